Background: an optimization exercise with open tools, aiming at small area and a short achievable clock period. Do not read the settings as production practice.
Function was checked by simulation only, so behaviour that the tests miss may differ from the original.
Order is by start time. A run may have started before the one above it ended, and the first run may already hold edits.
The series may have gaps, and a smaller design here may also do less where the tests do not look.
Power is estimated from default activity; no workload was simulated.

File: design.v
module mult_unit (
    input  logic        clock,
    input  logic        reset,
    input  logic        start,
    input  logic [31:0] rs1,
    input  logic [31:0] rs2,
    input  logic [2:0]  func,
    input  logic [5:0]  dest_tag_in,
    input  logic        cdb_taken,
    input  logic        branch_mispredict,
    output logic [5:0]  dest_tag_out,
    output logic [31:0] result,
    output logic        done,
    output logic        full
);
    mult u_mult (
        .clock             (clock),
        .reset             (reset),
        .start             (start),
        .rs1               (rs1),
        .rs2               (rs2),
        .func              (func),
        .dest_tag_in       (dest_tag_in),
        .cdb_taken         (cdb_taken),
        .branch_mispredict (branch_mispredict),
        .dest_tag_out      (dest_tag_out),
        .result            (result),
        .done              (done),
        .full              (full)
    );
endmodule

`timescale 1ns/100ps
typedef logic [31:0] DATA;
typedef enum logic [2:0] {
    M_MUL,
    M_MULH,
    M_MULHSU,
    M_MULHU
} MULT_FUNC;
module mult (
    input clock, reset, start,
    input DATA rs1, rs2,
    input MULT_FUNC func,
    input logic [6-1:0] dest_tag_in,
    input logic cdb_taken,
    input logic branch_mispredict,
    output logic [6-1:0] dest_tag_out,
    output DATA result,
    output logic done,
    output logic full
);
    MULT_FUNC [4-2:0] internal_funcs;
    MULT_FUNC func_out;
    logic cool;
    logic [(64*(4-1))-1:0] internal_sums, internal_mcands, internal_mpliers;
    logic [4-2:0] internal_dones;
    logic  [4-2:0][6-1:0] dest_tag_internal;
    logic [63:0] mcand, mplier, product;
    logic [63:0] mcand_out, mplier_out;  
    logic [4-1:0][63:0] product_sum_reg, next_mplier_reg, next_mcand_reg;
    logic [4-1:0] empty, new_empty, new_start, new_done, new_done2;
    mult_stage mstage [4-1:0] (
        .clock (clock),
        .reset (reset || branch_mispredict),
        .func        ({internal_funcs,   func}),
        .dest_tag_in({dest_tag_internal, dest_tag_in}),
        .start       (new_start),  
        .prev_sum    ({internal_sums,    64'h0}),  
        .mplier      ({internal_mpliers, mplier}),
        .mcand       ({internal_mcands,  mcand}),
        .product_sum ({product,    internal_sums}),
        .next_mplier ({mplier_out, internal_mpliers}),
        .next_mcand  ({mcand_out,  internal_mcands}),
        .next_func   ({func_out,   internal_funcs}),
        .done        ({cool,       internal_dones}),  
        .dest_tag_out({dest_tag_out, dest_tag_internal})
    );
   always_ff @(posedge clock) begin
        if(reset || branch_mispredict)begin
            empty <= '1;
            new_done <= '0;
            done <= 0;
        end else begin
            empty <= new_empty;
            new_done <= new_done2;
            done <= new_done2[4 - 1];
        end
   end
   always_comb begin
        new_empty = empty;
        new_start = '0;
        new_done2 = new_done;
        full = 0;
        if(cdb_taken)begin
            new_empty = new_empty << 1;
            new_empty[0] = ~start;
            new_start = ~new_empty;
            new_done2 = ~new_empty;
        end else begin
            for(int i = 4 - 2; i >=0; i--)begin
                if(new_empty[i+1] && !new_empty[i])begin
                    new_empty[i+1] = 0;
                    new_empty[i] = 1;
                    new_start[i+1] = 1;
                    new_done2[i+1] = 1;
                    new_done2[i] = 0;
                end else begin
                    new_start[i+1] = 0;
                end
            end
            if(new_empty[0])begin
                new_empty[0] = ~start;
                new_start[0] = start;
                new_done2[0] = start;
            end else begin
                new_start[0] = 0;
            end
        end
        if(~cdb_taken && ~new_empty[0] && ~new_empty[1] && ~new_empty[2] && ~new_empty[3]) begin
            full = 1;
        end
   end
    always_comb begin
        case (func)
            M_MUL, M_MULH, M_MULHSU: mcand = {{(32){rs1[31]}}, rs1};
            default:                 mcand = {32'b0, rs1};
        endcase
        case (func)
            M_MUL, M_MULH: mplier = {{(32){rs2[31]}}, rs2};
            default:       mplier = {32'b0, rs2};
        endcase
    end
    assign result = (func_out == M_MUL) ? product[31:0] : product[63:32];
    logic [31:0] count;
endmodule  
module mult_stage (
    input clock, reset, start,
    input [63:0] prev_sum, mplier, mcand,
    input MULT_FUNC func,
    input  [6-1:0] dest_tag_in,
    output logic [63:0] product_sum, next_mplier, next_mcand,
    output MULT_FUNC next_func,
    output logic done,
    output logic [6-1:0] dest_tag_out
);
    parameter SHIFT = 64/4;
    logic [63:0] partial_product, shifted_mplier, shifted_mcand;
    assign partial_product = mplier[SHIFT-1:0] * mcand;
    assign shifted_mplier = {{SHIFT{1'b0}}, mplier[63:SHIFT]};
    assign shifted_mcand = {mcand[63-SHIFT:0], {SHIFT{1'b0}}};
    always_ff @(posedge clock) begin
        if(start) begin
            product_sum <= prev_sum + partial_product;
            next_mplier <= shifted_mplier;
            next_mcand  <= shifted_mcand;
            next_func   <= func;
            dest_tag_out <= dest_tag_in;
        end
    end
    always_ff @(posedge clock) begin
        if (reset) begin
            done <= 1'b0;
        end else begin
            done <= start;
        end
    end
endmodule  
File: run.sh
#!/bin/bash
# synth_recipe.tcl (not shown) runs the flow's synth.tcl, then flattens the netlist and writes it again
# the make line also repeats each setting of config.mk as NAME=value (left out here)
make -C /OpenROAD-flow-scripts/flow DESIGN_CONFIG=/design/flow/config.mk WORK_HOME=/design/flow/orfs CLKGATE_MAP_FILE= SYNTH_SCRIPT=/design/flow/synth_recipe.tcl finish
File: config.mk
export PLATFORM = sky130hd
export DESIGN_NAME = mult_unit
export DESIGN_NICKNAME = mult_unit
export VERILOG_FILES = /design/flow/design.v
export SDC_FILE = /design/flow/constraint.sdc
export NUM_CORES = 4
export LEC_CHECK = 0
export CAP_MARGIN = 20
export CORE_MARGIN = 2
export CORE_UTILIZATION = 40
export PLACE_DENSITY = 0.6
export SLEW_MARGIN = 20
File: constraint.sdc
create_clock -name core_clock -period 9.5 [get_ports {clock}]
set_input_delay 1.9000 -clock core_clock [delete_from_list [all_inputs] [get_ports {clock}]]
set_output_delay 1.9000 -clock core_clock [all_outputs]
set_load 0.01 [all_outputs]
==> implementation parameters, run 1 <==
Parameter                              Value

Setup path
  FF-to-FF setup slack ... 0.41 ns
  Cell with the largest stage delay on the worst path ... edfxtp_1
  Type of the worst setup path ... flop to flop
  Most prevalent standard cell on the critical path ... fa_1
  Worst Setup Start Kind ... flop
  Worst reg2reg path startpoint ... u_mult.mstage[0].next_mcand[27]
  Stages on the worst setup path ... 28
  Setup crit start ... u_mult.mstage[0].next_mcand[27]
  Highest fanout seen on the critical path ... 11
  Crit-path leading delay family ... adder cells
  Worst setup path end ... u_mult.mstage[1].product_sum[58]
  Reg-to-reg endpoint ... u_mult.mstage[1].product_sum[58]
  Count of buffer and inverter cells on the critical path ... 3
  Endpoint kind of the worst setup timing path ... flop
  Data required, critical path ... 9.85 ns
  Slowest stage delay, CP ... 0.75 ns
  Data arrival, critical path ... 9.45 ns
  Worst r2r path cells ... 28

Floorplan
  I/O Pins ... 118
  Starting utilization of the core area ... 40.3%
  Chip width ... 390 microns
  Die footprint ... 152000 sq um
  Std cell rows ... 141
  Core outline area ... 148000 sq um
  Height of the chip ... 390 microns

Synth
  Synthesis-stage register bit count ... 397
  Async set or reset register ratio after synthesis ... 0%
  Number of synthesized flops with an enable pin ... 392
  Number of distinct library cells after synthesis ... 87
  Yosys warning count ... 2
  Gate count after technology mapping ... 5816
  Mean instance size in the synthesized netlist ... 10.2 sq um
  Most used flip-flop cell after synthesis ... edfxtp_1
  Netlist area before placement ... 59500 sq um
  Syn_nets ... 7436
  Post-synthesis sequential area ratio ... 19.9%

Timing
  Unrepaired setup endpoints after global routing ... no
  Share of the cycle needed by the critical path after routing ... 95.7%
  Sum of negative setup slack ... 0 ns
  Top achievable clock speed ... 110 MHz
  Number of endpoints failing setup at the final stage ... 0
  Worst slew slack as a fraction of its limit ... 28.1%
  Minimum period implied by the final worst setup slack ... 9.09 ns
  Slew at the pin closest to its max-slew limit ... 1.08 ns
  Count of final hold-check violations ... 0
  Worst clock skew on the final layout ... 0.0294 ns
  Number of max-slew violations in the final report ... 0

Detailed routing
  Vias per cell ... 5.09
  DRT Pass-1 Iters ... 5
  Overall via count from detail_route ... 40.3k
  Detailed Route Iter0 Violations ... 2470
  Number of remaining DRC errors ... 0
  Final Routed Wirelength ... 155000 microns
  Antenna Nets Post-Route ... 0
  Detailed-route wire length per cell ... 19.6 microns

Clock tree
  Number of levels the H-tree was split into ... 2
  Total clock sinks ... 397
  Clock-pin slew of the registers on the worst-case setup and hold paths ... 0.07 ns
  TritonCTS clock tree ... yes
  Maximum count of clock buffers along a single path ... 3
  Clk root buf ... clkbuf_16
  Clock latency on the worst-skew pair ... 0.62 ns
  TritonCTS buffer count ... 46

Final layout
  Area Growth Syn to Fin ... 9.94%
  Non-Filler Instances ... 7927
  Net total in the final layout ... 7582
  Count of antenna diodes in the layout ... 0
  Layout cells sized above 1 ... 5.37%
  Flip-flop count of the largest register after layout ... 256

Global route
  Leftover overflow at the end of global routing ... 0
  Number of antenna violations at the first check in global routing ... 9
  Wire length of the first global-routing pass ... 248000 microns
  Pin count of the biggest net entering global routing ... 75
  Via count of the first global-routing pass ... 43.5k
  Total GRT Usage ... 21.0%

Job
  Max-capacitance violation count ... 0

Placed design
  Placer's final routability congestion estimate ... 0.900
  Half-perimeter wire length after detailed placement ... 130000 microns
  Number of input and output port buffers inserted ... 117
  Total instance count after detailed placement ... 7831

Min path
  Hold crit path type ... flop to flop
  Hold path startpoint ... u_mult.mstage[0].dest_tag_out[3]

Outcome
  Outcome ... timing/DRC/antenna clean
==> per-layer routing <==
metal,up-vias,share of wire [%],routed length [microns],GRT usage [%]
met2,1117,48,74000,34.8
met4,8,1.6,2530,3.73
met3,171,5.8,9060,2.89
met1,20800,45,69700,29.9
li1,18200,-,-,-
met5,-,0.033,52,0
==> final cells by class <==
type                       instances  area (sq um)
timing repair buffer             299          2730
clock buffer                      53          1180
tap                             1930          2410
inverter                        1239          4650
fill                           14000         82400
multi-input combinational       3979         42300
sequential                       397         11900
clock inverter                    30           299
==> worst reg2reg max path, delay by kind of cell, from the launching register on <==
kind                       cells  cell delay [ns]
DFF                            1             0.75
xor gates and xnor gates       2             0.64
AOI/OAI and AO/OA             12             2.81
and+or+nand+nor                3             0.61
buffers and inverters          3             0.15
adders and majority gates      8             3.84
==> placed cells by master, fill, tap and decap left out, drive strengths merged, types with 6 or more instances in the layout <==
cell              n
or2               6
or3              14
clkinv           23
clkdlybuf4s50   116
ha              323
mux2             32
nand3            39
a21oi           192
and3             27
nor2            119
xnor2           169
a211o             9
nor2b            30
a211oi           23
a21o            105
fa             1219
a21boi            6
xor2             64
a31o              7
clkbuf           53
buf             183
inv            1241
nand4            25
nand2b           24
and2            375
and4              7
o21a             33
a31oi            15
o21bai           26
nor3             40
o21ai           104
edfxtp          392
o31ai             7
nand2           841
o31a              6
o211ai           15
==> synthesized netlist by cell type (6+ instances only) <==
master    count  area [sq um]
a211o_1       9          78.8
a211oi_1     22           165
a21o_1      105           788
a21oi_1     191           956
a31o_2        6          52.6
a31oi_1      15          93.8
and2_1      374          2340
and3_1       27           169
and4_1        6          52.6
clkbuf_1    199           747
edfxtp_1    392         11800
fa_1       1219         24400
ha_1        323          4040
inv_1      1239          4650
mux2_2       32           360
nand2_1     841          3160
nand2b_1     24           150
nand3_1      39           195
nand4_1      25           156
nor2_1      119           447
nor2b_1      30           188
nor3_1       38           190
o211ai_1     15           113
o21a_1       32           240
o21ai_0      93           465
o21ai_1      10          50.1
o21bai_1     26           195
o31a_1        6          52.6
or2_2         6          37.5
or3_1        13          81.3
xnor2_1     169          1480
xor2_1       64           561
==> worst min path at each step <==
stage	to	slack [ns]	cells past startpoint
after CTS	u_mult.mstage[2].dest_tag_out[2]	0.40	0
after detailed placement	u_mult.mstage[2].dest_tag_out[2]	0.40	0
after global routing	u_mult.mstage[3].product_sum[10]	0.42	0
final	u_mult.mstage[1].dest_tag_out[3]	0.41	0
after floorplan	u_mult.mstage[1].dest_tag_out[0]	0.40	0
after global placement	u_mult.mstage[3].dest_tag_out[3]	0.40	0
==> through the flow <==
stage                     util, %  cell area (sq um)  hold WS (ns)  setup WS (ns)
after detailed placement     43.2              63800         0.405          0.141
after CTS                    44.2              65300         0.400          0.317
after global routing         44.3              65500         0.416        0.00152
final                        44.3              65500         0.405          0.406
after global placement       43.2              63800         0.401          0.194
after floorplan                 -              59500         0.400           1.34
==> cells by family after synthesis <==
family / Yosys count / synth area share [%]
multiplexers: 34 / 0.639
AND/OR/NAND/NOR: 1562 / 12.3
flip-flops: 397 / 19.9
AO/OA/AOI/OAI: 607 / 6.78
adder cells (fa/ha/maj): 1542 / 47.8
buffers and inverters: 1440 / 9.08
XOR/XNOR: 234 / 3.47
==> timing repair <==
action	CTS	global route
setup endpoints to repair	0	7
hold buffers	0	0
resized for setup	0	1
buffers inserted	0	13
Power of run 1 is left out: the tool's default activity adds up to more than one toggle a clock period on the data nets, which glitch-free logic cannot reach.
==> run 2: too many edits to list; what changed since run 1 <==
design.v: 168 -> 1795 lines; modules unchanged: 1
  mult: edited, 96 -> 66 lines
  mul33: new, 1689 lines, shown in part
  removed: mult_stage
==> module mult as of run 2 <==
module mult (
    input clock, reset, start,
    input DATA rs1, rs2,
    input MULT_FUNC func,
    input logic [6-1:0] dest_tag_in,
    input logic cdb_taken,
    input logic branch_mispredict,
    output logic [6-1:0] dest_tag_out,
    output DATA result,
    output logic done,
    output logic full
);
    logic [3:0] v, nv;
    logic [3:0] en;          
    logic [3:0] stay;        
    assign stay[3] = v[3];
    assign stay[2] = v[2] & v[3];
    assign stay[1] = v[1] & stay[2];
    assign stay[0] = v[0] & stay[1];
    assign en = {4{cdb_taken}} | ~stay;
    always_comb begin
        nv[0] = start | (~cdb_taken & stay[0]);
        nv[1] = v[0]  | (~cdb_taken & stay[1]);
        nv[2] = v[1]  | (~cdb_taken & stay[2]);
        nv[3] = v[2]  | (~cdb_taken & stay[3]);
    end
    assign full = ~cdb_taken & (start | stay[0]) & (v[0] | stay[1])
                & (v[1] | stay[2]) & (v[2] | v[3]);
    always_ff @(posedge clock) begin
        if (reset || branch_mispredict) v <= '0;
        else                            v <= nv;
    end
    assign done = v[3];
    logic [31:0] a, b;
    logic        sa, sb, hi;
    logic [6-1:0] tag0, tag1, tag2, tag3;
    logic [31:0] res1, res2, res3;
    always_ff @(posedge clock) begin
        if (en[0]) begin
            a    <= rs1;
            b    <= rs2;
            sa   <= rs1[31] & ((func == M_MUL) | (func == M_MULH) | (func == M_MULHSU));
            sb   <= rs2[31] & ((func == M_MUL) | (func == M_MULH));
            hi   <= (func != M_MUL);
            tag0 <= dest_tag_in;
        end
    end
    logic [63:0] prod;
    mul33 u_mul (.x({sa, a}), .y({sb, b}), .p(prod));
    always_ff @(posedge clock) begin
        if (en[1]) begin
            res1 <= hi ? prod[63:32] : prod[31:0];
            tag1 <= tag0;
        end
        if (en[2]) begin
            res2 <= res1;
            tag2 <= tag1;
        end
        if (en[3]) begin
            res3 <= res2;
            tag3 <= tag2;
        end
    end
    assign result = res3;
    assign dest_tag_out = tag3;
endmodule
==> module mul33 as of run 2, first 37 of 1689 lines <==
module mul33 (input [32:0] x, input [32:0] y, output [63:0] p);
    wire [34:0] yy = {y[32], y, 1'b0};   
    wire [16:0] one, two, neg;
    assign one[0] = yy[1] ^ yy[0];
    assign two[0] = (yy[2] & ~yy[1] & ~yy[0]) | (~yy[2] & yy[1] & yy[0]);
    assign neg[0] = yy[2];
    assign one[1] = yy[3] ^ yy[2];
    assign two[1] = (yy[4] & ~yy[3] & ~yy[2]) | (~yy[4] & yy[3] & yy[2]);
    assign neg[1] = yy[4];
    assign one[2] = yy[5] ^ yy[4];
    assign two[2] = (yy[6] & ~yy[5] & ~yy[4]) | (~yy[6] & yy[5] & yy[4]);
    assign neg[2] = yy[6];
    assign one[3] = yy[7] ^ yy[6];
    assign two[3] = (yy[8] & ~yy[7] & ~yy[6]) | (~yy[8] & yy[7] & yy[6]);
    assign neg[3] = yy[8];
    assign one[4] = yy[9] ^ yy[8];
    assign two[4] = (yy[10] & ~yy[9] & ~yy[8]) | (~yy[10] & yy[9] & yy[8]);
    assign neg[4] = yy[10];
    assign one[5] = yy[11] ^ yy[10];
    assign two[5] = (yy[12] & ~yy[11] & ~yy[10]) | (~yy[12] & yy[11] & yy[10]);
    assign neg[5] = yy[12];
    assign one[6] = yy[13] ^ yy[12];
    assign two[6] = (yy[14] & ~yy[13] & ~yy[12]) | (~yy[14] & yy[13] & yy[12]);
    assign neg[6] = yy[14];
    assign one[7] = yy[15] ^ yy[14];
    assign two[7] = (yy[16] & ~yy[15] & ~yy[14]) | (~yy[16] & yy[15] & yy[14]);
    assign neg[7] = yy[16];
    assign one[8] = yy[17] ^ yy[16];
    assign two[8] = (yy[18] & ~yy[17] & ~yy[16]) | (~yy[18] & yy[17] & yy[16]);
    assign neg[8] = yy[18];
    assign one[9] = yy[19] ^ yy[18];
    assign two[9] = (yy[20] & ~yy[19] & ~yy[18]) | (~yy[20] & yy[19] & yy[18]);
    assign neg[9] = yy[20];
    assign one[10] = yy[21] ^ yy[20];
    assign two[10] = (yy[22] & ~yy[21] & ~yy[20]) | (~yy[22] & yy[21] & yy[20]);
    assign neg[10] = yy[22];
    assign one[11] = yy[23] ^ yy[22];
--- a/config.mk
+++ b/config.mk
@@ -6,4 +6,5 @@
 export NUM_CORES = 4
 export LEC_CHECK = 0
+export ABC_AREA = 1
 export CAP_MARGIN = 20
 export CORE_MARGIN = 2
==> run 2 against run 1 <==
  * Worst hold slack better by 0.0090 ns
  * Via count is 29% lower
  * Sequential share of layout area is 2.1 points lower
  * Area after synthesis is 45% lower
  * Clock skew is 0.0031 ns lower
  * Die area is 45% lower
  * Setup slack better by 0.28 ns
  * Critical path type unchanged
==> implementation parameters, run 2 <==
Parameter                              Value

Outcome
  Outcome ... timing/DRC/antenna clean

Global route
  Via count of the first global-routing pass ... 28.8k (-34%)
  Leftover overflow at the end of global routing ... 0 (unchanged)
  Total GRT Usage ... 30.8% (+9.8 points)
  Number of antenna violations at the first check in global routing ... 3 (-6)
  Wire length of the first global-routing pass ... 189000 microns (-24%)
  Pin count of the biggest net entering global routing ... 58 (-23%)

Detailed routing
  DRT Pass-1 Iters ... 8 (+3)
  Detailed Route Iter0 Violations ... 3354 (+36%)
  Final Routed Wirelength ... 128000 microns (-17%)
  Detailed-route wire length per cell ... 26.5 microns (+35%)
  Number of remaining DRC errors ... 0 (unchanged)
  Vias per cell ... 5.87 (+15%)
  Antenna Nets Post-Route ... 0 (unchanged)
  Overall via count from detail_route ... 28.4k (-29%)

Synth
  Cell with the most instances after synthesis ... inv_1
  Netlist area before placement ... 32700 sq um (-45%)
  Top cell type by total area after synthesis ... fa_1
  Yosys warning count ... 1 (-1)
  Most used flip-flop cell after synthesis ... edfxtp_1
  Top cell type's share of synthesized area ... 28.4% (-13 points)
  Number of distinct library cells after synthesis ... 38 (-56%)
  Async set or reset register ratio after synthesis ... 0% (unchanged)
  Synthesis-stage register bit count ... 191 (-52%)
  Number of synthesized flops with an enable pin ... 187 (-52%)
  Cell types occupying the most area after synthesis ... fa_1 28%, edfxtp_1 17%, xor2_1 14%
  Syn_nets ... 4481 (-40%)
  Gate count after technology mapping ... 3814 (-34%)
  List of most frequent post-synthesis cells ... 673 x inv_1, 528 x xor2_1, 510 x o22ai_1
  Post-synthesis sequential area ratio ... 17.4% (-2.5 points)
  Mean instance size in the synthesized netlist ... 8.56 sq um (-16%)

Setup path
  Data required, critical path ... 9.74 ns (-0.11 ns)
  Data arrival, critical path ... 9.06 ns (-0.39 ns)
  Most prevalent standard cell on the critical path ... fa_1
  Worst path cell trace ... inv_2, o21ai_2, o22ai_1, xor2_1, fa_1, fa_1, fa_1, fa_1, inv_1, fa_1, inv_1, fa_1, inv_1, fa_1, inv_1, ha_1, a21oi_1, o21ai_0, a21oi_1, nand2_1, nand3b_1, o21ai_1, o21ai_1
  FF-to-FF setup slack ... 0.69 ns (+0.28 ns)
  Type of the worst setup path ... flop to flop
  Worst reg2reg path startpoint ... u_mult.b[23]
  Slowest stage delay, CP ... 1.09 ns (+0.34 ns)
  Endpoint kind of the worst setup timing path ... flop
  Cell with the largest stage delay on the worst path ... o21ai_2
  Worst Setup Start Kind ... flop
  Setup crit start ... u_mult.b[23]
  Highest fanout seen on the critical path ... 28 (+17)

Timing
  Slew at the pin closest to its max-slew limit ... 1.23 ns (+0.149 ns)
  Worst slew slack as a fraction of its limit ... 18.2% (-10 points)
  Top achievable clock speed ... 113 MHz (+3.2%)
  Unrepaired setup endpoints after global routing ... no
  Count of final hold-check violations ... 0 (unchanged)
  Minimum period implied by the final worst setup slack ... 8.81 ns (-0.280 ns)
  Worst clock skew on the final layout ... 0.0263 ns (-0.00314 ns)
  Share of the cycle needed by the critical path after routing ... 92.8% (-2.9 points)
  Number of endpoints failing setup at the final stage ... 0 (unchanged)
  Number of max-slew violations in the final report ... 0 (unchanged)
  Sum of negative setup slack ... 0 ns (unchanged)

Floorplan
  Starting utilization of the core area ... 40.5% (+0.21 points)
  Std cell rows ... 104 (-26%)
  Core outline area ... 80700 sq um (-45%)
  Height of the chip ... 290 microns (-26%)
  Chip width ... 290 microns (-26%)
  I/O Pins ... 118 (unchanged)
  Die footprint ... 84000 sq um (-45%)

Clock tree
  TritonCTS buffer count ... 17 (-63%)
  TritonCTS clock tree ... yes
  Total clock sinks ... 191 (-52%)
  Clock-pin slew of the registers on the worst-case setup and hold paths ... 0.09 ns (+0.02 ns)
  Clk root buf ... clkbuf_16
  Clock latency on the worst-skew pair ... 0.52 ns (-0.10 ns)
  Number of hold buffers added after cts ... 0 (unchanged)
  Maximum count of clock buffers along a single path ... 2 (-1)
  # resized after CTS ... 0 (unchanged)
  Post-CTS Repair Setup Buffers ... 0 (unchanged)
  Number of levels the H-tree was split into ... 4 (+2)

Placed design
  Number of input and output port buffers inserted ... 117 (unchanged)
  Placer's final routability congestion estimate ... 1.02 (+13%)
  Half-perimeter wire length after detailed placement ... 94400 microns (-28%)

Final layout
  Most common cell after layout, fill and taps aside ... inv_1
  Leading cell types in the layout, fill and taps excluded ... 658 x inv_1, 528 x xor2_1, 510 x o22ai_1, 464 x fa_1, 356 x nand2_1
  Count of antenna diodes in the layout ... 0 (unchanged)
  Layout cells sized above 1 ... 5.52% (+0.15 points)
  Net total in the final layout ... 4442 (-41%)
  Area Growth Syn to Fin ... 8.91%

Min path
  Hold path startpoint ... u_mult.res2[8]
  Hold crit path type ... flop to flop

Job
  Max-capacitance violation count ... 0 (unchanged)
## run 2: cell count changes in the layout (fill, tap and decap cells not counted), moves of 37 or more
cell,before,now
xor2_1,64,528
fa_1,1219,464
inv_2,0,37
nand2_1,841,356
inv_1,1239,658
buf_4,166,92
a21oi_1,190,130
ha_1,323,125
and2_1,374,0
edfxtp_1,392,187
o22ai_1,3,510
nor2_1,116,199
xnor2_1,169,2
a21o_1,105,8
## run 2: through the flow
stage | instance area [sq um] | setup slack (ns) | std cells | util (%) | hold WS, ns
2_1_floorplan | 32700 | 3.42 | 3814 | - | 0.400
3_3_place_gp | 34900 | 1.02 | 4815 | 43.3 | 0.402
3_5_place_dp | 34900 | 1.06 | 4815 | 43.3 | 0.405
4_1_cts | 35500 | 1.02 | 4847 | 44.1 | 0.416
5_1_grt | 35600 | 0.537 | 4848 | 44.1 | 0.425
6_report | 35600 | 0.686 | 4848 | 44.1 | 0.414
## run 2: final cells by class
cell class / instances / area (sq um)
timing repair buffer: 210 / 1880
inverter: 707 / 2650
fill: 8034 / 45100
clock buffer: 18 / 439
multi-input combinational: 2648 / 23400
clock inverter: 14 / 204
sequential: 191 / 5700
tap: 1060 / 1330
## run 2: critical path, delay by kind of cell (launching register included)
| kind | cells | cell delay (ns) |
|---|---|---|
| AOI/OAI and AO/OA | 7 | 2.61 |
| xor gates and xnor gates | 1 | 0.22 |
| adders and majority gates | 8 | 3.35 |
| buffers and inverters | 5 | 0.90 |
| DFF | 1 | 0.96 |
| and+or+nand+nor | 2 | 0.46 |
## run 2: metal layers
layer | up-vias | global-route usage [%] | wire length (microns)
li1 | 12300 | - | -
met1 | 13600 | 39.4 | 48800
met2 | 2049 | 46.4 | 54900
met3 | 456 | 9.76 | 16400
met4 | 2 | 17.0 | 8230
met5 | - | 0 | 11
## run 2: kinds of logic after synthesis
group	synth area share [%]
AO/OA/AOI/OAI	15.1
XOR/XNOR	14.2
adder cells (fa/ha/maj)	33.2
buffers and inverters	11.3
flip-flops	17.4
AND/OR/NAND/NOR	8.65
## run 2: final timing paths
kind,end,cells past startpoint
max,u_mult.res1[6],23
min,u_mult.res3[8],0
max reg2reg,u_mult.res1[6],23
min reg2reg,u_mult.res3[8],0
Power of run 2 is left out for the same reason.
==> inputs of run 3 (changes only) <==
--- a/config.mk
+++ b/config.mk
@@ -11,3 +11,4 @@
 export CORE_UTILIZATION = 40
 export PLACE_DENSITY = 0.6
+export SETUP_SLACK_MARGIN = 5
 export SLEW_MARGIN = 20
==> run 3 against run 2 <==
  * Routed wire length increased by 17%
  * First-iteration DRC count increased by 24%
  * Flip-flop and latch count unchanged
  * Synthesized cell count unchanged
  * Non-clock buffer count increased by 255
  * Global-route usage increased by 4.8 points
  * Worst hold slack improved by 0.0055 ns
  * Critical endpoint is now u_mult.res1[16]
==> implementation parameters, run 3 <==
Parameter                              Value

Final layout
  Layout cells sized above 1 ... 23.5% (+18 points)
  Net total in the final layout ... 4717 (+6.2%)
  Most common cell after layout, fill and taps aside ... inv_1
  Area Growth Syn to Fin ... 28.2%
  Fill count ... 7341 (-8.6%)
  Leading cell types in the layout, fill and taps excluded ... 578 x inv_1, 521 x xor2_1, 483 x o22ai_1, 394 x fa_1, 292 x nand2_1
  Post-Layout Inst Area ... 41900 sq um (+18%)
  Area of the multi-input gates ... 26200 sq um (+12%)
  Area taken by flip-flops and latches ... 5700 sq um (unchanged)

Setup path
  Highest fanout seen on the critical path ... 19 (-32%)
  Most prevalent standard cell on the critical path ... fa_1
  Worst r2r path cells ... 25 (+8.7%)
  Worst Setup Start Kind ... flop
  Data required, critical path ... 9.74 ns (about the same)
  Data arrival, critical path ... 6.80 ns (-2.26 ns)
  Type of the worst setup path ... flop to flop
  Endpoint kind of the worst setup timing path ... flop
  Slowest stage delay, CP ... 0.54 ns (-0.55 ns)
  Cell with the largest stage delay on the worst path ... fa_1

Placed design
  Number of input and output port buffers inserted ... 117 (unchanged)
  Half-perimeter wire length after detailed placement ... 93400 microns (-1.1%)
  Placed Instance Area ... 35400 sq um (+1.3%)
  Placer's final routability congestion estimate ... 1.00 (-1.5%)

Synth
  Most used flip-flop cell after synthesis ... edfxtp_1
  Syn_nets ... 4481 (unchanged)
  Number of synthesized flops with an enable pin ... 187 (unchanged)
  Yosys warning count ... 1 (unchanged)
  Gate count after technology mapping ... 3814 (unchanged)
  List of most frequent post-synthesis cells ... 673 x inv_1, 528 x xor2_1, 510 x o22ai_1
  Synthesis-stage register bit count ... 191 (unchanged)
  Top cell type's share of synthesized area ... 28.4% (unchanged)
  Top cell type by total area after synthesis ... fa_1
  Async set or reset register ratio after synthesis ... 0% (unchanged)
  Netlist area before placement ... 32700 sq um (unchanged)
  Post-synthesis sequential area ratio ... 17.4% (unchanged)
  Cell types occupying the most area after synthesis ... fa_1 28%, edfxtp_1 17%, xor2_1 14%
  Mean instance size in the synthesized netlist ... 8.56 sq um (unchanged)
  Number of distinct library cells after synthesis ... 38 (unchanged)
  Cell with the most instances after synthesis ... inv_1

Global route
  Total GRT Usage ... 35.7% (+4.8 points)
  Met3 Resource Use GR ... 16.0% (+6.2 points)
  Via count of the first global-routing pass ... 31.9k (+11%)
  Pin count of the biggest net entering global routing ... 59 (+1.7%)
  GR Layer Usage met1 ... 43.2% (+3.8 points)
  Most Used Layer, Global Route ... met2
  Met2 track demand over resource ... 52.0% (+5.6 points)
  Number of antenna violations at the first check in global routing ... 3 (unchanged)
  Wire length of the first global-routing pass ... 216000 microns (+14%)
  Leftover overflow at the end of global routing ... 0 (unchanged)

Floorplan
  Chip width ... 290 microns (unchanged)
  Starting utilization of the core area ... 40.5% (unchanged)
  Std cell rows ... 104 (unchanged)
  I/O Pins ... 118 (unchanged)
  Height of the chip ... 290 microns (unchanged)
  Core outline area ... 80700 sq um (unchanged)
  Die footprint ... 84000 sq um (unchanged)

Detailed routing
  Antenna Nets Post-Route ... 0 (unchanged)
  Detailed Route Iter0 Violations ... 4171 (+24%)
  Number of remaining DRC errors ... 0 (unchanged)
  Detailed-route wire length per cell ... 29.4 microns (+11%)
  Final Routed Wirelength ... 151000 microns (+17%)
  Overall via count from detail_route ... 31.7k (+11%)
  Vias per cell ... 6.19 (+5.5%)
  DRT Pass-1 Iters ... 12 (+4)

Timing
  Worst slew slack as a fraction of its limit ... 23.5% (+5.3 points)
  Slew at the pin closest to its max-slew limit ... 1.14 ns (-0.0913 ns)
  Number of endpoints failing setup at the final stage ... 0 (unchanged)
  Unrepaired setup endpoints after global routing ... yes
  Number of max-slew violations in the final report ... 0 (unchanged)
  Sum of negative setup slack ... 0 ns (unchanged)
  Post-Route Hold Slack ... 0.420 ns (+0.00547 ns)
  Minimum period implied by the final worst setup slack ... 6.56 ns (-2.25 ns)
  Top achievable clock speed ... 152 MHz (+34%)
  Share of the cycle needed by the critical path after routing ... 69.1% (-24 points)
  Count of final hold-check violations ... 0 (unchanged)
  Worst clock skew on the final layout ... 0.0310 ns (+0.00468 ns)

Clock tree
  Clk root buf ... clkbuf_16
  Maximum count of clock buffers along a single path ... 2 (unchanged)
  TritonCTS buffer count ... 17 (unchanged)
  Total clock sinks ... 191 (unchanged)
  Number of hold buffers added after cts ... 0 (unchanged)
  Clock latency on the worst-skew pair ... 0.52 ns (about the same)
  Clock-pin slew of the registers on the worst-case setup and hold paths ... 0.11 ns (+0.02 ns)
  Number of levels the H-tree was split into ... 4 (unchanged)
  TritonCTS clock tree ... yes

Min path
  Hold crit path type ... flop to flop
  Hold Path Cell Cnt ... 0 (unchanged)

Job
  Max-capacitance violation count ... 0 (unchanged)

Outcome
  Outcome ... timing/DRC/antenna clean
[run 3: logic make-up after synthesis]
| group | count (synthesis) | share of synthesized area (%) |
|---|---|---|
| buffers and inverters | 975 | 11.3 |
| flip-flops | 191 | 17.4 |
| AND/OR/NAND/NOR | 694 | 8.65 |
| XOR/XNOR | 530 | 14.2 |
| AO/OA/AOI/OAI | 835 | 15.1 |
| adder cells (fa/ha/maj) | 589 | 33.2 |
[run 3: worst paths after layout]
check	end	slack [ns]	start
worst max-delay path	u_mult.res1[16]	2.94	u_mult.a[8]
worst min-delay path	u_mult.res3[7]	0.42	u_mult.res2[7]
worst min register to register	u_mult.res3[7]	0.42	u_mult.res2[7]
worst max register to register	u_mult.res1[16]	2.94	u_mult.a[8]
[run 3: layout make-up]
cell class	count	share of cell area, %
multi-input combinational	2661	62.5
sequential	191	13.6
timing repair buffer	465	12.1
inverter	707	7.01
tap	1060	3.17
clock buffer	17	1.02
clock inverter	15	0.433
timing repair inverter	7	0.149
antenna	1	0.00598
[run 3: critical path, delay by kind of cell (launching register included)]
family / cells / cell delay, ns
and+or+nand+nor: 9 / 1.01
AOI/OAI and AO/OA: 1 / 0.17
xor gates and xnor gates: 1 / 0.21
DFF: 1 / 0.48
buffers and inverters: 7 / 1.13
adders and majority gates: 7 / 3.26
[run 3: what timing repair did]
action / 4_1_cts / 5_1_grt
resized for setup: 502 / 236
endpoints found under the hold margin: 0 / 0
gates cloned: 34 / 3
pin swaps: 122 / 85
endpoints found under the setup margin: 33 / 33
setup buffers: 212 / 37
[run 3: stage by stage]
| stage | setup WS (ns) | util [%] | std cells |
|---|---|---|---|
| 2_1_floorplan | 3.74 | - | 3814 |
| 3_3_place_gp | 1.36 | 43.8 | 4803 |
| 3_5_place_dp | 1.43 | 43.8 | 4803 |
| 4_1_cts | 3.14 | 50.2 | 5081 |
| 5_1_grt | 2.81 | 51.9 | 5123 |
| 6_report | 2.94 | 51.9 | 5124 |
[run 3: metal layers]
layer	part of all wire (%)	wire length, microns
met5	0.11	167
met4	8.2	12400
met3	15	23200
met2	41	61700
met1	35	53200
Power of run 3 is left out for the same reason.
==> inputs of run 4 (changes only) <==
--- a/design.v
+++ b/design.v
@@ -72,6 +72,19 @@
     end
     assign done = v[3];
-    logic [31:0] a, b;
-    logic        sa, sb, hi;
+    logic [31:0] a;
+    logic        sa, hi;
+    logic [16:0] one, two, neg;
+    logic        sbi;
+    logic [34:0] yy;
+    logic [16:0] one_in, two_in, neg_in;
+    assign sbi = rs2[31] & ((func == M_MUL) | (func == M_MULH));
+    assign yy  = {sbi, sbi, rs2, 1'b0};
+    always_comb begin
+        for (int j = 0; j < 17; j++) begin
+            one_in[j] = yy[2*j+1] ^ yy[2*j];
+            two_in[j] = (yy[2*j+2] & ~yy[2*j+1] & ~yy[2*j]) | (~yy[2*j+2] & yy[2*j+1] & yy[2*j]);
+            neg_in[j] = yy[2*j+2];
+        end
+    end
     logic [6-1:0] tag0, tag1, tag2, tag3;
     logic [31:0] res1, res2, res3;
@@ -79,7 +92,8 @@
         if (en[0]) begin
             a    <= rs1;
-            b    <= rs2;
+            one  <= one_in;
+            two  <= two_in;
+            neg  <= neg_in;
             sa   <= rs1[31] & ((func == M_MUL) | (func == M_MULH) | (func == M_MULHSU));
-            sb   <= rs2[31] & ((func == M_MUL) | (func == M_MULH));
             hi   <= (func != M_MUL);
             tag0 <= dest_tag_in;
@@ -87,5 +101,5 @@
     end
     logic [63:0] prod;
-    mul33 u_mul (.x({sa, a}), .y({sb, b}), .p(prod));
+    mul33 u_mul (.x({sa, a}), .one(one), .two(two), .neg(neg), .p(prod));
     always_ff @(posedge clock) begin
         if (en[1]) begin
@@ -105,58 +119,5 @@
     assign dest_tag_out = tag3;
 endmodule
-module mul33 (input [32:0] x, input [32:0] y, output [63:0] p);
-    wire [34:0] yy = {y[32], y, 1'b0};   
-    wire [16:0] one, two, neg;
-    assign one[0] = yy[1] ^ yy[0];
-    assign two[0] = (yy[2] & ~yy[1] & ~yy[0]) | (~yy[2] & yy[1] & yy[0]);
-    assign neg[0] = yy[2];
-    assign one[1] = yy[3] ^ yy[2];
-    assign two[1] = (yy[4] & ~yy[3] & ~yy[2]) | (~yy[4] & yy[3] & yy[2]);
-    assign neg[1] = yy[4];
-    assign one[2] = yy[5] ^ yy[4];
-    assign two[2] = (yy[6] & ~yy[5] & ~yy[4]) | (~yy[6] & yy[5] & yy[4]);
-    assign neg[2] = yy[6];
-    assign one[3] = yy[7] ^ yy[6];
-    assign two[3] = (yy[8] & ~yy[7] & ~yy[6]) | (~yy[8] & yy[7] & yy[6]);
-    assign neg[3] = yy[8];
-    assign one[4] = yy[9] ^ yy[8];
-    assign two[4] = (yy[10] & ~yy[9] & ~yy[8]) | (~yy[10] & yy[9] & yy[8]);
-    assign neg[4] = yy[10];
-    assign one[5] = yy[11] ^ yy[10];
-    assign two[5] = (yy[12] & ~yy[11] & ~yy[10]) | (~yy[12] & yy[11] & yy[10]);
-    assign neg[5] = yy[12];
-    assign one[6] = yy[13] ^ yy[12];
-    assign two[6] = (yy[14] & ~yy[13] & ~yy[12]) | (~yy[14] & yy[13] & yy[12]);
-    assign neg[6] = yy[14];
-    assign one[7] = yy[15] ^ yy[14];
-    assign two[7] = (yy[16] & ~yy[15] & ~yy[14]) | (~yy[16] & yy[15] & yy[14]);
-    assign neg[7] = yy[16];
-    assign one[8] = yy[17] ^ yy[16];
-    assign two[8] = (yy[18] & ~yy[17] & ~yy[16]) | (~yy[18] & yy[17] & yy[16]);
-    assign neg[8] = yy[18];
-    assign one[9] = yy[19] ^ yy[18];
-    assign two[9] = (yy[20] & ~yy[19] & ~yy[18]) | (~yy[20] & yy[19] & yy[18]);
-    assign neg[9] = yy[20];
-    assign one[10] = yy[21] ^ yy[20];
-    assign two[10] = (yy[22] & ~yy[21] & ~yy[20]) | (~yy[22] & yy[21] & yy[20]);
-    assign neg[10] = yy[22];
-    assign one[11] = yy[23] ^ yy[22];
-    assign two[11] = (yy[24] & ~yy[23] & ~yy[22]) | (~yy[24] & yy[23] & yy[22]);
-    assign neg[11] = yy[24];
-    assign one[12] = yy[25] ^ yy[24];
-    assign two[12] = (yy[26] & ~yy[25] & ~yy[24]) | (~yy[26] & yy[25] & yy[24]);
-    assign neg[12] = yy[26];
-    assign one[13] = yy[27] ^ yy[26];
-    assign two[13] = (yy[28] & ~yy[27] & ~yy[26]) | (~yy[28] & yy[27] & yy[26]);
-    assign neg[13] = yy[28];
-    assign one[14] = yy[29] ^ yy[28];
-    assign two[14] = (yy[30] & ~yy[29] & ~yy[28]) | (~yy[30] & yy[29] & yy[28]);
-    assign neg[14] = yy[30];
-    assign one[15] = yy[31] ^ yy[30];
-    assign two[15] = (yy[32] & ~yy[31] & ~yy[30]) | (~yy[32] & yy[31] & yy[30]);
-    assign neg[15] = yy[32];
-    assign one[16] = yy[33] ^ yy[32];
-    assign two[16] = (yy[34] & ~yy[33] & ~yy[32]) | (~yy[34] & yy[33] & yy[32]);
-    assign neg[16] = yy[34];
+module mul33 (input [32:0] x, input [16:0] one, input [16:0] two, input [16:0] neg, output [63:0] p);
     wire [34:0] xx = {x[32], x, 1'b0};   
     wire pp0_0 = ((one[0] & xx[1]) | (two[0] & xx[0])) ^ neg[0];
==> run 4 against run 3 <==
  * Utilization decreased by 1.2 points
  * Setup slack better by 0.48 ns
  * Critical path depth shrank 4
  * Sequential share of layout area grew 1.1 points
  * Flip-flop and latch count grew 17
  * Still clean
  * Worst hold slack got worse by 0.0055 ns
  * Global-route usage decreased by 3.0 points
==> implementation parameters, run 4 <==
Parameter                              Value

Setup path
  Worst setup path end ... u_mult.res1[21]
  FF-to-FF setup slack ... 3.42 ns (+0.48 ns)
  Endpoint kind of the worst setup timing path ... flop
  Worst reg2reg path startpoint ... u_mult.a[1]
  Data required, critical path ... 9.79 ns (+0.05 ns)
  Highest fanout seen on the critical path ... 17 (-2)
  Reg-to-reg endpoint ... u_mult.res1[21]
  Data arrival, critical path ... 6.37 ns (-0.43 ns)
  Setup crit start ... u_mult.a[1]
  Type of the worst setup path ... flop to flop
  Worst Setup Start Kind ... flop
  Worst r2r path cells ... 21 (-16%)

Clock tree
  Number of levels the H-tree was split into ... 1 (-3)
  Maximum count of clock buffers along a single path ... 3 (+1)
  Clock-pin slew of the registers on the worst-case setup and hold paths ... 0.06 ns (-0.05 ns)
  Total clock sinks ... 208 (+8.9%)
  TritonCTS clock tree ... yes
  Clock latency on the worst-skew pair ... 0.58 ns (+0.06 ns)
  Clk root buf ... clkbuf_16
  TritonCTS buffer count ... 26 (+9)

Timing
  Top achievable clock speed ... 164 MHz (+7.8%)
  Slew at the pin closest to its max-slew limit ... 0.873 ns (-0.263 ns)
  Post-Route Hold Slack ... 0.414 ns (-0.00551 ns)
  Count of final hold-check violations ... 0 (unchanged)
  Minimum period implied by the final worst setup slack ... 6.08 ns (-0.476 ns)
  Worst clock skew on the final layout ... 0.0203 ns (-0.0107 ns)
  Sum of negative setup slack ... 0 ns (unchanged)
  Worst slew slack as a fraction of its limit ... 41.6% (+18 points)
  Number of endpoints failing setup at the final stage ... 0 (unchanged)
  Number of max-slew violations in the final report ... 0 (unchanged)
  Unrepaired setup endpoints after global routing ... yes
  Share of the cycle needed by the critical path after routing ... 64.0% (-5.0 points)

Detailed routing
  Antenna Nets Post-Route ... 0 (unchanged)
  Number of remaining DRC errors ... 0 (unchanged)
  Final Routed Wirelength ... 144000 microns (-4.5%)
  Detailed Route Iter0 Violations ... 4291 (+2.9%)
  Detailed-route wire length per cell ... 27.9 microns (-5.1%)
  DRT Pass-1 Iters ... 9 (-3)
  Vias per cell ... 5.98 (-3.3%)
  Overall via count from detail_route ... 30.8k (-2.8%)

Final layout
  Leading cell types in the layout, fill and taps excluded ... 593 x inv_1, 549 x xor2_1, 463 x o22ai_1, 379 x fa_1, 300 x nand2_1
  Area Growth Syn to Fin ... 25.3%
  Layout cells sized above 1 ... 23.8% (+0.32 points)
  Most common cell after layout, fill and taps aside ... inv_1
  Net total in the final layout ... 4719 (+0.042%)

Floorplan
  Core outline area ... 83600 sq um (+3.6%)
  Die footprint ... 86700 sq um (+3.3%)
  Chip width ... 295 microns (+1.6%)
  Std cell rows ... 106 (+1.9%)
  I/O Pins ... 118 (unchanged)
  Height of the chip ... 295 microns (+1.6%)
  Starting utilization of the core area ... 40.4% (-0.083 points)

Global route
  Total GRT Usage ... 32.7% (-3.0 points)
  Number of antenna violations at the first check in global routing ... 1 (-2)
  Via count of the first global-routing pass ... 30.8k (-3.7%)
  Pin count of the biggest net entering global routing ... 55 (-6.8%)
  Wire length of the first global-routing pass ... 207000 microns (-3.9%)
  Leftover overflow at the end of global routing ... 0 (unchanged)

Synth
  Cell types occupying the most area after synthesis ... fa_1 28%, edfxtp_1 18%, xor2_1 15%
  Gate count after technology mapping ... 3865 (+1.3%)
  List of most frequent post-synthesis cells ... 699 x inv_1, 580 x xor2_1, 512 x o22ai_1
  Most used flip-flop cell after synthesis ... edfxtp_1
  Netlist area before placement ... 33800 sq um (+3.4%)
  Syn_nets ... 4532 (+1.1%)
  Number of distinct library cells after synthesis ... 51 (+34%)
  Top cell type's share of synthesized area ... 27.5% (-0.92 points)
  Synthesis-stage register bit count ... 208 (+8.9%)
  Async set or reset register ratio after synthesis ... 0% (unchanged)
  Post-synthesis sequential area ratio ... 18.4% (+0.95 points)
  Number of synthesized flops with an enable pin ... 204 (+9.1%)
  Cell with the most instances after synthesis ... inv_1
  Mean instance size in the synthesized netlist ... 8.73 sq um (+2.0%)
  Yosys warning count ... 1 (unchanged)
  Top cell type by total area after synthesis ... fa_1

Min path
  Hold path startpoint ... u_mult.res2[24]
  Hold Path Cell Cnt ... 0 (unchanged)
  Hold crit path type ... flop to flop

Placed design
  Number of input and output port buffers inserted ... 117 (unchanged)
  Placer's final routability congestion estimate ... 0.991 (-1.1%)
  Half-perimeter wire length after detailed placement ... 94900 microns (+1.7%)

Outcome
  Outcome ... timing/DRC/antenna clean

Job
  Max-capacitance violation count ... 0 (unchanged)
run 4: cell types whose count changed after synthesis, moves of 10 or more:
cell / delta
inv_1: +26
nand2_1: -25
a211oi_1: -10
mux2_2: +14
edfxtp_1: +17
xor2_1: +52
buf_2: +13
buf_1: -42
inv_2: +19
a21oi_1: -14
o21ai_1: -19
nor2_2: +18
clkbuf_1: +18
o21ai_0: -25
run 4: how the worst min path moves through the flow:
stage | endpoint
after floorplan | u_mult.res2[0]
after global routing | u_mult.res2[22]
after CTS | u_mult.res3[24]
after detailed placement | u_mult.res2[1]
final | u_mult.res3[24]
after global placement | u_mult.tag2[5]
run 4: metal layers:
metal  vias up  part of all wire, %  GRT usage, %
li1      12800                    -             -
met1     14700                   36          40.4
met2      2564                   42          48.9
met3       747                   14          12.0
met4         4                  8.3          19.2
met5         -                0.088          1.08
run 4: stage by stage:
| step | util, % | std cells | setup WS, ns | cell area [sq um] |
|---|---|---|---|---|
| after floorplan | - | 3865 | 4.14 | 35200 |
| after global placement | 43.5 | 4870 | 2.35 | 36400 |
| after detailed placement | 43.5 | 4870 | 2.35 | 36400 |
| after CTS | 49.4 | 5114 | 3.55 | 41200 |
| after global routing | 50.6 | 5152 | 3.28 | 42300 |
| final | 50.6 | 5154 | 3.42 | 42300 |
run 4: cell type report:
cell class	instances	area (sq um)
timing repair inverter	20	163
fill	7681	41200
antenna	2	5.00
tap	1080	1350
multi-input combinational	2645	26100
timing repair buffer	398	4180
sequential	208	6210
inverter	753	3460
clock buffer	34	732
clock inverter	14	114
run 4: cell families after synthesis:
family / share of synthesized area [%]
AOI/OAI and AO/OA: 13.6
xor gates and xnor gates: 15.2
adders and majority gates: 32.1
buffers and inverters: 11.5
DFF: 18.4
muxes: 0.467
and+or+nand+nor: 8.78
run 4: critical path: stages, from the launching register on:
cell and delay [ns]:
edfxtp_1 0.42, inv_1 0.12, buf_4 0.32, o22ai_2 0.17, xor2_2 0.24, fa_1 0.43, fa_1 0.42, fa_1 0.37
inv_1 0.08, fa_1 0.43, fa_2 0.62, inv_1 0.06, ha_1 0.31, ha_4 0.29, a21oi_1 0.22, o21ai_0 0.14
inv_1 0.09, o21ai_1 0.11, inv_1 0.07, nand2_1 0.14, o21ai_0 0.54, nand2_1 0.17
run 4: what timing repair did:
action | CTS | global route
setup buffers | 168 | 35
cloned | 28 | 2
setup endpoints to repair | 33 | 33
resized for setup | 565 | 187
hold buffers | 0 | 0
pin swaps | 77 | 103
Power of run 4 is left out for the same reason.
--- run 5: outline of the changes from run 4 ---
design.v: 1756 -> 1224 lines; modules unchanged: 1
  mult: edited, 80 -> 113 lines
  tree8: new, 1071 lines, shown in part
  removed: mul33
==> module mult as of run 5 <==
module mult (
    input clock, reset, start,
    input DATA rs1, rs2,
    input MULT_FUNC func,
    input logic [6-1:0] dest_tag_in,
    input logic cdb_taken,
    input logic branch_mispredict,
    output logic [6-1:0] dest_tag_out,
    output DATA result,
    output logic done,
    output logic full
);
    logic [3:0] v, nv;
    logic [3:0] en;          
    logic [3:0] stay;        
    assign stay[3] = v[3];
    assign stay[2] = v[2] & v[3];
    assign stay[1] = v[1] & stay[2];
    assign stay[0] = v[0] & stay[1];
    assign en = {4{cdb_taken}} | ~stay;
    always_comb begin
        nv[0] = start | (~cdb_taken & stay[0]);
        nv[1] = v[0]  | (~cdb_taken & stay[1]);
        nv[2] = v[1]  | (~cdb_taken & stay[2]);
        nv[3] = v[2]  | (~cdb_taken & stay[3]);
    end
    assign full = ~cdb_taken & (start | stay[0]) & (v[0] | stay[1])
                & (v[1] | stay[2]) & (v[2] | v[3]);
    always_ff @(posedge clock) begin
        if (reset || branch_mispredict) v <= '0;
        else                            v <= nv;
    end
    assign done = v[3];
    logic [31:0] a;
    logic        sa, hi;
    logic [34:0] t;
    logic [10:0] s1, s2, s3, s4, neg;
    logic [6-1:0] tag0, tag1, tag2, tag3;
    logic        sai, sbi;
    logic [35:0] yy;
    logic [34:0] xin;
    logic [10:0] s1_in, s2_in, s3_in, s4_in, neg_in;
    logic [2:0]  mag [11];
    assign sai = rs1[31] & ((func == M_MUL) | (func == M_MULH) | (func == M_MULHSU));
    assign sbi = rs2[31] & ((func == M_MUL) | (func == M_MULH));
    assign xin = {sai, sai, sai, rs1};
    assign yy  = {sbi, sbi, sbi, rs2, 1'b0};
    always_comb begin
        for (int j = 0; j < 11; j++) begin
            mag[j] = {1'b0, yy[3*j+2], 1'b0} + {2'b0, yy[3*j+1]} + {2'b0, yy[3*j]};
            if (yy[3*j+3]) mag[j] = 3'd4 - mag[j];
            s1_in[j] = (mag[j] == 3'd1);
            s2_in[j] = (mag[j] == 3'd2);
            s3_in[j] = (mag[j] == 3'd3);
            s4_in[j] = (mag[j] == 3'd4);
            neg_in[j] = yy[3*j+3];
        end
    end
    always_ff @(posedge clock) begin
        if (en[0]) begin
            a    <= rs1;
            sa   <= sai;
            t    <= xin + {xin[33:0], 1'b0};
            s1   <= s1_in;
            s2   <= s2_in;
            s3   <= s3_in;
            s4   <= s4_in;
            neg  <= neg_in;
            hi   <= (func != M_MUL);
            tag0 <= dest_tag_in;
        end
    end
    logic [63:0] ra, rb;
    tree8 u_tree (.x({sa, a}), .t(t), .s1(s1), .s2(s2), .s3(s3), .s4(s4), .neg(neg), .ra(ra), .rb(rb));
    logic [7:0] g_lo, p_lo;
    always_comb begin
        for (int k = 0; k < 8; k++) begin
            logic [4:0] s;
            s = {1'b0, ra[4*k +: 4]} + {1'b0, rb[4*k +: 4]};
            g_lo[k] = s[4];
            p_lo[k] = &(ra[4*k +: 4] ^ rb[4*k +: 4]);
        end
    end
    logic [31:0] ua, ub;
    logic [7:0]  ug, up;
    always_ff @(posedge clock) begin
        if (en[1]) begin
            ua   <= hi ? ra[63:32] : ra[31:0];
            ub   <= hi ? rb[63:32] : rb[31:0];
            ug   <= hi ? g_lo : 8'b0;
            up   <= p_lo;
            tag1 <= tag0;
        end
    end
    logic        cin;
    logic [31:0] res2, res3;
    always_comb begin
        cin = 1'b0;
        for (int k = 0; k < 8; k++) cin = ug[k] | (up[k] & cin);
    end
    always_ff @(posedge clock) begin
        if (en[2]) begin
            res2 <= ua + ub + {31'b0, cin};
            tag2 <= tag1;
        end
        if (en[3]) begin
            res3 <= res2;
            tag3 <= tag2;
        end
    end
    assign result = res3;
    assign dest_tag_out = tag3;
endmodule
==> module tree8 as of run 5, first 19 of 1071 lines <==
module tree8 (input [32:0] x, input [34:0] t, input [10:0] s1, input [10:0] s2,
    input [10:0] s3, input [10:0] s4, input [10:0] neg,
    output [63:0] ra, output [63:0] rb);
    wire [36:0] xe = {{2{x[32]}}, x, 2'b00};   
    wire pp0_0 = ((s1[0] & xe[2]) | (s2[0] & xe[1]) | (s3[0] & t[0]) | (s4[0] & xe[0])) ^ neg[0];
    wire pp0_1 = ((s1[0] & xe[3]) | (s2[0] & xe[2]) | (s3[0] & t[1]) | (s4[0] & xe[1])) ^ neg[0];
    wire pp0_2 = ((s1[0] & xe[4]) | (s2[0] & xe[3]) | (s3[0] & t[2]) | (s4[0] & xe[2])) ^ neg[0];
    wire pp0_3 = ((s1[0] & xe[5]) | (s2[0] & xe[4]) | (s3[0] & t[3]) | (s4[0] & xe[3])) ^ neg[0];
    wire pp0_4 = ((s1[0] & xe[6]) | (s2[0] & xe[5]) | (s3[0] & t[4]) | (s4[0] & xe[4])) ^ neg[0];
    wire pp0_5 = ((s1[0] & xe[7]) | (s2[0] & xe[6]) | (s3[0] & t[5]) | (s4[0] & xe[5])) ^ neg[0];
    wire pp0_6 = ((s1[0] & xe[8]) | (s2[0] & xe[7]) | (s3[0] & t[6]) | (s4[0] & xe[6])) ^ neg[0];
    wire pp0_7 = ((s1[0] & xe[9]) | (s2[0] & xe[8]) | (s3[0] & t[7]) | (s4[0] & xe[7])) ^ neg[0];
    wire pp0_8 = ((s1[0] & xe[10]) | (s2[0] & xe[9]) | (s3[0] & t[8]) | (s4[0] & xe[8])) ^ neg[0];
    wire pp0_9 = ((s1[0] & xe[11]) | (s2[0] & xe[10]) | (s3[0] & t[9]) | (s4[0] & xe[9])) ^ neg[0];
    wire pp0_10 = ((s1[0] & xe[12]) | (s2[0] & xe[11]) | (s3[0] & t[10]) | (s4[0] & xe[10])) ^ neg[0];
    wire pp0_11 = ((s1[0] & xe[13]) | (s2[0] & xe[12]) | (s3[0] & t[11]) | (s4[0] & xe[11])) ^ neg[0];
    wire pp0_12 = ((s1[0] & xe[14]) | (s2[0] & xe[13]) | (s3[0] & t[12]) | (s4[0] & xe[12])) ^ neg[0];
    wire pp0_13 = ((s1[0] & xe[15]) | (s2[0] & xe[14]) | (s3[0] & t[13]) | (s4[0] & xe[13])) ^ neg[0];
    wire pp0_14 = ((s1[0] & xe[16]) | (s2[0] & xe[15]) | (s3[0] & t[14]) | (s4[0] & xe[14])) ^ neg[0];
--- a/config.mk
+++ b/config.mk
@@ -11,4 +11,4 @@
 export CORE_UTILIZATION = 40
 export PLACE_DENSITY = 0.6
-export SETUP_SLACK_MARGIN = 5
+export SETUP_SLACK_MARGIN = 3
 export SLEW_MARGIN = 20
==> run 5 against run 4 <==
  * Final cell count is 11% lower
  * Largest cell class unchanged
  * Critical path type unchanged
  * Register-to-register slack improved by 0.20 ns
  * Critical endpoint is now u_mult.ug[6]
  * Via count fell by 4.4%
  * Setup slack improved by 0.20 ns
  * First-iteration DRC count up 12%
  * Global-route usage hardly changed
  * Area after synthesis shrank 2.3%
==> implementation parameters, run 5 <==
Parameter                              Value

Setup path
  Worst path cell trace ... inv_1, o22ai_1, a221oi_1, xor2_1, fa_1, fa_1, fa_1, inv_1, fa_1, inv_1, ha_1, ha_1, a21oi_1, or2_2, a21oi_1
  FF-to-FF setup slack ... 3.62 ns (+0.20 ns)
  Data arrival, critical path ... 6.33 ns (-0.04 ns)
  Crit-path leading delay family ... adder cells
  Slowest stage delay, CP ... 0.97 ns (+0.35 ns)
  Cell with the largest stage delay on the worst path ... a221oi_1
  Worst Setup Start Kind ... flop
  Count of buffer and inverter cells on the critical path ... 3 (-3)
  Most prevalent standard cell on the critical path ... fa_1
  Endpoint kind of the worst setup timing path ... flop
  Worst r2r path cells ... 15 (-29%)
  Type of the worst setup path ... flop to flop
  Highest fanout seen on the critical path ... 22 (+5)
  Data required, critical path ... 9.95 ns (+0.16 ns)
  Reg-to-reg endpoint ... u_mult.ug[6]
  Worst reg2reg path startpoint ... u_mult.a[12]

Final layout
  Layout cells sized above 1 ... 5.46% (-18 points)
  Most common cell after layout, fill and taps aside ... inv_1
  Most flop-heavy register ... u_mult.t
  Area of the multi-input gates ... 21100 sq um (-19%)
  Net total in the final layout ... 4019 (-15%)
  Leading cell types in the layout, fill and taps excluded ... 437 x inv_1, 428 x nand2_1, 422 x xor2_1, 340 x o22ai_1, 337 x a221oi_1
  Area Growth Syn to Fin ... 8.43%
  Post-Layout Inst Area ... 35800 sq um (-15%)
  Area taken by flip-flops and latches ... 8760 sq um (+41%)
  Flip-flop count of the largest register after layout ... 35
  Fill count ... 8073 (+5.1%)

Synth
  Netlist area before placement ... 33000 sq um (-2.3%)
  List of most frequent post-synthesis cells ... 438 x inv_1, 430 x nand2_1, 422 x xor2_1
  Syn_nets ... 4115 (-9.2%)
  Synthesis-stage register bit count ... 293 (+41%)
  Gate count after technology mapping ... 3573 (-7.6%)
  Number of synthesized flops with an enable pin ... 289 (+42%)
  Yosys warning count ... 2 (+1)
  Most used flip-flop cell after synthesis ... edfxtp_1
  Cell types occupying the most area after synthesis ... edfxtp_1 26%, fa_1 17%, xor2_1 11%
  Async set or reset register ratio after synthesis ... 0% (unchanged)
  Post-synthesis sequential area ratio ... 26.6% (+8.2 points)
  Number of distinct library cells after synthesis ... 47 (-7.8%)
  Top cell type's share of synthesized area ... 26.3% (-1.2 points)
  Mean instance size in the synthesized netlist ... 9.23 sq um (+5.7%)
  Cell with the most instances after synthesis ... inv_1
  Top cell type by total area after synthesis ... edfxtp_1

Floorplan
  Std cell rows ... 105 (-0.94%)
  Height of the chip ... 291 microns (-1.1%)
  Starting utilization of the core area ... 40.3% (-0.11 points)
  Die footprint ... 84800 sq um (-2.3%)
  Core outline area ... 81800 sq um (-2.0%)
  Chip width ... 291 microns (-1.1%)
  I/O Pins ... 118 (unchanged)

Detailed routing
  Vias per cell ... 6.45 (+7.8%)
  Routed met3 length ... 19400 microns (-6.3%)
  Overall via count from detail_route ... 29.5k (-4.4%)
  Detailed Route Iter0 Violations ... 4806 (+12%)
  Uppermost metal layer occupied by signal nets ... met5
  Final Routed Wirelength ... 142000 microns (-1.3%)
  Antenna Nets Post-Route ... 0 (unchanged)
  Met1 Wirelength ... 53300 microns (+4.0%)
  Number of remaining DRC errors ... 0 (unchanged)
  DRT Pass-1 Iters ... 9 (unchanged)
  Detailed-route wire length per cell ... 31.1 microns (+11%)
  Detailed route wirelength on metal2 ... 59400 microns (-0.71%)

Global route
  Number of antenna violations at the first check in global routing ... 2 (+1)
  Total GRT Usage ... 32.8% (+0.048 points)
  Pin count of the biggest net entering global routing ... 78 (+42%)
  Leftover overflow at the end of global routing ... 0 (unchanged)
  Wire length of the first global-routing pass ... 203000 microns (-1.9%)
  Via count of the first global-routing pass ... 28.4k (-7.9%)

Outcome
  Outcome ... timing/DRC/antenna clean

Min path
  Hold path startpoint ... u_mult.res2[21]
  Hold Path Cell Cnt ... 0 (unchanged)
  Hold crit path type ... flop to flop
  Hold-critical path endpoint ... u_mult.res3[21]

Clock tree
  TritonCTS clock tree ... yes
  TritonCTS buffer count ... 35 (+35%)
  Clock latency on the worst-skew pair ... 0.61 ns (+0.03 ns)
  Maximum count of clock buffers along a single path ... 3 (unchanged)
  Post-CTS Repair Setup Buffers ... 0 (-100%)
  Total clock sinks ... 293 (+41%)
  Clk root buf ... clkbuf_16
  # resized after CTS ... 0 (-100%)
  Number of levels the H-tree was split into ... 2 (+1)
  Number of hold buffers added after cts ... 0 (unchanged)
  Clock-pin slew of the registers on the worst-case setup and hold paths ... 0.06 ns (about the same)

Placed design
  Placed Instance Area ... 34700 sq um (-4.7%)
  Placer's final routability congestion estimate ... 1.07 (+8.3%)
  Number of input and output port buffers inserted ... 117 (unchanged)
  Half-perimeter wire length after detailed placement ... 103000 microns (+8.6%)

Timing
  Number of max-slew violations in the final report ... 0 (unchanged)
  Number of endpoints failing setup at the final stage ... 0 (unchanged)
  Worst slew slack as a fraction of its limit ... 18.9% (-23 points)
  Minimum period implied by the final worst setup slack ... 5.88 ns (-0.200 ns)
  Sum of negative setup slack ... 0 ns (unchanged)
  Top achievable clock speed ... 170 MHz (+3.4%)
  Worst clock skew on the final layout ... 0.0654 ns (+0.0451 ns)
  Count of final hold-check violations ... 0 (unchanged)
  Slew at the pin closest to its max-slew limit ... 1.22 ns (+0.343 ns)
  Share of the cycle needed by the critical path after routing ... 61.9% (-2.1 points)
  Unrepaired setup endpoints after global routing ... no

Job
  Max-capacitance violation count ... 0 (unchanged)
## run 5: layer usage
metal / GRT usage (%) / up-vias
met5: 0 / -
met4: 17.1 / 4
met3: 13.1 / 612
met2: 49.0 / 2240
met1: 40.7 / 14200
li1: - / 12500
## run 5: layout make-up
type | count | share of cell area (%)
Multi-Input combinational cell | 2494 | 58.9
Clock inverter | 23 | 0.591
Clock buffer | 37 | 2.47
Inverter | 453 | 4.76
Sequential cell | 293 | 24.5
Antenna cell | 1 | 0.00700
Tap cell | 1070 | 3.74
Timing Repair Buffer | 200 | 5.02
## run 5: worst max path at each step
stage            startpoint           end  slack (ns)  cells past startpoint
2_1_floorplan     cdb_taken  u_mult.a[10]        4.27                      2
3_5_place_dp   u_mult.a[11]  u_mult.ug[6]        3.82                     15
4_1_cts        u_mult.a[11]  u_mult.ug[6]        3.82                     15
5_1_grt        u_mult.a[14]  u_mult.ug[7]        3.47                     18
6_report       u_mult.a[12]  u_mult.ug[6]        3.62                     15
3_3_place_gp   u_mult.a[12]  u_mult.ug[6]        3.83                     15
## run 5: cells by family after synthesis
group | after synthesis | synth area share [%]
compound gates | 945 | 20.2
buf+inv | 786 | 9.61
simple gates | 643 | 8.04
fa+ha+maj | 464 | 23.8
xor+xnor | 442 | 11.7
flops | 293 | 26.6
## run 5: per-stage QoR
stage | hold slack [ns] | worst slack [ns] | instances | util, %
2_1_floorplan | 0.400 | 4.27 | 3573 | -
3_3_place_gp | 0.401 | 3.83 | 4510 | 42.3
3_5_place_dp | 0.405 | 3.82 | 4510 | 42.3
4_1_cts | 0.416 | 3.82 | 4570 | 43.7
5_1_grt | 0.424 | 3.47 | 4570 | 43.7
6_report | 0.414 | 3.62 | 4571 | 43.7
## run 5: worst register-to-register path, cell delays in order, from the launching register on
cell and delay, ns:
edfxtp_1 0.62, inv_1 0.70, o22ai_1 0.20, a221oi_1 0.97, xor2_1 0.23, fa_1 0.50
fa_1 0.43, fa_1 0.51, inv_1 0.05, fa_1 0.47, inv_1 0.04, ha_1 0.29
ha_1 0.30, a21oi_1 0.07, or2_2 0.27, a21oi_1 0.12
Power of run 5 is not shown: the default activity estimate is doubtful for this run.
==> inputs of run 6 (changes only) <==
--- a/design.v
+++ b/design.v
@@ -113,20 +113,19 @@
     logic [63:0] ra, rb;
     tree8 u_tree (.x({sa, a}), .t(t), .s1(s1), .s2(s2), .s3(s3), .s4(s4), .neg(neg), .ra(ra), .rb(rb));
-    logic [7:0] g_lo, p_lo;
+    logic [15:0] g_lo, p_lo;
     always_comb begin
-        for (int k = 0; k < 8; k++) begin
-            logic [4:0] s;
-            s = {1'b0, ra[4*k +: 4]} + {1'b0, rb[4*k +: 4]};
-            g_lo[k] = s[4];
-            p_lo[k] = &(ra[4*k +: 4] ^ rb[4*k +: 4]);
+        for (int k = 0; k < 16; k++) begin
+            g_lo[k] = (ra[2*k+1] & rb[2*k+1])
+                    | ((ra[2*k+1] ^ rb[2*k+1]) & ra[2*k] & rb[2*k]);
+            p_lo[k] = (ra[2*k+1] ^ rb[2*k+1]) & (ra[2*k] ^ rb[2*k]);
         end
     end
     logic [31:0] ua, ub;
-    logic [7:0]  ug, up;
+    logic [15:0] ug, up;
     always_ff @(posedge clock) begin
         if (en[1]) begin
             ua   <= hi ? ra[63:32] : ra[31:0];
             ub   <= hi ? rb[63:32] : rb[31:0];
-            ug   <= hi ? g_lo : 8'b0;
+            ug   <= hi ? g_lo : 16'b0;
             up   <= p_lo;
             tag1 <= tag0;
@@ -134,12 +133,13 @@
     end
     logic        cin;
-    logic [31:0] res2, res3;
+    logic [31:0] res2, res3, sum2;
+    add32bk u_add (.a(ua), .b(ub), .ci(cin), .s(sum2));
     always_comb begin
         cin = 1'b0;
-        for (int k = 0; k < 8; k++) cin = ug[k] | (up[k] & cin);
+        for (int k = 0; k < 16; k++) cin = ug[k] | (up[k] & cin);
     end
     always_ff @(posedge clock) begin
         if (en[2]) begin
-            res2 <= ua + ub + {31'b0, cin};
+            res2 <= sum2;
             tag2 <= tag1;
         end
@@ -1223,2 +1223,154 @@
     assign rb = {fs679, fc676, fs675, fs673, fc666, fs665, fs661, fc650, fs649, fs643, fc628, fs627, fs619, fc600, fs599, fs589, fc566, fs565, fs553, fs539, fs525, fs511, fc480, fs479, fs463, fs445, fs427, fs409, fs389, fs369, fs349, fs329, fs309, fs289, fs269, fs251, fs233, fs215, fs199, fs183, fs167, fs153, fs139, fs125, fs113, fs101, fs89, fs79, fs69, fs59, fs51, fs43, fs35, fs29, fs23, fs17, fs13, fs9, fs5, fs3, fs1, 1'b0, 1'b0, pp0_0};
 endmodule
+module add32bk (input [31:0] a, input [31:0] b, input ci, output [31:0] s);
+    wire [31:0] p = a ^ b;
+    wire [31:0] g = a & b;
+    wire gg1 = g[0] | (p[0] & ci);
+    wire pp1 = p[0] & 1'b0;
+    wire gg2 = g[2] | (p[2] & g[1]);
+    wire pp2 = p[2] & p[1];
+    wire gg3 = g[4] | (p[4] & g[3]);
+    wire pp3 = p[4] & p[3];
+    wire gg4 = g[6] | (p[6] & g[5]);
+    wire pp4 = p[6] & p[5];
+    wire gg5 = g[8] | (p[8] & g[7]);
+    wire pp5 = p[8] & p[7];
+    wire gg6 = g[10] | (p[10] & g[9]);
+    wire pp6 = p[10] & p[9];
+    wire gg7 = g[12] | (p[12] & g[11]);
+    wire pp7 = p[12] & p[11];
+    wire gg8 = g[14] | (p[14] & g[13]);
+    wire pp8 = p[14] & p[13];
+    wire gg9 = g[16] | (p[16] & g[15]);
+    wire pp9 = p[16] & p[15];
+    wire gg10 = g[18] | (p[18] & g[17]);
+    wire pp10 = p[18] & p[17];
+    wire gg11 = g[20] | (p[20] & g[19]);
+    wire pp11 = p[20] & p[19];
+    wire gg12 = g[22] | (p[22] & g[21]);
+    wire pp12 = p[22] & p[21];
+    wire gg13 = g[24] | (p[24] & g[23]);
+    wire pp13 = p[24] & p[23];
+    wire gg14 = g[26] | (p[26] & g[25]);
+    wire pp14 = p[26] & p[25];
+    wire gg15 = g[28] | (p[28] & g[27]);
+    wire pp15 = p[28] & p[27];
+    wire gg16 = g[30] | (p[30] & g[29]);
+    wire pp16 = p[30] & p[29];
+    wire gg17 = gg2 | (pp2 & gg1);
+    wire pp17 = pp2 & pp1;
+    wire gg18 = gg4 | (pp4 & gg3);
+    wire pp18 = pp4 & pp3;
+    wire gg19 = gg6 | (pp6 & gg5);
+    wire pp19 = pp6 & pp5;
+    wire gg20 = gg8 | (pp8 & gg7);
+    wire pp20 = pp8 & pp7;
+    wire gg21 = gg10 | (pp10 & gg9);
+    wire pp21 = pp10 & pp9;
+    wire gg22 = gg12 | (pp12 & gg11);
+    wire pp22 = pp12 & pp11;
+    wire gg23 = gg14 | (pp14 & gg13);
+    wire pp23 = pp14 & pp13;
+    wire gg24 = gg16 | (pp16 & gg15);
+    wire pp24 = pp16 & pp15;
+    wire gg25 = gg18 | (pp18 & gg17);
+    wire pp25 = pp18 & pp17;
+    wire gg26 = gg20 | (pp20 & gg19);
+    wire pp26 = pp20 & pp19;
+    wire gg27 = gg22 | (pp22 & gg21);
+    wire pp27 = pp22 & pp21;
+    wire gg28 = gg24 | (pp24 & gg23);
+    wire pp28 = pp24 & pp23;
+    wire gg29 = gg26 | (pp26 & gg25);
+    wire pp29 = pp26 & pp25;
+    wire gg30 = gg28 | (pp28 & gg27);
+    wire pp30 = pp28 & pp27;
+    wire gg31 = gg30 | (pp30 & gg29);
+    wire pp31 = pp30 & pp29;
+    wire gg32 = gg27 | (pp27 & gg29);
+    wire pp32 = pp27 & pp29;
+    wire gg33 = gg19 | (pp19 & gg25);
+    wire pp33 = pp19 & pp25;
+    wire gg34 = gg21 | (pp21 & gg29);
+    wire pp34 = pp21 & pp29;
+    wire gg35 = gg23 | (pp23 & gg32);
+    wire pp35 = pp23 & pp32;
+    wire gg36 = gg3 | (pp3 & gg17);
+    wire pp36 = pp3 & pp17;
+    wire gg37 = gg5 | (pp5 & gg25);
+    wire pp37 = pp5 & pp25;
+    wire gg38 = gg7 | (pp7 & gg33);
+    wire pp38 = pp7 & pp33;
+    wire gg39 = gg9 | (pp9 & gg29);
+    wire pp39 = pp9 & pp29;
+    wire gg40 = gg11 | (pp11 & gg34);
+    wire pp40 = pp11 & pp34;
+    wire gg41 = gg13 | (pp13 & gg32);
+    wire pp41 = pp13 & pp32;
+    wire gg42 = gg15 | (pp15 & gg35);
+    wire pp42 = pp15 & pp35;
+    wire gg43 = g[1] | (p[1] & gg1);
+    wire pp43 = p[1] & pp1;
+    wire gg44 = g[3] | (p[3] & gg17);
+    wire pp44 = p[3] & pp17;
+    wire gg45 = g[5] | (p[5] & gg36);
+    wire pp45 = p[5] & pp36;
+    wire gg46 = g[7] | (p[7] & gg25);
+    wire pp46 = p[7] & pp25;
+    wire gg47 = g[9] | (p[9] & gg37);
+    wire pp47 = p[9] & pp37;
+    wire gg48 = g[11] | (p[11] & gg33);
+    wire pp48 = p[11] & pp33;
+    wire gg49 = g[13] | (p[13] & gg38);
+    wire pp49 = p[13] & pp38;
+    wire gg50 = g[15] | (p[15] & gg29);
+    wire pp50 = p[15] & pp29;
+    wire gg51 = g[17] | (p[17] & gg39);
+    wire pp51 = p[17] & pp39;
+    wire gg52 = g[19] | (p[19] & gg34);
+    wire pp52 = p[19] & pp34;
+    wire gg53 = g[21] | (p[21] & gg40);
+    wire pp53 = p[21] & pp40;
+    wire gg54 = g[23] | (p[23] & gg32);
+    wire pp54 = p[23] & pp32;
+    wire gg55 = g[25] | (p[25] & gg41);
+    wire pp55 = p[25] & pp41;
+    wire gg56 = g[27] | (p[27] & gg35);
+    wire pp56 = p[27] & pp35;
+    wire gg57 = g[29] | (p[29] & gg42);
+    wire pp57 = p[29] & pp42;
+    wire gg58 = g[31] | (p[31] & gg31);
+    wire pp58 = p[31] & pp31;
+    assign s[0] = p[0] ^ ci;
+    assign s[1] = p[1] ^ gg1;
+    assign s[2] = p[2] ^ gg43;
+    assign s[3] = p[3] ^ gg17;
+    assign s[4] = p[4] ^ gg44;
+    assign s[5] = p[5] ^ gg36;
+    assign s[6] = p[6] ^ gg45;
+    assign s[7] = p[7] ^ gg25;
+    assign s[8] = p[8] ^ gg46;
+    assign s[9] = p[9] ^ gg37;
+    assign s[10] = p[10] ^ gg47;
+    assign s[11] = p[11] ^ gg33;
+    assign s[12] = p[12] ^ gg48;
+    assign s[13] = p[13] ^ gg38;
+    assign s[14] = p[14] ^ gg49;
+    assign s[15] = p[15] ^ gg29;
+    assign s[16] = p[16] ^ gg50;
+    assign s[17] = p[17] ^ gg39;
+    assign s[18] = p[18] ^ gg51;
+    assign s[19] = p[19] ^ gg34;
+    assign s[20] = p[20] ^ gg52;
+    assign s[21] = p[21] ^ gg40;
+    assign s[22] = p[22] ^ gg53;
+    assign s[23] = p[23] ^ gg32;
+    assign s[24] = p[24] ^ gg54;
+    assign s[25] = p[25] ^ gg41;
+    assign s[26] = p[26] ^ gg55;
+    assign s[27] = p[27] ^ gg35;
+    assign s[28] = p[28] ^ gg56;
+    assign s[29] = p[29] ^ gg42;
+    assign s[30] = p[30] ^ gg57;
+    assign s[31] = p[31] ^ gg31;
+endmodule
--- a/config.mk
+++ b/config.mk
@@ -11,4 +11,5 @@
 export CORE_UTILIZATION = 40
 export PLACE_DENSITY = 0.6
-export SETUP_SLACK_MARGIN = 3
+export SETUP_SLACK_MARGIN = 5
 export SLEW_MARGIN = 20
+export TNS_END_PERCENT = 0
==> run 6 against run 5 <==
  * Area after synthesis fell by 2.3%
  * First-iteration DRC count rose by 10%
  * Register-to-register slack improved by 0.83 ns
  * Utilization rose by 2.1 points
  * Still clean
  * Die area fell by 2.3%
  * Final cell count fell by 2.1%
==> implementation parameters, run 6 <==
Parameter                              Value

Floorplan
  Height of the chip ... 288 microns (-1.1%)
  Chip width ... 288 microns (-1.1%)
  Core outline area ... 80200 sq um (-2.1%)
  Std cell rows ... 104 (-0.95%)
  Die footprint ... 82800 sq um (-2.3%)
  I/O Pins ... 118 (unchanged)
  Starting utilization of the core area ... 40.2% (-0.10 points)

Timing
  Number of endpoints failing setup at the final stage ... 0 (unchanged)
  Worst clock skew on the final layout ... 0.0550 ns (-0.0104 ns)
  Share of the cycle needed by the critical path after routing ... 53.2% (-8.7 points)
  Unrepaired setup endpoints after global routing ... yes
  Number of max-slew violations in the final report ... 0 (unchanged)
  Post-Route Hold Slack ... 0.415 ns (+0.00189 ns)
  Minimum period implied by the final worst setup slack ... 5.06 ns (-0.827 ns)
  Slew at the pin closest to its max-slew limit ... 0.990 ns (-0.226 ns)
  Count of final hold-check violations ... 0 (unchanged)
  Worst slew slack as a fraction of its limit ... 33.6% (+15 points)
  Top achievable clock speed ... 198 MHz (+16%)
  Sum of negative setup slack ... 0 ns (unchanged)

Synth
  Mean instance size in the synthesized netlist ... 9.60 sq um (+4.0%)
  Top cell type by total area after synthesis ... edfxtp_1
  Post-synthesis sequential area ratio ... 28.7% (+2.1 points)
  Most used flip-flop cell after synthesis ... edfxtp_1
  Dominant combinational cell family by area after synthesis ... adder cells
  Syn_nets ... 3897 (-5.3%)
  Cell types occupying the most area after synthesis ... edfxtp_1 28%, fa_1 18%, xor2_1 11%
  Portion of netlist area occupied by mux cells ... 0% (unchanged)
  Number of distinct library cells after synthesis ... 41 (-13%)
  Synthesis-stage register bit count ... 309 (+5.5%)
  Number of synthesized flops with an enable pin ... 305 (+5.5%)
  Adder and majority cell fraction of the synthesized area ... 24.7% (+0.85 points)
  Gate count after technology mapping ... 3356 (-6.1%)
  Netlist area before placement ... 32200 sq um (-2.3%)
  Yosys warning count ... 2 (unchanged)
  Share of the synthesized netlist area taken by xor and xnor gates ... 12.0% (+0.22 points)
  List of most frequent post-synthesis cells ... 437 x inv_1, 411 x xor2_1, 359 x nand2_1
  Top cell type's share of synthesized area ... 28.4% (+2.1 points)
  Simple logic cell fraction of the synthesized area ... 6.17% (-1.9 points)
  Cell with the most instances after synthesis ... inv_1
  Async set or reset register ratio after synthesis ... 0% (unchanged)
  Synth Area in Compound Gates ... 19.4% (-0.82 points)

Global route
  Most Used Layer, Global Route ... met2
  GR Layer Usage met1 ... 40.3% (-0.38 points)
  Total GRT Usage ... 32.6% (-0.19 points)
  Via count of the first global-routing pass ... 28.2k (-0.49%)
  Pin count of the biggest net entering global routing ... 73 (-6.4%)
  Met2 track demand over resource ... 47.1% (-2.0 points)
  Number of antenna violations at the first check in global routing ... 4 (+2)
  Wire length of the first global-routing pass ... 197000 microns (-3.0%)
  Leftover overflow at the end of global routing ... 0 (unchanged)
  Met3 Resource Use GR ... 14.4% (+1.3 points)

Detailed routing
  Detailed-route wire length per cell ... 30.6 microns (-1.6%)
  Number of remaining DRC errors ... 0 (unchanged)
  Final Routed Wirelength ... 137000 microns (-3.6%)
  DRT Pass-1 Iters ... 8 (-1)
  Vias per cell ... 6.54 (+1.4%)
  Overall via count from detail_route ... 29.3k (-0.70%)
  Detailed Route Iter0 Violations ... 5307 (+10%)
  Antenna Nets Post-Route ... 0 (unchanged)

Job
  Max-capacitance violation count ... 0 (unchanged)

Setup path
  Endpoint kind of the worst setup timing path ... flop
  FF-to-FF setup slack ... 4.44 ns (+0.83 ns)
  Crit-path leading delay family ... adder cells
  Type of the worst setup path ... flop to flop
  Worst path cell trace ... buf_4, clkinvlp_2, o22ai_1, a221oi_1, xor2_1, fa_1, fa_1, fa_1, inv_1, fa_1, ha_1, ha_1, nand3_1, a21oi_1
  Cell with the largest stage delay on the worst path ... a221oi_1
  Slowest stage delay, CP ... 0.67 ns (-0.30 ns)
  Count of buffer and inverter cells on the critical path ... 3 (unchanged)
  Data required, critical path ... 9.81 ns (-0.14 ns)
  Highest fanout seen on the critical path ... 11 (-50%)
  Most prevalent standard cell on the critical path ... fa_1
  Data arrival, critical path ... 5.37 ns (-0.96 ns)
  Worst Setup Start Kind ... flop

Outcome
  Outcome ... timing/DRC/antenna clean

Clock tree
  Clock latency on the worst-skew pair ... 0.61 ns (about the same)
  Maximum count of clock buffers along a single path ... 3 (unchanged)
  Number of levels the H-tree was split into ... 2 (unchanged)
  TritonCTS buffer count ... 38 (+8.6%)
  Number of hold buffers added after cts ... 0 (unchanged)
  Clk root buf ... clkbuf_16
  Clock-pin slew of the registers on the worst-case setup and hold paths ... 0.06 ns (about the same)
  TritonCTS clock tree ... yes
  Total clock sinks ... 309 (+5.5%)

Final layout
  Net total in the final layout ... 3930 (-2.2%)
  Leading cell types in the layout, fill and taps excluded ... 410 x xor2_1, 399 x inv_1, 346 x nand2_1, 341 x o22ai_1, 333 x a221oi_1
  Share of the core filled with cells in the final layout ... 45.8% (+2.1 points)
  Area Growth Syn to Fin ... 14.0%
  Post-Layout Inst Area ... 36700 sq um (+2.7%)
  Layout cells sized above 1 ... 10.9% (+5.5 points)
  Most flop-heavy register ... u_mult.t
  Most common cell after layout, fill and taps aside ... xor2_1
  Flip-flop count of the largest register after layout ... 35 (unchanged)

Min path
  Hold crit path type ... flop to flop

Placed design
  Placer's final routability congestion estimate ... 1.02 (-4.5%)
  Half-perimeter wire length after detailed placement ... 89100 microns (-14%)
  Placed Instance Area ... 34100 sq um (-1.5%)
  Number of input and output port buffers inserted ... 117 (unchanged)
[run 6: cell count changes after synthesis, moves of 14 or more]
| cell | before | now |
|---|---|---|
| nand3_1 | 49 | 34 |
| nor2_1 | 84 | 58 |
| buf_1 | 5 | 35 |
| ha_1 | 191 | 176 |
| nand2_1 | 430 | 359 |
| clkbuf_1 | 159 | 301 |
| a21oi_1 | 113 | 66 |
| buf_2 | 166 | 0 |
| o21ai_0 | 75 | 52 |
| fa_1 | 273 | 287 |
| edfxtp_1 | 289 | 305 |
[run 6: repair_timing]
action                     in CTS  in global routing
buffers inserted              100                  3
setup endpoints to repair      98                102
resized for setup             122                 13
cloned                         21                  0
pin swaps                      10                 15
[run 6: worst reg2reg max path, stage by stage (launching register included)]
cell	delay (ns)
edfxtp_1	0.49
buf_4	0.19
clkinvlp_2	0.40
o22ai_1	0.13
a221oi_1	0.67
xor2_1	0.19
fa_1	0.51
fa_1	0.45
fa_1	0.53
inv_1	0.07
fa_1	0.43
ha_1	0.25
ha_1	0.31
nand3_1	0.09
a21oi_1	0.06
[run 6: stage by stage]
stage / setup slack, ns / std cells
3_5_place_dp: 4.08 / 4285
6_report: 4.44 / 4477
3_3_place_gp: 4.08 / 4285
4_1_cts: 4.73 / 4473
2_1_floorplan: 4.81 / 3356
5_1_grt: 4.44 / 4476
[run 6: per-layer routing]
metal / vias to the layer above / wire, microns
met1: 14000 / 48800
met4: 10 / 11300
li1: 12000 / -
met3: 772 / 21300
met2: 2516 / 55400
met5: - / 115
[run 6: kinds of logic (layout without fill, tap and decap cells)]
logic type,after synthesis,count (layout)
AOI/OAI and AO/OA,864,864
xor gates and xnor gates,440,440
adders and majority gates,463,463
buffers and inverters,781,841
DFF,309,309
other,0,1
and+or+nand+nor,499,499
[run 6: layout make-up]
class,count,area (sq um)
diodes,1,2.50
clock buffers,47,1010
clock inverters,20,175
fillers,7726,43400
inverters,445,1790
multi-input cells,2266,20200
flip-flops and latches,309,9240
well taps,1060,1330
repair buffers,309,2820
repair inverters,20,115
[run 6: worst paths after layout]
kind	from	to	cells past startpoint
min reg2reg	u_mult.tag1[5]	u_mult.tag2[5]	0
min	u_mult.tag1[5]	u_mult.tag2[5]	0
max	u_mult.a[16]	u_mult.ug[10]	14
max reg2reg	u_mult.a[16]	u_mult.ug[10]	14
Power of run 6 is not shown: the default activity estimate is doubtful for this run.
--- run 7: outline of the changes from run 6 ---
design.v: 1376 -> 1521 lines; modules unchanged: 1
  mult: edited, 113 -> 100 lines
  tree8: edited, 1071 -> 1071 lines, shown in part
  add64bk: new, 310 lines
  removed: add32bk
==> module mult, changes in run 7 <==
@@ -73,33 +73,20 @@
     logic [63:0] ra, rb;
     tree8 u_tree (.x({sa, a}), .t(t), .s1(s1), .s2(s2), .s3(s3), .s4(s4), .neg(neg), .ra(ra), .rb(rb));
-    logic [15:0] g_lo, p_lo;
-    always_comb begin
-        for (int k = 0; k < 16; k++) begin
-            g_lo[k] = (ra[2*k+1] & rb[2*k+1])
-                    | ((ra[2*k+1] ^ rb[2*k+1]) & ra[2*k] & rb[2*k]);
-            p_lo[k] = (ra[2*k+1] ^ rb[2*k+1]) & (ra[2*k] ^ rb[2*k]);
-        end
-    end
-    logic [31:0] ua, ub;
-    logic [15:0] ug, up;
+    logic [63:0] ua, ub;
+    logic        hi1;
     always_ff @(posedge clock) begin
         if (en[1]) begin
-            ua   <= hi ? ra[63:32] : ra[31:0];
-            ub   <= hi ? rb[63:32] : rb[31:0];
-            ug   <= hi ? g_lo : 16'b0;
-            up   <= p_lo;
+            ua   <= ra;
+            ub   <= rb;
+            hi1  <= hi;
             tag1 <= tag0;
         end
     end
-    logic        cin;
-    logic [31:0] res2, res3, sum2;
-    add32bk u_add (.a(ua), .b(ub), .ci(cin), .s(sum2));
-    always_comb begin
-        cin = 1'b0;
-        for (int k = 0; k < 16; k++) cin = ug[k] | (up[k] & cin);
-    end
+    logic [63:0] sum2;
+    logic [31:0] res2, res3;
+    add64bk u_add (.a(ua), .b(ub), .ci(1'b0), .s(sum2));
     always_ff @(posedge clock) begin
         if (en[2]) begin
-            res2 <= sum2;
+            res2 <= hi1 ? sum2[63:32] : sum2[31:0];
             tag2 <= tag1;
         end
==> module tree8 as of run 7, first 19 of 1071 lines <==
module tree8 (input [32:0] x, input [34:0] t, input [10:0] s1, input [10:0] s2,
    input [10:0] s3, input [10:0] s4, input [10:0] neg,
    output [63:0] ra, output [63:0] rb);
    wire [36:0] xe = {{2{x[32]}}, x, 2'b00};   
    wire pp0_0 = ((s1[0] & xe[2]) | (s2[0] & xe[1]) | (s3[0] & t[0]) | (s4[0] & xe[0])) ^ neg[0];
    wire pp0_1 = ((s1[0] & xe[3]) | (s2[0] & xe[2]) | (s3[0] & t[1]) | (s4[0] & xe[1])) ^ neg[0];
    wire pp0_2 = ((s1[0] & xe[4]) | (s2[0] & xe[3]) | (s3[0] & t[2]) | (s4[0] & xe[2])) ^ neg[0];
    wire pp0_3 = ((s1[0] & xe[5]) | (s2[0] & xe[4]) | (s3[0] & t[3]) | (s4[0] & xe[3])) ^ neg[0];
    wire pp0_4 = ((s1[0] & xe[6]) | (s2[0] & xe[5]) | (s3[0] & t[4]) | (s4[0] & xe[4])) ^ neg[0];
    wire pp0_5 = ((s1[0] & xe[7]) | (s2[0] & xe[6]) | (s3[0] & t[5]) | (s4[0] & xe[5])) ^ neg[0];
    wire pp0_6 = ((s1[0] & xe[8]) | (s2[0] & xe[7]) | (s3[0] & t[6]) | (s4[0] & xe[6])) ^ neg[0];
    wire pp0_7 = ((s1[0] & xe[9]) | (s2[0] & xe[8]) | (s3[0] & t[7]) | (s4[0] & xe[7])) ^ neg[0];
    wire pp0_8 = ((s1[0] & xe[10]) | (s2[0] & xe[9]) | (s3[0] & t[8]) | (s4[0] & xe[8])) ^ neg[0];
    wire pp0_9 = ((s1[0] & xe[11]) | (s2[0] & xe[10]) | (s3[0] & t[9]) | (s4[0] & xe[9])) ^ neg[0];
    wire pp0_10 = ((s1[0] & xe[12]) | (s2[0] & xe[11]) | (s3[0] & t[10]) | (s4[0] & xe[10])) ^ neg[0];
    wire pp0_11 = ((s1[0] & xe[13]) | (s2[0] & xe[12]) | (s3[0] & t[11]) | (s4[0] & xe[11])) ^ neg[0];
    wire pp0_12 = ((s1[0] & xe[14]) | (s2[0] & xe[13]) | (s3[0] & t[12]) | (s4[0] & xe[12])) ^ neg[0];
    wire pp0_13 = ((s1[0] & xe[15]) | (s2[0] & xe[14]) | (s3[0] & t[13]) | (s4[0] & xe[13])) ^ neg[0];
    wire pp0_14 = ((s1[0] & xe[16]) | (s2[0] & xe[15]) | (s3[0] & t[14]) | (s4[0] & xe[14])) ^ neg[0];
==> module add64bk as of run 7 <==
module add64bk (input [63:0] a, input [63:0] b, input ci, output [63:0] s);
    wire [63:0] p = a ^ b;
    wire [63:0] g = a & b;
    wire gg1 = g[0] | (p[0] & ci);
    wire pp1 = p[0] & 1'b0;
    wire gg2 = g[2] | (p[2] & g[1]);
    wire pp2 = p[2] & p[1];
    wire gg3 = g[4] | (p[4] & g[3]);
    wire pp3 = p[4] & p[3];
    wire gg4 = g[6] | (p[6] & g[5]);
    wire pp4 = p[6] & p[5];
    wire gg5 = g[8] | (p[8] & g[7]);
    wire pp5 = p[8] & p[7];
    wire gg6 = g[10] | (p[10] & g[9]);
    wire pp6 = p[10] & p[9];
    wire gg7 = g[12] | (p[12] & g[11]);
    wire pp7 = p[12] & p[11];
    wire gg8 = g[14] | (p[14] & g[13]);
    wire pp8 = p[14] & p[13];
    wire gg9 = g[16] | (p[16] & g[15]);
    wire pp9 = p[16] & p[15];
    wire gg10 = g[18] | (p[18] & g[17]);
    wire pp10 = p[18] & p[17];
    wire gg11 = g[20] | (p[20] & g[19]);
    wire pp11 = p[20] & p[19];
    wire gg12 = g[22] | (p[22] & g[21]);
    wire pp12 = p[22] & p[21];
    wire gg13 = g[24] | (p[24] & g[23]);
    wire pp13 = p[24] & p[23];
    wire gg14 = g[26] | (p[26] & g[25]);
    wire pp14 = p[26] & p[25];
    wire gg15 = g[28] | (p[28] & g[27]);
    wire pp15 = p[28] & p[27];
    wire gg16 = g[30] | (p[30] & g[29]);
    wire pp16 = p[30] & p[29];
    wire gg17 = g[32] | (p[32] & g[31]);
    wire pp17 = p[32] & p[31];
    wire gg18 = g[34] | (p[34] & g[33]);
    wire pp18 = p[34] & p[33];
    wire gg19 = g[36] | (p[36] & g[35]);
    wire pp19 = p[36] & p[35];
    wire gg20 = g[38] | (p[38] & g[37]);
    wire pp20 = p[38] & p[37];
    wire gg21 = g[40] | (p[40] & g[39]);
    wire pp21 = p[40] & p[39];
    wire gg22 = g[42] | (p[42] & g[41]);
    wire pp22 = p[42] & p[41];
    wire gg23 = g[44] | (p[44] & g[43]);
    wire pp23 = p[44] & p[43];
    wire gg24 = g[46] | (p[46] & g[45]);
    wire pp24 = p[46] & p[45];
    wire gg25 = g[48] | (p[48] & g[47]);
    wire pp25 = p[48] & p[47];
    wire gg26 = g[50] | (p[50] & g[49]);
    wire pp26 = p[50] & p[49];
    wire gg27 = g[52] | (p[52] & g[51]);
    wire pp27 = p[52] & p[51];
    wire gg28 = g[54] | (p[54] & g[53]);
    wire pp28 = p[54] & p[53];
    wire gg29 = g[56] | (p[56] & g[55]);
    wire pp29 = p[56] & p[55];
    wire gg30 = g[58] | (p[58] & g[57]);
    wire pp30 = p[58] & p[57];
    wire gg31 = g[60] | (p[60] & g[59]);
    wire pp31 = p[60] & p[59];
    wire gg32 = g[62] | (p[62] & g[61]);
    wire pp32 = p[62] & p[61];
    wire gg33 = gg2 | (pp2 & gg1);
    wire pp33 = pp2 & pp1;
    wire gg34 = gg4 | (pp4 & gg3);
    wire pp34 = pp4 & pp3;
    wire gg35 = gg6 | (pp6 & gg5);
    wire pp35 = pp6 & pp5;
    wire gg36 = gg8 | (pp8 & gg7);
    wire pp36 = pp8 & pp7;
    wire gg37 = gg10 | (pp10 & gg9);
    wire pp37 = pp10 & pp9;
    wire gg38 = gg12 | (pp12 & gg11);
    wire pp38 = pp12 & pp11;
    wire gg39 = gg14 | (pp14 & gg13);
    wire pp39 = pp14 & pp13;
    wire gg40 = gg16 | (pp16 & gg15);
    wire pp40 = pp16 & pp15;
    wire gg41 = gg18 | (pp18 & gg17);
    wire pp41 = pp18 & pp17;
    wire gg42 = gg20 | (pp20 & gg19);
    wire pp42 = pp20 & pp19;
    wire gg43 = gg22 | (pp22 & gg21);
    wire pp43 = pp22 & pp21;
    wire gg44 = gg24 | (pp24 & gg23);
    wire pp44 = pp24 & pp23;
    wire gg45 = gg26 | (pp26 & gg25);
    wire pp45 = pp26 & pp25;
    wire gg46 = gg28 | (pp28 & gg27);
    wire pp46 = pp28 & pp27;
    wire gg47 = gg30 | (pp30 & gg29);
    wire pp47 = pp30 & pp29;
    wire gg48 = gg32 | (pp32 & gg31);
    wire pp48 = pp32 & pp31;
    wire gg49 = gg34 | (pp34 & gg33);
    wire pp49 = pp34 & pp33;
    wire gg50 = gg36 | (pp36 & gg35);
    wire pp50 = pp36 & pp35;
    wire gg51 = gg38 | (pp38 & gg37);
    wire pp51 = pp38 & pp37;
    wire gg52 = gg40 | (pp40 & gg39);
    wire pp52 = pp40 & pp39;
    wire gg53 = gg42 | (pp42 & gg41);
    wire pp53 = pp42 & pp41;
    wire gg54 = gg44 | (pp44 & gg43);
    wire pp54 = pp44 & pp43;
    wire gg55 = gg46 | (pp46 & gg45);
    wire pp55 = pp46 & pp45;
    wire gg56 = gg48 | (pp48 & gg47);
    wire pp56 = pp48 & pp47;
    wire gg57 = gg50 | (pp50 & gg49);
    wire pp57 = pp50 & pp49;
    wire gg58 = gg52 | (pp52 & gg51);
    wire pp58 = pp52 & pp51;
    wire gg59 = gg54 | (pp54 & gg53);
    wire pp59 = pp54 & pp53;
    wire gg60 = gg56 | (pp56 & gg55);
    wire pp60 = pp56 & pp55;
    wire gg61 = gg58 | (pp58 & gg57);
    wire pp61 = pp58 & pp57;
    wire gg62 = gg60 | (pp60 & gg59);
    wire pp62 = pp60 & pp59;
    wire gg63 = gg62 | (pp62 & gg61);
    wire pp63 = pp62 & pp61;
    wire gg64 = gg59 | (pp59 & gg61);
    wire pp64 = pp59 & pp61;
    wire gg65 = gg51 | (pp51 & gg57);
    wire pp65 = pp51 & pp57;
    wire gg66 = gg53 | (pp53 & gg61);
    wire pp66 = pp53 & pp61;
    wire gg67 = gg55 | (pp55 & gg64);
    wire pp67 = pp55 & pp64;
    wire gg68 = gg35 | (pp35 & gg49);
    wire pp68 = pp35 & pp49;
    wire gg69 = gg37 | (pp37 & gg57);
    wire pp69 = pp37 & pp57;
    wire gg70 = gg39 | (pp39 & gg65);
    wire pp70 = pp39 & pp65;
    wire gg71 = gg41 | (pp41 & gg61);
    wire pp71 = pp41 & pp61;
    wire gg72 = gg43 | (pp43 & gg66);
    wire pp72 = pp43 & pp66;
    wire gg73 = gg45 | (pp45 & gg64);
    wire pp73 = pp45 & pp64;
    wire gg74 = gg47 | (pp47 & gg67);
    wire pp74 = pp47 & pp67;
    wire gg75 = gg3 | (pp3 & gg33);
    wire pp75 = pp3 & pp33;
    wire gg76 = gg5 | (pp5 & gg49);
    wire pp76 = pp5 & pp49;
    wire gg77 = gg7 | (pp7 & gg68);
    wire pp77 = pp7 & pp68;
    wire gg78 = gg9 | (pp9 & gg57);
    wire pp78 = pp9 & pp57;
    wire gg79 = gg11 | (pp11 & gg69);
    wire pp79 = pp11 & pp69;
    wire gg80 = gg13 | (pp13 & gg65);
    wire pp80 = pp13 & pp65;
    wire gg81 = gg15 | (pp15 & gg70);
    wire pp81 = pp15 & pp70;
    wire gg82 = gg17 | (pp17 & gg61);
    wire pp82 = pp17 & pp61;
    wire gg83 = gg19 | (pp19 & gg71);
    wire pp83 = pp19 & pp71;
    wire gg84 = gg21 | (pp21 & gg66);
    wire pp84 = pp21 & pp66;
    wire gg85 = gg23 | (pp23 & gg72);
    wire pp85 = pp23 & pp72;
    wire gg86 = gg25 | (pp25 & gg64);
    wire pp86 = pp25 & pp64;
    wire gg87 = gg27 | (pp27 & gg73);
    wire pp87 = pp27 & pp73;
    wire gg88 = gg29 | (pp29 & gg67);
    wire pp88 = pp29 & pp67;
    wire gg89 = gg31 | (pp31 & gg74);
    wire pp89 = pp31 & pp74;
    wire gg90 = g[1] | (p[1] & gg1);
    wire pp90 = p[1] & pp1;
    wire gg91 = g[3] | (p[3] & gg33);
    wire pp91 = p[3] & pp33;
    wire gg92 = g[5] | (p[5] & gg75);
    wire pp92 = p[5] & pp75;
    wire gg93 = g[7] | (p[7] & gg49);
    wire pp93 = p[7] & pp49;
    wire gg94 = g[9] | (p[9] & gg76);
    wire pp94 = p[9] & pp76;
    wire gg95 = g[11] | (p[11] & gg68);
    wire pp95 = p[11] & pp68;
    wire gg96 = g[13] | (p[13] & gg77);
    wire pp96 = p[13] & pp77;
    wire gg97 = g[15] | (p[15] & gg57);
    wire pp97 = p[15] & pp57;
    wire gg98 = g[17] | (p[17] & gg78);
    wire pp98 = p[17] & pp78;
    wire gg99 = g[19] | (p[19] & gg69);
    wire pp99 = p[19] & pp69;
    wire gg100 = g[21] | (p[21] & gg79);
    wire pp100 = p[21] & pp79;
    wire gg101 = g[23] | (p[23] & gg65);
    wire pp101 = p[23] & pp65;
    wire gg102 = g[25] | (p[25] & gg80);
    wire pp102 = p[25] & pp80;
    wire gg103 = g[27] | (p[27] & gg70);
    wire pp103 = p[27] & pp70;
    wire gg104 = g[29] | (p[29] & gg81);
    wire pp104 = p[29] & pp81;
    wire gg105 = g[31] | (p[31] & gg61);
    wire pp105 = p[31] & pp61;
    wire gg106 = g[33] | (p[33] & gg82);
    wire pp106 = p[33] & pp82;
    wire gg107 = g[35] | (p[35] & gg71);
    wire pp107 = p[35] & pp71;
    wire gg108 = g[37] | (p[37] & gg83);
    wire pp108 = p[37] & pp83;
    wire gg109 = g[39] | (p[39] & gg66);
    wire pp109 = p[39] & pp66;
    wire gg110 = g[41] | (p[41] & gg84);
    wire pp110 = p[41] & pp84;
    wire gg111 = g[43] | (p[43] & gg72);
    wire pp111 = p[43] & pp72;
    wire gg112 = g[45] | (p[45] & gg85);
    wire pp112 = p[45] & pp85;
    wire gg113 = g[47] | (p[47] & gg64);
    wire pp113 = p[47] & pp64;
    wire gg114 = g[49] | (p[49] & gg86);
    wire pp114 = p[49] & pp86;
    wire gg115 = g[51] | (p[51] & gg73);
    wire pp115 = p[51] & pp73;
    wire gg116 = g[53] | (p[53] & gg87);
    wire pp116 = p[53] & pp87;
    wire gg117 = g[55] | (p[55] & gg67);
    wire pp117 = p[55] & pp67;
    wire gg118 = g[57] | (p[57] & gg88);
    wire pp118 = p[57] & pp88;
    wire gg119 = g[59] | (p[59] & gg74);
    wire pp119 = p[59] & pp74;
    wire gg120 = g[61] | (p[61] & gg89);
    wire pp120 = p[61] & pp89;
    wire gg121 = g[63] | (p[63] & gg63);
    wire pp121 = p[63] & pp63;
    assign s[0] = p[0] ^ ci;
    assign s[1] = p[1] ^ gg1;
    assign s[2] = p[2] ^ gg90;
    assign s[3] = p[3] ^ gg33;
    assign s[4] = p[4] ^ gg91;
    assign s[5] = p[5] ^ gg75;
    assign s[6] = p[6] ^ gg92;
    assign s[7] = p[7] ^ gg49;
    assign s[8] = p[8] ^ gg93;
    assign s[9] = p[9] ^ gg76;
    assign s[10] = p[10] ^ gg94;
    assign s[11] = p[11] ^ gg68;
    assign s[12] = p[12] ^ gg95;
    assign s[13] = p[13] ^ gg77;
    assign s[14] = p[14] ^ gg96;
    assign s[15] = p[15] ^ gg57;
    assign s[16] = p[16] ^ gg97;
    assign s[17] = p[17] ^ gg78;
    assign s[18] = p[18] ^ gg98;
    assign s[19] = p[19] ^ gg69;
    assign s[20] = p[20] ^ gg99;
    assign s[21] = p[21] ^ gg79;
    assign s[22] = p[22] ^ gg100;
    assign s[23] = p[23] ^ gg65;
    assign s[24] = p[24] ^ gg101;
    assign s[25] = p[25] ^ gg80;
    assign s[26] = p[26] ^ gg102;
    assign s[27] = p[27] ^ gg70;
    assign s[28] = p[28] ^ gg103;
    assign s[29] = p[29] ^ gg81;
    assign s[30] = p[30] ^ gg104;
    assign s[31] = p[31] ^ gg61;
    assign s[32] = p[32] ^ gg105;
    assign s[33] = p[33] ^ gg82;
    assign s[34] = p[34] ^ gg106;
    assign s[35] = p[35] ^ gg71;
    assign s[36] = p[36] ^ gg107;
    assign s[37] = p[37] ^ gg83;
    assign s[38] = p[38] ^ gg108;
    assign s[39] = p[39] ^ gg66;
    assign s[40] = p[40] ^ gg109;
    assign s[41] = p[41] ^ gg84;
    assign s[42] = p[42] ^ gg110;
    assign s[43] = p[43] ^ gg72;
    assign s[44] = p[44] ^ gg111;
    assign s[45] = p[45] ^ gg85;
    assign s[46] = p[46] ^ gg112;
    assign s[47] = p[47] ^ gg64;
    assign s[48] = p[48] ^ gg113;
    assign s[49] = p[49] ^ gg86;
    assign s[50] = p[50] ^ gg114;
    assign s[51] = p[51] ^ gg73;
    assign s[52] = p[52] ^ gg115;
    assign s[53] = p[53] ^ gg87;
    assign s[54] = p[54] ^ gg116;
    assign s[55] = p[55] ^ gg67;
    assign s[56] = p[56] ^ gg117;
    assign s[57] = p[57] ^ gg88;
    assign s[58] = p[58] ^ gg118;
    assign s[59] = p[59] ^ gg74;
    assign s[60] = p[60] ^ gg119;
    assign s[61] = p[61] ^ gg89;
    assign s[62] = p[62] ^ gg120;
    assign s[63] = p[63] ^ gg63;
endmodule
==> run 7 against run 6 <==
  * Setup slack better by 0.39 ns
  * Non-clock buffer count is 72 lower
  * Utilization down 1.2 points
  * Clock skew about the same
  * Sequential share of layout area up 1.8 points
  * Via count decreased by 0.68%
  * Register-to-register slack gained 0.39 ns
  * First-iteration DRC count down 20%
  * Flip-flop and latch count grew 32
  * Critical endpoint is now u_mult.ub[22]
  * Largest cell class unchanged
  * Highest routed layer is now met4
==> implementation parameters, run 7 <==
Parameter                              Value

Outcome
  Outcome ... timing/DRC/antenna clean

Setup path
  Data required, critical path ... 9.77 ns (-0.04 ns)
  Type of the worst setup path ... flop to flop
  Data arrival, critical path ... 4.94 ns (-0.43 ns)
  Endpoint kind of the worst setup timing path ... flop
  Worst r2r path cells ... 10 (-4)
  Worst reg2reg path startpoint ... u_mult.a[6]
  Worst Setup Start Kind ... flop
  Reg-to-reg endpoint ... u_mult.ub[22]
  FF-to-FF setup slack ... 4.83 ns (+0.39 ns)
  Highest fanout seen on the critical path ... 13 (+2)

Global route
  Total GRT Usage ... 29.7% (-2.9 points)
  Pin count of the biggest net entering global routing ... 75 (+2.7%)
  Via count of the first global-routing pass ... 28.5k (+1.0%)
  Number of antenna violations at the first check in global routing ... 1 (-3)
  Wire length of the first global-routing pass ... 191000 microns (-3.2%)
  Leftover overflow at the end of global routing ... 0 (unchanged)

Synth
  Number of distinct library cells after synthesis ... 46 (+12%)
  Cell types occupying the most area after synthesis ... edfxtp_1 30%, fa_1 18%, xor2_1 11%
  Gate count after technology mapping ... 3463 (+3.2%)
  Number of synthesized flops with an enable pin ... 337 (+10%)
  Async set or reset register ratio after synthesis ... 0% (unchanged)
  Cell with the most instances after synthesis ... inv_1
  Top cell type's share of synthesized area ... 29.7% (+1.2 points)
  Yosys warning count ... 2 (unchanged)
  Post-synthesis sequential area ratio ... 29.9% (+1.2 points)
  Most used flip-flop cell after synthesis ... edfxtp_1
  Syn_nets ... 4026 (+3.3%)
  Synthesis-stage register bit count ... 341 (+10%)
  Netlist area before placement ... 34100 sq um (+5.9%)
  Mean instance size in the synthesized netlist ... 9.85 sq um (+2.6%)
  List of most frequent post-synthesis cells ... 547 x inv_1, 413 x xor2_1, 353 x a221oi_1
  Top cell type by total area after synthesis ... edfxtp_1

Min path
  Hold path startpoint ... u_mult.res2[8]
  Hold-critical path endpoint ... u_mult.res3[8]
  Hold crit path type ... flop to flop
  Hold Path Cell Cnt ... 0 (unchanged)

Final layout
  Area Growth Syn to Fin ... 10.9%
  Net total in the final layout ... 3984 (+1.4%)
  Most common cell after layout, fill and taps aside ... inv_1
  Flip-flop count of the largest register after layout ... 64 (+83%)
  Leading cell types in the layout, fill and taps excluded ... 531 x inv_1, 411 x xor2_1, 352 x a221oi_1, 341 x o22ai_1, 337 x edfxtp_1
  Fill count ... 8065 (+4.4%)
  Largest registers ... u_mult.ua x64, u_mult.ub x62, u_mult.t x35
  Non-Filler Instances ... 4596 (+2.7%)
  Most flop-heavy register ... u_mult.ua
  Share of the core filled with cells in the final layout ... 44.6% (-1.2 points)
  Post-Layout Inst Area ... 37800 sq um (+3.0%)
  Layout cells sized above 1 ... 7.19% (-3.7 points)

Clock tree
  TritonCTS clock tree ... yes
  Number of hold buffers added after cts ... 0 (unchanged)
  Clock-pin slew of the registers on the worst-case setup and hold paths ... 0.06 ns (about the same)
  Number of levels the H-tree was split into ... 2 (unchanged)
  Maximum count of clock buffers along a single path ... 3 (unchanged)
  Clk root buf ... clkbuf_16
  TritonCTS buffer count ... 38 (unchanged)
  Total clock sinks ... 341 (+10%)
  Clock latency on the worst-skew pair ... 0.61 ns (about the same)

Placed design
  Half-perimeter wire length after detailed placement ... 90300 microns (+1.3%)
  Setup WS pre-CTS ... 4.34 ns (+0.264 ns)
  Number of input and output port buffers inserted ... 117 (unchanged)
  Placer's final routability congestion estimate ... 1.04 (+1.1%)
  Placed Instance Area ... 36200 sq um (+5.9%)
  Total instance count after detailed placement ... 4486 (+4.7%)

Detailed routing
  Detailed route wirelength on metal2 ... 52700 microns (-4.9%)
  Antenna Nets Post-Route ... 0 (unchanged)
  Detailed-route wire length per cell ... 28.5 microns (-6.8%)
  Detailed Route Iter0 Violations ... 4233 (-20%)
  Met1 Wirelength ... 48400 microns (-0.82%)
  Final Routed Wirelength ... 131000 microns (-4.3%)
  Uppermost metal layer occupied by signal nets ... met4
  Vias per cell ... 6.32 (-3.3%)
  Routed met3 length ... 19500 microns (-8.1%)
  DRT Pass-1 Iters ... 9 (+1)
  Number of remaining DRC errors ... 0 (unchanged)
  Overall via count from detail_route ... 29.1k (-0.68%)

Timing
  Count of final hold-check violations ... 0 (unchanged)
  Number of endpoints failing setup at the final stage ... 0 (unchanged)
  Sum of negative setup slack ... 0 ns (unchanged)
  Unrepaired setup endpoints after global routing ... yes
  Share of the cycle needed by the critical path after routing ... 49.1% (-4.1 points)
  Worst slew slack as a fraction of its limit ... 26.8% (-6.8 points)
  Slew at the pin closest to its max-slew limit ... 1.09 ns (+0.104 ns)
  Worst clock skew on the final layout ... 0.0554 ns (+0.000424 ns)
  Top achievable clock speed ... 214 MHz (+8.3%)
  Post-layout worst setup margin ... 4.83 ns (+0.389 ns)
  Number of max-slew violations in the final report ... 0 (unchanged)
  Minimum period implied by the final worst setup slack ... 4.67 ns (-0.389 ns)
  Post-Route Hold Slack ... 0.411 ns (-0.00476 ns)

Floorplan
  Std cell rows ... 107 (+2.9%)
  Chip width ... 296 microns (+2.9%)
  Starting utilization of the core area ... 40.2% (about the same)
  Core outline area ... 84900 sq um (+5.9%)
  Height of the chip ... 296 microns (+2.9%)
  Die footprint ... 87600 sq um (+5.8%)
  I/O Pins ... 118 (unchanged)

Pwr
  Leakage power figure ... 15.5 nW
  Total design power ... 13.9 mW
  PwrDens ... 369 nW/um^2
  Worst voltage drop across the vdd grid ... 201 uV

Job
  Max-capacitance violation count ... 0 (unchanged)
[run 7: cell types whose count changed after synthesis, moves of 8 or more]
cell / before / now
clkbuf_1: 301 / 260
a21o_1: 2 / 15
a221oi_1: 345 / 353
xnor2_1: 29 / 41
edfxtp_1: 305 / 337
nor2_1: 58 / 74
fa_1: 287 / 309
buf_2: 0 / 19
buf_1: 35 / 49
nand2_1: 359 / 223
o21ai_0: 52 / 63
nand4_1: 5 / 14
inv_1: 437 / 547
[run 7: kinds of logic (layout without fill, tap and decap cells)]
family,after synthesis,after routing,share of synthesized area [%]
mux,4,4,0.117
simple gates,405,405,5.21
fa+ha+maj,485,485,24.6
other cells,0,3,0
compound gates,889,889,18.7
flops,341,341,29.9
xor+xnor,454,454,11.7
buf+inv,885,871,9.81
[run 7: how the worst max path moves through the flow]
stage,from,to,slack [ns],cells after the start
2_1_floorplan,cdb_taken,u_mult.a[10],4.24,2
3_3_place_gp,start,full,4.33,4
3_5_place_dp,start,full,4.34,4
4_1_cts,cdb_taken,full,4.94,3
5_1_grt,u_mult.s2[3],u_mult.ub[33],4.89,13
6_report,u_mult.a[6],u_mult.ub[22],4.83,10
[run 7: worst max-delay path, stage by stage (launching register included)]
cell	delay, ns
edfxtp_1	0.95
clkinvlp_2	0.88
o22ai_1	0.29
a221oi_1	0.09
xor2_1	0.20
ha_1	0.27
fa_1	0.56
inv_1	0.06
fa_1	0.48
inv_1	0.05
fa_1	0.52
[run 7: layout make-up]
type                       instances  area [sq um]  share of cell area (%)
antenna                            3          7.51                  0.0199
multi-input combinational       2237         20600                    54.5
clock buffer                      43           991                    2.62
sequential                       341         10200                    27.0
timing repair buffer             237          2090                    5.54
clock inverter                    25           270                   0.715
timing repair inverter             9          47.5                   0.126
tap                             1144          1430                    3.79
inverter                         557          2150                    5.68
[run 7: power by group]
group	total (mW)	switching [mW]	internal (mW)	leakage, nW
clock	1.50	0.634	0.868	0.604
sequential	3.26	0.417	2.84	3.67
combinational	9.18	5.69	3.49	11.3
[run 7: timing repair]
item | CTS | global route
setup endpoints to repair | 34 | 43
pin swaps | 2 | 0
buffers inserted | 21 | 9
gates cloned | 8 | 1
resized for setup | 20 | 16
[run 7: per-layer routing]
| layer | global-route usage, % | vias to the layer above |
|---|---|---|
| met5 | 0.277 | - |
| met4 | 17.4 | 0 |
| met3 | 13.3 | 657 |
| met1 | 36.9 | 13900 |
| met2 | 42.4 | 2410 |
| li1 | - | 12100 |
==> inputs of run 8 (changes only) <==
--- a/config.mk
+++ b/config.mk
@@ -10,4 +10,5 @@
 export CORE_MARGIN = 2
 export CORE_UTILIZATION = 40
+export CTS_BUF_LIST = sky130_fd_sc_hd__clkbuf_4 sky130_fd_sc_hd__clkbuf_8
 export PLACE_DENSITY = 0.6
 export SETUP_SLACK_MARGIN = 5
==> run 8 against run 7 <==
  * Maximum frequency rose by 2.4%
  * Still clean
  * Via count grew 0.12%
  * Sequential share of layout area hardly changed
  * Combinational power barely moved
  * Critical path type unchanged
  * Final cell count is 0.96% higher
==> implementation parameters, run 8 <==
Parameter                              Value

Clock tree
  Clock latency on the worst-skew pair ... 0.69 ns (+0.08 ns)
  TritonCTS buffer count ... 59 (+55%)
  Total clock sinks ... 341 (unchanged)
  Maximum count of clock buffers along a single path ... 3 (unchanged)
  Number of levels the H-tree was split into ... 2 (unchanged)
  Number of hold buffers added after cts ... 0 (unchanged)
  Clock-pin slew of the registers on the worst-case setup and hold paths ... 0.06 ns (about the same)
  Clk root buf ... clkbuf_8
  TritonCTS clock tree ... yes

Global route
  Wire length of the first global-routing pass ... 191000 microns (+0.32%)
  Met3 Resource Use GR ... 14.3% (+0.92 points)
  Pin count of the biggest net entering global routing ... 75 (unchanged)
  GR Layer Usage met1 ... 36.4% (-0.51 points)
  Met2 track demand over resource ... 42.9% (+0.46 points)
  Via count of the first global-routing pass ... 28.7k (+0.64%)
  Total GRT Usage ... 29.8% (+0.11 points)
  Number of antenna violations at the first check in global routing ... 3 (+2)
  Most Used Layer, Global Route ... met2
  Leftover overflow at the end of global routing ... 0 (unchanged)

Final layout
  Share of the core filled with cells in the final layout ... 44.5% (about the same)
  Area of the multi-input gates ... 20600 sq um (about the same)
  Area Growth Syn to Fin ... 10.8% (about the same)
  Layout cells sized above 1 ... 8.10% (+0.91 points)
  Most flop-heavy register ... u_mult.ua
  Non-Filler Instances ... 4640 (+0.96%)
  Net total in the final layout ... 4008 (+0.60%)
  Leading cell types in the layout, fill and taps excluded ... 531 x inv_1, 410 x xor2_1, 352 x a221oi_1, 341 x o22ai_1, 337 x edfxtp_1
  Post-Layout Inst Area ... 37800 sq um (about the same)
  Fill count ... 8120 (+0.68%)
  Flip-flop count of the largest register after layout ... 64 (unchanged)
  Largest registers ... u_mult.ua x64, u_mult.ub x62, u_mult.t x35
  Most common cell after layout, fill and taps aside ... inv_1
  Area taken by flip-flops and latches ... 10200 sq um (unchanged)

Floorplan
  Die footprint ... 87600 sq um (unchanged)
  Chip width ... 296 microns (unchanged)
  Starting utilization of the core area ... 40.2% (unchanged)
  Core outline area ... 84900 sq um (unchanged)
  I/O Pins ... 118 (unchanged)
  Std cell rows ... 107 (unchanged)
  Height of the chip ... 296 microns (unchanged)

Synth
  Gate count after technology mapping ... 3463 (unchanged)
  List of most frequent post-synthesis cells ... 547 x inv_1, 413 x xor2_1, 353 x a221oi_1
  Top cell type's share of synthesized area ... 29.7% (unchanged)
  Yosys warning count ... 2 (unchanged)
  Cell types occupying the most area after synthesis ... edfxtp_1 30%, fa_1 18%, xor2_1 11%
  Mean instance size in the synthesized netlist ... 9.85 sq um (unchanged)
  Top cell type by total area after synthesis ... edfxtp_1
  Syn_nets ... 4026 (unchanged)
  Number of synthesized flops with an enable pin ... 337 (unchanged)
  Netlist area before placement ... 34100 sq um (unchanged)
  Most used flip-flop cell after synthesis ... edfxtp_1
  Cell with the most instances after synthesis ... inv_1
  Post-synthesis sequential area ratio ... 29.9% (unchanged)
  Number of distinct library cells after synthesis ... 46 (unchanged)
  Async set or reset register ratio after synthesis ... 0% (unchanged)
  Synthesis-stage register bit count ... 341 (unchanged)

Pwr
  Total design power ... 13.8 mW (-1.0%)
  Worst voltage drop across the vdd grid ... 215 uV (+7.0%)
  Leakage power figure ... 15.6 nW (+0.19%)
  PwrDens ... 365 nW/um^2 (-0.95%)

Setup path
  Worst Setup Start Kind ... flop
  Count of buffer and inverter cells on the critical path ... 3 (unchanged)
  Slowest stage delay, CP ... 0.97 ns (+0.02 ns)
  Endpoint kind of the worst setup timing path ... flop
  Worst path cell trace ... clkinvlp_4, o22ai_1, a221oi_1, xor2_1, fa_1, fa_1, inv_1, fa_1, inv_1, fa_1
  Type of the worst setup path ... flop to flop
  Data arrival, critical path ... 4.98 ns (+0.04 ns)
  Cell with the largest stage delay on the worst path ... edfxtp_1
  Data required, critical path ... 9.92 ns (+0.15 ns)
  Crit-path leading delay family ... adder cells
  Most prevalent standard cell on the critical path ... fa_1
  Highest fanout seen on the critical path ... 13 (unchanged)

Timing
  Sum of negative setup slack ... 0 ns (unchanged)
  Count of final hold-check violations ... 0 (unchanged)
  Worst slew slack as a fraction of its limit ... 33.8% (+7.0 points)
  Slew at the pin closest to its max-slew limit ... 0.990 ns (-0.105 ns)
  Post-Route Hold Slack ... 0.383 ns (-0.0276 ns)
  Number of endpoints failing setup at the final stage ... 0 (unchanged)
  Number of max-slew violations in the final report ... 0 (unchanged)
  Top achievable clock speed ... 219 MHz (+2.4%)
  Worst clock skew on the final layout ... 0.0569 ns (+0.00152 ns)
  Share of the cycle needed by the critical path after routing ... 48.0% (-1.2 points)
  Unrepaired setup endpoints after global routing ... yes
  Minimum period implied by the final worst setup slack ... 4.56 ns (-0.111 ns)
  Post-layout worst setup margin ... 4.94 ns (+0.111 ns)

Detailed routing
  Number of remaining DRC errors ... 0 (unchanged)
  Detailed Route Iter0 Violations ... 4304 (+1.7%)
  Vias per cell ... 6.27 (-0.83%)
  Antenna Nets Post-Route ... 0 (unchanged)
  DRT Pass-1 Iters ... 10 (+1)
  Final Routed Wirelength ... 131000 microns (+0.39%)
  Overall via count from detail_route ... 29.1k (+0.12%)
  Detailed-route wire length per cell ... 28.3 microns (-0.57%)

Placed design
  Placed Instance Area ... 36200 sq um (unchanged)
  Placer's final routability congestion estimate ... 1.04 (unchanged)
  Setup WS pre-CTS ... 4.34 ns (unchanged)
  Number of input and output port buffers inserted ... 117 (unchanged)
  Half-perimeter wire length after detailed placement ... 90300 microns (unchanged)
  Total instance count after detailed placement ... 4486 (unchanged)

Min path
  Hold crit path type ... flop to flop

Outcome
  Outcome ... timing/DRC/antenna clean

Job
  Max-capacitance violation count ... 0 (unchanged)
-- run 8: cell counts after synthesis --
Identical to the previous run, type by type.
-- run 8: metal layers --
metal / share of wire (%) / wire length [microns]
met1: 36 / 47900
met2: 40 / 52800
met3: 15 / 20400
met4: 7.9 / 10400
met5: 0 / 0
-- run 8: cells by family (layout without fill, tap and decap cells) --
group	count (synthesis)	in the layout	synth area share, %
buffers and inverters	885	915	9.81
other	0	3	0
AO/OA/AOI/OAI	889	889	18.7
adder cells (fa/ha/maj)	485	485	24.6
AND/OR/NAND/NOR	405	405	5.21
flip-flops	341	341	29.9
multiplexers	4	4	0.117
XOR/XNOR	454	454	11.7
-- run 8: timing repair --
action / in CTS / in global routing
resized for setup: 19 / 21
setup endpoints to repair: 31 / 41
cloned: 8 / 1
pin swaps: 1 / 0
setup buffers: 21 / 12
-- run 8: path summary, 6_finish.rpt --
kind                        from             end  slack [ns]  cells past startpoint
setup / recovery     u_mult.a[6]   u_mult.ub[32]        4.94                     10
hold / removal    u_mult.tag2[4]  u_mult.tag3[4]        0.38                      0
setup reg to reg     u_mult.a[6]   u_mult.ub[32]        4.94                     10
hold reg to reg   u_mult.tag2[4]  u_mult.tag3[4]        0.38                      0
-- run 8: cell type report --
cell class                      instances  share of cell area, %
Antenna cell                            3                 0.0199
Tap cell                             1144                   3.79
Clock inverter                         34                  0.656
Timing Repair Buffer                  240                   5.61
Timing Repair inverter                  9                  0.132
Sequential cell                       341                   27.0
Clock buffer                           75                   2.48
Multi-Input combinational cell       2237                   54.6
Inverter                              557                   5.69
-- run 8: worst reg2reg max path, delay by kind of cell (launching register included) --
family | cells | cell delay (ns)
xor+xnor | 1 | 0.22
fa+ha+maj | 4 | 2.00
compound gates | 2 | 0.38
flops | 1 | 0.97
buf+inv | 3 | 0.71
-- run 8: power by group --
part           internal (mW)  switching [mW]  total (mW)
registers               2.84           0.421        3.26
clock network          0.731           0.621        1.35
logic                   3.49            5.69        9.18
==> inputs of run 9 (changes only) <==
--- a/config.mk
+++ b/config.mk
@@ -9,5 +9,5 @@
 export CAP_MARGIN = 20
 export CORE_MARGIN = 2
-export CORE_UTILIZATION = 40
+export CORE_UTILIZATION = 50
 export CTS_BUF_LIST = sky130_fd_sc_hd__clkbuf_4 sky130_fd_sc_hd__clkbuf_8
 export PLACE_DENSITY = 0.6
==> run 9 against run 8 <==
  * Critical path type unchanged
  * Utilization is 11 points higher
  * Register-to-register slack got worse by 0.18 ns
  * Count of clock-buffer cells in the layout rose by 5
  * Largest cell class unchanged
  * Area after synthesis stayed put
  * Critical endpoint is now u_mult.ua[40]
  * Still clean on timing, DRC and antenna
  * Clock power grew 9%
  * Synthesized cell count unchanged
==> implementation parameters, run 9 <==
Parameter                              Value

Timing
  Top achievable clock speed ... 211 MHz (-3.8%)
  Unrepaired setup endpoints after global routing ... yes
  Count of final hold-check violations ... 0 (unchanged)
  Number of endpoints failing setup at the final stage ... 0 (unchanged)
  Minimum period implied by the final worst setup slack ... 4.74 ns (+0.182 ns)
  Number of max-slew violations in the final report ... 0 (unchanged)
  Share of the cycle needed by the critical path after routing ... 49.9% (+1.9 points)
  Worst slew slack as a fraction of its limit ... 29.8% (-4.0 points)
  Worst clock skew on the final layout ... 0.0508 ns (-0.00616 ns)
  Sum of negative setup slack ... 0 ns (unchanged)
  Slew at the pin closest to its max-slew limit ... 1.05 ns (+0.0628 ns)

Synth
  Cell with the most instances after synthesis ... inv_1
  Async set or reset register ratio after synthesis ... 0% (unchanged)
  Synthesis-stage register bit count ... 341 (unchanged)
  Top cell type's share of synthesized area ... 29.7% (unchanged)
  Gate count after technology mapping ... 3463 (unchanged)
  List of most frequent post-synthesis cells ... 547 x inv_1, 413 x xor2_1, 353 x a221oi_1
  Post-synthesis sequential area ratio ... 29.9% (unchanged)
  Number of synthesized flops with an enable pin ... 337 (unchanged)
  Top cell type by total area after synthesis ... edfxtp_1
  Netlist area before placement ... 34100 sq um (unchanged)
  Most used flip-flop cell after synthesis ... edfxtp_1
  Cell types occupying the most area after synthesis ... edfxtp_1 30%, fa_1 18%, xor2_1 11%
  Number of distinct library cells after synthesis ... 46 (unchanged)
  Mean instance size in the synthesized netlist ... 9.85 sq um (unchanged)
  Yosys warning count ... 2 (unchanged)
  Syn_nets ... 4026 (unchanged)

Clock tree
  TritonCTS clock tree ... yes
  TritonCTS buffer count ... 61 (+3.4%)
  Number of hold buffers added after cts ... 0 (unchanged)
  Clock latency on the worst-skew pair ... 0.73 ns (+0.04 ns)
  Total clock sinks ... 341 (unchanged)
  Maximum count of clock buffers along a single path ... 3 (unchanged)
  Clk root buf ... clkbuf_8
  Number of levels the H-tree was split into ... 2 (unchanged)
  Clock-pin slew of the registers on the worst-case setup and hold paths ... 0.06 ns (about the same)

Setup path
  Worst Setup Start Kind ... flop
  Data arrival, critical path ... 5.13 ns (+0.15 ns)
  FF-to-FF setup slack ... 4.76 ns (-0.18 ns)
  Setup crit start ... u_mult.a[7]
  Reg-to-reg endpoint ... u_mult.ua[40]
  Worst r2r path cells ... 11 (+1)
  Type of the worst setup path ... flop to flop
  Data required, critical path ... 9.89 ns (-0.03 ns)
  Worst reg2reg path startpoint ... u_mult.a[7]
  Highest fanout seen on the critical path ... 13 (unchanged)
  Endpoint kind of the worst setup timing path ... flop

Detailed routing
  Detailed-route wire length per cell ... 32.1 microns (+13%)
  Detailed Route Iter0 Violations ... 4584 (+6.5%)
  Overall via count from detail_route ... 29.8k (+2.4%)
  Vias per cell ... 6.80 (+8.5%)
  Antenna Nets Post-Route ... 0 (unchanged)
  DRT Pass-1 Iters ... 11 (+1)
  Final Routed Wirelength ... 141000 microns (+6.9%)
  Number of remaining DRC errors ... 0 (unchanged)

Min path
  Hold path startpoint ... u_mult.res2[29]
  Hold Path Cell Cnt ... 0 (unchanged)
  Hold crit path type ... flop to flop
  Hold-critical path endpoint ... u_mult.res3[29]

Pwr
  Worst voltage drop across the vdd grid ... 213 uV (-0.76%)
  Leakage power figure ... 15.5 nW (-0.20%)
  PwrDens ... 366 nW/um^2 (+0.17%)

Placed design
  Number of input and output port buffers inserted ... 117 (unchanged)
  Half-perimeter wire length after detailed placement ... 97000 microns (+7.5%)
  Placer's final routability congestion estimate ... 1.06 (+2.3%)

Global route
  Total GRT Usage ... 39.6% (+9.9 points)
  Number of antenna violations at the first check in global routing ... 7 (+4)
  Via count of the first global-routing pass ... 29.5k (+2.9%)
  Pin count of the biggest net entering global routing ... 135 (+80%)
  Wire length of the first global-routing pass ... 203000 microns (+6.1%)
  Leftover overflow at the end of global routing ... 0 (unchanged)

Floorplan
  Height of the chip ... 265 microns (-10%)
  Chip width ... 265 microns (-10%)
  Die footprint ... 70300 sq um (-20%)
  Starting utilization of the core area ... 50.6% (+10 points)
  Core outline area ... 67400 sq um (-21%)
  Std cell rows ... 95 (-11%)
  I/O Pins ... 118 (unchanged)

Final layout
  Most flop-heavy register ... u_mult.ua
  Largest registers ... u_mult.ua x64, u_mult.ub x62, u_mult.t x35
  Area Growth Syn to Fin ... 10.2%
  Net total in the final layout ... 4017 (+0.22%)
  Leading cell types in the layout, fill and taps excluded ... 514 x inv_1, 411 x xor2_1, 352 x a221oi_1, 341 x o22ai_1, 337 x edfxtp_1
  Layout cells sized above 1 ... 8.74% (+0.64 points)
  Most common cell after layout, fill and taps aside ... inv_1
  Share of the core filled with cells in the final layout ... 55.8% (+11 points)
  Flip-flop count of the largest register after layout ... 64 (unchanged)

Outcome
  Outcome ... timing/DRC/antenna clean

Job
  Max-capacitance violation count ... 0 (unchanged)
==> run 9: what timing repair did <==
item | CTS | global route
endpoints found under the setup margin | 39 | 49
pin swaps | 2 | 0
cloned | 21 | 2
resized for setup | 34 | 9
buffers inserted | 19 | 22
==> run 9: final cells by class <==
cell class / count / area (sq um)
fillers: 5997 / 29800
multi-input cells: 2237 / 20600
flip-flops and latches: 341 / 10200
inverters: 557 / 2190
repair buffers: 233 / 2120
well taps: 873 / 1090
clock buffers: 80 / 982
clock inverters: 29 / 270
repair inverters: 23 / 120
diodes: 5 / 12.5
==> run 9: critical path, stage by stage (launching register included) <==
cell,delay (ns)
edfxtp_1,0.92
clkinvlp_2,0.89
o22ai_1,0.31
a221oi_1,0.10
xor2_1,0.36
fa_1,0.24
inv_1,0.05
fa_1,0.47
inv_1,0.05
fa_1,0.49
inv_1,0.05
fa_1,0.47
==> run 9: through the flow <==
stage	setup WS (ns)	std cells	hold slack [ns]	instance area, sq um	power (mW)
6_report	4.76	4378	0.418	37600	13.8
4_1_cts	4.96	4347	0.419	37300	13.6
2_1_floorplan	4.24	3463	0.400	34100	8.48
3_5_place_dp	4.37	4198	0.405	35700	12.1
5_1_grt	4.85	4376	0.422	37600	14.8
3_3_place_gp	4.32	4198	0.400	35700	11.7
==> run 9: layer usage <==
| layer | GRT usage [%] | wire (microns) | vias up |
|---|---|---|---|
| li1 | - | - | 12200 |
| met1 | 50.6 | 52500 | 14500 |
| met2 | 57.4 | 57800 | 2439 |
| met3 | 16.1 | 19900 | 643 |
| met4 | 21.6 | 10300 | 4 |
| met5 | 0 | 37 | - |
==> run 9: cells by family after synthesis <==
kind of cell / Yosys count / synth area share [%]
xor+xnor: 454 / 11.7
buf+inv: 885 / 9.81
flops: 341 / 29.9
simple gates: 405 / 5.21
compound gates: 889 / 18.7
mux: 4 / 0.117
fa+ha+maj: 485 / 24.6
==> run 9: power breakdown <==
| part | total (mW) | internal, mW | switching (mW) |
|---|---|---|---|
| combinational | 8.96 | 3.46 | 5.50 |
| sequential | 3.32 | 2.84 | 0.478 |
| clock | 1.47 | 0.809 | 0.659 |
| total | 13.8 | 7.11 | 6.64 |
==> run 9: worst max path at each step <==
stage | to | slack, ns | depth (start not counted)
after detailed placement | full | 4.37 | 4
after floorplan | u_mult.a[10] | 4.24 | 2
final | u_mult.ua[40] | 4.76 | 11
after CTS | u_mult.ub[34] | 4.96 | 13
after global routing | u_mult.ub[29] | 4.85 | 14
after global placement | full | 4.32 | 4
==> inputs of run 10 (changes only) <==
--- a/config.mk
+++ b/config.mk
@@ -9,8 +9,8 @@
 export CAP_MARGIN = 20
 export CORE_MARGIN = 2
-export CORE_UTILIZATION = 50
+export CORE_UTILIZATION = 40
 export CTS_BUF_LIST = sky130_fd_sc_hd__clkbuf_4 sky130_fd_sc_hd__clkbuf_8
 export PLACE_DENSITY = 0.6
 export SETUP_SLACK_MARGIN = 5
-export SLEW_MARGIN = 20
+export SLEW_MARGIN = 60
 export TNS_END_PERCENT = 0
==> run 10 against run 9 <==
  * Still clean on timing, DRC and antenna
  * Count of clock-buffer cells in the layout decreased by 10
  * Global-route usage shrank 10 points
  * Area after synthesis is the same
  * Clock power is 6% lower
  * Critical path depth grew 3
  * First-iteration DRC count shrank 9.9%
  * Clock skew shrank 0.0080 ns
  * Routed wire length decreased by 7.3%
  * Sequential power down 5%
  * Sequential share of layout area shrank 0.58 points
  * Power increased by 1.3%
  * Utilization fell by 11 points
  * Largest cell class unchanged
  * Largest power group unchanged
==> implementation parameters, run 10 <==
Parameter                              Value

Clock tree
  Number of levels the H-tree was split into ... 2 (unchanged)
  TritonCTS clock tree ... yes
  Number of hold buffers added after cts ... 0 (unchanged)
  Total clock sinks ... 341 (unchanged)
  Maximum count of clock buffers along a single path ... 3 (unchanged)
  TritonCTS buffer count ... 57 (-6.6%)
  Clk root buf ... clkbuf_8
  Clock-pin slew of the registers on the worst-case setup and hold paths ... 0.06 ns (about the same)
  Clock latency on the worst-skew pair ... 0.69 ns (-0.04 ns)

Setup path
  Data arrival, critical path ... 4.92 ns (-0.21 ns)
  Slowest stage delay, CP ... 0.61 ns (-0.31 ns)
  FF-to-FF setup slack ... 4.97 ns (+0.20 ns)
  Reg-to-reg endpoint ... u_mult.ub[35]
  Worst path cell trace ... buf_6, clkinvlp_4, buf_8, o22ai_1, a221oi_2, xor2_1, fa_1, inv_1, fa_1, inv_1, fa_1, fa_1, inv_1, fa_1
  Data required, critical path ... 9.89 ns (about the same)
  Endpoint kind of the worst setup timing path ... flop
  Worst Setup Start Kind ... flop
  Worst reg2reg path startpoint ... u_mult.a[25]
  Highest fanout seen on the critical path ... 13 (unchanged)
  Worst r2r path cells ... 14 (+3)
  Type of the worst setup path ... flop to flop
  Most prevalent standard cell on the critical path ... fa_1
  Cell with the largest stage delay on the worst path ... fa_1
  Count of buffer and inverter cells on the critical path ... 6 (+2)
  Crit-path leading delay family ... adder cells

Floorplan
  Height of the chip ... 296 microns (+12%)
  Die footprint ... 87600 sq um (+25%)
  Std cell rows ... 107 (+13%)
  I/O Pins ... 118 (unchanged)
  Starting utilization of the core area ... 40.2% (-10 points)
  Core outline area ... 84900 sq um (+26%)
  Chip width ... 296 microns (+12%)

Synth
  Top cell type by total area after synthesis ... edfxtp_1
  Most used flip-flop cell after synthesis ... edfxtp_1
  Gate count after technology mapping ... 3463 (unchanged)
  Cell types occupying the most area after synthesis ... edfxtp_1 30%, fa_1 18%, xor2_1 11%
  Adder and majority cell fraction of the synthesized area ... 24.6% (unchanged)
  Yosys warning count ... 2 (unchanged)
  Number of distinct library cells after synthesis ... 46 (unchanged)
  Portion of netlist area occupied by mux cells ... 0.117% (unchanged)
  Synthesis-stage register bit count ... 341 (unchanged)
  Async set or reset register ratio after synthesis ... 0% (unchanged)
  Post-synthesis sequential area ratio ... 29.9% (unchanged)
  Cell with the most instances after synthesis ... inv_1
  Number of synthesized flops with an enable pin ... 337 (unchanged)
  Share of the synthesized netlist area taken by xor and xnor gates ... 11.7% (unchanged)
  Dominant combinational cell family by area after synthesis ... adder cells
  Syn_nets ... 4026 (unchanged)
  Simple logic cell fraction of the synthesized area ... 5.21% (unchanged)
  Synth Area in Compound Gates ... 18.7% (unchanged)
  Netlist area before placement ... 34100 sq um (unchanged)
  Top cell type's share of synthesized area ... 29.7% (unchanged)
  List of most frequent post-synthesis cells ... 547 x inv_1, 413 x xor2_1, 353 x a221oi_1
  Mean instance size in the synthesized netlist ... 9.85 sq um (unchanged)

Pwr
  Worst voltage drop across the vdd grid ... 192 uV (-9.8%)
  PwrDens ... 363 nW/um^2 (-0.84%)
  Leakage power figure ... 16.0 nW (+2.8%)

Global route
  Wire length of the first global-routing pass ... 191000 microns (-6.1%)
  Via count of the first global-routing pass ... 28.4k (-3.9%)
  Total GRT Usage ... 29.5% (-10 points)
  Leftover overflow at the end of global routing ... 0 (unchanged)
  Pin count of the biggest net entering global routing ... 75 (-44%)
  Number of antenna violations at the first check in global routing ... 2 (-5)

Final layout
  Most flop-heavy register ... u_mult.ua
  Non-Filler Instances ... 4673 (+6.7%)
  Net total in the final layout ... 4043 (+0.65%)
  Leading cell types in the layout, fill and taps excluded ... 529 x inv_1, 401 x xor2_1, 347 x a221oi_1, 341 x o22ai_1, 337 x edfxtp_1
  Flip-flop count of the largest register after layout ... 64 (unchanged)
  Layout cells sized above 1 ... 9.87% (+1.1 points)
  Largest registers ... u_mult.ua x64, u_mult.ub x62, u_mult.t x35
  Area Growth Syn to Fin ... 12.7%
  Most common cell after layout, fill and taps aside ... inv_1

Min path
  Hold-critical path endpoint ... u_mult.res3[27]
  Hold path startpoint ... u_mult.res2[27]
  Hold Path Cell Cnt ... 0 (unchanged)
  Hold crit path type ... flop to flop

Timing
  Slew at the pin closest to its max-slew limit ... 0.695 ns (-0.357 ns)
  Worst clock skew on the final layout ... 0.0428 ns (-0.00801 ns)
  Number of endpoints failing setup at the final stage ... 0 (unchanged)
  Count of final hold-check violations ... 0 (unchanged)
  Minimum period implied by the final worst setup slack ... 4.53 ns (-0.205 ns)
  Top achievable clock speed ... 221 MHz (+4.5%)
  Worst slew slack as a fraction of its limit ... 53.6% (+24 points)
  Unrepaired setup endpoints after global routing ... yes
  Sum of negative setup slack ... 0 ns (unchanged)
  Share of the cycle needed by the critical path after routing ... 47.7% (-2.2 points)
  Number of max-slew violations in the final report ... 0 (unchanged)

Detailed routing
  Detailed Route Iter0 Violations ... 4130 (-9.9%)
  Detailed-route wire length per cell ... 27.9 microns (-13%)
  DRT Pass-1 Iters ... 11 (unchanged)
  Number of remaining DRC errors ... 0 (unchanged)
  Antenna Nets Post-Route ... 0 (unchanged)
  Overall via count from detail_route ... 29.1k (-2.3%)
  Final Routed Wirelength ... 130000 microns (-7.3%)
  Vias per cell ... 6.22 (-8.5%)

Placed design
  Half-perimeter wire length after detailed placement ... 94000 microns (-3.1%)
  Total instance count after detailed placement ... 4537 (+8.1%)
  Number of input and output port buffers inserted ... 117 (unchanged)
  Placer's final routability congestion estimate ... 1.04 (-2.2%)

Job
  Max-capacitance violation count ... 0 (unchanged)

Outcome
  Outcome ... timing/DRC/antenna clean
[run 10: cell counts after synthesis]
Identical to the previous run, type by type.
[run 10: per-stage QoR]
step | setup slack, ns | power (mW) | utilization (%) | hold WS [ns] | area, sq um
finish | 4.97 | 13.9 | 45.3 | 0.410 | 38400
global route | 4.93 | 15.1 | 45.3 | 0.421 | 38400
CTS | 4.89 | 13.8 | 44.8 | 0.410 | 38000
detailed placement | 4.31 | 12.3 | 43.3 | 0.405 | 36800
global placement | 4.33 | 12.0 | 42.6 | 0.403 | 36200
floorplan | 4.24 | 8.48 | - | 0.400 | 34100
[run 10: per-layer routing]
| metal | track usage [%] | vias to the layer above | share of wire, % |
|---|---|---|---|
| met5 | 0 | - | 0.010 |
| met4 | 15.5 | 2 | 7.6 |
| met3 | 11.7 | 666 | 15 |
| met2 | 43.5 | 2367 | 41 |
| met1 | 37.3 | 13800 | 37 |
| li1 | - | 12300 | - |
[run 10: kinds of logic after synthesis]
family	after synthesis
AO/OA/AOI/OAI	889
multiplexers	4
flip-flops	341
XOR/XNOR	454
adder cells (fa/ha/maj)	485
AND/OR/NAND/NOR	405
buffers and inverters	885
[run 10: worst max-delay path by stage]
| stage | start | to | slack (ns) | cells past startpoint |
|---|---|---|---|---|
| 2_1_floorplan | cdb_taken | u_mult.a[10] | 4.24 | 2 |
| 3_3_place_gp | start | full | 4.33 | 4 |
| 3_5_place_dp | start | full | 4.31 | 4 |
| 4_1_cts | u_mult.a[25] | u_mult.ub[35] | 4.89 | 14 |
| 5_1_grt | u_mult.a[26] | u_mult.ub[37] | 4.93 | 13 |
| 6_report | u_mult.a[25] | u_mult.ub[35] | 4.97 | 14 |
[run 10: layout make-up]
class / count / area (sq um)
clock inverters: 36 / 313
clock buffers: 70 / 882
diodes: 2 / 5.00
repair buffers: 286 / 2600
well taps: 1144 / 1430
multi-input cells: 2237 / 20800
inverters: 557 / 2140
flip-flops and latches: 341 / 10200
fillers: 8161 / 46500
[run 10: what timing repair did]
item                       CTS  global route
resized for setup           11            43
pin swaps                    1             1
setup endpoints to repair   26            27
setup buffers                2            17
[run 10: power breakdown]
| group | internal [mW] | switching, mW | leakage (nW) | total [mW] |
|---|---|---|---|---|
| registers | 2.84 | 0.318 | 3.68 | 3.16 |
| logic | 3.59 | 5.81 | 11.7 | 9.40 |
| clock network | 0.755 | 0.623 | 0.631 | 1.38 |
| total | 7.19 | 6.75 | 16.0 | 13.9 |
==> inputs of run 11 (changes only) <==
==> flow/run.sh (new file) <==
#!/bin/bash
# The standard layout, with the port buffers made of sky130_fd_sc_hd__buf_2
# cells (every input and output port still gets its own buffer).
set -euo pipefail
export BUFFER_PORTS_ARGS="-buffer_cell sky130_fd_sc_hd__buf_2"
bash standard.sh > standard.log 2>&1
==> standard.sh (new file) <==
#!/bin/bash
# synth_recipe.tcl (not shown) runs the flow's synth.tcl, then flattens the netlist and writes it again
# the make line also repeats each setting of config.mk as NAME=value (left out here)
make -C /OpenROAD-flow-scripts/flow DESIGN_CONFIG=/design/flow/config.mk WORK_HOME=/design/flow/orfs CLKGATE_MAP_FILE= SYNTH_SCRIPT=/design/flow/synth_recipe.tcl "${@:-finish}"
--- a/config.mk
+++ b/config.mk
@@ -13,4 +13,4 @@
 export PLACE_DENSITY = 0.6
 export SETUP_SLACK_MARGIN = 5
-export SLEW_MARGIN = 60
+export SLEW_MARGIN = 20
 export TNS_END_PERCENT = 0
removed: run.sh
==> run 11 against run 10 <==
  * Critical path type unchanged
  * Power down 0.50%
  * Utilization down 1.1 points
  * Still clean on timing, DRC and antenna
  * Non-clock buffer count down 36
  * Worst hold slack about the same
  * Largest power group unchanged
==> implementation parameters, run 11 <==
Parameter                              Value

Setup path
  Type of the worst setup path ... flop to flop
  Most prevalent standard cell on the critical path ... fa_1
  Worst path cell trace ... buf_4, inv_2, xor2_2, fa_1, fa_1, fa_1, fa_1, inv_1, fa_1
  Worst r2r path cells ... 9 (-5)
  Endpoint kind of the worst setup timing path ... flop
  Worst Setup Start Kind ... flop
  Cell with the largest stage delay on the worst path ... fa_1
  Reg-to-reg endpoint ... u_mult.ub[41]
  Data arrival, critical path ... 4.99 ns (+0.07 ns)
  Data required, critical path ... 9.90 ns (about the same)
  Highest fanout seen on the critical path ... 21 (+8)
  Slowest stage delay, CP ... 0.59 ns (-0.02 ns)
  Count of buffer and inverter cells on the critical path ... 3 (-3)
  FF-to-FF setup slack ... 4.91 ns (-0.05 ns)
  Worst reg2reg path startpoint ... u_mult.neg[2]
  Crit-path leading delay family ... adder cells

Detailed routing
  Final Routed Wirelength ... 134000 microns (+3.0%)
  Number of remaining DRC errors ... 0 (unchanged)
  Vias per cell ... 6.31 (+1.3%)
  Detailed-route wire length per cell ... 28.8 microns (+3.4%)
  Detailed route wirelength on metal2 ... 53100 microns (+0.29%)
  Detailed Route Iter0 Violations ... 4463 (+8.1%)
  Uppermost metal layer occupied by signal nets ... met5
  Routed met3 length ... 20300 microns (+6.4%)
  DRT Pass-1 Iters ... 10 (-1)
  Overall via count from detail_route ... 29.3k (+0.88%)
  Met1 Wirelength ... 49300 microns (+2.2%)
  Antenna Nets Post-Route ... 0 (unchanged)

Timing
  Unrepaired setup endpoints after global routing ... yes
  Slew at the pin closest to its max-slew limit ... 1.09 ns (+0.390 ns)
  Worst slew slack as a fraction of its limit ... 27.4% (-26 points)
  Number of endpoints failing setup at the final stage ... 0 (unchanged)
  Share of the cycle needed by the critical path after routing ... 48.3% (+0.57 points)
  Minimum period implied by the final worst setup slack ... 4.59 ns (+0.0544 ns)
  Sum of negative setup slack ... 0 ns (unchanged)
  Count of final hold-check violations ... 0 (unchanged)
  Worst clock skew on the final layout ... 0.0552 ns (+0.0125 ns)
  Number of max-slew violations in the final report ... 0 (unchanged)
  Post-layout worst setup margin ... 4.91 ns (-0.0544 ns)
  Top achievable clock speed ... 218 MHz (-1.2%)

Min path
  Hold path startpoint ... u_mult.res2[13]
  Hold-critical path endpoint ... u_mult.res3[13]
  Hold Path Cell Cnt ... 0 (unchanged)
  Hold crit path type ... flop to flop

Global route
  Number of antenna violations at the first check in global routing ... 7 (+5)
  Total GRT Usage ... 30.2% (+0.68 points)
  Wire length of the first global-routing pass ... 194000 microns (+1.6%)
  Via count of the first global-routing pass ... 28.6k (+0.82%)
  Pin count of the biggest net entering global routing ... 135 (+80%)
  Leftover overflow at the end of global routing ... 0 (unchanged)

Synth
  Cell with the most instances after synthesis ... inv_1
  Netlist area before placement ... 34100 sq um (unchanged)
  List of most frequent post-synthesis cells ... 547 x inv_1, 413 x xor2_1, 353 x a221oi_1
  Synthesis-stage register bit count ... 341 (unchanged)
  Most used flip-flop cell after synthesis ... edfxtp_1
  Syn_nets ... 4026 (unchanged)
  Async set or reset register ratio after synthesis ... 0% (unchanged)
  Gate count after technology mapping ... 3463 (unchanged)
  Number of synthesized flops with an enable pin ... 337 (unchanged)
  Yosys warning count ... 2 (unchanged)
  Mean instance size in the synthesized netlist ... 9.85 sq um (unchanged)
  Cell types occupying the most area after synthesis ... edfxtp_1 30%, fa_1 18%, xor2_1 11%
  Post-synthesis sequential area ratio ... 29.9% (unchanged)
  Top cell type by total area after synthesis ... edfxtp_1
  Number of distinct library cells after synthesis ... 46 (unchanged)
  Top cell type's share of synthesized area ... 29.7% (unchanged)

Final layout
  Most flop-heavy register ... u_mult.ua
  Fill count ... 8182 (+0.26%)
  Non-Filler Instances ... 4652 (-0.45%)
  Largest registers ... u_mult.ua x64, u_mult.ub x62, u_mult.t x35
  Leading cell types in the layout, fill and taps excluded ... 523 x inv_1, 409 x xor2_1, 351 x a221oi_1, 341 x o22ai_1, 337 x edfxtp_1
  Area Growth Syn to Fin ... 9.80%
  Net total in the final layout ... 4023 (-0.49%)
  Most common cell after layout, fill and taps aside ... inv_1
  Layout cells sized above 1 ... 12.3% (+2.4 points)
  Flip-flop count of the largest register after layout ... 64 (unchanged)
  Share of the core filled with cells in the final layout ... 44.1% (-1.1 points)

Floorplan
  Height of the chip ... 296 microns (unchanged)
  Chip width ... 296 microns (unchanged)
  Core outline area ... 84900 sq um (unchanged)
  I/O Pins ... 118 (unchanged)
  Std cell rows ... 107 (unchanged)
  Starting utilization of the core area ... 40.2% (unchanged)
  Die footprint ... 87600 sq um (unchanged)

Clock tree
  Clock latency on the worst-skew pair ... 0.70 ns (about the same)
  Clock-pin slew of the registers on the worst-case setup and hold paths ... 0.06 ns (about the same)
  TritonCTS clock tree ... yes
  Maximum count of clock buffers along a single path ... 3 (unchanged)
  Total clock sinks ... 341 (unchanged)
  Clk root buf ... clkbuf_8
  TritonCTS buffer count ... 57 (unchanged)
  Number of hold buffers added after cts ... 0 (unchanged)
  Number of levels the H-tree was split into ... 2 (unchanged)

Placed design
  Placer's final routability congestion estimate ... 1.01 (-2.8%)
  Half-perimeter wire length after detailed placement ... 92300 microns (-1.9%)
  Total instance count after detailed placement ... 4476 (-1.3%)
  Setup WS pre-CTS ... 4.40 ns (+0.0873 ns)
  Number of input and output port buffers inserted ... 117 (unchanged)

Outcome
  Outcome ... timing/DRC/antenna clean

Pwr
  Total design power ... 13.9 mW (-0.50%)
  Worst voltage drop across the vdd grid ... 186 uV (-3.4%)
  PwrDens ... 370 nW/um^2 (+2.1%)
  Leakage power figure ... 15.6 nW (-2.2%)

Job
  Max-capacitance violation count ... 0 (unchanged)
-- run 11: cell count changes in the layout (fill, tap and decap cells not counted), sizes merged --
cell / previous run / this run
clkinv: 29 / 24
clkdlybuf4s50: 114 / 0
dlymetal6s2s: 2 / 0
clkinvlp: 8 / 42
buf: 166 / 250
clkbuf: 73 / 69
inv: 551 / 534
dlygate4sd2: 1 / 0
bufinv: 5 / 8
diode: 2 / 3
-- run 11: power breakdown --
part / leakage [nW] / internal (mW) / switching (mW)
Combinational: 11.3 / 3.42 / 5.74
Clock: 0.656 / 0.831 / 0.631
Sequential: 3.67 / 2.84 / 0.410
Total: 15.6 / 7.08 / 6.78
-- run 11: per-stage QoR --
| stage | cell area, sq um | hold WS [ns] |
|---|---|---|
| 6_report | 37400 | 0.410 |
| 5_1_grt | 37400 | 0.419 |
| 4_1_cts | 37100 | 0.414 |
| 3_5_place_dp | 35500 | 0.405 |
| 3_3_place_gp | 35500 | 0.401 |
| 2_1_floorplan | 34100 | 0.400 |
-- run 11: cell families (layout without fill, tap and decap cells) --
family | Yosys count | after routing | share of synthesized area, %
flip-flops | 341 | 341 | 29.9
multiplexers | 4 | 4 | 0.117
AO/OA/AOI/OAI | 889 | 889 | 18.7
adder cells (fa/ha/maj) | 485 | 485 | 24.6
XOR/XNOR | 454 | 454 | 11.7
other | 0 | 3 | 0
AND/OR/NAND/NOR | 405 | 405 | 5.21
buffers and inverters | 885 | 927 | 9.81
-- run 11: what timing repair did --
action	CTS	global route
gates resized for setup	17	24
setup buffers	25	28
endpoints found under the setup margin	48	49
hold endpoints to repair	0	0
cloned	15	1
-- run 11: area by class of cell --
class                      instances  area (sq um)  area share, %
antenna                            3          7.51         0.0200
sequential                       341         10200           27.2
inverter                         557          2180           5.81
timing repair buffer             250          1640           4.38
tap                             1144          1430           3.82
timing repair inverter            16          82.6          0.221
multi-input combinational       2237         20700           55.1
clock buffer                      69           875           2.34
clock inverter                    35           384           1.03
-- run 11: metal layers --
metal,vias to the layer above,track usage [%]
met5,-,1.05
met4,6,17.6
met3,722,13.5
met2,2378,43.0
met1,14000,37.7
li1,12200,-
-- run 11: worst max path at each step --
stage | startpoint | endpoint | slack (ns) | depth (start not counted)
final | u_mult.neg[2] | u_mult.ub[41] | 4.91 | 9
after CTS | u_mult.a[18] | u_mult.ub[32] | 4.82 | 12
after global routing | u_mult.s1[6] | u_mult.ub[37] | 4.94 | 12
after global placement | u_mult.a[31] | u_mult.ub[32] | 4.45 | 13
after floorplan | cdb_taken | u_mult.a[10] | 4.24 | 2
after detailed placement | u_mult.a[31] | u_mult.ub[32] | 4.40 | 13
==> inputs of run 12 (changes only) <==
--- a/design.v
+++ b/design.v
@@ -85,4 +85,6 @@
     assign sbi = rs2[31] & ((func == M_MUL) | (func == M_MULH));
     assign xin = {sai, sai, sai, rs1};
+    logic [34:0] t_in;
+    add35bk u_add3 (.a(xin), .b({xin[33:0], 1'b0}), .ci(1'b0), .s(t_in));
     assign yy  = {sbi, sbi, sbi, rs2, 1'b0};
     always_comb begin
@@ -101,5 +103,5 @@
             a    <= rs1;
             sa   <= sai;
-            t    <= xin + {xin[33:0], 1'b0};
+            t    <= t_in;
             s1   <= s1_in;
             s2   <= s2_in;
@@ -1520,2 +1522,169 @@
     assign s[63] = p[63] ^ gg63;
 endmodule
+module add35bk (input [34:0] a, input [34:0] b, input ci, output [34:0] s);
+    wire [34:0] p = a ^ b;
+    wire [34:0] g = a & b;
+    wire gg1 = g[0] | (p[0] & ci);
+    wire pp1 = p[0] & 1'b0;
+    wire gg2 = g[2] | (p[2] & g[1]);
+    wire pp2 = p[2] & p[1];
+    wire gg3 = g[4] | (p[4] & g[3]);
+    wire pp3 = p[4] & p[3];
+    wire gg4 = g[6] | (p[6] & g[5]);
+    wire pp4 = p[6] & p[5];
+    wire gg5 = g[8] | (p[8] & g[7]);
+    wire pp5 = p[8] & p[7];
+    wire gg6 = g[10] | (p[10] & g[9]);
+    wire pp6 = p[10] & p[9];
+    wire gg7 = g[12] | (p[12] & g[11]);
+    wire pp7 = p[12] & p[11];
+    wire gg8 = g[14] | (p[14] & g[13]);
+    wire pp8 = p[14] & p[13];
+    wire gg9 = g[16] | (p[16] & g[15]);
+    wire pp9 = p[16] & p[15];
+    wire gg10 = g[18] | (p[18] & g[17]);
+    wire pp10 = p[18] & p[17];
+    wire gg11 = g[20] | (p[20] & g[19]);
+    wire pp11 = p[20] & p[19];
+    wire gg12 = g[22] | (p[22] & g[21]);
+    wire pp12 = p[22] & p[21];
+    wire gg13 = g[24] | (p[24] & g[23]);
+    wire pp13 = p[24] & p[23];
+    wire gg14 = g[26] | (p[26] & g[25]);
+    wire pp14 = p[26] & p[25];
+    wire gg15 = g[28] | (p[28] & g[27]);
+    wire pp15 = p[28] & p[27];
+    wire gg16 = g[30] | (p[30] & g[29]);
+    wire pp16 = p[30] & p[29];
+    wire gg17 = g[32] | (p[32] & g[31]);
+    wire pp17 = p[32] & p[31];
+    wire gg18 = g[34] | (p[34] & g[33]);
+    wire pp18 = p[34] & p[33];
+    wire gg19 = gg2 | (pp2 & gg1);
+    wire pp19 = pp2 & pp1;
+    wire gg20 = gg4 | (pp4 & gg3);
+    wire pp20 = pp4 & pp3;
+    wire gg21 = gg6 | (pp6 & gg5);
+    wire pp21 = pp6 & pp5;
+    wire gg22 = gg8 | (pp8 & gg7);
+    wire pp22 = pp8 & pp7;
+    wire gg23 = gg10 | (pp10 & gg9);
+    wire pp23 = pp10 & pp9;
+    wire gg24 = gg12 | (pp12 & gg11);
+    wire pp24 = pp12 & pp11;
+    wire gg25 = gg14 | (pp14 & gg13);
+    wire pp25 = pp14 & pp13;
+    wire gg26 = gg16 | (pp16 & gg15);
+    wire pp26 = pp16 & pp15;
+    wire gg27 = gg18 | (pp18 & gg17);
+    wire pp27 = pp18 & pp17;
+    wire gg28 = gg20 | (pp20 & gg19);
+    wire pp28 = pp20 & pp19;
+    wire gg29 = gg22 | (pp22 & gg21);
+    wire pp29 = pp22 & pp21;
+    wire gg30 = gg24 | (pp24 & gg23);
+    wire pp30 = pp24 & pp23;
+    wire gg31 = gg26 | (pp26 & gg25);
+    wire pp31 = pp26 & pp25;
+    wire gg32 = gg29 | (pp29 & gg28);
+    wire pp32 = pp29 & pp28;
+    wire gg33 = gg31 | (pp31 & gg30);
+    wire pp33 = pp31 & pp30;
+    wire gg34 = gg33 | (pp33 & gg32);
+    wire pp34 = pp33 & pp32;
+    wire gg35 = gg30 | (pp30 & gg32);
+    wire pp35 = pp30 & pp32;
+    wire gg36 = gg21 | (pp21 & gg28);
+    wire pp36 = pp21 & pp28;
+    wire gg37 = gg23 | (pp23 & gg32);
+    wire pp37 = pp23 & pp32;
+    wire gg38 = gg25 | (pp25 & gg35);
+    wire pp38 = pp25 & pp35;
+    wire gg39 = gg27 | (pp27 & gg34);
+    wire pp39 = pp27 & pp34;
+    wire gg40 = gg3 | (pp3 & gg19);
+    wire pp40 = pp3 & pp19;
+    wire gg41 = gg5 | (pp5 & gg28);
+    wire pp41 = pp5 & pp28;
+    wire gg42 = gg7 | (pp7 & gg36);
+    wire pp42 = pp7 & pp36;
+    wire gg43 = gg9 | (pp9 & gg32);
+    wire pp43 = pp9 & pp32;
+    wire gg44 = gg11 | (pp11 & gg37);
+    wire pp44 = pp11 & pp37;
+    wire gg45 = gg13 | (pp13 & gg35);
+    wire pp45 = pp13 & pp35;
+    wire gg46 = gg15 | (pp15 & gg38);
+    wire pp46 = pp15 & pp38;
+    wire gg47 = gg17 | (pp17 & gg34);
+    wire pp47 = pp17 & pp34;
+    wire gg48 = g[1] | (p[1] & gg1);
+    wire pp48 = p[1] & pp1;
+    wire gg49 = g[3] | (p[3] & gg19);
+    wire pp49 = p[3] & pp19;
+    wire gg50 = g[5] | (p[5] & gg40);
+    wire pp50 = p[5] & pp40;
+    wire gg51 = g[7] | (p[7] & gg28);
+    wire pp51 = p[7] & pp28;
+    wire gg52 = g[9] | (p[9] & gg41);
+    wire pp52 = p[9] & pp41;
+    wire gg53 = g[11] | (p[11] & gg36);
+    wire pp53 = p[11] & pp36;
+    wire gg54 = g[13] | (p[13] & gg42);
+    wire pp54 = p[13] & pp42;
+    wire gg55 = g[15] | (p[15] & gg32);
+    wire pp55 = p[15] & pp32;
+    wire gg56 = g[17] | (p[17] & gg43);
+    wire pp56 = p[17] & pp43;
+    wire gg57 = g[19] | (p[19] & gg37);
+    wire pp57 = p[19] & pp37;
+    wire gg58 = g[21] | (p[21] & gg44);
+    wire pp58 = p[21] & pp44;
+    wire gg59 = g[23] | (p[23] & gg35);
+    wire pp59 = p[23] & pp35;
+    wire gg60 = g[25] | (p[25] & gg45);
+    wire pp60 = p[25] & pp45;
+    wire gg61 = g[27] | (p[27] & gg38);
+    wire pp61 = p[27] & pp38;
+    wire gg62 = g[29] | (p[29] & gg46);
+    wire pp62 = p[29] & pp46;
+    wire gg63 = g[31] | (p[31] & gg34);
+    wire pp63 = p[31] & pp34;
+    wire gg64 = g[33] | (p[33] & gg47);
+    wire pp64 = p[33] & pp47;
+    assign s[0] = p[0] ^ ci;
+    assign s[1] = p[1] ^ gg1;
+    assign s[2] = p[2] ^ gg48;
+    assign s[3] = p[3] ^ gg19;
+    assign s[4] = p[4] ^ gg49;
+    assign s[5] = p[5] ^ gg40;
+    assign s[6] = p[6] ^ gg50;
+    assign s[7] = p[7] ^ gg28;
+    assign s[8] = p[8] ^ gg51;
+    assign s[9] = p[9] ^ gg41;
+    assign s[10] = p[10] ^ gg52;
+    assign s[11] = p[11] ^ gg36;
+    assign s[12] = p[12] ^ gg53;
+    assign s[13] = p[13] ^ gg42;
+    assign s[14] = p[14] ^ gg54;
+    assign s[15] = p[15] ^ gg32;
+    assign s[16] = p[16] ^ gg55;
+    assign s[17] = p[17] ^ gg43;
+    assign s[18] = p[18] ^ gg56;
+    assign s[19] = p[19] ^ gg37;
+    assign s[20] = p[20] ^ gg57;
+    assign s[21] = p[21] ^ gg44;
+    assign s[22] = p[22] ^ gg58;
+    assign s[23] = p[23] ^ gg35;
+    assign s[24] = p[24] ^ gg59;
+    assign s[25] = p[25] ^ gg45;
+    assign s[26] = p[26] ^ gg60;
+    assign s[27] = p[27] ^ gg38;
+    assign s[28] = p[28] ^ gg61;
+    assign s[29] = p[29] ^ gg46;
+    assign s[30] = p[30] ^ gg62;
+    assign s[31] = p[31] ^ gg34;
+    assign s[32] = p[32] ^ gg63;
+    assign s[33] = p[33] ^ gg47;
+    assign s[34] = p[34] ^ gg64;
+endmodule
==> run.sh (new file) <==
#!/bin/bash
# synth_recipe.tcl (not shown) runs the flow's synth.tcl, then flattens the netlist and writes it again
# the make line also repeats each setting of config.mk as NAME=value (left out here)
make -C /OpenROAD-flow-scripts/flow DESIGN_CONFIG=/design/flow/config.mk WORK_HOME=/design/flow/orfs CLKGATE_MAP_FILE= SYNTH_SCRIPT=/design/flow/synth_recipe.tcl finish
removed: flow/run.sh
removed: standard.sh
==> run 12 against run 11 <==
  * Final area grew 0.18%
  * Largest cell class unchanged
  * Routed wire length fell by 4.7%
  * Sequential share of layout area about the same
  * Die area is 1.5% lower
  * First-iteration DRC count is 5.0% higher
  * Via count decreased by 3.8%
  * Combinational power is essentially flat
  * Count of clock-buffer cells in the layout is 7 higher
==> implementation parameters, run 12 <==
Parameter                              Value

Timing
  Post-layout worst setup margin ... 4.75 ns (-0.158 ns)
  Top achievable clock speed ... 211 MHz (-3.3%)
  Share of the cycle needed by the critical path after routing ... 50.0% (+1.7 points)
  Number of max-slew violations in the final report ... 0 (unchanged)
  Minimum period implied by the final worst setup slack ... 4.75 ns (+0.158 ns)
  Slew at the pin closest to its max-slew limit ... 1.18 ns (+0.0930 ns)
  Count of final hold-check violations ... 0 (unchanged)
  Number of endpoints failing setup at the final stage ... 0 (unchanged)
  Sum of negative setup slack ... 0 ns (unchanged)
  Worst slew slack as a fraction of its limit ... 21.4% (-6.0 points)
  Unrepaired setup endpoints after global routing ... yes
  Worst clock skew on the final layout ... 0.0368 ns (-0.0185 ns)

Floorplan
  Chip width ... 294 microns (-0.77%)
  Die footprint ... 86300 sq um (-1.5%)
  Std cell rows ... 106 (-0.93%)
  Core outline area ... 83400 sq um (-1.7%)
  I/O Pins ... 118 (unchanged)
  Height of the chip ... 294 microns (-0.77%)
  Starting utilization of the core area ... 40.3% (+0.070 points)

Detailed routing
  Antenna Nets Post-Route ... 0 (unchanged)
  DRT Pass-1 Iters ... 7 (-3)
  Final Routed Wirelength ... 128000 microns (-4.7%)
  Vias per cell ... 6.35 (+0.65%)
  Number of remaining DRC errors ... 0 (unchanged)
  Detailed-route wire length per cell ... 28.7 microns (-0.35%)
  Detailed Route Iter0 Violations ... 4685 (+5.0%)
  Overall via count from detail_route ... 28.2k (-3.8%)

Final layout
  Net total in the final layout ... 3896 (-3.2%)
  Most common cell after layout, fill and taps aside ... inv_1
  Non-Filler Instances ... 4447 (-4.4%)
  Area Growth Syn to Fin ... 11.7%
  Share of the core filled with cells in the final layout ... 45.0% (+0.85 points)
  Largest registers ... u_mult.ua x64, u_mult.ub x62, u_mult.t x35
  Layout cells sized above 1 ... 9.92% (-2.3 points)
  Fill count ... 7796 (-4.7%)
  Leading cell types in the layout, fill and taps excluded ... 490 x inv_1, 409 x xor2_1, 349 x a221oi_1, 341 x o22ai_1, 337 x edfxtp_1
  Flip-flop count of the largest register after layout ... 64 (unchanged)
  Most flop-heavy register ... u_mult.ua

Synth
  Post-synthesis sequential area ratio ... 30.4% (+0.47 points)
  Dominant combinational cell family by area after synthesis ... adder cells
  Cell types occupying the most area after synthesis ... edfxtp_1 30%, fa_1 19%, xor2_1 11%
  Synth Area in Compound Gates ... 18.2% (-0.48 points)
  Most used flip-flop cell after synthesis ... edfxtp_1
  Adder and majority cell fraction of the synthesized area ... 25.8% (+1.2 points)
  Synthesis-stage register bit count ... 341 (unchanged)
  Number of distinct library cells after synthesis ... 44 (-4.3%)
  Number of synthesized flops with an enable pin ... 337 (unchanged)
  Portion of netlist area occupied by mux cells ... 0.119% (+0.0018 points)
  Netlist area before placement ... 33600 sq um (-1.5%)
  Syn_nets ... 3882 (-3.6%)
  Yosys warning count ... 2 (unchanged)
  Mean instance size in the synthesized netlist ... 10.2 sq um (+3.2%)
  Simple logic cell fraction of the synthesized area ... 4.21% (-1.0 points)
  List of most frequent post-synthesis cells ... 524 x inv_1, 410 x xor2_1, 350 x a221oi_1
  Top cell type by total area after synthesis ... edfxtp_1
  Top cell type's share of synthesized area ... 30.1% (+0.47 points)
  Cell with the most instances after synthesis ... inv_1
  Gate count after technology mapping ... 3305 (-4.6%)
  Async set or reset register ratio after synthesis ... 0% (unchanged)
  Share of the synthesized netlist area taken by xor and xnor gates ... 11.5% (-0.16 points)

Global route
  Number of antenna violations at the first check in global routing ... 2 (-5)
  Via count of the first global-routing pass ... 27.6k (-3.4%)
  Pin count of the biggest net entering global routing ... 69 (-49%)
  Total GRT Usage ... 29.2% (-1.1 points)
  Leftover overflow at the end of global routing ... 0 (unchanged)
  Wire length of the first global-routing pass ... 186000 microns (-3.9%)

Setup path
  Worst Setup Start Kind ... flop
  Worst reg2reg path startpoint ... u_mult.a[9]
  Data arrival, critical path ... 5.15 ns (+0.16 ns)
  Highest fanout seen on the critical path ... 13 (-38%)
  Endpoint kind of the worst setup timing path ... flop
  Data required, critical path ... 9.90 ns (about the same)
  Type of the worst setup path ... flop to flop
  Setup crit start ... u_mult.a[9]

Min path
  Hold crit path type ... flop to flop
  Hold path startpoint ... u_mult.res2[8]

Outcome
  Outcome ... timing/DRC/antenna clean

Pwr
  PwrDens ... 370 nW/um^2 (about the same)
  Switching power ... 6.67 mW (-1.7%)
  Internal power of the cells ... 7.23 mW (+2.1%)
  Leakage power figure ... 15.4 nW (-1.5%)
  Share of total power in sequential cells ... 23.3% (about the same)
  Worst voltage drop across the vdd grid ... 209 uV (+12%)
  Switching share of power ... 48.0% (-0.95 points)
  Portion of total power attributed to the clock network ... 10.7% (+0.2 points)
  Total design power ... 13.9 mW (+0.23%)
  Logic gate share of total power ... 66.0% (about the same)

Placed design
  Setup WS pre-CTS ... 4.16 ns (-0.237 ns)
  Placer's final routability congestion estimate ... 1.03 (+2.5%)
  Total instance count after detailed placement ... 4250 (-5.0%)
  Number of input and output port buffers inserted ... 117 (unchanged)
  Half-perimeter wire length after detailed placement ... 86900 microns (-5.9%)

Clock tree
  Clock-pin slew of the registers on the worst-case setup and hold paths ... 0.07 ns (about the same)
  Clk root buf ... clkbuf_8
  TritonCTS clock tree ... yes
  Total clock sinks ... 341 (unchanged)
  TritonCTS buffer count ... 60 (+5.3%)
  Clock latency on the worst-skew pair ... 0.70 ns (about the same)
  Maximum count of clock buffers along a single path ... 3 (unchanged)
  Number of hold buffers added after cts ... 0 (unchanged)
  Number of levels the H-tree was split into ... 2 (unchanged)

Job
  Max-capacitance violation count ... 0 (unchanged)
-- run 12: cell types whose count changed in the layout (fill, tap and decap cells not counted), sizes merged, moves of 23 or more --
cell / previous run / this run
nor2: 76 / 40
buf: 250 / 143
nand2: 233 / 185
a21oi: 70 / 47
inv: 534 / 511
clkdlybuf4s50: 0 / 114
-- run 12: timing repair --
action | CTS | global route
pin swaps | 2 | 0
cloned | 14 | 5
buffers inserted | 51 | 17
resized for setup | 36 | 25
endpoints found under the setup margin | 35 | 51
-- run 12: area by class of cell --
class,instances,area (sq um),area share (%)
antenna,1,2.50,0.00667
multi-input combinational,2100,20200,53.8
tap,1080,1350,3.60
clock buffer,76,946,2.52
inverter,538,2110,5.63
timing repair buffer,259,2290,6.10
clock inverter,33,352,0.937
sequential,341,10200,27.2
timing repair inverter,19,97.6,0.260
-- run 12: through the flow --
stage / cell area, sq um / hold slack [ns]
after floorplan: 33600 / 0.400
after detailed placement: 35400 / 0.405
after global placement: 35400 / 0.403
after global routing: 37500 / 0.414
after CTS: 37300 / 0.408
final: 37500 / 0.406
-- run 12: routing by layer --
layer / share of wire (%) / vias to the layer above / GRT usage (%)
li1: - / 11700 / -
met1: 37 / 13400 / 37.6
met2: 40 / 2422 / 41.6
met3: 15 / 697 / 11.4
met4: 7.5 / 4 / 16.3
met5: 0.064 / - / 0.624
-- run 12: worst paths after layout --
path                                  endpoint  slack [ns]  cells past startpoint
worst min register to register  u_mult.res3[8]        0.41                      0
worst max-delay path             u_mult.ub[25]        4.75                     11
worst min-delay path            u_mult.res3[8]        0.41                      0
worst max register to register   u_mult.ub[25]        4.75                     11
-- run 12: logic make-up (layout without fill, tap and decap cells) --
group / Yosys count / in the layout
simple gates: 315 / 315
other cells: 0 / 1
flops: 341 / 341
fa+ha+maj: 499 / 499
xor+xnor: 441 / 441
mux: 4 / 4
buf+inv: 864 / 925
compound gates: 841 / 841
-- run 12: critical path: stages, from the launching register on --
cell and delay (ns):
edfxtp_1 0.89, clkinvlp_2 0.76, o22ai_1 0.34, a221oi_1 0.08
xor2_1 0.22, fa_1 0.45, inv_1 0.16, fa_1 0.47
inv_1 0.11, fa_1 0.42, inv_1 0.12, fa_1 0.45
-- run 12: power by group through the flow --
stage | clock network (mW) | logic (mW) | registers, mW
detailed placement | 0 | 9.01 | 3.26
global route | 1.59 | 10.2 | 3.28
CTS | 1.54 | 9.05 | 3.22
finish | 1.48 | 9.18 | 3.24
global placement | 0 | 8.82 | 3.25
floorplan | 0 | 5.39 | 3.05
==> inputs of run 13 (changes only) <==
==> design.v: back to that of run 7 <==
==> flow/run.sh (new file) <==
#!/bin/bash
# The standard layout, with two changes:
#  - the port buffers are sky130_fd_sc_hd__buf_2 cells (every input and
#    output port still gets its own buffer);
#  - timing repair aims at 5 ns of setup slack from clock tree synthesis on,
#    but not during floorplanning (no sizing before placement).
set -euo pipefail
export BUFFER_PORTS_ARGS="-buffer_cell sky130_fd_sc_hd__buf_2"
SETUP_SLACK_MARGIN=0 bash standard.sh floorplan > standard_floorplan.log 2>&1
SETUP_SLACK_MARGIN=5 bash standard.sh > standard_finish.log 2>&1
==> standard.sh (new file) <==
#!/bin/bash
# synth_recipe.tcl (not shown) runs the flow's synth.tcl, then flattens the netlist and writes it again
# the make line also repeats each setting of config.mk as NAME=value (left out here)
make -C /OpenROAD-flow-scripts/flow DESIGN_CONFIG=/design/flow/config.mk WORK_HOME=/design/flow/orfs CLKGATE_MAP_FILE= SYNTH_SCRIPT=/design/flow/synth_recipe.tcl "${@:-finish}"
--- a/config.mk
+++ b/config.mk
@@ -12,5 +12,4 @@
 export CTS_BUF_LIST = sky130_fd_sc_hd__clkbuf_4 sky130_fd_sc_hd__clkbuf_8
 export PLACE_DENSITY = 0.6
-export SETUP_SLACK_MARGIN = 5
 export SLEW_MARGIN = 20
 export TNS_END_PERCENT = 0
removed: run.sh
==> run 13 against run 12 <==
  * Utilization down 1.0 points
  * Synthesized cell count up 4.8%
  * Maximum frequency up 3.8%
  * Final area down 0.55%
  * Sequential power about the same
  * Final cell count up 4.5%
  * Critical path type unchanged
  * Highest routed layer unchanged
==> implementation parameters, run 13 <==
Parameter                              Value

Final layout
  Post-Layout Inst Area ... 37300 sq um (-0.55%)
  Most common cell after layout, fill and taps aside ... inv_1
  Leading cell types in the layout, fill and taps excluded ... 530 x inv_1, 410 x xor2_1, 351 x a221oi_1, 341 x o22ai_1, 337 x edfxtp_1
  Area taken by flip-flops and latches ... 10200 sq um (unchanged)
  Fill count ... 8264 (+6.0%)
  Flip-flop count of the largest register after layout ... 64 (unchanged)
  Area of the multi-input gates ... 20600 sq um (+2.2%)
  Most flop-heavy register ... u_mult.ua
  Layout cells sized above 1 ... 11.7% (+1.8 points)
  Net total in the final layout ... 4017 (+3.1%)
  Largest registers ... u_mult.ua x64, u_mult.ub x62, u_mult.t x35
  Non-Filler Instances ... 4645 (+4.5%)
  Area Growth Syn to Fin ... 9.40%

Global route
  Pin count of the biggest net entering global routing ... 74 (+7.2%)
  Via count of the first global-routing pass ... 28.6k (+3.3%)
  Total GRT Usage ... 30.3% (+1.1 points)
  Leftover overflow at the end of global routing ... 0 (unchanged)
  Wire length of the first global-routing pass ... 194000 microns (+4.3%)
  Number of antenna violations at the first check in global routing ... 7 (+5)

Job
  Max-capacitance violation count ... 0 (unchanged)

Timing
  Number of endpoints failing setup at the final stage ... 0 (unchanged)
  Minimum period implied by the final worst setup slack ... 4.57 ns (-0.172 ns)
  Worst clock skew on the final layout ... 0.0307 ns (-0.00606 ns)
  Top achievable clock speed ... 219 MHz (+3.8%)
  Number of max-slew violations in the final report ... 0 (unchanged)
  Count of final hold-check violations ... 0 (unchanged)
  Slew at the pin closest to its max-slew limit ... 1.06 ns (-0.122 ns)
  Post-layout worst setup margin ... 4.93 ns (+0.172 ns)
  Share of the cycle needed by the critical path after routing ... 48.2% (-1.8 points)
  Worst slew slack as a fraction of its limit ... 29.3% (+7.9 points)
  Sum of negative setup slack ... 0 ns (unchanged)
  Unrepaired setup endpoints after global routing ... yes

Synth
  Most used flip-flop cell after synthesis ... edfxtp_1
  Yosys warning count ... 2 (unchanged)
  Netlist area before placement ... 34100 sq um (+1.6%)
  Top cell type by total area after synthesis ... edfxtp_1
  Post-synthesis sequential area ratio ... 29.9% (-0.47 points)
  Syn_nets ... 4026 (+3.7%)
  Number of synthesized flops with an enable pin ... 337 (unchanged)
  Number of distinct library cells after synthesis ... 46 (+4.5%)
  Cell with the most instances after synthesis ... inv_1
  Mean instance size in the synthesized netlist ... 9.85 sq um (-3.1%)
  List of most frequent post-synthesis cells ... 547 x inv_1, 413 x xor2_1, 353 x a221oi_1
  Top cell type's share of synthesized area ... 29.7% (-0.47 points)
  Cell types occupying the most area after synthesis ... edfxtp_1 30%, fa_1 18%, xor2_1 11%
  Async set or reset register ratio after synthesis ... 0% (unchanged)
  Gate count after technology mapping ... 3463 (+4.8%)
  Synthesis-stage register bit count ... 341 (unchanged)

Detailed routing
  Antenna Nets Post-Route ... 0 (unchanged)
  Detailed-route wire length per cell ... 28.8 microns (about the same)
  Number of remaining DRC errors ... 0 (unchanged)
  Overall via count from detail_route ... 29.0k (+2.7%)
  Detailed Route Iter0 Violations ... 4667 (-0.38%)
  Vias per cell ... 6.24 (-1.7%)
  Final Routed Wirelength ... 134000 microns (+4.5%)
  DRT Pass-1 Iters ... 10 (+3)

Clock tree
  TritonCTS buffer count ... 57 (-5.0%)
  Clk root buf ... clkbuf_8
  Maximum count of clock buffers along a single path ... 3 (unchanged)
  Clock latency on the worst-skew pair ... 0.68 ns (-0.02 ns)
  Total clock sinks ... 341 (unchanged)
  Clock-pin slew of the registers on the worst-case setup and hold paths ... 0.07 ns (about the same)
  Number of hold buffers added after cts ... 0 (unchanged)
  Number of levels the H-tree was split into ... 2 (unchanged)
  TritonCTS clock tree ... yes

Placed design
  Placed Instance Area ... 35600 sq um (+0.49%)
  Total instance count after detailed placement ... 4493 (+5.7%)
  Half-perimeter wire length after detailed placement ... 93200 microns (+7.2%)
  Setup WS pre-CTS ... 4.55 ns (+0.386 ns)
  Number of input and output port buffers inserted ... 117 (unchanged)
  Placer's final routability congestion estimate ... 1.02 (-0.94%)

Floorplan
  Height of the chip ... 296 microns (+0.77%)
  Chip width ... 296 microns (+0.77%)
  Die footprint ... 87600 sq um (+1.5%)
  Starting utilization of the core area ... 40.2% (-0.070 points)
  Core outline area ... 84900 sq um (+1.7%)
  Std cell rows ... 107 (+0.94%)
  I/O Pins ... 118 (unchanged)

Setup path
  FF-to-FF setup slack ... 4.93 ns (+0.17 ns)
  Data arrival, critical path ... 4.98 ns (-0.17 ns)
  Most prevalent standard cell on the critical path ... inv_1
  Endpoint kind of the worst setup timing path ... flop
  Slowest stage delay, CP ... 0.61 ns (-0.28 ns)
  Reg-to-reg endpoint ... u_mult.ub[39]
  Worst r2r path cells ... 14 (+3)
  Type of the worst setup path ... flop to flop
  Crit-path leading delay family ... adder cells
  Cell with the largest stage delay on the worst path ... fa_2
  Worst reg2reg path startpoint ... u_mult.a[31]
  Stages on the worst setup path ... 14 (+3)
  Count of buffer and inverter cells on the critical path ... 6 (+2)
  Data required, critical path ... 9.90 ns (about the same)
  Worst Setup Start Kind ... flop
  Worst path cell trace ... buf_4, inv_1, buf_6, o22ai_1, a221oi_1, xor2_1, ha_1, fa_2, inv_1, fa_1, inv_1, fa_1, inv_1, fa_1
  Highest fanout seen on the critical path ... 20 (+7)

Pwr
  Logic gate share of total power ... 66.4% (+0.4 points)
  Leakage power figure ... 15.6 nW (+1.7%)
  Share of total power in sequential cells ... 23.5% (+0.2 points)
  Internal power of the cells ... 7.03 mW (-2.8%)
  Switching power ... 6.74 mW (+1.1%)
  Worst voltage drop across the vdd grid ... 191 uV (-8.7%)
  Portion of total power attributed to the clock network ... 10.1% (-0.6 points)
  Switching share of power ... 48.9% (+0.97 points)
  PwrDens ... 369 nW/um^2 (-0.39%)

Min path
  Hold Path Cell Cnt ... 0 (unchanged)
  Hold-critical path endpoint ... u_mult.res3[1]
  Hold crit path type ... flop to flop
  Hold path startpoint ... u_mult.res2[1]

Outcome
  Outcome ... timing/DRC/antenna clean
[run 13: changes by cell type in the layout (fill, tap and decap cells not counted), sizes merged, moves of 10 or more]
cell | previous run | this run
a21oi | 47 | 70
buf | 143 | 250
clkbuf | 77 | 66
clkdlybuf4s50 | 114 | 0
clkinvlp | 45 | 26
fa | 324 | 309
inv | 511 | 541
nand2 | 185 | 233
nor2 | 40 | 76
o21ai | 51 | 69
xnor2 | 31 | 41
[run 13: worst max path at each step]
stage                             from       endpoint  slack [ns]
after floorplan              cdb_taken     u_mult.hi1        4.15
final                     u_mult.a[31]  u_mult.ub[39]        4.93
after CTS                 u_mult.a[21]  u_mult.ub[35]        4.90
after global routing      u_mult.s1[0]  u_mult.ub[33]        4.93
after global placement    u_mult.a[27]  u_mult.ub[35]        4.62
after detailed placement  u_mult.a[27]  u_mult.ub[35]        4.55
[run 13: layout make-up]
| cell class | instances | share of cell area [%] |
|---|---|---|
| clock inverters | 39 | 0.949 |
| clock buffers | 66 | 2.28 |
| multi-input cells | 2237 | 55.3 |
| repair buffers | 250 | 4.43 |
| flip-flops and latches | 341 | 27.3 |
| repair inverters | 10 | 0.134 |
| diodes | 1 | 0.00671 |
| well taps | 1144 | 3.84 |
| inverters | 557 | 5.75 |
[run 13: layer usage]
layer	GRT usage, %	routed length (microns)	up-vias
met5	0.721	214	-
met4	16.5	10000	14
met3	13.9	20200	670
met2	43.5	54100	2314
met1	37.7	49000	13800
li1	-	-	12200
[run 13: worst reg2reg max path, delay by kind of cell (launching register included)]
family	cells	cell delay [ns]
buf+inv	6	0.81
xor+xnor	1	0.57
fa+ha+maj	5	2.15
compound gates	2	0.42
flops	1	0.37
[run 13: stage by stage]
| step | total power [mW] | hold slack, ns | util (%) |
|---|---|---|---|
| 2_1_floorplan | 8.48 | 0.400 | - |
| 3_3_place_gp | 12.0 | 0.401 | 42.0 |
| 3_5_place_dp | 12.2 | 0.405 | 42.0 |
| 4_1_cts | 13.6 | 0.419 | 43.6 |
| 5_1_grt | 15.0 | 0.425 | 44.0 |
| 6_report | 13.8 | 0.415 | 44.0 |
[run 13: power groups by stage]
stage | Clock (mW) | Combinational [mW] | Sequential, mW
final | 1.39 | 9.14 | 3.24
after floorplan | 0 | 5.42 | 3.05
after detailed placement | 0 | 8.95 | 3.25
after global placement | 0 | 8.71 | 3.24
after CTS | 1.43 | 8.98 | 3.21
after global routing | 1.49 | 10.3 | 3.27
[run 13: cell families after synthesis]
kind of cell | count (synthesis) | synth area share, %
AOI/OAI and AO/OA | 889 | 18.7
buffers and inverters | 885 | 9.81
adders and majority gates | 485 | 24.6
xor gates and xnor gates | 454 | 11.7
and+or+nand+nor | 405 | 5.21
DFF | 341 | 29.9
muxes | 4 | 0.117
[run 13: timing repair]
item                                    CTS  global route
endpoints found under the setup margin   36            41
resized for setup                        12            31
buffers inserted                         18            18
gates cloned                              8             2
==> inputs of run 14 (changes only) <==
==> design.v: back to that of run 12 <==
==> flow/run.sh (replaced) <==
#!/bin/bash
# The standard layout, with the port buffers made of sky130_fd_sc_hd__buf_2
# cells (every input and output port still gets its own buffer).
set -euo pipefail
export BUFFER_PORTS_ARGS="-buffer_cell sky130_fd_sc_hd__buf_2"
bash standard.sh > standard.log 2>&1
--- a/config.mk
+++ b/config.mk
@@ -12,4 +12,5 @@
 export CTS_BUF_LIST = sky130_fd_sc_hd__clkbuf_4 sky130_fd_sc_hd__clkbuf_8
 export PLACE_DENSITY = 0.6
+export SETUP_SLACK_MARGIN = 5
 export SLEW_MARGIN = 20
 export TNS_END_PERCENT = 0
==> run 14 against run 13 <==
  * Routed wire length decreased by 0.50%
  * Clock skew is 0.029 ns higher
  * Setup slack got worse by 0.039 ns
  * Final area fell by 0.98%
  * First-iteration DRC count up 5.4%
  * Largest cell class unchanged
  * Flip-flop and latch count did not move
  * Register-to-register slack got worse by 0.04 ns
  * Power about the same
  * Maximum frequency decreased by 0.84%
  * Global-route usage about the same
==> implementation parameters, run 14 <==
Parameter                              Value

Detailed routing
  Final Routed Wirelength ... 133000 microns (-0.50%)
  Detailed Route Iter0 Violations ... 4921 (+5.4%)
  Detailed-route wire length per cell ... 29.9 microns (+4.0%)
  DRT Pass-1 Iters ... 22 (+12)
  Antenna Nets Post-Route ... 0 (unchanged)
  Overall via count from detail_route ... 28.4k (-1.9%)
  Vias per cell ... 6.40 (+2.5%)
  Number of remaining DRC errors ... 0 (unchanged)

Setup path
  Endpoint kind of the worst setup timing path ... flop
  Data arrival, critical path ... 5.00 ns (+0.02 ns)
  Worst reg2reg path startpoint ... u_mult.a[10]
  Worst Setup Start Kind ... flop
  FF-to-FF setup slack ... 4.89 ns (-0.04 ns)
  Cell with the largest stage delay on the worst path ... edfxtp_1
  Type of the worst setup path ... flop to flop
  Worst r2r path cells ... 10 (-4)
  Most prevalent standard cell on the critical path ... fa_1
  Worst path cell trace ... clkinvlp_2, o22ai_1, a221oi_1, xor2_1, fa_1, fa_1, inv_1, fa_1, inv_1, fa_1
  Slowest stage delay, CP ... 0.82 ns (+0.21 ns)
  Data required, critical path ... 9.89 ns (about the same)
  Highest fanout seen on the critical path ... 13 (-35%)
  Reg-to-reg endpoint ... u_mult.ub[42]

Final layout
  Leading cell types in the layout, fill and taps excluded ... 491 x inv_1, 408 x xor2_1, 345 x a221oi_1, 341 x o22ai_1, 337 x edfxtp_1
  Most flop-heavy register ... u_mult.ua
  Post-Layout Inst Area ... 36900 sq um (-0.98%)
  Largest registers ... u_mult.ua x64, u_mult.ub x62, u_mult.t x35
  Net total in the final layout ... 3894 (-3.1%)
  Most common cell after layout, fill and taps aside ... inv_1
  Layout cells sized above 1 ... 13.5% (+1.8 points)
  Flip-flop count of the largest register after layout ... 64 (unchanged)
  Area Growth Syn to Fin ... 10.0%

Synth
  Async set or reset register ratio after synthesis ... 0% (unchanged)
  Most used flip-flop cell after synthesis ... edfxtp_1
  Syn_nets ... 3882 (-3.6%)
  Yosys warning count ... 2 (unchanged)
  List of most frequent post-synthesis cells ... 524 x inv_1, 410 x xor2_1, 350 x a221oi_1
  Top cell type's share of synthesized area ... 30.1% (+0.47 points)
  Cell with the most instances after synthesis ... inv_1
  Adder and majority cell fraction of the synthesized area ... 25.8% (+1.2 points)
  Number of synthesized flops with an enable pin ... 337 (unchanged)
  Post-synthesis sequential area ratio ... 30.4% (+0.47 points)
  Cell types occupying the most area after synthesis ... edfxtp_1 30%, fa_1 19%, xor2_1 11%
  Number of distinct library cells after synthesis ... 44 (-4.3%)
  Dominant combinational cell family by area after synthesis ... adder cells
  Simple logic cell fraction of the synthesized area ... 4.21% (-1.0 points)
  Mean instance size in the synthesized netlist ... 10.2 sq um (+3.2%)
  Portion of netlist area occupied by mux cells ... 0.119% (+0.0018 points)
  Gate count after technology mapping ... 3305 (-4.6%)
  Share of the synthesized netlist area taken by xor and xnor gates ... 11.5% (-0.16 points)
  Top cell type by total area after synthesis ... edfxtp_1
  Netlist area before placement ... 33600 sq um (-1.5%)
  Synth Area in Compound Gates ... 18.2% (-0.48 points)
  Synthesis-stage register bit count ... 341 (unchanged)

Pwr
  PwrDens ... 373 nW/um^2 (+0.98%)
  Leakage power figure ... 15.3 nW (-1.9%)
  Worst voltage drop across the vdd grid ... 185 uV (-3.0%)

Placed design
  Placer's final routability congestion estimate ... 1.02 (+0.12%)
  Number of input and output port buffers inserted ... 117 (unchanged)
  Half-perimeter wire length after detailed placement ... 89200 microns (-4.3%)
  Placed Instance Area ... 34900 sq um (-2.2%)

Clock tree
  TritonCTS buffer count ... 66 (+16%)
  Number of levels the H-tree was split into ... 3 (+1)
  Number of hold buffers added after cts ... 0 (unchanged)
  Total clock sinks ... 341 (unchanged)
  Clk root buf ... clkbuf_8
  TritonCTS clock tree ... yes
  Maximum count of clock buffers along a single path ... 3 (unchanged)
  Clock latency on the worst-skew pair ... 0.70 ns (+0.02 ns)
  Clock-pin slew of the registers on the worst-case setup and hold paths ... 0.06 ns (about the same)

Timing
  Unrepaired setup endpoints after global routing ... yes
  Top achievable clock speed ... 217 MHz (-0.84%)
  Number of max-slew violations in the final report ... 0 (unchanged)
  Sum of negative setup slack ... 0 ns (unchanged)
  Share of the cycle needed by the critical path after routing ... 48.6% (+0.41 points)
  Number of endpoints failing setup at the final stage ... 0 (unchanged)
  Count of final hold-check violations ... 0 (unchanged)
  Worst clock skew on the final layout ... 0.0597 ns (+0.0290 ns)
  Worst slew slack as a fraction of its limit ... 26.6% (-2.7 points)
  Minimum period implied by the final worst setup slack ... 4.61 ns (+0.0386 ns)
  Slew at the pin closest to its max-slew limit ... 1.10 ns (+0.0403 ns)

Global route
  Number of antenna violations at the first check in global routing ... 4 (-3)
  Pin count of the biggest net entering global routing ... 70 (-5.4%)
  Wire length of the first global-routing pass ... 191000 microns (-1.5%)
  Total GRT Usage ... 30.3% (about the same)
  Via count of the first global-routing pass ... 27.6k (-3.3%)
  Leftover overflow at the end of global routing ... 0 (unchanged)

Min path
  Hold Path Cell Cnt ... 0 (unchanged)
  Hold crit path type ... flop to flop
  Hold-critical path endpoint ... u_mult.tag1[4]
  Hold path startpoint ... u_mult.tag0[4]

Floorplan
  Core outline area ... 83400 sq um (-1.7%)
  Chip width ... 294 microns (-0.77%)
  Std cell rows ... 106 (-0.93%)
  Starting utilization of the core area ... 40.3% (+0.070 points)
  Height of the chip ... 294 microns (-0.77%)
  Die footprint ... 86300 sq um (-1.5%)
  I/O Pins ... 118 (unchanged)

Outcome
  Outcome ... timing/DRC/antenna clean

Job
  Max-capacitance violation count ... 0 (unchanged)
## run 14: worst max-delay path: cells and delay by family (launching register included)
kind | cells | cell delay, ns
buf+inv | 3 | 0.90
fa+ha+maj | 4 | 1.68
flops | 1 | 0.82
compound gates | 2 | 0.47
xor+xnor | 1 | 0.44
## run 14: through the flow
stage	worst slack [ns]	hold WS, ns	cells	util, %	power, mW
4_1_cts	4.87	0.413	4388	43.6	13.6
5_1_grt	4.93	0.420	4445	44.3	15.0
3_5_place_dp	4.56	0.405	4249	41.8	12.1
3_3_place_gp	4.51	0.403	4249	41.8	11.8
2_1_floorplan	4.80	0.400	3305	-	8.44
6_report	4.89	0.411	4445	44.3	13.8
## run 14: power by group
group          internal [mW]  leakage (nW)  switching [mW]
Combinational           3.41          11.0            5.59
Sequential              2.84          3.67           0.412
Clock                  0.813         0.682           0.703
## run 14: how the worst max path moves through the flow
stage / start / to / slack, ns / cells after the start
after detailed placement: u_mult.a[19] / u_mult.ub[32] / 4.56 / 12
after global routing: u_mult.s1[1] / u_mult.ub[32] / 4.93 / 13
after floorplan: cdb_taken / u_mult.a[10] / 4.80 / 2
final: u_mult.a[10] / u_mult.ub[42] / 4.89 / 10
after global placement: u_mult.neg[10] / u_mult.ub[44] / 4.51 / 9
after CTS: u_mult.a[25] / u_mult.ub[32] / 4.87 / 12
## run 14: kinds of logic after synthesis
family,count (synthesis)
buf+inv,864
flops,341
mux,4
fa+ha+maj,499
simple gates,315
xor+xnor,441
compound gates,841
## run 14: layer usage
metal  GRT usage (%)  part of all wire, %  up-vias
li1                -                    -    11700
met1            38.1                   37    13500
met5            1.47                 0.16        -
met4            16.1                  7.5       12
met2            43.4                   40     2488
met3            13.4                   15      720
## run 14: layout make-up
| class | count | area [sq um] |
|---|---|---|
| inverter | 538 | 2130 |
| timing repair inverter | 23 | 125 |
| clock buffer | 83 | 1050 |
| fill | 7880 | 46500 |
| multi-input combinational | 2100 | 20200 |
| clock inverter | 32 | 245 |
| sequential | 341 | 10200 |
| tap | 1080 | 1350 |
| timing repair buffer | 247 | 1640 |
| antenna | 1 | 2.50 |
## run 14: timing repair
item,in CTS,in global routing
setup buffers,12,44
pin swaps,0,0
cloned,12,11
endpoints found under the setup margin,53,59
resized for setup,18,38
==> inputs of run 15 (changes only) <==
==> flow/run.sh (replaced) <==
#!/bin/bash
# The standard layout, with two changes:
#  - the port buffers are sky130_fd_sc_hd__buf_2 cells (every input and
#    output port still gets its own buffer);
#  - timing repair aims at 5 ns of setup slack from clock tree synthesis on,
#    but not during floorplanning (no sizing before placement).
set -euo pipefail
export BUFFER_PORTS_ARGS="-buffer_cell sky130_fd_sc_hd__buf_2"
SETUP_SLACK_MARGIN=0 bash standard.sh floorplan > standard_floorplan.log 2>&1
SETUP_SLACK_MARGIN=5 bash standard.sh > standard_finish.log 2>&1
--- a/config.mk
+++ b/config.mk
@@ -12,5 +12,4 @@
 export CTS_BUF_LIST = sky130_fd_sc_hd__clkbuf_4 sky130_fd_sc_hd__clkbuf_8
 export PLACE_DENSITY = 0.6
-export SETUP_SLACK_MARGIN = 5
 export SLEW_MARGIN = 20
 export TNS_END_PERCENT = 0
==> run 15 against run 14 <==
  * Sequential share of layout area increased by 0.14 points
  * Non-clock buffer count decreased by 21
  * Utilization decreased by 0.22 points
  * Global-route usage decreased by 0.64 points
  * Clock skew increased by 0.0080 ns
  * Power increased by 0.67%
  * Critical path depth decreased by 1
  * Via count decreased by 1.5%
  * Worst hold slack about the same
  * Highest routed layer unchanged
  * Synthesized cell count unchanged
  * Maximum frequency decreased by 4.4%
==> implementation parameters, run 15 <==
Parameter                              Value

Outcome
  Outcome ... timing/DRC/antenna clean

Synth
  Top cell type by total area after synthesis ... edfxtp_1
  Synthesis-stage register bit count ... 341 (unchanged)
  Most used flip-flop cell after synthesis ... edfxtp_1
  Cell types occupying the most area after synthesis ... edfxtp_1 30%, fa_1 19%, xor2_1 11%
  Number of distinct library cells after synthesis ... 44 (unchanged)
  List of most frequent post-synthesis cells ... 524 x inv_1, 410 x xor2_1, 350 x a221oi_1
  Gate count after technology mapping ... 3305 (unchanged)
  Adder and majority cell fraction of the synthesized area ... 25.8% (unchanged)
  Share of the synthesized netlist area taken by xor and xnor gates ... 11.5% (unchanged)
  Portion of netlist area occupied by mux cells ... 0.119% (unchanged)
  Synth Area in Compound Gates ... 18.2% (unchanged)
  Cell with the most instances after synthesis ... inv_1
  Async set or reset register ratio after synthesis ... 0% (unchanged)
  Mean instance size in the synthesized netlist ... 10.2 sq um (unchanged)
  Post-synthesis sequential area ratio ... 30.4% (unchanged)
  Syn_nets ... 3882 (unchanged)
  Yosys warning count ... 2 (unchanged)
  Simple logic cell fraction of the synthesized area ... 4.21% (unchanged)
  Number of synthesized flops with an enable pin ... 337 (unchanged)
  Dominant combinational cell family by area after synthesis ... adder cells
  Top cell type's share of synthesized area ... 30.1% (unchanged)
  Netlist area before placement ... 33600 sq um (unchanged)

Pwr
  Internal power of the cells ... 7.15 mW (+1.3%)
  Switching power ... 6.71 mW (about the same)
  Switching share of power ... 48.4% (-0.30 points)
  Worst voltage drop across the vdd grid ... 188 uV (+1.7%)
  Share of total power in sequential cells ... 23.5% (about the same)
  Portion of total power attributed to the clock network ... 11.6% (+0.6 points)
  Leakage power figure ... 15.3 nW (-0.31%)
  PwrDens ... 377 nW/um^2 (+1.2%)
  Logic gate share of total power ... 64.9% (-0.5 points)

Final layout
  Fill count ... 7900 (+0.25%)
  Net total in the final layout ... 3869 (-0.64%)
  Largest registers ... u_mult.ua x64, u_mult.ub x62, u_mult.t x35
  Leading cell types in the layout, fill and taps excluded ... 498 x inv_1, 410 x xor2_1, 347 x a221oi_1, 341 x o22ai_1, 337 x edfxtp_1
  Share of the core filled with cells in the final layout ... 44.1% (-0.22 points)
  Most flop-heavy register ... u_mult.ua
  Area taken by flip-flops and latches ... 10200 sq um (unchanged)
  Area of the multi-input gates ... 20200 sq um (-0.18%)
  Area Growth Syn to Fin ... 9.48%
  Layout cells sized above 1 ... 12.6% (-0.92 points)
  Most common cell after layout, fill and taps aside ... inv_1
  Flip-flop count of the largest register after layout ... 64 (unchanged)

Clock tree
  TritonCTS buffer count ... 66 (unchanged)
  Number of levels the H-tree was split into ... 3 (unchanged)
  Total clock sinks ... 341 (unchanged)
  Clock-pin slew of the registers on the worst-case setup and hold paths ... 0.06 ns (about the same)
  Clk root buf ... clkbuf_8
  Number of hold buffers added after cts ... 0 (unchanged)
  Clock latency on the worst-skew pair ... 0.71 ns (about the same)
  Maximum count of clock buffers along a single path ... 3 (unchanged)
  TritonCTS clock tree ... yes

Timing
  Worst clock skew on the final layout ... 0.0676 ns (+0.00797 ns)
  Share of the cycle needed by the critical path after routing ... 50.8% (+2.2 points)
  Slew at the pin closest to its max-slew limit ... 1.16 ns (+0.0651 ns)
  Worst slew slack as a fraction of its limit ... 21.5% (-5.1 points)
  Sum of negative setup slack ... 0 ns (unchanged)
  Top achievable clock speed ... 207 MHz (-4.4%)
  Minimum period implied by the final worst setup slack ... 4.83 ns (+0.212 ns)
  Count of final hold-check violations ... 0 (unchanged)
  Number of max-slew violations in the final report ... 0 (unchanged)
  Unrepaired setup endpoints after global routing ... yes
  Number of endpoints failing setup at the final stage ... 0 (unchanged)
  Post-Route Hold Slack ... 0.411 ns (+0.000173 ns)

Floorplan
  Die footprint ... 86300 sq um (unchanged)
  I/O Pins ... 118 (unchanged)
  Std cell rows ... 106 (unchanged)
  Starting utilization of the core area ... 40.3% (unchanged)
  Height of the chip ... 294 microns (unchanged)
  Core outline area ... 83400 sq um (unchanged)
  Chip width ... 294 microns (unchanged)

Detailed routing
  Vias per cell ... 6.33 (-1.0%)
  Antenna Nets Post-Route ... 0 (unchanged)
  Number of remaining DRC errors ... 0 (unchanged)
  Overall via count from detail_route ... 28.0k (-1.5%)
  DRT Pass-1 Iters ... 9 (-59%)
  Detailed-route wire length per cell ... 29.4 microns (-1.6%)
  Final Routed Wirelength ... 130000 microns (-2.2%)
  Detailed Route Iter0 Violations ... 4655 (-5.4%)

Setup path
  Type of the worst setup path ... flop to flop
  Data required, critical path ... 9.91 ns (+0.02 ns)
  Endpoint kind of the worst setup timing path ... flop
  FF-to-FF setup slack ... 4.67 ns (-0.21 ns)
  Most prevalent standard cell on the critical path ... fa_1
  Cell with the largest stage delay on the worst path ... clkinvlp_2
  Worst Setup Start Kind ... flop
  Highest fanout seen on the critical path ... 13 (unchanged)
  Worst path cell trace ... clkinvlp_2, o22ai_1, a221oi_1, xor2_1, fa_1, fa_1, inv_1, fa_1, fa_1
  Slowest stage delay, CP ... 0.84 ns (+0.02 ns)
  Crit-path leading delay family ... adder cells
  Data arrival, critical path ... 5.23 ns (+0.23 ns)
  Count of buffer and inverter cells on the critical path ... 2 (-1)

Global route
  Number of antenna violations at the first check in global routing ... 3 (-1)
  Pin count of the biggest net entering global routing ... 69 (-1.4%)
  Wire length of the first global-routing pass ... 187000 microns (-2.3%)
  Total GRT Usage ... 29.6% (-0.64 points)
  Leftover overflow at the end of global routing ... 0 (unchanged)
  Via count of the first global-routing pass ... 26.8k (-3.1%)

Job
  Max-capacitance violation count ... 0 (unchanged)

Placed design
  Half-perimeter wire length after detailed placement ... 90000 microns (+0.95%)
  Placer's final routability congestion estimate ... 0.995 (-2.9%)
  Number of input and output port buffers inserted ... 117 (unchanged)

Min path
  Hold crit path type ... flop to flop
run 15: worst register-to-register path: stages (launching register included):
cell	delay, ns
edfxtp_1	0.78
clkinvlp_2	0.84
o22ai_1	0.32
a221oi_1	0.15
xor2_1	0.24
fa_1	0.58
fa_1	0.53
inv_1	0.05
fa_1	0.63
fa_1	0.46
run 15: layout make-up:
class                   count  area share (%)
flip-flops and latches    341            27.7
clock buffers              82            2.81
clock inverters            33            1.00
multi-input cells        2100            54.8
repair inverters           19           0.279
diodes                      2          0.0136
well taps                1080            3.68
repair buffers            226            3.89
inverters                 538            5.75
run 15: final timing paths:
path	start	to	cells past startpoint
min reg2reg	u_mult.res2[31]	u_mult.res3[31]	0
max reg2reg	u_mult.a[21]	u_mult.ub[23]	9
min	u_mult.res2[31]	u_mult.res3[31]	0
max	u_mult.a[21]	u_mult.ub[23]	9
run 15: repair_timing:
item	CTS	global route
resized for setup	24	15
cloned	11	8
setup endpoints to repair	41	51
buffers inserted	10	22
run 15: logic make-up after synthesis:
| family | count (synthesis) |
|---|---|
| adders and majority gates | 499 |
| DFF | 341 |
| AOI/OAI and AO/OA | 841 |
| muxes | 4 |
| xor gates and xnor gates | 441 |
| and+or+nand+nor | 315 |
| buffers and inverters | 864 |
run 15: power groups by stage:
stage / Combinational, mW / Sequential, mW / Clock, mW
5_1_grt: 10.1 / 3.29 / 1.71
2_1_floorplan: 5.39 / 3.05 / 0
3_5_place_dp: 8.79 / 3.27 / 0
4_1_cts: 8.82 / 3.23 / 1.66
6_report: 9.00 / 3.26 / 1.60
3_3_place_gp: 8.67 / 3.25 / 0
run 15: metal layers:
metal | part of all wire, % | global-route usage, % | up-vias
met1 | 38 | 38.9 | 13400
met5 | 0.049 | 0.681 | -
li1 | - | - | 11700
met2 | 40 | 41.9 | 2334
met3 | 15 | 11.8 | 598
met4 | 7.5 | 15.5 | 2
run 15: stage by stage:
step	worst slack, ns	area, sq um	total power, mW	cells
detailed placement	4.66	34900	12.1	4253
global placement	4.65	34900	11.9	4253
global route	4.78	36800	15.1	4421
finish	4.67	36800	13.9	4421
CTS	4.86	36500	13.7	4389
floorplan	3.17	33600	8.44	3305
==> inputs of run 16 (changes only) <==
==> design.v: back to that of run 7 <==
==> flow/run.sh (replaced) <==
#!/bin/bash
# The standard layout, with the port buffers made of sky130_fd_sc_hd__buf_2
# cells (every input and output port still gets its own buffer).
set -euo pipefail
export BUFFER_PORTS_ARGS="-buffer_cell sky130_fd_sc_hd__buf_2"
bash standard.sh > standard.log 2>&1
--- a/config.mk
+++ b/config.mk
@@ -11,5 +11,6 @@
 export CORE_UTILIZATION = 40
 export CTS_BUF_LIST = sky130_fd_sc_hd__clkbuf_4 sky130_fd_sc_hd__clkbuf_8
-export PLACE_DENSITY = 0.6
+export PLACE_DENSITY = 0.65
+export SETUP_SLACK_MARGIN = 5
 export SLEW_MARGIN = 20
 export TNS_END_PERCENT = 0
==> run 16 against run 15 <==
  * Still clean on timing, DRC and antenna
  * Sequential share of layout area fell by 0.22 points
  * Routed wire length rose by 1.6%
  * Area after synthesis rose by 1.6%
  * Count of clock-buffer cells in the layout fell by 16
  * Via count rose by 3.9%
  * Non-clock buffer count rose by 8
  * Global-route usage rose by 0.17 points
  * Largest cell class unchanged
==> implementation parameters, run 16 <==
Parameter                              Value

Clock tree
  Clk root buf ... clkbuf_8
  Total clock sinks ... 341 (unchanged)
  Number of hold buffers added after cts ... 0 (unchanged)
  Clock-pin slew of the registers on the worst-case setup and hold paths ... 0.07 ns (about the same)
  Number of levels the H-tree was split into ... 2 (-1)
  Clock latency on the worst-skew pair ... 0.70 ns (about the same)
  TritonCTS buffer count ... 57 (-14%)
  Maximum count of clock buffers along a single path ... 3 (unchanged)
  TritonCTS clock tree ... yes

Setup path
  Worst Setup Start Kind ... flop
  Highest fanout seen on the critical path ... 13 (unchanged)
  Data arrival, critical path ... 5.27 ns (+0.04 ns)
  Data required, critical path ... 9.91 ns (about the same)
  Most prevalent standard cell on the critical path ... fa_1
  Endpoint kind of the worst setup timing path ... flop
  Slowest stage delay, CP ... 0.94 ns (+0.10 ns)
  Worst path cell trace ... clkinvlp_2, o22ai_1, a221oi_1, xor2_1, fa_1, inv_1, fa_1, inv_1, fa_1, fa_1
  Cell with the largest stage delay on the worst path ... clkinvlp_2
  Type of the worst setup path ... flop to flop

Final layout
  Most flop-heavy register ... u_mult.ua
  Largest registers ... u_mult.ua x64, u_mult.ub x62, u_mult.t x35
  Share of the core filled with cells in the final layout ... 43.7% (-0.42 points)
  Fill count ... 8236 (+4.3%)
  Area Growth Syn to Fin ... 8.64%
  Layout cells sized above 1 ... 11.0% (-1.6 points)
  Area taken by flip-flops and latches ... 10200 sq um (unchanged)
  Area of the multi-input gates ... 20600 sq um (+2.3%)
  Most common cell after layout, fill and taps aside ... inv_1
  Flip-flop count of the largest register after layout ... 64 (unchanged)
  Leading cell types in the layout, fill and taps excluded ... 531 x inv_1, 411 x xor2_1, 353 x a221oi_1, 341 x o22ai_1, 337 x edfxtp_1
  Net total in the final layout ... 4000 (+3.4%)

Pwr
  Total design power ... 13.7 mW (-0.93%)
  Logic gate share of total power ... 66.7% (+1.8 points)
  Switching power ... 6.81 mW (+1.5%)
  Worst voltage drop across the vdd grid ... 175 uV (-7.2%)
  PwrDens ... 371 nW/um^2 (-1.7%)
  Switching share of power ... 49.6% (+1.2 points)
  Leakage power figure ... 15.5 nW (+1.3%)
  Share of total power in sequential cells ... 23.7% (+0.2 points)
  Internal power of the cells ... 6.92 mW (-3.2%)
  Portion of total power attributed to the clock network ... 9.7% (-1.9 points)

Detailed routing
  Overall via count from detail_route ... 29.1k (+3.9%)
  Vias per cell ... 6.28 (-0.87%)
  Number of remaining DRC errors ... 0 (unchanged)
  Detailed Route Iter0 Violations ... 4743 (+1.9%)
  Detailed-route wire length per cell ... 28.5 microns (-3.0%)
  Antenna Nets Post-Route ... 0 (unchanged)
  Final Routed Wirelength ... 132000 microns (+1.6%)
  DRT Pass-1 Iters ... 13 (+4)

Global route
  Wire length of the first global-routing pass ... 191000 microns (+2.4%)
  Leftover overflow at the end of global routing ... 0 (unchanged)
  Total GRT Usage ... 29.8% (+0.17 points)
  Pin count of the biggest net entering global routing ... 135 (+96%)
  Number of antenna violations at the first check in global routing ... 5 (+2)
  Via count of the first global-routing pass ... 28.6k (+7.0%)

Placed design
  Number of input and output port buffers inserted ... 117 (unchanged)
  Placer's final routability congestion estimate ... 1.03 (+3.8%)
  Half-perimeter wire length after detailed placement ... 91100 microns (+1.2%)
  Setup WS pre-CTS ... 4.67 ns (+0.0112 ns)

Timing
  Slew at the pin closest to its max-slew limit ... 1.13 ns (-0.0341 ns)
  Worst slew slack as a fraction of its limit ... 24.8% (+3.3 points)
  Count of final hold-check violations ... 0 (unchanged)
  Top achievable clock speed ... 206 MHz (-0.71%)
  Minimum period implied by the final worst setup slack ... 4.86 ns (+0.0347 ns)
  Worst clock skew on the final layout ... 0.0712 ns (+0.00363 ns)
  Sum of negative setup slack ... 0 ns (unchanged)
  Share of the cycle needed by the critical path after routing ... 51.2% (+0.36 points)
  Post-layout worst setup margin ... 4.64 ns (-0.0347 ns)
  Number of endpoints failing setup at the final stage ... 0 (unchanged)
  Number of max-slew violations in the final report ... 0 (unchanged)
  Unrepaired setup endpoints after global routing ... yes
  Post-Route Hold Slack ... 0.407 ns (-0.00370 ns)

Synth
  Synthesis-stage register bit count ... 341 (unchanged)
  Number of distinct library cells after synthesis ... 46 (+4.5%)
  List of most frequent post-synthesis cells ... 547 x inv_1, 413 x xor2_1, 353 x a221oi_1
  Mean instance size in the synthesized netlist ... 9.85 sq um (-3.1%)
  Async set or reset register ratio after synthesis ... 0% (unchanged)
  Syn_nets ... 4026 (+3.7%)
  Netlist area before placement ... 34100 sq um (+1.6%)
  Cell types occupying the most area after synthesis ... edfxtp_1 30%, fa_1 18%, xor2_1 11%
  Gate count after technology mapping ... 3463 (+4.8%)
  Most used flip-flop cell after synthesis ... edfxtp_1
  Post-synthesis sequential area ratio ... 29.9% (-0.47 points)
  Top cell type's share of synthesized area ... 29.7% (-0.47 points)
  Yosys warning count ... 2 (unchanged)
  Cell with the most instances after synthesis ... inv_1
  Number of synthesized flops with an enable pin ... 337 (unchanged)
  Top cell type by total area after synthesis ... edfxtp_1

Floorplan
  Height of the chip ... 296 microns (+0.77%)
  Die footprint ... 87600 sq um (+1.5%)
  Chip width ... 296 microns (+0.77%)
  Core outline area ... 84900 sq um (+1.7%)
  Starting utilization of the core area ... 40.2% (-0.070 points)
  I/O Pins ... 118 (unchanged)
  Std cell rows ... 107 (+0.94%)

Job
  Max-capacitance violation count ... 0 (unchanged)

Min path
  Hold crit path type ... flop to flop

Outcome
  Outcome ... timing/DRC/antenna clean
==> run 16: cell count changes after synthesis, sizes merged, moves of 5 or more <==
| cell | before | now |
|---|---|---|
| a21oi | 47 | 70 |
| buf | 73 | 68 |
| clkbuf | 253 | 260 |
| fa | 324 | 309 |
| inv | 536 | 555 |
| nand2 | 185 | 233 |
| nor2 | 40 | 76 |
| o21ai | 51 | 69 |
| xnor2 | 31 | 41 |
==> run 16: stage by stage <==
stage,instances,cell area [sq um]
floorplan,3463,34100
global placement,4489,35600
detailed placement,4489,35600
CTS,4619,37000
global route,4630,37000
finish,4633,37100
==> run 16: cells by family (layout without fill, tap and decap cells) <==
| family | after synthesis | after routing | share of synthesized area (%) |
|---|---|---|---|
| AOI/OAI and AO/OA | 889 | 889 | 18.7 |
| xor gates and xnor gates | 454 | 454 | 11.7 |
| and+or+nand+nor | 405 | 405 | 5.21 |
| other | 0 | 4 | 0 |
| DFF | 341 | 341 | 29.9 |
| adders and majority gates | 485 | 485 | 24.6 |
| buffers and inverters | 885 | 907 | 9.81 |
| muxes | 4 | 4 | 0.117 |
==> run 16: layout make-up <==
cell class | instances | share of cell area (%)
antenna | 4 | 0.0270
timing repair inverter | 9 | 0.122
sequential | 341 | 27.5
inverter | 557 | 5.80
clock buffer | 66 | 2.30
multi-input combinational | 2237 | 55.6
clock inverter | 41 | 0.770
tap | 1144 | 3.86
timing repair buffer | 234 | 3.95
==> run 16: worst max-delay path: cells and delay by family, from the launching register on <==
family / cells / cell delay [ns]
buf+inv: 3 / 1.09
flops: 1 / 0.81
compound gates: 2 / 0.52
xor+xnor: 1 / 0.20
fa+ha+maj: 4 / 1.97
==> run 16: final timing paths <==
| path | startpoint | endpoint | slack [ns] | depth (start not counted) |
|---|---|---|---|---|
| max | u_mult.a[13] | u_mult.ub[23] | 4.64 | 10 |
| min | u_mult.res2[24] | u_mult.res3[24] | 0.41 | 0 |
| min reg2reg | u_mult.res2[24] | u_mult.res3[24] | 0.41 | 0 |
| max reg2reg | u_mult.a[13] | u_mult.ub[23] | 4.64 | 10 |
==> run 16: repair_timing <==
item | in CTS | in global routing
buffers inserted | 14 | 9
setup endpoints to repair | 36 | 50
pin swaps | 1 | 0
gates resized for setup | 16 | 3
cloned | 9 | 0
==> run 16: metal layers <==
layer | vias to the layer above | global-route usage [%] | part of all wire [%] | routed length, microns
li1 | 12200 | - | - | -
met1 | 13800 | 36.0 | 36 | 47400
met2 | 2400 | 43.5 | 41 | 53900
met3 | 744 | 14.1 | 15 | 20400
met4 | 2 | 16.9 | 7.8 | 10300
met5 | - | 0.831 | 0.079 | 104
==> run 16: power groups by stage <==
stage	sequential, mW	combinational, mW	clock [mW]
6_report	3.25	9.15	1.33
5_1_grt	3.27	10.1	1.43
4_1_cts	3.21	8.92	1.37
3_5_place_dp	3.25	8.89	0
3_3_place_gp	3.24	8.70	0
2_1_floorplan	3.05	5.42	0
==> inputs of run 17 (changes only) <==
--- a/config.mk
+++ b/config.mk
@@ -9,7 +9,7 @@
 export CAP_MARGIN = 20
 export CORE_MARGIN = 2
-export CORE_UTILIZATION = 40
+export CORE_UTILIZATION = 45
 export CTS_BUF_LIST = sky130_fd_sc_hd__clkbuf_4 sky130_fd_sc_hd__clkbuf_8
-export PLACE_DENSITY = 0.65
+export PLACE_DENSITY = 0.6
 export SETUP_SLACK_MARGIN = 5
 export SLEW_MARGIN = 20
==> run 17 against run 16 <==
  * Critical path type unchanged
  * Critical path depth is 1 lower
  * Routed wire length is 0.77% higher
  * Sequential share of layout area hardly changed
  * Setup slack better by 0.27 ns
  * Clock power is 5% higher
  * Maximum frequency is 5.9% higher
  * Sequential power hardly changed
  * Non-clock buffer count is 17 higher
  * Worst hold slack better by 0.0031 ns
  * Via count is 0.50% higher
  * Power is 0.38% higher
==> implementation parameters, run 17 <==
Parameter                              Value

Outcome
  Outcome ... timing/DRC/antenna clean

Setup path
  Count of buffer and inverter cells on the critical path ... 3 (unchanged)
  Crit-path leading delay family ... adder cells
  Data required, critical path ... 9.90 ns (about the same)
  Endpoint kind of the worst setup timing path ... flop
  Cell with the largest stage delay on the worst path ... xor2_2
  Highest fanout seen on the critical path ... 21 (+8)
  Type of the worst setup path ... flop to flop
  Slowest stage delay, CP ... 0.54 ns (-0.40 ns)
  Data arrival, critical path ... 4.99 ns (-0.28 ns)
  Worst path cell trace ... buf_4, inv_2, xor2_2, fa_1, fa_1, fa_1, fa_1, inv_1, fa_1
  Worst Setup Start Kind ... flop
  Most prevalent standard cell on the critical path ... fa_1

Synth
  Async set or reset register ratio after synthesis ... 0% (unchanged)
  Synth Area in Compound Gates ... 18.7% (unchanged)
  Dominant combinational cell family by area after synthesis ... adder cells
  Top cell type's share of synthesized area ... 29.7% (unchanged)
  Most used flip-flop cell after synthesis ... edfxtp_1
  Post-synthesis sequential area ratio ... 29.9% (unchanged)
  Simple logic cell fraction of the synthesized area ... 5.21% (unchanged)
  Cell types occupying the most area after synthesis ... edfxtp_1 30%, fa_1 18%, xor2_1 11%
  Adder and majority cell fraction of the synthesized area ... 24.6% (unchanged)
  Mean instance size in the synthesized netlist ... 9.85 sq um (unchanged)
  Netlist area before placement ... 34100 sq um (unchanged)
  Portion of netlist area occupied by mux cells ... 0.117% (unchanged)
  Number of synthesized flops with an enable pin ... 337 (unchanged)
  Syn_nets ... 4026 (unchanged)
  Number of distinct library cells after synthesis ... 46 (unchanged)
  Synthesis-stage register bit count ... 341 (unchanged)
  Cell with the most instances after synthesis ... inv_1
  List of most frequent post-synthesis cells ... 547 x inv_1, 413 x xor2_1, 353 x a221oi_1
  Yosys warning count ... 2 (unchanged)
  Share of the synthesized netlist area taken by xor and xnor gates ... 11.7% (unchanged)
  Gate count after technology mapping ... 3463 (unchanged)
  Top cell type by total area after synthesis ... edfxtp_1

Clock tree
  Number of hold buffers added after cts ... 0 (unchanged)
  Maximum count of clock buffers along a single path ... 3 (unchanged)
  Clk root buf ... clkbuf_8
  TritonCTS buffer count ... 59 (+3.5%)
  Clock latency on the worst-skew pair ... 0.72 ns (+0.02 ns)
  TritonCTS clock tree ... yes
  Clock-pin slew of the registers on the worst-case setup and hold paths ... 0.06 ns (about the same)
  Total clock sinks ... 341 (unchanged)
  Number of levels the H-tree was split into ... 2 (unchanged)

Final layout
  Most common cell after layout, fill and taps aside ... inv_1
  Largest registers ... u_mult.ua x64, u_mult.ub x62, u_mult.t x35
  Fill count ... 6894 (-16%)
  Leading cell types in the layout, fill and taps excluded ... 531 x inv_1, 408 x xor2_1, 352 x a221oi_1, 341 x o22ai_1, 337 x edfxtp_1
  Net total in the final layout ... 4019 (+0.48%)
  Area Growth Syn to Fin ... 8.79%
  Flip-flop count of the largest register after layout ... 64 (unchanged)
  Most flop-heavy register ... u_mult.ua
  Layout cells sized above 1 ... 11.7% (+0.63 points)

Pwr
  Portion of total power attributed to the clock network ... 10.1% (+0.4 points)
  Internal power of the cells ... 7.01 mW (+1.3%)
  Share of total power in sequential cells ... 23.6% (about the same)
  Total design power ... 13.8 mW (+0.38%)
  Leakage power figure ... 15.6 nW (+0.95%)
  Switching power ... 6.77 mW (-0.56%)
  Logic gate share of total power ... 66.3% (-0.4 points)
  Switching share of power ... 49.1% (-0.47 points)
  PwrDens ... 371 nW/um^2 (+0.25%)
  Worst voltage drop across the vdd grid ... 227 uV (+30%)

Timing
  Sum of negative setup slack ... 0 ns (unchanged)
  Minimum period implied by the final worst setup slack ... 4.59 ns (-0.269 ns)
  Count of final hold-check violations ... 0 (unchanged)
  Number of max-slew violations in the final report ... 0 (unchanged)
  Worst clock skew on the final layout ... 0.0696 ns (-0.00169 ns)
  Worst slew slack as a fraction of its limit ... 20.5% (-4.3 points)
  Unrepaired setup endpoints after global routing ... yes
  Top achievable clock speed ... 218 MHz (+5.9%)
  Share of the cycle needed by the critical path after routing ... 48.3% (-2.8 points)
  Slew at the pin closest to its max-slew limit ... 1.19 ns (+0.0603 ns)
  Number of endpoints failing setup at the final stage ... 0 (unchanged)
  Post-Route Hold Slack ... 0.410 ns (+0.00313 ns)

Global route
  Pin count of the biggest net entering global routing ... 135 (unchanged)
  Via count of the first global-routing pass ... 28.7k (+0.35%)
  Wire length of the first global-routing pass ... 193000 microns (+0.83%)
  Leftover overflow at the end of global routing ... 0 (unchanged)
  Total GRT Usage ... 33.7% (+3.9 points)
  Number of antenna violations at the first check in global routing ... 5 (unchanged)

Floorplan
  Starting utilization of the core area ... 45.7% (+5.5 points)
  Core outline area ... 74700 sq um (-12%)
  Chip width ... 279 microns (-5.6%)
  Std cell rows ... 100 (-6.5%)
  I/O Pins ... 118 (unchanged)
  Die footprint ... 78000 sq um (-11%)
  Height of the chip ... 279 microns (-5.6%)

Detailed routing
  Detailed Route Iter0 Violations ... 4928 (+3.9%)
  DRT Pass-1 Iters ... 12 (-1)
  Antenna Nets Post-Route ... 0 (unchanged)
  Overall via count from detail_route ... 29.2k (+0.50%)
  Detailed-route wire length per cell ... 29.7 microns (+4.3%)
  Vias per cell ... 6.53 (+4.0%)
  Number of remaining DRC errors ... 0 (unchanged)
  Final Routed Wirelength ... 133000 microns (+0.77%)

Job
  Max-capacitance violation count ... 0 (unchanged)

Min path
  Hold crit path type ... flop to flop

Placed design
  Number of input and output port buffers inserted ... 117 (unchanged)
  Placer's final routability congestion estimate ... 1.03 (about the same)
  Half-perimeter wire length after detailed placement ... 90500 microns (-0.71%)
## run 17: cell counts after synthesis
Identical to the previous run, type by type.
## run 17: per-layer routing
layer	GRT usage [%]	wire length, microns	share of wire, %
met2	48.1	53400	40
met3	16.8	21200	16
met1	41.6	48500	36
met4	17.7	9820	7.4
met5	1.06	221	0.17
## run 17: what timing repair did
action | in CTS | in global routing
gates cloned | 8 | 1
resized for setup | 13 | 18
endpoints found under the setup margin | 33 | 55
hold endpoints to repair | 0 | 0
buffers inserted | 15 | 29
## run 17: per-stage QoR
step                utilization (%)  cell area [sq um]  worst slack (ns)  cells
floorplan                         -              34100              4.24   3463
global placement               47.3              35300              4.69   4310
detailed placement             47.3              35300              4.67   4310
CTS                            49.2              36800              4.93   4442
global route                   49.7              37100              4.91   4475
finish                         49.7              37100              4.91   4477
## run 17: power by group through the flow
stage | Sequential, mW | Combinational, mW | Clock [mW]
6_report | 3.25 | 9.14 | 1.39
5_1_grt | 3.28 | 10.2 | 1.49
4_1_cts | 3.23 | 8.91 | 1.43
3_5_place_dp | 3.26 | 8.88 | 0
3_3_place_gp | 3.26 | 8.70 | 0
2_1_floorplan | 3.05 | 5.42 | 0
## run 17: worst register-to-register path, stage by stage, from the launching register on
cell	delay [ns]
edfxtp_1	0.32
buf_4	0.44
inv_2	0.44
xor2_2	0.54
fa_1	0.51
fa_1	0.46
fa_1	0.53
fa_1	0.53
inv_1	0.05
fa_1	0.44
## run 17: final cells by class
type	instances	area, sq um	area share [%]
diodes	4	10.0	0.0270
well taps	969	1210	3.27
repair inverters	9	47.5	0.128
flip-flops and latches	341	10200	27.5
inverters	557	2150	5.79
repair buffers	251	1640	4.41
clock buffers	71	902	2.43
multi-input cells	2237	20600	55.6
clock inverters	38	304	0.819
## run 17: worst paths after layout
kind / startpoint / end / slack (ns) / depth (start not counted)
min reg2reg: u_mult.tag1[3] / u_mult.tag2[3] / 0.41 / 0
max reg2reg: u_mult.neg[2] / u_mult.ub[41] / 4.91 / 9
min: u_mult.tag1[3] / u_mult.tag2[3] / 0.41 / 0
max: u_mult.neg[2] / u_mult.ub[41] / 4.91 / 9
## run 17: logic make-up (layout without fill, tap and decap cells)
| logic type | Yosys count | in the layout |
|---|---|---|
| XOR/XNOR | 454 | 454 |
| buffers and inverters | 885 | 926 |
| flip-flops | 341 | 341 |
| adder cells (fa/ha/maj) | 485 | 485 |
| multiplexers | 4 | 4 |
| AND/OR/NAND/NOR | 405 | 405 |
| other | 0 | 4 |
| AO/OA/AOI/OAI | 889 | 889 |

## what the ideal ports hide
The results above use ideal ports. As a check the final layouts listed here were re-extracted and re-timed, cells and wires unchanged.
Step 1 (the two cells are an assumption about what drives the block):
set clk [get_ports {clock}]
set_driving_cell -lib_cell sky130_fd_sc_hd__clkbuf_16 $clk
set_driving_cell -lib_cell sky130_fd_sc_hd__buf_2 [delete_from_list [all_inputs] $clk]
Step 2, shift: input delay + t, output delay - t, t = (earliest + latest rising clock arrival at the registers) / 2. This alone moves slack from input paths to output paths.
Slacks: ideal / step 1 / step 2; pairs: ideal / step 1.
| run | shift t [ns] | slack for setup (ns) | worst setup path after step 2 | latest minus earliest clock arrival (ns) | worst register clock-pin slew, ns |
|---|---|---|---|---|---|
| run 1 | 0.670 | 0.406 / 0.406 / 0.175 | input to register | 0.030 / 0.030 | 0.07 / 0.07 |
| run 2 | 0.579 | 0.686 / 0.686 / 0.686 | register to register | 0.028 / 0.028 | 0.10 / 0.10 |
| run 3 | 0.575 | 2.940 / 2.940 / 2.940 | register to register | 0.031 / 0.031 | 0.12 / 0.12 |
| run 4 | 0.644 | 3.416 / 3.416 / 3.416 | register to register | 0.021 / 0.020 | 0.07 / 0.07 |
| run 5 | 0.641 | 3.616 / 3.616 / 3.616 | register to register | 0.065 / 0.065 | 0.06 / 0.06 |
| run 6 | 0.659 | 4.444 / 4.444 / 4.215 | input to register | 0.057 / 0.057 | 0.07 / 0.07 |
| run 7 | 0.647 | 4.833 / 4.833 / 4.819 | input to register | 0.056 / 0.057 | 0.07 / 0.07 |
| run 8 | 0.722 | 4.943 / 4.921 / 4.840 | input to register | 0.059 / 0.059 | 0.07 / 0.07 |
| run 9 | 0.759 | 4.761 / 4.761 / 4.708 | input to register | 0.055 / 0.054 | 0.09 / 0.09 |
| run 10 | 0.734 | 4.966 / 4.966 / 4.934 | input to register | 0.042 / 0.043 | 0.07 / 0.07 |
| run 11 | 0.731 | 4.912 / 4.912 / 4.912 | register to register | 0.056 / 0.056 | 0.08 / 0.08 |
| run 12 | 0.738 | 4.753 / 4.753 / 4.233 | input to register | 0.037 / 0.037 | 0.08 / 0.08 |
| run 13 | 0.726 | 4.925 / 4.925 / 4.925 | register to register | 0.031 / 0.030 | 0.07 / 0.07 |
| run 14 | 0.726 | 4.887 / 4.887 / 4.749 | input to register | 0.060 / 0.060 | 0.08 / 0.08 |
| run 15 | 0.736 | 4.674 / 4.674 / 4.674 | register to register | 0.068 / 0.068 | 0.09 / 0.09 |
| run 16 | 0.727 | 4.640 / 4.640 / 4.640 | register to register | 0.074 / 0.074 | 0.07 / 0.07 |
| run 17 | 0.758 | 4.909 / 4.909 / 4.909 | register to register | 0.072 / 0.072 | 0.08 / 0.08 |
After both steps setup and hold are still met in every run listed. The setup slack of run 12, which loses most, moves by 0.000 ns with the drivers and by -0.520 ns with both steps.
